This design comes from an exercise in tuning for small area on the open sky130 flow, not from production work.
RTL that was checked went through simulation tests only; none was proved equivalent to the original.
Runs are listed by start time; runs that overlapped did not see each other's results, and the first one shown may already differ from the original design.
Some runs may be left out. An edit can pass the tests and still lose a function that they never use.
No functional check of the RTL was part of runs 2 and 3.
Power and IR drop assume default switching activity.

$ cat flow/run.sh
#!/bin/bash
# synth_recipe.tcl (not shown) runs the flow's synth.tcl, then flattens the netlist and writes it again
# the make line also repeats each setting of config.mk as NAME=value (left out here)
make -C /OpenROAD-flow-scripts/flow DESIGN_CONFIG=/design/flow/config.mk WORK_HOME=/design/flow/orfs CLKGATE_MAP_FILE= SYNTH_SCRIPT=/design/flow/synth_recipe.tcl finish
$ cat flow/config.mk
export PLATFORM = sky130hd
export DESIGN_NAME = sys_mult
export DESIGN_NICKNAME = sys_mult
export VERILOG_FILES = /design/flow/design.v
export SDC_FILE = /design/flow/constraint.sdc
export NUM_CORES = 4
export LEC_CHECK = 0
export CAP_MARGIN = 20
export CORE_MARGIN = 2
export CORE_UTILIZATION = 40
export SLEW_MARGIN = 20
$ cat flow/constraint.sdc
create_clock -name core_clock -period 6.5 [get_ports {clk}]
set_input_delay 1.3000 -clock core_clock [delete_from_list [all_inputs] [get_ports {clk}]]
set_output_delay 1.3000 -clock core_clock [all_outputs]
set_load 0.01 [all_outputs]
$ cat flow/design.v
module PE (
    input  signed [7:0]  a,
    input  signed [7:0]  b,
    input                clk,
    input                rst,
    output        [15:0] cell_val,
    output reg signed [7:0] a_out,
    output reg signed [7:0] b_out);
reg signed [15:0] accum;
always @(posedge clk or posedge rst) begin
    if (rst) begin
        accum <= 16'sd0;
        a_out <= 8'sd0;
        b_out <= 8'sd0;
    end else begin
        accum <= accum + a * b;
        a_out <= a;
        b_out <= b;
    end
end
assign cell_val = accum;
endmodule
module sys_mult (
    input  [31:0]  a_in,
    input  [31:0]  b_in,
    input          clk,
    input          rst,
    output [255:0] c_out);
wire signed [7:0] C11_a, C11_b, C12_a, C12_b, C13_a, C13_b, C14_a, C14_b;
wire signed [7:0] C21_a, C21_b, C22_a, C22_b, C23_a, C23_b, C24_a, C24_b;
wire signed [7:0] C31_a, C31_b, C32_a, C32_b, C33_a, C33_b, C34_a, C34_b;
wire signed [7:0] C41_a, C42_a, C43_a, C44_a;  
wire [15:0] comp_array [0:15];
reg  [15:0] ans_memory [0:15];
reg [3:0] count;
always @(posedge clk or posedge rst) begin
    if (rst) begin
        count <= 4'd0;
    end else begin
        if (count <= 4'd10) begin
            count <= count + 4'd1;
        end
    end
end
always @(posedge clk) begin
    if (!rst && count <= 4'd10) begin
        if (count == 4'd4) begin
            ans_memory[0] <= comp_array[0];
        end else if (count == 4'd5) begin
            ans_memory[1] <= comp_array[1];
            ans_memory[4] <= comp_array[4];
        end else if (count == 4'd6) begin
            ans_memory[2] <= comp_array[2];
            ans_memory[5] <= comp_array[5];
            ans_memory[8] <= comp_array[8];
        end else if (count == 4'd7) begin
            ans_memory[3] <= comp_array[3];
            ans_memory[6] <= comp_array[6];
            ans_memory[9] <= comp_array[9];
            ans_memory[12] <= comp_array[12];
        end else if (count == 4'd8) begin
            ans_memory[7] <= comp_array[7];
            ans_memory[10] <= comp_array[10];
            ans_memory[13] <= comp_array[13];
        end else if (count == 4'd9) begin
            ans_memory[11] <= comp_array[11];
            ans_memory[14] <= comp_array[14];
        end else if (count == 4'd10) begin
            ans_memory[15] <= comp_array[15];
        end
    end
end
genvar k;
generate
    for (k = 0; k < 16; k = k + 1) begin : g_out
        assign c_out[16*k +: 16] = ans_memory[k];
    end
endgenerate
PE PE_C11 (.a(a_in[7:0]),   .b(b_in[7:0]),   .clk(clk), .rst(rst), .cell_val(comp_array[0]),  .a_out(C11_a), .b_out(C11_b));
PE PE_C12 (.a(C11_a),       .b(b_in[15:8]),  .clk(clk), .rst(rst), .cell_val(comp_array[1]),  .a_out(C12_a), .b_out(C12_b));
PE PE_C13 (.a(C12_a),       .b(b_in[23:16]), .clk(clk), .rst(rst), .cell_val(comp_array[2]),  .a_out(C13_a), .b_out(C13_b));
PE PE_C14 (.a(C13_a),       .b(b_in[31:24]), .clk(clk), .rst(rst), .cell_val(comp_array[3]),  .a_out(C14_a), .b_out(C14_b));
PE PE_C21 (.a(a_in[15:8]),  .b(C11_b),       .clk(clk), .rst(rst), .cell_val(comp_array[4]),  .a_out(C21_a), .b_out(C21_b));
PE PE_C22 (.a(C21_a),       .b(C12_b),       .clk(clk), .rst(rst), .cell_val(comp_array[5]),  .a_out(C22_a), .b_out(C22_b));
PE PE_C23 (.a(C22_a),       .b(C13_b),       .clk(clk), .rst(rst), .cell_val(comp_array[6]),  .a_out(C23_a), .b_out(C23_b));
PE PE_C24 (.a(C23_a),       .b(C14_b),       .clk(clk), .rst(rst), .cell_val(comp_array[7]),  .a_out(C24_a), .b_out(C24_b));
PE PE_C31 (.a(a_in[23:16]), .b(C21_b),       .clk(clk), .rst(rst), .cell_val(comp_array[8]),  .a_out(C31_a), .b_out(C31_b));
PE PE_C32 (.a(C31_a),       .b(C22_b),       .clk(clk), .rst(rst), .cell_val(comp_array[9]),  .a_out(C32_a), .b_out(C32_b));
PE PE_C33 (.a(C32_a),       .b(C23_b),       .clk(clk), .rst(rst), .cell_val(comp_array[10]), .a_out(C33_a), .b_out(C33_b));
PE PE_C34 (.a(C33_a),       .b(C24_b),       .clk(clk), .rst(rst), .cell_val(comp_array[11]), .a_out(C34_a), .b_out(C34_b));
PE PE_C41 (.a(a_in[31:24]), .b(C31_b),       .clk(clk), .rst(rst), .cell_val(comp_array[12]), .a_out(C41_a), .b_out());
PE PE_C42 (.a(C41_a),       .b(C32_b),       .clk(clk), .rst(rst), .cell_val(comp_array[13]), .a_out(C42_a), .b_out());
PE PE_C43 (.a(C42_a),       .b(C33_b),       .clk(clk), .rst(rst), .cell_val(comp_array[14]), .a_out(C43_a), .b_out());
PE PE_C44 (.a(C43_a),       .b(C34_b),       .clk(clk), .rst(rst), .cell_val(comp_array[15]), .a_out(C44_a), .b_out());
endmodule
==> results.json, run 1 <==
{
  "outcome": "complete, no violations",
  "synth-xor-area-share": 0.04306,
  "relSlewSlack": 0.3394,
  "grt_pass1_wl_mm": 241.1,
  "initial_core_util": 0.4036,
  "path_class": "in2reg",
  "grt_pass1_vias": 43920,
  "numCtsBuffers": 88,
  "ant_nets": 0,
  "syn-num-nets": 7283,
  "first_pass_iters": 5,
  "syn_to_final_growth_pct": 14.55,
  "port_buffers": 321,
  "clk_latency_ns": 0.71,
  "ios": 322,
  "final_cells": 8188,
  "avgSynthCellArea_um2": 11.83,
  "period_needed_ns": 5.665,
  "yosysTopAreaCell": "fa_1",
  "die_w_um": 406.8,
  "gp_congestion": 0.8546,
  "crit_arrival_ns": 6.24,
  "netlist_area_mm2": 0.06488,
  "overflow": 0,
  "drt-total-wl_mm": 144.5,
  "synth_top_family_by_area": "adder cells",
  "n_antenna_cell": 0,
  "hold_viol": 0,
  "dp_hpwl_mm": 119.0,
  "drt_iter0_drc": 1452,
  "synth_fa_ha_area_frac": 0.4654,
  "cts.sinks": 708,
  "synth_edf_count": 256,
  "grt_max_degree": 142,
  "hold_buffers": 0,
  "cts_tree": "done",
  "fin_crit_sh": 0.8715,
  "via_per_inst": 4.736,
  "yosysWarnings": 4,
  "wl_per_cell_um": 17.65,
  "cp.required_ns": 7.07,
  "cts.path.max_buffers": 3,
  "clkTransAtPathRegs_ns": 0.06,
  "clock.fmax_mhz": 176.5,
  "ctsHtreeMaxLevel": 3,
  "min_path_type": "reg2reg",
  "drive_gt1_frac": 0.03948,
  "muxShareOfSynthArea": 0.001118,
  "post_cts_resized": 0,
  "cts_setup_buffers": 0,
  "fill_cells": 14710,
  "synth_cell_types": 56,
  "endpoint_kind": "register",
  "root_buffer": "clkbuf_16",
  "tightest_slew_ns": 0.9910,
  "synth_cells": 5485,
  "setup_viol": 0,
  "synth.top_cells.by_area": "fa_1 35%, dfrtp_1 17%, edfxtp_1 12%",
  "final_core_util": 0.4624,
  "tns_ns": 0,
  "slew_violations": 0,
  "startpoint_type": "input pin",
  "fp.dieH_um": 406.8,
  "antenna_found_initial": 10,
  "synth_compound_area_frac": 0.03539,
  "fp.dieArea_mm2": 0.1654,
  "async_reset_ff_frac": 0.6384,
  "yosys.area_share.simple": 0.09509,
  "grt_usage": 0.1863,
  "fin_nets": 7750,
  "synth.top_cell.area_share": 0.3505,
  "ys_ff_latch": 708,
  "dpl.cell_count": 8022,
  "maxCapViolations": 0,
  "rows": 147,
  "drc": 0,
  "vias": 38780,
  "rsz0062_at_grt": "no",
  "cp_max_fo": 9,
  "core_mm2": 0.1608,
  "ys_seq_area_frac": 0.2928,
  "synth_ff_type": "dfrtp_1",
  "finClkSkew_ns": 0.02301
}
[routing by layer]
layer | track usage | vias to the layer above | share of wire
li1 | - | 17820 | -
met1 | 0.2494 | 20190 | 0.43
met2 | 0.3145 | 561 | 0.50
met3 | 0.03294 | 186 | 0.043
met4 | 0.04438 | 12 | 0.023
met5 | 0 | - | 0.00046
[synth_stat cells (7+ instances only)]
| cell type | number |
|---|---|
| fa_1 | 1136 |
| inv_1 | 1136 |
| ha_1 | 596 |
| and2_1 | 512 |
| dfrtp_1 | 452 |
| nand2_1 | 426 |
| xnor2_1 | 269 |
| edfxtp_1 | 256 |
| nor2_1 | 165 |
| a21oi_1 | 80 |
| o21ai_0 | 62 |
| a21o_1 | 53 |
| xor2_1 | 50 |
| nand2b_1 | 29 |
| o21a_1 | 28 |
| o21bai_1 | 26 |
| a211oi_1 | 22 |
| a31oi_1 | 20 |
| nor2b_1 | 19 |
| clkinv_1 | 14 |
| nor3_1 | 12 |
| clkbuf_1 | 10 |
| nand4_1 | 9 |
| o211ai_1 | 8 |
| a211o_1 | 7 |
[worst max-delay path: stages]
cell and delay [ns]:
clkdlybuf4s50_1 0.68, and2_1 0.45, fa_1 0.52, fa_1 0.49, fa_1 0.57, fa_1 0.43
ha_1 0.29, ha_1 0.34, a211o_1 0.31, o21ai_0 0.29, o21ai_0 0.21, a31oi_1 0.26
xnor2_1 0.10
[state kept, by name (all words and copies together), names as in the netlist, 16 cells and up]
| register | count |
|---|---|
| PE_C44.accum | 16 |
| PE_C21.accum | 16 |
| PE_C32.accum | 16 |
| PE_C42.accum | 16 |
| PE_C22.accum | 16 |
| PE_C41.accum | 16 |
| PE_C34.accum | 16 |
| PE_C43.accum | 16 |
| PE_C31.accum | 16 |
| PE_C24.accum | 16 |
| PE_C12.accum | 16 |
| PE_C14.accum | 16 |
| PE_C33.accum | 16 |
| PE_C13.accum | 16 |
| ans_memory | 256 |
| PE_C23.accum | 16 |
| PE_C11.accum | 16 |
[cell families after synthesis]
logic type	Yosys count
flip-flops	708
AND/OR/NAND/NOR	1216
AO/OA/AOI/OAI	343
XOR/XNOR	319
adder cells (fa/ha/maj)	1732
multiplexers	7
buffers and inverters	1160
[path summary, 6_finish.rpt]
path | slack [ns] | end | startpoint | depth (start not counted)
max | 0.84 | PE_C11.accum[15] | b_in[1] | 13
min | 0.45 | ans_memory[2][5] | PE_C13.accum[5] | 0
max reg2reg | 1.15 | PE_C33.accum[15] | PE_C32.a_out[7] | 15
min reg2reg | 0.45 | ans_memory[2][5] | PE_C13.accum[5] | 0
max in group asynchronous | 3.97 | PE_C42.accum[9] | rst | 4
min in group asynchronous | 1.27 | count[0] | rst | 3
[final cells by class]
| class | instances | area (um2) | area share |
|---|---|---|---|
| clock inverter | 51 | 563.0 | 0.007575 |
| timing repair buffer | 387 | 3746 | 0.05040 |
| inverter | 1150 | 4320 | 0.05813 |
| tap | 2160 | 2703 | 0.03636 |
| multi-input combinational | 3617 | 41570 | 0.5593 |
| sequential | 708 | 19000 | 0.2556 |
| clock buffer | 115 | 2426 | 0.03264 |
[cell usage in the layout (no fill, tap or decap), types with 29 or more instances in the layout]
cell type and instances:
dfrtp_1 452, a21oi_1 80, xor2_1 50, ha_1 596
o21ai_0 62, clkdlybuf4s50_1 321, fa_1 1136, buf_4 63
a21o_1 53, clkbuf_16 90, nand2b_1 29, nand2_1 426
xnor2_1 269, nor2_1 164, edfxtp_1 256, and2_1 512
inv_1 1135
[per-stage QoR]
step                      cell area [um2]  hold slack, ns  setup slack [ns]
after floorplan                     64890          0.3519            -3.088
after global placement              71340          0.4308            0.2324
after detailed placement            71340          0.4328            0.1636
after CTS                           74330          0.4476            0.9364
after global routing                74330          0.4567            0.6151
final                               74330          0.4451            0.8352
Power of run 1 is not shown: the default activity estimate is doubtful for this run.
==> run 2, diff against run 1 <==
==> flow/design.v (replaced) <==
module PE (
    input      [7:0]  a,
    input      [7:0]  b,
    input             clk,
    input             rst,
    output reg [15:0] acc);
    wire p1 = a[0] & b[0];
    wire p2 = a[0] & b[1];
    wire p3 = a[0] & b[2];
    wire p4 = a[0] & b[3];
    wire p5 = a[0] & b[4];
    wire p6 = a[0] & b[5];
    wire p7 = a[0] & b[6];
    wire p8 = ~(a[0] & b[7]);
    wire p9 = a[1] & b[0];
    wire p10 = a[1] & b[1];
    wire p11 = a[1] & b[2];
    wire p12 = a[1] & b[3];
    wire p13 = a[1] & b[4];
    wire p14 = a[1] & b[5];
    wire p15 = a[1] & b[6];
    wire p16 = ~(a[1] & b[7]);
    wire p17 = a[2] & b[0];
    wire p18 = a[2] & b[1];
    wire p19 = a[2] & b[2];
    wire p20 = a[2] & b[3];
    wire p21 = a[2] & b[4];
    wire p22 = a[2] & b[5];
    wire p23 = a[2] & b[6];
    wire p24 = ~(a[2] & b[7]);
    wire p25 = a[3] & b[0];
    wire p26 = a[3] & b[1];
    wire p27 = a[3] & b[2];
    wire p28 = a[3] & b[3];
    wire p29 = a[3] & b[4];
    wire p30 = a[3] & b[5];
    wire p31 = a[3] & b[6];
    wire p32 = ~(a[3] & b[7]);
    wire p33 = a[4] & b[0];
    wire p34 = a[4] & b[1];
    wire p35 = a[4] & b[2];
    wire p36 = a[4] & b[3];
    wire p37 = a[4] & b[4];
    wire p38 = a[4] & b[5];
    wire p39 = a[4] & b[6];
    wire p40 = ~(a[4] & b[7]);
    wire p41 = a[5] & b[0];
    wire p42 = a[5] & b[1];
    wire p43 = a[5] & b[2];
    wire p44 = a[5] & b[3];
    wire p45 = a[5] & b[4];
    wire p46 = a[5] & b[5];
    wire p47 = a[5] & b[6];
    wire p48 = ~(a[5] & b[7]);
    wire p49 = a[6] & b[0];
    wire p50 = a[6] & b[1];
    wire p51 = a[6] & b[2];
    wire p52 = a[6] & b[3];
    wire p53 = a[6] & b[4];
    wire p54 = a[6] & b[5];
    wire p55 = a[6] & b[6];
    wire p56 = ~(a[6] & b[7]);
    wire p57 = ~(a[7] & b[0]);
    wire p58 = ~(a[7] & b[1]);
    wire p59 = ~(a[7] & b[2]);
    wire p60 = ~(a[7] & b[3]);
    wire p61 = ~(a[7] & b[4]);
    wire p62 = ~(a[7] & b[5]);
    wire p63 = ~(a[7] & b[6]);
    wire p64 = a[7] & b[7];
    wire s65 = acc[0] ^ p1;
    wire c66 = acc[0] & p1;
    wire s67 = acc[1] ^ p2 ^ p9;
    wire c68 = (acc[1] & p2) | (p9 & (acc[1] ^ p2));
    wire s69 = c66 ^ s67;
    wire c70 = c66 & s67;
    wire s71 = acc[2] ^ p10 ^ p17;
    wire c72 = (acc[2] & p10) | (p17 & (acc[2] ^ p10));
    wire s73 = p3 ^ c68 ^ s71;
    wire c74 = (p3 & c68) | (s71 & (p3 ^ c68));
    wire s75 = c70 ^ s73;
    wire c76 = c70 & s73;
    wire s77 = acc[3] ^ p11 ^ p18;
    wire c78 = (acc[3] & p11) | (p18 & (acc[3] ^ p11));
    wire s79 = p25 ^ p4 ^ c72;
    wire c80 = (p25 & p4) | (c72 & (p25 ^ p4));
    wire s81 = s77 ^ c74 ^ s79;
    wire c82 = (s77 & c74) | (s79 & (s77 ^ c74));
    wire s83 = c76 ^ s81;
    wire c84 = c76 & s81;
    wire s85 = acc[4] ^ p12 ^ p19;
    wire c86 = (acc[4] & p12) | (p19 & (acc[4] ^ p12));
    wire s87 = p26 ^ p33 ^ p5;
    wire c88 = (p26 & p33) | (p5 & (p26 ^ p33));
    wire s89 = c78 ^ s85 ^ s87;
    wire c90 = (c78 & s85) | (s87 & (c78 ^ s85));
    wire s91 = c80 ^ s89 ^ c82;
    wire c92 = (c80 & s89) | (c82 & (c80 ^ s89));
    wire s93 = c84 ^ s91;
    wire c94 = c84 & s91;
    wire s95 = acc[5] ^ p13 ^ p20;
    wire c96 = (acc[5] & p13) | (p20 & (acc[5] ^ p13));
    wire s97 = p27 ^ p34 ^ p41;
    wire c98 = (p27 & p34) | (p41 & (p27 ^ p34));
    wire s99 = p6 ^ c86 ^ c88;
    wire c100 = (p6 & c86) | (c88 & (p6 ^ c86));
    wire s101 = s95 ^ s97 ^ c90;
    wire c102 = (s95 & s97) | (c90 & (s95 ^ s97));
    wire s103 = s99 ^ s101 ^ c92;
    wire c104 = (s99 & s101) | (c92 & (s99 ^ s101));
    wire s105 = c94 ^ s103;
    wire c106 = c94 & s103;
    wire s107 = acc[6] ^ p14 ^ p21;
    wire c108 = (acc[6] & p14) | (p21 & (acc[6] ^ p14));
    wire s109 = p28 ^ p35 ^ p42;
    wire c110 = (p28 & p35) | (p42 & (p28 ^ p35));
    wire s111 = p49 ^ p7 ^ c96;
    wire c112 = (p49 & p7) | (c96 & (p49 ^ p7));
    wire s113 = c98 ^ s107 ^ s109;
    wire c114 = (c98 & s107) | (s109 & (c98 ^ s107));
    wire s115 = c100 ^ s111 ^ s113;
    wire c116 = (c100 & s111) | (s113 & (c100 ^ s111));
    wire s117 = c102 ^ s115 ^ c104;
    wire c118 = (c102 & s115) | (c104 & (c102 ^ s115));
    wire s119 = c106 ^ s117;
    wire c120 = c106 & s117;
    wire s121 = acc[7] ^ p15 ^ p22;
    wire c122 = (acc[7] & p15) | (p22 & (acc[7] ^ p15));
    wire s123 = p29 ^ p36 ^ p43;
    wire c124 = (p29 & p36) | (p43 & (p29 ^ p36));
    wire s125 = p50 ^ p57 ^ p8;
    wire c126 = (p50 & p57) | (p8 & (p50 ^ p57));
    wire s127 = c108 ^ c110 ^ s121;
    wire c128 = (c108 & c110) | (s121 & (c108 ^ c110));
    wire s129 = s123 ^ s125 ^ c112;
    wire c130 = (s123 & s125) | (c112 & (s123 ^ s125));
    wire s131 = c114 ^ s127 ^ s129;
    wire c132 = (c114 & s127) | (s129 & (c114 ^ s127));
    wire s133 = c116 ^ s131 ^ c118;
    wire c134 = (c116 & s131) | (c118 & (c116 ^ s131));
    wire s135 = c120 ^ s133;
    wire c136 = c120 & s133;
    wire s137 = 1'b1 ^ acc[8] ^ p16;
    wire c138 = (1'b1 & acc[8]) | (p16 & (1'b1 ^ acc[8]));
    wire s139 = p23 ^ p30 ^ p37;
    wire c140 = (p23 & p30) | (p37 & (p23 ^ p30));
    wire s141 = p44 ^ p51 ^ p58;
    wire c142 = (p44 & p51) | (p58 & (p44 ^ p51));
    wire s143 = c122 ^ c124 ^ c126;
    wire c144 = (c122 & c124) | (c126 & (c122 ^ c124));
    wire s145 = s137 ^ s139 ^ s141;
    wire c146 = (s137 & s139) | (s141 & (s137 ^ s139));
    wire s147 = c128 ^ s143 ^ s145;
    wire c148 = (c128 & s143) | (s145 & (c128 ^ s143));
    wire s149 = c130 ^ s147 ^ c132;
    wire c150 = (c130 & s147) | (c132 & (c130 ^ s147));
    wire s151 = s149 ^ c134 ^ c136;
    wire c152 = (s149 & c134) | (c136 & (s149 ^ c134));
    wire s153 = acc[9] ^ p24 ^ p31;
    wire c154 = (acc[9] & p24) | (p31 & (acc[9] ^ p24));
    wire s155 = p38 ^ p45 ^ p52;
    wire c156 = (p38 & p45) | (p52 & (p38 ^ p45));
    wire s157 = p59 ^ c138 ^ c140;
    wire c158 = (p59 & c138) | (c140 & (p59 ^ c138));
    wire s159 = c142 ^ s153 ^ s155;
    wire c160 = (c142 & s153) | (s155 & (c142 ^ s153));
    wire s161 = c144 ^ c146 ^ s157;
    wire c162 = (c144 & c146) | (s157 & (c144 ^ c146));
    wire s163 = s159 ^ c148 ^ s161;
    wire c164 = (s159 & c148) | (s161 & (s159 ^ c148));
    wire s165 = s163 ^ c150 ^ c152;
    wire c166 = (s163 & c150) | (c152 & (s163 ^ c150));
    wire s167 = acc[10] ^ p32 ^ p39;
    wire c168 = (acc[10] & p32) | (p39 & (acc[10] ^ p32));
    wire s169 = p46 ^ p53 ^ p60;
    wire c170 = (p46 & p53) | (p60 & (p46 ^ p53));
    wire s171 = c154 ^ c156 ^ s167;
    wire c172 = (c154 & c156) | (s167 & (c154 ^ c156));
    wire s173 = s169 ^ c158 ^ c160;
    wire c174 = (s169 & c158) | (c160 & (s169 ^ c158));
    wire s175 = s171 ^ c162 ^ s173;
    wire c176 = (s171 & c162) | (s173 & (s171 ^ c162));
    wire s177 = c164 ^ s175 ^ c166;
    wire c178 = (c164 & s175) | (c166 & (c164 ^ s175));
    wire s179 = acc[11] ^ p40 ^ p47;
    wire c180 = (acc[11] & p40) | (p47 & (acc[11] ^ p40));
    wire s181 = p54 ^ p61 ^ c168;
    wire c182 = (p54 & p61) | (c168 & (p54 ^ p61));
    wire s183 = c170 ^ s179 ^ c172;
    wire c184 = (c170 & s179) | (c172 & (c170 ^ s179));
    wire s185 = s181 ^ c174 ^ s183;
    wire c186 = (s181 & c174) | (s183 & (s181 ^ c174));
    wire s187 = c176 ^ s185 ^ c178;
    wire c188 = (c176 & s185) | (c178 & (c176 ^ s185));
    wire s189 = acc[12] ^ p48 ^ p55;
    wire c190 = (acc[12] & p48) | (p55 & (acc[12] ^ p48));
    wire s191 = p62 ^ c180 ^ s189;
    wire c192 = (p62 & c180) | (s189 & (p62 ^ c180));
    wire s193 = c182 ^ s191 ^ c184;
    wire c194 = (c182 & s191) | (c184 & (c182 ^ s191));
    wire s195 = c186 ^ s193 ^ c188;
    wire c196 = (c186 & s193) | (c188 & (c186 ^ s193));
    wire s197 = acc[13] ^ p56 ^ p63;
    wire c198 = (acc[13] & p56) | (p63 & (acc[13] ^ p56));
    wire s199 = c190 ^ s197 ^ c192;
    wire c200 = (c190 & s197) | (c192 & (c190 ^ s197));
    wire s201 = s199 ^ c194 ^ c196;
    wire c202 = (s199 & c194) | (c196 & (s199 ^ c194));
    wire s203 = acc[14] ^ p64 ^ c198;
    wire c204 = (acc[14] & p64) | (c198 & (acc[14] ^ p64));
    wire s205 = s203 ^ c200 ^ c202;
    wire c206 = (s203 & c200) | (c202 & (s203 ^ c200));
    wire x207 = 1'b1 ^ acc[15];
    wire x208 = x207 ^ c204;
    wire x209 = x208 ^ c206;
    wire [15:0] nxt = {x209, s205, s201, s195, s187, s177, s165, s151, s135, s119, s105, s93, s83, s75, s69, s65};
always @(posedge clk or posedge rst) begin
    if (rst)
        acc <= 16'd0;
    else
        acc <= nxt;
end
endmodule
module sys_mult (
    input  [31:0]  a_in,
    input  [31:0]  b_in,
    input          clk,
    input          rst,
    output [255:0] c_out);
reg [2:0] cnt;
always @(posedge clk or posedge rst) begin
    if (rst)
        cnt <= 3'd0;
    else if (cnt != 3'd7)
        cnt <= cnt + 3'd1;
end
wire [7:0] ga0 = (cnt < 3'd4) ? a_in[7:0]   : 8'd0;
wire [7:0] ga1 = (cnt < 3'd5) ? a_in[15:8]  : 8'd0;
wire [7:0] ga2 = (cnt < 3'd6) ? a_in[23:16] : 8'd0;
wire [7:0] ga3 = (cnt < 3'd7) ? a_in[31:24] : 8'd0;
reg [7:0] a0_1, a0_2, a0_3, a1_1, a1_2, a2_1;
reg [7:0] b0_1, b0_2, b0_3, b1_1, b1_2, b2_1;
always @(posedge clk) begin
    a0_1 <= ga0; a0_2 <= a0_1; a0_3 <= a0_2;
    a1_1 <= ga1; a1_2 <= a1_1;
    a2_1 <= ga2;
    b0_1 <= b_in[7:0];   b0_2 <= b0_1; b0_3 <= b0_2;
    b1_1 <= b_in[15:8];  b1_2 <= b1_1;
    b2_1 <= b_in[23:16];
end
wire [7:0] b0 = b_in[7:0], b1 = b_in[15:8], b2 = b_in[23:16], b3 = b_in[31:24];
PE PE_C11 (.a(ga0),  .b(b0),   .clk(clk), .rst(rst), .acc(c_out[16*0  +: 16]));
PE PE_C12 (.a(a0_1), .b(b1),   .clk(clk), .rst(rst), .acc(c_out[16*1  +: 16]));
PE PE_C13 (.a(a0_2), .b(b2),   .clk(clk), .rst(rst), .acc(c_out[16*2  +: 16]));
PE PE_C14 (.a(a0_3), .b(b3),   .clk(clk), .rst(rst), .acc(c_out[16*3  +: 16]));
PE PE_C21 (.a(ga1),  .b(b0_1), .clk(clk), .rst(rst), .acc(c_out[16*4  +: 16]));
PE PE_C22 (.a(ga1),  .b(b1),   .clk(clk), .rst(rst), .acc(c_out[16*5  +: 16]));
PE PE_C23 (.a(a1_1), .b(b2),   .clk(clk), .rst(rst), .acc(c_out[16*6  +: 16]));
PE PE_C24 (.a(a1_2), .b(b3),   .clk(clk), .rst(rst), .acc(c_out[16*7  +: 16]));
PE PE_C31 (.a(ga2),  .b(b0_2), .clk(clk), .rst(rst), .acc(c_out[16*8  +: 16]));
PE PE_C32 (.a(ga2),  .b(b1_1), .clk(clk), .rst(rst), .acc(c_out[16*9  +: 16]));
PE PE_C33 (.a(ga2),  .b(b2),   .clk(clk), .rst(rst), .acc(c_out[16*10 +: 16]));
PE PE_C34 (.a(a2_1), .b(b3),   .clk(clk), .rst(rst), .acc(c_out[16*11 +: 16]));
PE PE_C41 (.a(ga3),  .b(b0_3), .clk(clk), .rst(rst), .acc(c_out[16*12 +: 16]));
PE PE_C42 (.a(ga3),  .b(b1_2), .clk(clk), .rst(rst), .acc(c_out[16*13 +: 16]));
PE PE_C43 (.a(ga3),  .b(b2_1), .clk(clk), .rst(rst), .acc(c_out[16*14 +: 16]));
PE PE_C44 (.a(ga3),  .b(b3),   .clk(clk), .rst(rst), .acc(c_out[16*15 +: 16]));
endmodule
==> results.json, run 2 <==
{
  "ctsHtreeMaxLevel": 2,
  "syn-num-nets": 4754,
  "drt_iter0_drc": 1216,
  "root_buffer": "clkbuf_16",
  "worstHoldPathCells": 0,
  "startpoint_type": "input pin",
  "layout_common_cells": "777 x inv_1, 769 x fa_1, 426 x and2_1, 315 x buf_4, 278 x clkdlybuf4s50_1",
  "synth_compound_area_frac": 0.001812,
  "hp-start": "a0_1[0]",
  "clkTransAtPathRegs_ns": 0.06,
  "netlist_area_mm2": 0.04005,
  "async_reset_ff_frac": 0.7296,
  "vdd_drop_max_mv": 0.2730,
  "wl_per_cell_um": 19.81,
  "tightest_slew_ns": 0.9609,
  "grt_usage": 0.2261,
  "synth_ff_type": "dfrtp_1",
  "avgSynthCellArea_um2": 11.28,
  "ios": 322,
  "yosysTopAreaCell": "fa_1",
  "so.violations": "setup timing",
  "synth-xor-area-share": 0.007216,
  "fp.dieArea_mm2": 0.1027,
  "vias": 26510,
  "regArea_mm2": 0.008406,
  "core_mm2": 0.09971,
  "grt_max_degree": 145,
  "drive_gt1_frac": 0.2056,
  "place_ws_ns": -1.849,
  "synth_cell_types": 22,
  "fin_nets": 5379,
  "gp_congestion": 0.8568,
  "initial_core_util": 0.4017,
  "path_class": "in2reg",
  "hold_path_end": "a0_2[0]",
  "antenna_found_initial": 3,
  "rows": 116,
  "final_common_cell": "inv_1",
  "syn_to_final_growth_pct": 27.16,
  "crit_arrival_ns": 7.67,
  "fin_ws_ns": -0.6508,
  "yosys.area_share.simple": 0.1482,
  "final_cells": 5514,
  "setup_viol": 36,
  "cts.path.max_buffers": 3,
  "min_path_type": "reg2reg",
  "power_leakage_nw": 22.70,
  "synth_edf_count": 0,
  "dp_hpwl_mm": 87.16,
  "power_density_mw_per_mm2": 334.4,
  "timing.rr.end": "PE_C31.acc[15]",
  "finClkSkew_ns": 0.01552,
  "grt_pass1_vias": 30730,
  "multi_input_area_mm2": 0.02898,
  "cts_tree": "done",
  "ys_ff_latch": 355,
  "synth_fa_ha_area_frac": 0.5414,
  "rsz0062_at_grt": "yes",
  "relSlewSlack": 0.3594,
  "maxCapViolations": 0,
  "hold_viol": 0,
  "yosysWarnings": 2,
  "rrSetupSlack_ns": -0.48,
  "reg2reg_from": "cnt[2]",
  "via_per_inst": 4.807,
  "synth.top_cell.area_share": 0.4958,
  "clk_latency_ns": 0.64,
  "synth.top_cells.by_area": "fa_1 50%, dfrtp_1 16%, inv_1 7.6%",
  "grt_pass1_wl_mm": 177.1,
  "synthTopCellsByCount": "992 x fa_1, 813 x inv_1, 460 x and2_1, 259 x dfrtp_1, 256 x and3_1",
  "cp.required_ns": 7.02,
  "outcome": "finished with violations",
  "muxShareOfSynthArea": 0.0005623,
  "numCtsBuffers": 49,
  "endpoint_kind": "register",
  "drt-total-wl_mm": 109.3,
  "fill_cells": 8940,
  "n_antenna_cell": 0,
  "fp.dieH_um": 320.4,
  "ys_seq_area_frac": 0.2098,
  "synth_top_family_by_area": "adder cells",
  "yosysMostFrequentCell": "fa_1",
  "port_buffers": 321,
  "reg2reg_depth": 25,
  "clock.fmax_mhz": 139.8,
  "first_pass_iters": 5,
  "synth_cells": 3550,
  "drc": 0,
  "die_w_um": 320.4,
  "cts.sinks": 355,
  "period_needed_ns": 7.151,
  "slew_violations": 0,
  "fin_crit_sh": 1.100,
  "dpl.cell_count": 5338,
  "cp_max_fo": 4,
  "ant_nets": 0,
  "overflow": 0
}
==> run 2: changes by cell type in the layout (fill, tap and decap cells not counted), moves of 119 or more <==
cell / delta
nand3_1: +119
and3_1: +240
nand2_1: -238
dfrtp_1: -195
xnor2_1: -253
edfxtp_1: -256
buf_4: +252
fa_1: -367
fa_2: +223
nor2_1: -164
inv_1: -358
ha_1: -466
==> run 2: report_power, final <==
group          leakage [nW]  internal (mW)  switching [mW]
combinational          18.0           4.85            4.97
clock                 0.904           1.95            1.15
sequential             3.80           3.21           0.906
==> run 2: layout make-up <==
| class | instances | area share |
|---|---|---|
| repair buffers | 725 | 0.1379 |
| clock buffers | 70 | 0.02928 |
| inverters | 813 | 0.05999 |
| flip-flops and latches | 355 | 0.1650 |
| clock inverters | 22 | 0.006903 |
| well taps | 1298 | 0.03189 |
| multi-input cells | 2231 | 0.5690 |
==> run 2: layer usage <==
metal	vias to the layer above	track usage	routed length, um
met1	14110	0.3064	46240
li1	11580	-	-
met4	2	0.06635	3234
met3	148	0.04199	6504
met5	-	0	13
met2	664	0.3720	53260
==> run 2: how the worst max path moves through the flow <==
stage	slack (ns)	from	to	cells after the start
2_1_floorplan	-1.26	a_in[18]	PE_C32.acc[15]	22
3_3_place_gp	-1.80	a_in[18]	PE_C32.acc[15]	22
3_5_place_dp	-1.85	a_in[17]	PE_C31.acc[15]	24
4_1_cts	-0.70	a_in[26]	PE_C41.acc[15]	22
5_1_grt	-0.81	a_in[17]	PE_C31.acc[15]	24
6_report	-0.65	a_in[17]	PE_C31.acc[15]	24
==> run 2: through the flow <==
stage	util	TNS (ns)	hold slack [ns]	power (mW)	instance area (um2)
floorplan	-	-26.07	0.3290	9.957	40890
global placement	0.4802	-73.94	0.4133	13.74	47880
detailed placement	0.4802	-76.39	0.4132	14.04	47880
CTS	0.5090	-14.55	0.4250	17.48	50750
global route	0.5108	-16.87	0.4474	19.01	50930
finish	0.5108	-11.70	0.4280	17.03	50930
==> run 2: cells by family (layout without fill, tap and decap cells) <==
| logic type | count (synthesis) | after routing |
|---|---|---|
| adders and majority gates | 1138 | 1138 |
| and+or+nand+nor | 1049 | 1049 |
| buffers and inverters | 964 | 1630 |
| DFF | 355 | 355 |
| xor gates and xnor gates | 33 | 33 |
| AOI/OAI and AO/OA | 9 | 9 |
| muxes | 2 | 2 |
==> run 2: what timing repair did <==
action / CTS / global route
pin swaps: 98 / 76
endpoints found under the setup margin: 51 / 47
gates resized for setup: 263 / 74
hold buffers: 0 / 0
cloned: 4 / 1
buffers inserted: 72 / 18
==> run 2: critical path, cell delays in order <==
cell and delay, ns:
buf_8 0.10, a21boi_4 0.15, buf_6 0.13, buf_6 0.10, and2_4 0.15, fa_2 0.53
inv_2 0.04, fa_2 0.35, fa_2 0.37, fa_2 0.35, fa_2 0.36, fa_2 0.35
fa_1 0.49, inv_1 0.04, ha_2 0.17, fa_2 0.33, fa_2 0.35, fa_2 0.35
fa_2 0.35, fa_2 0.34, fa_2 0.34, fa_2 0.34, xor2_1 0.15, xnor2_1 0.13
==> run 3, diff against run 2 <==
==> flow/design.v (replaced) <==
module PE (
    input  [7:0]  a,
    input         one0, two0, neg0,
    input         one1, two1, neg1,
    input         sh,
    input         clk,
    input         rst,
    output [15:0] c);
reg [15:0] acc;
reg cr8;
    wire tp1 = acc[0] & ~sh;
    wire tp2 = acc[1] & ~sh;
    wire tp3 = acc[2] & ~sh;
    wire tp4 = acc[3] & ~sh;
    wire tp5 = sh ? acc[0] : acc[4];
    wire tp6 = sh ? acc[1] : acc[5];
    wire tp7 = sh ? acc[2] : acc[6];
    wire tp8 = sh ? acc[3] : acc[7];
    wire tp9 = sh ? acc[4] : acc[8];
    wire tp10 = sh ? acc[5] : acc[9];
    wire tp11 = sh ? acc[6] : acc[10];
    wire tp12 = sh ? acc[7] : acc[11];
    wire tp13 = sh ? acc[8] : acc[12];
    wire tp14 = sh ? acc[9] : acc[13];
    wire tp15 = sh ? acc[10] : acc[14];
    wire tp16 = sh ? acc[11] : acc[15];
    wire tp17 = cr8 & ~sh;
    wire tp18 = cr8 & sh;
    wire tp19 = (one0 & a[0]) ^ neg0;
    wire tp20 = ((one0 & a[1]) | (two0 & a[0])) ^ neg0;
    wire tp21 = ((one0 & a[2]) | (two0 & a[1])) ^ neg0;
    wire tp22 = ((one0 & a[3]) | (two0 & a[2])) ^ neg0;
    wire tp23 = ((one0 & a[4]) | (two0 & a[3])) ^ neg0;
    wire tp24 = ((one0 & a[5]) | (two0 & a[4])) ^ neg0;
    wire tp25 = ((one0 & a[6]) | (two0 & a[5])) ^ neg0;
    wire tp26 = ((one0 & a[7]) | (two0 & a[6])) ^ neg0;
    wire tp27 = ~(((one0 | two0) & a[7]) ^ neg0);
    wire tp28 = (one1 & a[0]) ^ neg1;
    wire tp29 = ((one1 & a[1]) | (two1 & a[0])) ^ neg1;
    wire tp30 = ((one1 & a[2]) | (two1 & a[1])) ^ neg1;
    wire tp31 = ((one1 & a[3]) | (two1 & a[2])) ^ neg1;
    wire tp32 = ((one1 & a[4]) | (two1 & a[3])) ^ neg1;
    wire tp33 = ((one1 & a[5]) | (two1 & a[4])) ^ neg1;
    wire tp34 = ((one1 & a[6]) | (two1 & a[5])) ^ neg1;
    wire tp35 = ((one1 & a[7]) | (two1 & a[6])) ^ neg1;
    wire tp36 = ~(((one1 | two1) & a[7]) ^ neg1);
    wire ts37 = 1'b1 ^ tp17;
    wire tc38 = 1'b1 & tp17;
    wire ts39 = tp3 ^ neg1;
    wire tc40 = tp3 & neg1;
    wire ts41 = tp4 ^ tp22;
    wire tc42 = tp4 & tp22;
    wire ts43 = tp5 ^ tp23;
    wire tc44 = tp5 & tp23;
    wire ts45 = tp6 ^ tp24;
    wire tc46 = tp6 & tp24;
    wire ts47 = tp7 ^ tp25;
    wire tc48 = tp7 & tp25;
    wire ts49 = tp8 ^ tp26;
    wire tc50 = tp8 & tp26;
    wire ts51 = tp9 ^ ts37 ^ tp27;
    wire tc52 = (tp9 & ts37) | (tp27 & (tp9 ^ ts37));
    wire ts53 = 1'b1 ^ tp10 ^ tc38;
    wire tc54 = (1'b1 & tp10) | (tc38 & (1'b1 ^ tp10));
    wire ts55 = tp1 ^ neg0;
    wire tc56 = tp1 & neg0;
    wire ts57 = tp2 ^ tp20;
    wire tc58 = tp2 & tp20;
    wire ts59 = ts39 ^ tp21 ^ tp28;
    wire tc60 = (ts39 & tp21) | (tp28 & (ts39 ^ tp21));
    wire ts61 = tc40 ^ tp29 ^ ts41;
    wire tc62 = (tc40 & tp29) | (ts41 & (tc40 ^ tp29));
    wire ts63 = tp30 ^ tc42 ^ ts43;
    wire tc64 = (tp30 & tc42) | (ts43 & (tp30 ^ tc42));
    wire ts65 = tp31 ^ tc44 ^ ts45;
    wire tc66 = (tp31 & tc44) | (ts45 & (tp31 ^ tc44));
    wire ts67 = tp32 ^ tc46 ^ ts47;
    wire tc68 = (tp32 & tc46) | (ts47 & (tp32 ^ tc46));
    wire ts69 = tp33 ^ tc48 ^ ts49;
    wire tc70 = (tp33 & tc48) | (ts49 & (tp33 ^ tc48));
    wire ts71 = tp34 ^ tc50 ^ ts51;
    wire tc72 = (tp34 & tc50) | (ts51 & (tp34 ^ tc50));
    wire ts73 = ts53 ^ tp35 ^ tc52;
    wire tc74 = (ts53 & tp35) | (tc52 & (ts53 ^ tp35));
    wire ts75 = tp11 ^ tc54 ^ tp36;
    wire tc76 = (tp11 & tc54) | (tp36 & (tp11 ^ tc54));
    wire ts77 = 1'b1 ^ tp12;
    wire tc78 = 1'b1 & tp12;
    wire ts79 = 1'b1 ^ tp13 ^ tp18;
    wire tc80 = (1'b1 & tp13) | (tp18 & (1'b1 ^ tp13));
    wire ts81 = 1'b1 ^ tp14;
    wire tc82 = 1'b1 & tp14;
    wire ts83 = 1'b1 ^ tp15;
    wire tc84 = 1'b1 & tp15;
    wire tx85 = 1'b1 ^ tp16;
    wire ts86 = ts55 ^ tp19;
    wire tc87 = ts55 & tp19;
    wire ts88 = tc56 ^ tc87 ^ ts57;
    wire tc89 = (tc56 & tc87) | (ts57 & (tc56 ^ tc87));
    wire ts90 = tc58 ^ ts59 ^ tc89;
    wire tc91 = (tc58 & ts59) | (tc89 & (tc58 ^ ts59));
    wire ts92 = tc60 ^ ts61 ^ tc91;
    wire tc93 = (tc60 & ts61) | (tc91 & (tc60 ^ ts61));
    wire ts94 = tc62 ^ ts63 ^ tc93;
    wire tc95 = (tc62 & ts63) | (tc93 & (tc62 ^ ts63));
    wire ts96 = tc64 ^ ts65 ^ tc95;
    wire tc97 = (tc64 & ts65) | (tc95 & (tc64 ^ ts65));
    wire ts98 = tc66 ^ ts67 ^ tc97;
    wire tc99 = (tc66 & ts67) | (tc97 & (tc66 ^ ts67));
    wire ts100 = tc68 ^ ts69 ^ tc99;
    wire tc101 = (tc68 & ts69) | (tc99 & (tc68 ^ ts69));
    wire ts102 = tc70 ^ ts71;
    wire tc103 = tc70 & ts71;
    wire ts104 = tc72 ^ ts73 ^ tc103;
    wire tc105 = (tc72 & ts73) | (tc103 & (tc72 ^ ts73));
    wire ts106 = ts75 ^ tc74 ^ tc105;
    wire tc107 = (ts75 & tc74) | (tc105 & (ts75 ^ tc74));
    wire ts108 = ts77 ^ tc76 ^ tc107;
    wire tc109 = (ts77 & tc76) | (tc107 & (ts77 ^ tc76));
    wire ts110 = tc78 ^ ts79 ^ tc109;
    wire tc111 = (tc78 & ts79) | (tc109 & (tc78 ^ ts79));
    wire ts112 = ts81 ^ tc80 ^ tc111;
    wire tc113 = (ts81 & tc80) | (tc111 & (ts81 ^ tc80));
    wire ts114 = tc82 ^ ts83 ^ tc113;
    wire tc115 = (tc82 & ts83) | (tc113 & (tc82 ^ ts83));
    wire tx116 = tc84 ^ tx85;
    wire tx117 = tx116 ^ tc115;
wire [15:0] nxt = {tx117, ts114, ts112, ts110, ts108, ts106, ts104, ts102, ts100, ts98, ts96, ts94, ts92, ts90, ts88, ts86};
always @(posedge clk or posedge rst) begin
    if (rst) begin
        acc <= 16'd0;
        cr8 <= 1'b0;
    end else begin
        acc <= nxt;
        cr8 <= tc101;
    end
end
wire [15:0] k;    
assign c[0] = acc[0];
assign k[0] = 1'b0;
assign c[1] = acc[1];
assign k[1] = 1'b0;
assign c[2] = acc[2];
assign k[2] = 1'b0;
assign c[3] = acc[3];
assign k[3] = 1'b0;
assign c[4] = acc[4];
assign k[4] = 1'b0;
assign c[5] = acc[5];
assign k[5] = 1'b0;
assign c[6] = acc[6];
assign k[6] = 1'b0;
assign c[7] = acc[7];
assign k[7] = 1'b0;
wire ci8 = cr8;
assign c[8] = acc[8] ^ ci8;
assign k[8] = acc[8] & ci8;
wire ci9 = k[8];
assign c[9] = acc[9] ^ ci9;
assign k[9] = acc[9] & ci9;
wire ci10 = k[9];
assign c[10] = acc[10] ^ ci10;
assign k[10] = acc[10] & ci10;
wire ci11 = k[10];
assign c[11] = acc[11] ^ ci11;
assign k[11] = acc[11] & ci11;
wire ci12 = k[11];
assign c[12] = acc[12] ^ ci12;
assign k[12] = acc[12] & ci12;
wire ci13 = k[12];
assign c[13] = acc[13] ^ ci13;
assign k[13] = acc[13] & ci13;
wire ci14 = k[13];
assign c[14] = acc[14] ^ ci14;
assign k[14] = acc[14] & ci14;
wire ci15 = k[14];
assign c[15] = acc[15] ^ ci15;
assign k[15] = acc[15] & ci15;
endmodule
module sys_mult (
    input  [31:0]  a_in,
    input  [31:0]  b_in,
    input          clk,
    input          rst,
    output [255:0] c_out);
reg [3:0] cnt;
always @(posedge clk or posedge rst) begin
    if (rst)
        cnt <= 4'd0;
    else if (cnt != 4'd11)
        cnt <= cnt + 4'd1;
end
wire hi_pass = (cnt >= 4'd3) && (cnt <= 4'd6);
wire lo_pass = (cnt >= 4'd7) && (cnt <= 4'd10);
wire sh      = (cnt == 4'd7);
wire ld0     = (cnt <= 4'd3);
wire ld1     = (cnt <= 4'd4);
wire ld2     = (cnt <= 4'd5);
reg [7:0] ra0_1, ra0_2, ra0_3, ra0_4;
reg [7:0] ra1_1, ra1_2, ra1_3, ra1_4;
reg [7:0] ra2_1, ra2_2, ra2_3, ra2_4;
reg [7:0] ra3_1, ra3_2, ra3_3, ra3_4;
always @(posedge clk) begin
    ra0_1 <= ld0 ? a_in[7:0]   : ra0_4; ra0_2 <= ra0_1; ra0_3 <= ra0_2; ra0_4 <= ra0_3;
    ra1_1 <= ld1 ? a_in[15:8]  : ra1_4; ra1_2 <= ra1_1; ra1_3 <= ra1_2; ra1_4 <= ra1_3;
    ra2_1 <= ld2 ? a_in[23:16] : ra2_4; ra2_2 <= ra2_1; ra2_3 <= ra2_2; ra2_4 <= ra2_3;
    ra3_1 <= a_in[31:24];               ra3_2 <= ra3_1; ra3_3 <= ra3_2; ra3_4 <= ra3_3;
end
wire [7:0] ar0 = ra0_3;
wire [7:0] ar1 = ra1_2;
wire [7:0] ar2 = ra2_1;
wire [7:0] ar3 = lo_pass ? ra3_4 : a_in[31:24];
reg [3:0] rl0_1, rl0_2, rl0_3, rl0_4;
reg [3:0] rl1_1, rl1_2, rl1_3, rl1_4;
reg [3:0] rl2_1, rl2_2, rl2_3, rl2_4;
reg [3:0] rl3_1, rl3_2, rl3_3, rl3_4;
reg [3:0] rh0_1, rh0_2, rh0_3;
reg [3:0] rh1_1, rh1_2;
reg [3:0] rh2_1;
always @(posedge clk) begin
    rl0_1 <= ld0 ? b_in[3:0]   : rl0_4; rl0_2 <= rl0_1; rl0_3 <= rl0_2; rl0_4 <= rl0_3;
    rl1_1 <= ld1 ? b_in[11:8]  : rl1_4; rl1_2 <= rl1_1; rl1_3 <= rl1_2; rl1_4 <= rl1_3;
    rl2_1 <= ld2 ? b_in[19:16] : rl2_4; rl2_2 <= rl2_1; rl2_3 <= rl2_2; rl2_4 <= rl2_3;
    rl3_1 <= b_in[27:24];               rl3_2 <= rl3_1; rl3_3 <= rl3_2; rl3_4 <= rl3_3;
    rh0_1 <= b_in[7:4];   rh0_2 <= rh0_1; rh0_3 <= rh0_2;
    rh1_1 <= b_in[15:12]; rh1_2 <= rh1_1;
    rh2_1 <= b_in[23:20];
end
wire [3:0] lo0 = rl0_3, lo1 = rl1_2, lo2 = rl2_1;
wire [3:0] hi0 = rh0_3, hi1 = rh1_2, hi2 = rh2_1, hi3 = b_in[31:28];
wire [4:0] w0 = ({5{hi_pass}} & {hi0, lo0[3]}) | ({5{lo_pass}} & {lo0, 1'b0});
wire [4:0] w1 = ({5{hi_pass}} & {hi1, lo1[3]}) | ({5{lo_pass}} & {lo1, 1'b0});
wire [4:0] w2 = ({5{hi_pass}} & {hi2, lo2[3]}) | ({5{lo_pass}} & {lo2, 1'b0});
wire [4:0] w3 = ({5{hi_pass}} & {hi3, b_in[27]}) | ({5{lo_pass}} & {rl3_4, 1'b0});
    wire one0_0 = (w0[1]) ^ (w0[0]); 
    wire two0_0 = (w0[2]) ? (~(w0[1]) & ~(w0[0])) : ((w0[1]) & (w0[0])); 
    wire neg0_0 = (w0[2]) & ~((w0[1]) & (w0[0]));
    wire one0_1 = (w0[3]) ^ (w0[2]); 
    wire two0_1 = (w0[4]) ? (~(w0[3]) & ~(w0[2])) : ((w0[3]) & (w0[2])); 
    wire neg0_1 = (w0[4]) & ~((w0[3]) & (w0[2]));
    wire one1_0 = (w1[1]) ^ (w1[0]); 
    wire two1_0 = (w1[2]) ? (~(w1[1]) & ~(w1[0])) : ((w1[1]) & (w1[0])); 
    wire neg1_0 = (w1[2]) & ~((w1[1]) & (w1[0]));
    wire one1_1 = (w1[3]) ^ (w1[2]); 
    wire two1_1 = (w1[4]) ? (~(w1[3]) & ~(w1[2])) : ((w1[3]) & (w1[2])); 
    wire neg1_1 = (w1[4]) & ~((w1[3]) & (w1[2]));
    wire one2_0 = (w2[1]) ^ (w2[0]); 
    wire two2_0 = (w2[2]) ? (~(w2[1]) & ~(w2[0])) : ((w2[1]) & (w2[0])); 
    wire neg2_0 = (w2[2]) & ~((w2[1]) & (w2[0]));
    wire one2_1 = (w2[3]) ^ (w2[2]); 
    wire two2_1 = (w2[4]) ? (~(w2[3]) & ~(w2[2])) : ((w2[3]) & (w2[2])); 
    wire neg2_1 = (w2[4]) & ~((w2[3]) & (w2[2]));
    wire one3_0 = (w3[1]) ^ (w3[0]); 
    wire two3_0 = (w3[2]) ? (~(w3[1]) & ~(w3[0])) : ((w3[1]) & (w3[0])); 
    wire neg3_0 = (w3[2]) & ~((w3[1]) & (w3[0]));
    wire one3_1 = (w3[3]) ^ (w3[2]); 
    wire two3_1 = (w3[4]) ? (~(w3[3]) & ~(w3[2])) : ((w3[3]) & (w3[2])); 
    wire neg3_1 = (w3[4]) & ~((w3[3]) & (w3[2]));
PE PE_C11 (.a(ar0), .one0(one0_0), .two0(two0_0), .neg0(neg0_0), .one1(one0_1), .two1(two0_1), .neg1(neg0_1), .sh(sh), .clk(clk), .rst(rst), .c(c_out[16*0 +: 16]));
PE PE_C12 (.a(ar0), .one0(one1_0), .two0(two1_0), .neg0(neg1_0), .one1(one1_1), .two1(two1_1), .neg1(neg1_1), .sh(sh), .clk(clk), .rst(rst), .c(c_out[16*1 +: 16]));
PE PE_C13 (.a(ar0), .one0(one2_0), .two0(two2_0), .neg0(neg2_0), .one1(one2_1), .two1(two2_1), .neg1(neg2_1), .sh(sh), .clk(clk), .rst(rst), .c(c_out[16*2 +: 16]));
PE PE_C14 (.a(ar0), .one0(one3_0), .two0(two3_0), .neg0(neg3_0), .one1(one3_1), .two1(two3_1), .neg1(neg3_1), .sh(sh), .clk(clk), .rst(rst), .c(c_out[16*3 +: 16]));
PE PE_C21 (.a(ar1), .one0(one0_0), .two0(two0_0), .neg0(neg0_0), .one1(one0_1), .two1(two0_1), .neg1(neg0_1), .sh(sh), .clk(clk), .rst(rst), .c(c_out[16*4 +: 16]));
PE PE_C22 (.a(ar1), .one0(one1_0), .two0(two1_0), .neg0(neg1_0), .one1(one1_1), .two1(two1_1), .neg1(neg1_1), .sh(sh), .clk(clk), .rst(rst), .c(c_out[16*5 +: 16]));
PE PE_C23 (.a(ar1), .one0(one2_0), .two0(two2_0), .neg0(neg2_0), .one1(one2_1), .two1(two2_1), .neg1(neg2_1), .sh(sh), .clk(clk), .rst(rst), .c(c_out[16*6 +: 16]));
PE PE_C24 (.a(ar1), .one0(one3_0), .two0(two3_0), .neg0(neg3_0), .one1(one3_1), .two1(two3_1), .neg1(neg3_1), .sh(sh), .clk(clk), .rst(rst), .c(c_out[16*7 +: 16]));
PE PE_C31 (.a(ar2), .one0(one0_0), .two0(two0_0), .neg0(neg0_0), .one1(one0_1), .two1(two0_1), .neg1(neg0_1), .sh(sh), .clk(clk), .rst(rst), .c(c_out[16*8 +: 16]));
PE PE_C32 (.a(ar2), .one0(one1_0), .two0(two1_0), .neg0(neg1_0), .one1(one1_1), .two1(two1_1), .neg1(neg1_1), .sh(sh), .clk(clk), .rst(rst), .c(c_out[16*9 +: 16]));
PE PE_C33 (.a(ar2), .one0(one2_0), .two0(two2_0), .neg0(neg2_0), .one1(one2_1), .two1(two2_1), .neg1(neg2_1), .sh(sh), .clk(clk), .rst(rst), .c(c_out[16*10 +: 16]));
PE PE_C34 (.a(ar2), .one0(one3_0), .two0(two3_0), .neg0(neg3_0), .one1(one3_1), .two1(two3_1), .neg1(neg3_1), .sh(sh), .clk(clk), .rst(rst), .c(c_out[16*11 +: 16]));
PE PE_C41 (.a(ar3), .one0(one0_0), .two0(two0_0), .neg0(neg0_0), .one1(one0_1), .two1(two0_1), .neg1(neg0_1), .sh(sh), .clk(clk), .rst(rst), .c(c_out[16*12 +: 16]));
PE PE_C42 (.a(ar3), .one0(one1_0), .two0(two1_0), .neg0(neg1_0), .one1(one1_1), .two1(two1_1), .neg1(neg1_1), .sh(sh), .clk(clk), .rst(rst), .c(c_out[16*13 +: 16]));
PE PE_C43 (.a(ar3), .one0(one2_0), .two0(two2_0), .neg0(neg2_0), .one1(one2_1), .two1(two2_1), .neg1(neg2_1), .sh(sh), .clk(clk), .rst(rst), .c(c_out[16*14 +: 16]));
PE PE_C44 (.a(ar3), .one0(one3_0), .two0(two3_0), .neg0(neg3_0), .one1(one3_1), .two1(two3_1), .neg1(neg3_1), .sh(sh), .clk(clk), .rst(rst), .c(c_out[16*15 +: 16]));
endmodule
==> results.json, run 3 <==
{
  "finClkSkew_ns": 0.02088,
  "regArea_mm2": 0.01123,
  "ios": 322,
  "rsz0062_at_grt": "no",
  "synth_cell_types": 64,
  "final_core_util": 0.4669,
  "synthTopCellsByCount": "530 x inv_1, 434 x nand2_1, 352 x fa_1, 340 x ha_1, 276 x dfrtp_1",
  "final_common_cell": "inv_1",
  "maxCapViolations": 0,
  "clock.fmax_mhz": 160.2,
  "yosysMostFrequentCell": "inv_1",
  "syn-num-nets": 4301,
  "hp-start": "rl3_3[2]",
  "min_path_type": "reg2reg",
  "cts.sinks": 492,
  "grt_pass1_vias": 25680,
  "reg2reg_depth": 25,
  "synth_cells": 3543,
  "fp.dieH_um": 307.9,
  "numCtsBuffers": 58,
  "fin_nets": 4436,
  "place_ws_ns": -0.1280,
  "power_density_mw_per_mm2": 352.7,
  "first_pass_iters": 9,
  "dp_hpwl_mm": 79.58,
  "clkTransAtPathRegs_ns": 0.06,
  "netlist_area_mm2": 0.03694,
  "cts_tree": "done",
  "worstHoldPathCells": 0,
  "outcome": "complete, no violations",
  "fin_ws_ns": 0.2564,
  "async_reset_ff_frac": 0.5610,
  "avgSynthCellArea_um2": 10.43,
  "core_mm2": 0.09166,
  "setup_viol": 0,
  "antenna_found_initial": 4,
  "grt_max_degree": 109,
  "hold_buffers": 0,
  "hold_path_end": "rl3_4[2]",
  "yosysTopAreaCell": "fa_1",
  "yosysWarnings": 2,
  "gp_congestion": 0.8869,
  "synth.top_cell.area_share": 0.1907,
  "cp.required_ns": 7.01,
  "fin_crit_sh": 0.9606,
  "endpoint_kind": "register",
  "vdd_drop_max_mv": 0.2021,
  "rrSetupSlack_ns": 0.26,
  "period_needed_ns": 6.244,
  "drt-total-wl_mm": 102.8,
  "wl_per_cell_um": 20.95,
  "die_w_um": 307.9,
  "ys_seq_area_frac": 0.3040,
  "clk_latency_ns": 0.63,
  "tightest_slew_ns": 1.097,
  "syn_to_final_growth_pct": 15.85,
  "slew_violations": 0,
  "drc": 0,
  "synth_ff_type": "dfrtp_1",
  "dpl.cell_count": 4801,
  "cts.path.max_buffers": 3,
  "grt_usage": 0.2175,
  "ys_ff_latch": 492,
  "rows": 111,
  "relSlewSlack": 0.2662,
  "timing.rr.end": "PE_C32.acc[15]",
  "ant_nets": 0,
  "fp.dieArea_mm2": 0.09481,
  "crit_arrival_ns": 6.76,
  "hold_viol": 0,
  "drt_iter0_drc": 2463,
  "final_cells": 4908,
  "synth.top_cells.by_area": "fa_1 19%, dfrtp_1 19%, dfxtp_1 12%",
  "ctsHtreeMaxLevel": 2,
  "overflow": 0,
  "path_class": "reg2reg",
  "root_buffer": "clkbuf_16",
  "via_per_inst": 5.208,
  "port_buffers": 321,
  "drive_gt1_frac": 0.09594,
  "multi_input_area_mm2": 0.02159,
  "tns_ns": 0,
  "initial_core_util": 0.4030,
  "grt_pass1_wl_mm": 157.8,
  "cp_max_fo": 11,
  "layout_common_cells": "528 x inv_1, 434 x nand2_1, 352 x fa_1, 339 x ha_1, 321 x clkdlybuf4s50_1",
  "hold_ws_ns": 0.3194,
  "reg2reg_from": "cnt[0]",
  "synth_edf_count": 0,
  "fill_cells": 8569,
  "vias": 25560,
  "startpoint_type": "register",
  "power_leakage_nw": 20.51
}
-- run 3: cell count changes in the layout (fill, tap and decap cells not counted), moves of 118 or more --
cell and change:
and2_1 -358, xnor2_1 +168, fa_2 -223, fa_1 -417
ha_1 +209, dfxtp_1 +120, buf_4 -190, inv_1 -249
and3_1 -218, nand2_1 +246, nand3_1 -118
-- run 3: final cells by class --
type,instances,area share
repair buffers,462,0.1043
inverters,538,0.04727
clock inverters,22,0.007074
flip-flops and latches,492,0.2624
multi-input cells,2126,0.5045
clock buffers,81,0.03973
diodes,1,0.00005847
well taps,1186,0.03467
-- run 3: what timing repair did --
item	CTS	global route
setup buffers	0	3
endpoints found under the setup margin	0	18
resized for setup	0	6
-- run 3: worst max-delay path, cell delays in order, from the launching register on --
cell and delay, ns:
dfrtp_1 0.41, inv_2 0.08, ha_1 0.20, and3b_2 0.28, nor2_4 0.07, buf_6 0.16
a22o_1 0.26, ha_1 0.37, inv_1 0.06, o2bb2ai_1 0.45, a22o_1 0.38, fa_1 0.49
fa_1 0.51, inv_1 0.05, ha_1 0.19, fa_1 0.38, fa_1 0.39, inv_1 0.08
fa_1 0.15, inv_1 0.04, fa_1 0.35, inv_1 0.07, fa_1 0.15, inv_1 0.05
fa_1 0.37, xnor2_1 0.13
-- run 3: power by group --
part / switching, mW / internal, mW
clock: 1.39 / 2.03
combinational: 3.41 / 3.31
sequential: 0.928 / 4.03
-- run 3: layer usage --
layer  up-vias  share of wire  global-route usage
met3       184          0.069             0.03415
met1     12660           0.45              0.3077
met2       939           0.45              0.3418
met5         -        0.00040                   0
met4         6          0.034             0.06818
li1      11770              -                   -
-- run 3: how the worst max path moves through the flow --
stage / end / cells after the start / startpoint / slack, ns
after global routing: PE_C23.acc[15] / 27 / cnt[0] / 0.02
after floorplan: PE_C11.acc[15] / 28 / cnt[1] / 0.05
after CTS: PE_C32.acc[15] / 25 / cnt[0] / 0.04
final: PE_C32.acc[15] / 25 / cnt[0] / 0.26
after global placement: PE_C34.acc[15] / 24 / b_in[29] / -0.03
after detailed placement: PE_C24.acc[15] / 24 / b_in[29] / -0.13
-- run 3: metrics by stage --
| stage | power (mW) | instance area [um2] |
|---|---|---|
| 2_1_floorplan | 9.270 | 36950 |
| 3_3_place_gp | 11.66 | 40760 |
| 3_5_place_dp | 11.87 | 40760 |
| 4_1_cts | 15.35 | 42760 |
| 5_1_grt | 16.43 | 42800 |
| 6_report | 15.09 | 42800 |
-- run 3: logic make-up (layout without fill, tap and decap cells) --
kind of cell,Yosys count,in the layout,share of synthesized area
buffers and inverters,925,1103,0.1134
adders and majority gates,692,692,0.3059
and+or+nand+nor,583,583,0.06868
DFF,492,492,0.3040
AOI/OAI and AO/OA,480,480,0.1129
xor gates and xnor gates,232,232,0.05500
muxes,139,139,0.04013
other,0,1,0
==> run 4, diff against run 3 <==
--- a/flow/design.v
+++ b/flow/design.v
@@ -7,7 +7,8 @@
     input         rst,
     output [15:0] c);
 reg [15:0] acc;
-reg cr8;
+reg cr5;
+reg cr10;
     wire tp1 = acc[0] & ~sh;
     wire tp2 = acc[1] & ~sh;
     wire tp3 = acc[2] & ~sh;
@@ -24,115 +25,119 @@
     wire tp14 = sh ? acc[9] : acc[13];
     wire tp15 = sh ? acc[10] : acc[14];
     wire tp16 = sh ? acc[11] : acc[15];
-    wire tp17 = cr8 & ~sh;
-    wire tp18 = cr8 & sh;
-    wire tp19 = (one0 & a[0]) ^ neg0;
-    wire tp20 = ((one0 & a[1]) | (two0 & a[0])) ^ neg0;
-    wire tp21 = ((one0 & a[2]) | (two0 & a[1])) ^ neg0;
-    wire tp22 = ((one0 & a[3]) | (two0 & a[2])) ^ neg0;
-    wire tp23 = ((one0 & a[4]) | (two0 & a[3])) ^ neg0;
-    wire tp24 = ((one0 & a[5]) | (two0 & a[4])) ^ neg0;
-    wire tp25 = ((one0 & a[6]) | (two0 & a[5])) ^ neg0;
-    wire tp26 = ((one0 & a[7]) | (two0 & a[6])) ^ neg0;
-    wire tp27 = ~(((one0 | two0) & a[7]) ^ neg0);
-    wire tp28 = (one1 & a[0]) ^ neg1;
-    wire tp29 = ((one1 & a[1]) | (two1 & a[0])) ^ neg1;
-    wire tp30 = ((one1 & a[2]) | (two1 & a[1])) ^ neg1;
-    wire tp31 = ((one1 & a[3]) | (two1 & a[2])) ^ neg1;
-    wire tp32 = ((one1 & a[4]) | (two1 & a[3])) ^ neg1;
-    wire tp33 = ((one1 & a[5]) | (two1 & a[4])) ^ neg1;
-    wire tp34 = ((one1 & a[6]) | (two1 & a[5])) ^ neg1;
-    wire tp35 = ((one1 & a[7]) | (two1 & a[6])) ^ neg1;
-    wire tp36 = ~(((one1 | two1) & a[7]) ^ neg1);
-    wire ts37 = 1'b1 ^ tp17;
-    wire tc38 = 1'b1 & tp17;
+    wire tp17 = cr5 & ~sh;
+    wire tp18 = cr5 & sh;
+    wire tp19 = cr10 & ~sh;
+    wire tp20 = cr10 & sh;
+    wire tp21 = (one0 & a[0]) ^ neg0;
+    wire tp22 = ((one0 & a[1]) | (two0 & a[0])) ^ neg0;
+    wire tp23 = ((one0 & a[2]) | (two0 & a[1])) ^ neg0;
+    wire tp24 = ((one0 & a[3]) | (two0 & a[2])) ^ neg0;
+    wire tp25 = ((one0 & a[4]) | (two0 & a[3])) ^ neg0;
+    wire tp26 = ((one0 & a[5]) | (two0 & a[4])) ^ neg0;
+    wire tp27 = ((one0 & a[6]) | (two0 & a[5])) ^ neg0;
+    wire tp28 = ((one0 & a[7]) | (two0 & a[6])) ^ neg0;
+    wire tp29 = ~(((one0 | two0) & a[7]) ^ neg0);
+    wire tp30 = (one1 & a[0]) ^ neg1;
+    wire tp31 = ((one1 & a[1]) | (two1 & a[0])) ^ neg1;
+    wire tp32 = ((one1 & a[2]) | (two1 & a[1])) ^ neg1;
+    wire tp33 = ((one1 & a[3]) | (two1 & a[2])) ^ neg1;
+    wire tp34 = ((one1 & a[4]) | (two1 & a[3])) ^ neg1;
+    wire tp35 = ((one1 & a[5]) | (two1 & a[4])) ^ neg1;
+    wire tp36 = ((one1 & a[6]) | (two1 & a[5])) ^ neg1;
+    wire tp37 = ((one1 & a[7]) | (two1 & a[6])) ^ neg1;
+    wire tp38 = ~(((one1 | two1) & a[7]) ^ neg1);
     wire ts39 = tp3 ^ neg1;
     wire tc40 = tp3 & neg1;
-    wire ts41 = tp4 ^ tp22;
-    wire tc42 = tp4 & tp22;
-    wire ts43 = tp5 ^ tp23;
-    wire tc44 = tp5 & tp23;
-    wire ts45 = tp6 ^ tp24;
-    wire tc46 = tp6 & tp24;
-    wire ts47 = tp7 ^ tp25;
-    wire tc48 = tp7 & tp25;
-    wire ts49 = tp8 ^ tp26;
-    wire tc50 = tp8 & tp26;
-    wire ts51 = tp9 ^ ts37 ^ tp27;
-    wire tc52 = (tp9 & ts37) | (tp27 & (tp9 ^ ts37));
-    wire ts53 = 1'b1 ^ tp10 ^ tc38;
-    wire tc54 = (1'b1 & tp10) | (tc38 & (1'b1 ^ tp10));
-    wire ts55 = tp1 ^ neg0;
-    wire tc56 = tp1 & neg0;
-    wire ts57 = tp2 ^ tp20;
-    wire tc58 = tp2 & tp20;
-    wire ts59 = ts39 ^ tp21 ^ tp28;
-    wire tc60 = (ts39 & tp21) | (tp28 & (ts39 ^ tp21));
-    wire ts61 = tc40 ^ tp29 ^ ts41;
-    wire tc62 = (tc40 & tp29) | (ts41 & (tc40 ^ tp29));
-    wire ts63 = tp30 ^ tc42 ^ ts43;
-    wire tc64 = (tp30 & tc42) | (ts43 & (tp30 ^ tc42));
-    wire ts65 = tp31 ^ tc44 ^ ts45;
-    wire tc66 = (tp31 & tc44) | (ts45 & (tp31 ^ tc44));
-    wire ts67 = tp32 ^ tc46 ^ ts47;
-    wire tc68 = (tp32 & tc46) | (ts47 & (tp32 ^ tc46));
-    wire ts69 = tp33 ^ tc48 ^ ts49;
-    wire tc70 = (tp33 & tc48) | (ts49 & (tp33 ^ tc48));
-    wire ts71 = tp34 ^ tc50 ^ ts51;
-    wire tc72 = (tp34 & tc50) | (ts51 & (tp34 ^ tc50));
-    wire ts73 = ts53 ^ tp35 ^ tc52;
-    wire tc74 = (ts53 & tp35) | (tc52 & (ts53 ^ tp35));
-    wire ts75 = tp11 ^ tc54 ^ tp36;
-    wire tc76 = (tp11 & tc54) | (tp36 & (tp11 ^ tc54));
-    wire ts77 = 1'b1 ^ tp12;
-    wire tc78 = 1'b1 & tp12;
-    wire ts79 = 1'b1 ^ tp13 ^ tp18;
-    wire tc80 = (1'b1 & tp13) | (tp18 & (1'b1 ^ tp13));
-    wire ts81 = 1'b1 ^ tp14;
-    wire tc82 = 1'b1 & tp14;
-    wire ts83 = 1'b1 ^ tp15;
-    wire tc84 = 1'b1 & tp15;
-    wire tx85 = 1'b1 ^ tp16;
-    wire ts86 = ts55 ^ tp19;
-    wire tc87 = ts55 & tp19;
-    wire ts88 = tc56 ^ tc87 ^ ts57;
-    wire tc89 = (tc56 & tc87) | (ts57 & (tc56 ^ tc87));
-    wire ts90 = tc58 ^ ts59 ^ tc89;
-    wire tc91 = (tc58 & ts59) | (tc89 & (tc58 ^ ts59));
+    wire ts41 = tp4 ^ tp24;
+    wire tc42 = tp4 & tp24;
+    wire ts43 = tp5 ^ tp25;
+    wire tc44 = tp5 & tp25;
+    wire ts45 = tp17 ^ tp6 ^ tp26;
+    wire tc46 = (tp17 & tp6) | (tp26 & (tp17 ^ tp6));
+    wire ts47 = tp7 ^ tp27;
+    wire tc48 = tp7 & tp27;
+    wire ts49 = tp8 ^ tp28;
+    wire tc50 = tp8 & tp28;
+    wire ts51 = 1'b1 ^ tp9 ^ tp29;
+    wire tc52 = (1'b1 & tp9) | (tp29 & (1'b1 ^ tp9));
+    wire ts53 = 1'b1 ^ tp10 ^ tp18;
+    wire tc54 = (1'b1 & tp10) | (tp18 & (1'b1 ^ tp10));
+    wire ts55 = tp11 ^ tp19;
+    wire tc56 = tp11 & tp19;
+    wire ts57 = tp1 ^ neg0;
+    wire tc58 = tp1 & neg0;
+    wire ts59 = tp2 ^ tp22;
+    wire tc60 = tp2 & tp22;
+    wire ts61 = ts39 ^ tp23 ^ tp30;
+    wire tc62 = (ts39 & tp23) | (tp30 & (ts39 ^ tp23));
+    wire ts63 = tc40 ^ tp31 ^ ts41;
+    wire tc64 = (tc40 & tp31) | (ts41 & (tc40 ^ tp31));
+    wire ts65 = tp32 ^ tc42 ^ ts43;
+    wire tc66 = (tp32 & tc42) | (ts43 & (tp32 ^ tc42));
+    wire ts67 = tp33 ^ tc44 ^ ts45;
+    wire tc68 = (tp33 & tc44) | (ts45 & (tp33 ^ tc44));
+    wire ts69 = tp34 ^ ts47 ^ tc46;
+    wire tc70 = (tp34 & ts47) | (tc46 & (tp34 ^ ts47));
+    wire ts71 = tp35 ^ tc48 ^ ts49;
+    wire tc72 = (tp35 & tc48) | (ts49 & (tp35 ^ tc48));
+    wire ts73 = tp36 ^ tc50 ^ ts51;
+    wire tc74 = (tp36 & tc50) | (ts51 & (tp36 ^ tc50));
+    wire ts75 = ts53 ^ tp37 ^ tc52;
+    wire tc76 = (ts53 & tp37) | (tc52 & (ts53 ^ tp37));
+    wire ts77 = ts55 ^ tc54 ^ tp38;
+    wire tc78 = (ts55 & tc54) | (tp38 & (ts55 ^ tc54));
+    wire ts79 = 1'b1 ^ tp12 ^ tc56;
+    wire tc80 = (1'b1 & tp12) | (tc56 & (1'b1 ^ tp12));
+    wire ts81 = 1'b1 ^ tp13;
+    wire tc82 = 1'b1 & tp13;
+    wire ts83 = 1'b1 ^ tp14;
+    wire tc84 = 1'b1 & tp14;
+    wire ts85 = 1'b1 ^ tp15 ^ tp20;
+    wire tc86 = (1'b1 & tp15) | (tp20 & (1'b1 ^ tp15));
+    wire tx87 = 1'b1 ^ tp16;
+    wire ts88 = ts57 ^ tp21;
+    wire tc89 = ts57 & tp21;
+    wire ts90 = tc58 ^ tc89 ^ ts59;
+    wire tc91 = (tc58 & tc89) | (ts59 & (tc58 ^ tc89));
     wire ts92 = tc60 ^ ts61 ^ tc91;
     wire tc93 = (tc60 & ts61) | (tc91 & (tc60 ^ ts61));
     wire ts94 = tc62 ^ ts63 ^ tc93;
     wire tc95 = (tc62 & ts63) | (tc93 & (tc62 ^ ts63));
     wire ts96 = tc64 ^ ts65 ^ tc95;
     wire tc97 = (tc64 & ts65) | (tc95 & (tc64 ^ ts65));
-    wire ts98 = tc66 ^ ts67 ^ tc97;
-    wire tc99 = (tc66 & ts67) | (tc97 & (tc66 ^ ts67));
+    wire ts98 = tc66 ^ ts67;
+    wire tc99 = tc66 & ts67;
     wire ts100 = tc68 ^ ts69 ^ tc99;
     wire tc101 = (tc68 & ts69) | (tc99 & (tc68 ^ ts69));
-    wire ts102 = tc70 ^ ts71;
-    wire tc103 = tc70 & ts71;
+    wire ts102 = ts71 ^ tc70 ^ tc101;
+    wire tc103 = (ts71 & tc70) | (tc101 & (ts71 ^ tc70));
     wire ts104 = tc72 ^ ts73 ^ tc103;
     wire tc105 = (tc72 & ts73) | (tc103 & (tc72 ^ ts73));
-    wire ts106 = ts75 ^ tc74 ^ tc105;
-    wire tc107 = (ts75 & tc74) | (tc105 & (ts75 ^ tc74));
-    wire ts108 = ts77 ^ tc76 ^ tc107;
-    wire tc109 = (ts77 & tc76) | (tc107 & (ts77 ^ tc76));
-    wire ts110 = tc78 ^ ts79 ^ tc109;
-    wire tc111 = (tc78 & ts79) | (tc109 & (tc78 ^ ts79));
+    wire ts106 = tc74 ^ ts75 ^ tc105;
+    wire tc107 = (tc74 & ts75) | (tc105 & (tc74 ^ ts75));
+    wire ts108 = ts77 ^ tc76;
+    wire tc109 = ts77 & tc76;
+    wire ts110 = ts79 ^ tc78 ^ tc109;
+    wire tc111 = (ts79 & tc78) | (tc109 & (ts79 ^ tc78));
     wire ts112 = ts81 ^ tc80 ^ tc111;
     wire tc113 = (ts81 & tc80) | (tc111 & (ts81 ^ tc80));
     wire ts114 = tc82 ^ ts83 ^ tc113;
     wire tc115 = (tc82 & ts83) | (tc113 & (tc82 ^ ts83));
-    wire tx116 = tc84 ^ tx85;
-    wire tx117 = tx116 ^ tc115;
-wire [15:0] nxt = {tx117, ts114, ts112, ts110, ts108, ts106, ts104, ts102, ts100, ts98, ts96, ts94, ts92, ts90, ts88, ts86};
+    wire ts116 = tc84 ^ ts85 ^ tc115;
+    wire tc117 = (tc84 & ts85) | (tc115 & (tc84 ^ ts85));
+    wire tx118 = tx87 ^ tc86;
+    wire tx119 = tx118 ^ tc117;
+wire [15:0] nxt = {tx119, ts116, ts114, ts112, ts110, ts108, ts106, ts104, ts102, ts100, ts98, ts96, ts94, ts92, ts90, ts88};
 always @(posedge clk or posedge rst) begin
     if (rst) begin
         acc <= 16'd0;
-        cr8 <= 1'b0;
+        cr5 <= 1'b0;
+        cr10 <= 1'b0;
     end else begin
         acc <= nxt;
-        cr8 <= tc101;
+        cr5 <= tc97;
+        cr10 <= tc107;
     end
 end
 wire [15:0] k;    
@@ -146,21 +151,23 @@
 assign k[3] = 1'b0;
 assign c[4] = acc[4];
 assign k[4] = 1'b0;
-assign c[5] = acc[5];
-assign k[5] = 1'b0;
-assign c[6] = acc[6];
-assign k[6] = 1'b0;
-assign c[7] = acc[7];
-assign k[7] = 1'b0;
-wire ci8 = cr8;
+wire ci5 = cr5;
+assign c[5] = acc[5] ^ ci5;
+assign k[5] = acc[5] & ci5;
+wire ci6 = k[5];
+assign c[6] = acc[6] ^ ci6;
+assign k[6] = acc[6] & ci6;
+wire ci7 = k[6];
+assign c[7] = acc[7] ^ ci7;
+assign k[7] = acc[7] & ci7;
+wire ci8 = k[7];
 assign c[8] = acc[8] ^ ci8;
 assign k[8] = acc[8] & ci8;
 wire ci9 = k[8];
 assign c[9] = acc[9] ^ ci9;
 assign k[9] = acc[9] & ci9;
-wire ci10 = k[9];
-assign c[10] = acc[10] ^ ci10;
-assign k[10] = acc[10] & ci10;
+assign c[10] = acc[10] ^ cr10 ^ k[9];
+assign k[10] = (acc[10] & cr10) | (acc[10] & k[9]) | (cr10 & k[9]);
 wire ci11 = k[10];
 assign c[11] = acc[11] ^ ci11;
 assign k[11] = acc[11] & ci11;
==> results.json, run 4 <==
{
  "clock.fmax_mhz": 168.2,
  "final_common_cell": "inv_1",
  "gp_congestion": 0.8713,
  "drt_iter0_drc": 2317,
  "drive_gt1_frac": 0.07157,
  "layout_common_cells": "677 x inv_1, 434 x nand2_1, 420 x ha_1, 352 x fa_1, 321 x clkdlybuf4s50_1",
  "cts_setup_buffers": 0,
  "rows": 113,
  "fin_crit_sh": 0.9144,
  "antenna_found_initial": 6,
  "synth_cell_types": 55,
  "synthTopCellsByCount": "678 x inv_1, 434 x nand2_1, 420 x ha_1, 352 x fa_1, 292 x dfrtp_1",
  "slew_violations": 0,
  "cpMaxStageDelayCell": "o21ai_4",
  "grt_max_degree": 148,
  "relSlewSlack": 0.2315,
  "fill_cells": 8933,
  "cpPeakStageDelay_ns": 0.73,
  "die_w_um": 312.8,
  "crit_arrival_ns": 6.45,
  "yosysWarnings": 2,
  "ctsHtreeMaxLevel": 2,
  "clk_latency_ns": 0.64,
  "finClkSkew_ns": 0.01184,
  "timing.rr.end": "PE_C32.acc[9]",
  "port_buffers": 321,
  "core_mm2": 0.09473,
  "maxCapViolations": 0,
  "min_path_type": "reg2reg",
  "path_cells": "nand2b_4, o21ai_4, a22o_1, ha_1, or2_1, o31a_1, a221o_1, fa_1, fa_1, ha_1, inv_1, fa_1, inv_1, fa_1, inv_1, fa_1, inv_1, fa_1",
  "cp.required_ns": 7.01,
  "yosysMostFrequentCell": "inv_1",
  "hold_buffers": 0,
  "post_cts_resized": 0,
  "drc": 0,
  "rrSetupSlack_ns": 0.56,
  "fp.dieH_um": 312.8,
  "final_core_util": 0.4648,
  "numCtsBuffers": 59,
  "async_reset_ff_frac": 0.5748,
  "ys_ff_latch": 508,
  "cp_max_fo": 32,
  "first_pass_iters": 6,
  "crit_top_cell": "fa_1",
  "root_buffer": "clkbuf_16",
  "overflow": 0,
  "endpoint_kind": "register",
  "synth_ff_type": "dfrtp_1",
  "hold_viol": 0,
  "worstHoldPathCells": 0,
  "vdd_drop_max_mv": 0.2056,
  "ant_nets": 0,
  "reg2reg_from": "cnt[2]",
  "fp.dieArea_mm2": 0.09785,
  "cts.path.max_buffers": 3,
  "tightest_slew_ns": 1.153,
  "wl_per_cell_um": 20.59,
  "fin_nets": 4715,
  "cts_tree": "done",
  "synth.top_cell.area_share": 0.1916,
  "rsz0062_at_grt": "no",
  "tns_ns": 0,
  "hp-start": "rl1_3[0]",
  "setup_viol": 0,
  "netlist_area_mm2": 0.03815,
  "power_leakage_nw": 21.27,
  "power_density_mw_per_mm2": 352.3,
  "dp_hpwl_mm": 81.90,
  "syn-num-nets": 4574,
  "clkTransAtPathRegs_ns": 0.07,
  "initial_core_util": 0.4027,
  "crit_buf_inv": 4,
  "yosysTopAreaCell": "dfrtp_1",
  "grt_pass1_wl_mm": 163.3,
  "avgSynthCellArea_um2": 10.21,
  "synth_cells": 3736,
  "grt_usage": 0.2181,
  "synth_edf_count": 0,
  "grt_pass1_vias": 26390,
  "path_class": "reg2reg",
  "startpoint_type": "register",
  "synth.top_cells.by_area": "dfrtp_1 19%, fa_1 18%, ha_1 14%",
  "cts.sinks": 508,
  "syn_to_final_growth_pct": 15.42,
  "ios": 322,
  "hold_path_end": "rl1_4[0]",
  "via_per_inst": 5.123,
  "drt-total-wl_mm": 107.0,
  "outcome": "complete, no violations",
  "path_delay_family": "adder cells",
  "vias": 26620,
  "period_needed_ns": 5.944,
  "ys_seq_area_frac": 0.3049,
  "reg2reg_depth": 18
}
-- run 4: stage by stage --
step	setup WS (ns)	instances	hold slack (ns)	total power, mW	instance area [um2]
after floorplan	1.047	3736	0.3096	9.345	38150
after global placement	0.5415	5081	0.3096	12.09	42020
after detailed placement	0.4675	5081	0.3121	12.29	42020
after CTS	0.6406	5191	0.3226	15.76	44010
after global routing	0.2984	5194	0.3286	16.85	44020
final	0.5561	5196	0.3232	15.51	44030
-- run 4: power breakdown --
group / switching, mW / internal (mW) / leakage (nW)
combinational: 3.57 / 3.46 / 15.0
sequential: 0.933 / 4.13 / 5.29
clock: 1.44 / 1.97 / 0.982
-- run 4: layout make-up --
cell class	instances	area [um2]	share of cell area
Multi-Input combinational cell	2217	22310	0.5068
Antenna cell	5	12.51	0.0002842
Sequential cell	508	11630	0.2642
Timing Repair Buffer	407	3921	0.08906
Inverter	684	2571	0.05840
Tap cell	1265	1583	0.03595
Clock inverter	28	279.0	0.006337
Clock buffer	82	1715	0.03896
-- run 4: worst max path at each step --
stage | from | endpoint | slack, ns | cells past startpoint
final | cnt[2] | PE_C32.acc[9] | 0.56 | 18
after CTS | cnt[2] | PE_C32.acc[9] | 0.64 | 18
after global placement | b_in[28] | PE_C14.acc[9] | 0.54 | 18
after global routing | cnt[2] | PE_C32.acc[9] | 0.30 | 18
after detailed placement | b_in[28] | PE_C44.acc[15] | 0.47 | 19
after floorplan | cnt[0] | PE_C24.acc[9] | 1.05 | 24
-- run 4: logic make-up (layout without fill, tap and decap cells) --
logic type               after synthesis  after routing  synth area share
AO/OA/AOI/OAI                        503            503            0.1066
XOR/XNOR                             190            190           0.04363
adder cells (fa/ha/maj)              772            772            0.3225
buffers and inverters               1011           1201            0.1107
flip-flops                           508            508            0.3049
multiplexers                         158            158           0.04359
other                                  0              5                 0
AND/OR/NAND/NOR                      594            594           0.06806
-- run 4: worst register-to-register path: cells and delay by family, from the launching register on --
family          cells  cell delay (ns)
flops               1             0.48
fa+ha+maj           8             2.57
compound gates      4             1.92
buf+inv             4             0.28
simple gates        2             0.59
-- run 4: layer usage --
layer | up-vias | routed length (um) | GRT usage
li1 | 12390 | - | -
met4 | 2 | 4221 | 0.08362
met1 | 13130 | 48780 | 0.3120
met5 | - | 11 | 0
met2 | 920 | 47410 | 0.3341
met3 | 178 | 6575 | 0.03149
==> run 5, diff against run 4 <==
==> flow/design.v (replaced) <==
module PE (
    input  [7:0]  a,
    input         one0, two0, neg0,
    input         one1, two1, neg1,
    input         sh,
    input         act,
    input         clk,
    input         rst,
    output [15:0] c);
reg [15:0] acc;
reg cr8;
    wire tp1 = acc[0] & ~sh;
    wire tp2 = acc[1] & ~sh;
    wire tp3 = acc[2] & ~sh;
    wire tp4 = acc[3] & ~sh;
    wire tp5 = sh ? acc[0] : acc[4];
    wire tp6 = sh ? acc[1] : acc[5];
    wire tp7 = sh ? acc[2] : acc[6];
    wire tp8 = sh ? acc[3] : acc[7];
    wire tp9 = sh ? acc[4] : acc[8];
    wire tp10 = sh ? acc[5] : acc[9];
    wire tp11 = sh ? acc[6] : acc[10];
    wire tp12 = sh ? acc[7] : acc[11];
    wire tp13 = sh ? acc[8] : acc[12];
    wire tp14 = sh ? acc[9] : acc[13];
    wire tp15 = sh ? acc[10] : acc[14];
    wire tp16 = sh ? acc[11] : acc[15];
    wire tp17 = cr8 & ~sh;
    wire tp18 = cr8 & sh;
    wire tp19 = (one0 & a[0]) ^ neg0;
    wire tp20 = ((one0 & a[1]) | (two0 & a[0])) ^ neg0;
    wire tp21 = ((one0 & a[2]) | (two0 & a[1])) ^ neg0;
    wire tp22 = ((one0 & a[3]) | (two0 & a[2])) ^ neg0;
    wire tp23 = ((one0 & a[4]) | (two0 & a[3])) ^ neg0;
    wire tp24 = ((one0 & a[5]) | (two0 & a[4])) ^ neg0;
    wire tp25 = ((one0 & a[6]) | (two0 & a[5])) ^ neg0;
    wire tp26 = ((one0 & a[7]) | (two0 & a[6])) ^ neg0;
    wire tp27 = act & ~(((one0 | two0) & a[7]) ^ neg0);
    wire tp28 = (one1 & a[0]) ^ neg1;
    wire tp29 = ((one1 & a[1]) | (two1 & a[0])) ^ neg1;
    wire tp30 = ((one1 & a[2]) | (two1 & a[1])) ^ neg1;
    wire tp31 = ((one1 & a[3]) | (two1 & a[2])) ^ neg1;
    wire tp32 = ((one1 & a[4]) | (two1 & a[3])) ^ neg1;
    wire tp33 = ((one1 & a[5]) | (two1 & a[4])) ^ neg1;
    wire tp34 = ((one1 & a[6]) | (two1 & a[5])) ^ neg1;
    wire tp35 = ((one1 & a[7]) | (two1 & a[6])) ^ neg1;
    wire tp36 = act & ~(((one1 | two1) & a[7]) ^ neg1);
    wire ts37 = tp1 ^ neg0 ^ tp19;
    wire tc38 = (tp1 & neg0) | (tp19 & (tp1 ^ neg0));
    wire ts39 = tp2 ^ tp20 ^ tc38;
    wire tc40 = (tp2 & tp20) | (tc38 & (tp2 ^ tp20));
    wire ts41 = tp3 ^ neg1 ^ tp21;
    wire tc42 = (tp3 & neg1) | (tp21 & (tp3 ^ neg1));
    wire ts43 = tp28 ^ ts41 ^ tc40;
    wire tc44 = (tp28 & ts41) | (tc40 & (tp28 ^ ts41));
    wire ts45 = tp4 ^ tp22 ^ tp29;
    wire tc46 = (tp4 & tp22) | (tp29 & (tp4 ^ tp22));
    wire ts47 = tc42 ^ ts45 ^ tc44;
    wire tc48 = (tc42 & ts45) | (tc44 & (tc42 ^ ts45));
    wire ts49 = tp5 ^ tp23 ^ tp30;
    wire tc50 = (tp5 & tp23) | (tp30 & (tp5 ^ tp23));
    wire ts51 = tc46 ^ ts49 ^ tc48;
    wire tc52 = (tc46 & ts49) | (tc48 & (tc46 ^ ts49));
    wire ts53 = tp6 ^ tp24 ^ tp31;
    wire tc54 = (tp6 & tp24) | (tp31 & (tp6 ^ tp24));
    wire ts55 = tc50 ^ ts53 ^ tc52;
    wire tc56 = (tc50 & ts53) | (tc52 & (tc50 ^ ts53));
    wire ts57 = tp7 ^ tp25 ^ tp32;
    wire tc58 = (tp7 & tp25) | (tp32 & (tp7 ^ tp25));
    wire ts59 = tc54 ^ ts57 ^ tc56;
    wire tc60 = (tc54 & ts57) | (tc56 & (tc54 ^ ts57));
    wire ts61 = tp8 ^ tp26 ^ tp33;
    wire tc62 = (tp8 & tp26) | (tp33 & (tp8 ^ tp26));
    wire ts63 = tc58 ^ ts61 ^ tc60;
    wire tc64 = (tc58 & ts61) | (tc60 & (tc58 ^ ts61));
    wire ts65 = tp17 ^ tp9 ^ tp27;
    wire tc66 = (tp17 & tp9) | (tp27 & (tp17 ^ tp9));
    wire ts67 = tp34 ^ tc62 ^ ts65;
    wire tc68 = (tp34 & tc62) | (ts65 & (tp34 ^ tc62));
    wire ts69 = tp10 ^ tp35 ^ tc66;
    wire tc70 = (tp10 & tp35) | (tc66 & (tp10 ^ tp35));
    wire ts71 = tc68 ^ ts69;
    wire tc72 = tc68 & ts69;
    wire ts73 = tp11 ^ tp36 ^ tc70;
    wire tc74 = (tp11 & tp36) | (tc70 & (tp11 ^ tp36));
    wire ts75 = tc72 ^ ts73;
    wire tc76 = tc72 & ts73;
    wire ts77 = tp12 ^ tc74 ^ tc76;
    wire tc78 = (tp12 & tc74) | (tc76 & (tp12 ^ tc74));
    wire ts79 = tp13 ^ tp18 ^ tc78;
    wire tc80 = (tp13 & tp18) | (tc78 & (tp13 ^ tp18));
    wire ts81 = tp14 ^ tc80;
    wire tc82 = tp14 & tc80;
    wire ts83 = tp15 ^ tc82;
    wire tc84 = tp15 & tc82;
    wire tx85 = tp16 ^ tc84;
wire [15:0] nxt = {tx85, ts83, ts81, ts79, ts77, ts75, ts71, ts67, ts63, ts59, ts55, ts51, ts47, ts43, ts39, ts37};
always @(posedge clk or posedge rst) begin
    if (rst) begin
        acc <= 16'h0AC0;
        cr8 <= 1'b0;
    end else begin
        acc <= nxt;
        cr8 <= tc64;
    end
end
wire [15:0] k;    
assign c[0] = acc[0];
assign k[0] = 1'b0;
assign c[1] = acc[1];
assign k[1] = 1'b0;
assign c[2] = acc[2];
assign k[2] = 1'b0;
assign c[3] = acc[3];
assign k[3] = 1'b0;
assign c[4] = acc[4];
assign k[4] = 1'b0;
assign c[5] = acc[5];
assign k[5] = 1'b0;
assign c[6] = acc[6];
assign k[6] = 1'b0;
assign c[7] = acc[7];
assign k[7] = 1'b0;
wire ci8 = cr8;
assign c[8] = acc[8] ^ ci8;
assign k[8] = acc[8] & ci8;
wire ci9 = k[8];
assign c[9] = acc[9] ^ ci9;
assign k[9] = acc[9] & ci9;
wire ci10 = k[9];
assign c[10] = acc[10] ^ ci10;
assign k[10] = acc[10] & ci10;
wire ci11 = k[10];
assign c[11] = acc[11] ^ ci11;
assign k[11] = acc[11] & ci11;
wire ci12 = k[11];
assign c[12] = acc[12] ^ ci12;
assign k[12] = acc[12] & ci12;
wire ci13 = k[12];
assign c[13] = acc[13] ^ ci13;
assign k[13] = acc[13] & ci13;
wire ci14 = k[13];
assign c[14] = acc[14] ^ ci14;
assign k[14] = acc[14] & ci14;
wire ci15 = k[14];
assign c[15] = acc[15] ^ ci15;
assign k[15] = acc[15] & ci15;
endmodule
module sys_mult (
    input  [31:0]  a_in,
    input  [31:0]  b_in,
    input          clk,
    input          rst,
    output [255:0] c_out);
reg [3:0] cnt;
always @(posedge clk or posedge rst) begin
    if (rst)
        cnt <= 4'd0;
    else if (cnt != 4'd11)
        cnt <= cnt + 4'd1;
end
reg hi_pass, lo_pass, sh, act;
always @(posedge clk or posedge rst) begin
    if (rst) begin
        hi_pass <= 1'b0;
        lo_pass <= 1'b0;
        sh      <= 1'b0;
        act     <= 1'b0;
    end else begin
        hi_pass <= (cnt >= 4'd2) && (cnt <= 4'd5);
        lo_pass <= (cnt >= 4'd6) && (cnt <= 4'd9);
        sh      <= (cnt == 4'd6);
        act     <= (cnt >= 4'd2) && (cnt <= 4'd9);
    end
end
wire ld0     = (cnt <= 4'd3);
wire ld1     = (cnt <= 4'd4);
wire ld2     = (cnt <= 4'd5);
reg [7:0] ra0_1, ra0_2, ra0_3, ra0_4;
reg [7:0] ra1_1, ra1_2, ra1_3, ra1_4;
reg [7:0] ra2_1, ra2_2, ra2_3, ra2_4;
reg [7:0] ra3_1, ra3_2, ra3_3, ra3_4;
always @(posedge clk) begin
    ra0_1 <= ld0 ? a_in[7:0]   : ra0_4; ra0_2 <= ra0_1; ra0_3 <= ra0_2; ra0_4 <= ra0_3;
    ra1_1 <= ld1 ? a_in[15:8]  : ra1_4; ra1_2 <= ra1_1; ra1_3 <= ra1_2; ra1_4 <= ra1_3;
    ra2_1 <= ld2 ? a_in[23:16] : ra2_4; ra2_2 <= ra2_1; ra2_3 <= ra2_2; ra2_4 <= ra2_3;
    ra3_1 <= a_in[31:24];               ra3_2 <= ra3_1; ra3_3 <= ra3_2; ra3_4 <= ra3_3;
end
wire [7:0] ar0 = ra0_3;
wire [7:0] ar1 = ra1_2;
wire [7:0] ar2 = ra2_1;
wire [7:0] ar3 = lo_pass ? ra3_4 : a_in[31:24];
reg [3:0] rl0_1, rl0_2, rl0_3, rl0_4;
reg [3:0] rl1_1, rl1_2, rl1_3, rl1_4;
reg [3:0] rl2_1, rl2_2, rl2_3, rl2_4;
reg [3:0] rl3_1, rl3_2, rl3_3, rl3_4;
reg [3:0] rh0_1, rh0_2, rh0_3;
reg [3:0] rh1_1, rh1_2;
reg [3:0] rh2_1;
always @(posedge clk) begin
    rl0_1 <= ld0 ? b_in[3:0]   : rl0_4; rl0_2 <= rl0_1; rl0_3 <= rl0_2; rl0_4 <= rl0_3;
    rl1_1 <= ld1 ? b_in[11:8]  : rl1_4; rl1_2 <= rl1_1; rl1_3 <= rl1_2; rl1_4 <= rl1_3;
    rl2_1 <= ld2 ? b_in[19:16] : rl2_4; rl2_2 <= rl2_1; rl2_3 <= rl2_2; rl2_4 <= rl2_3;
    rl3_1 <= b_in[27:24];               rl3_2 <= rl3_1; rl3_3 <= rl3_2; rl3_4 <= rl3_3;
    rh0_1 <= b_in[7:4];   rh0_2 <= rh0_1; rh0_3 <= rh0_2;
    rh1_1 <= b_in[15:12]; rh1_2 <= rh1_1;
    rh2_1 <= b_in[23:20];
end
wire [3:0] lo0 = rl0_3, lo1 = rl1_2, lo2 = rl2_1;
wire [3:0] hi0 = rh0_3, hi1 = rh1_2, hi2 = rh2_1, hi3 = b_in[31:28];
wire [4:0] w0 = ({5{hi_pass}} & {hi0, lo0[3]}) | ({5{lo_pass}} & {lo0, 1'b0});
wire [4:0] w1 = ({5{hi_pass}} & {hi1, lo1[3]}) | ({5{lo_pass}} & {lo1, 1'b0});
wire [4:0] w2 = ({5{hi_pass}} & {hi2, lo2[3]}) | ({5{lo_pass}} & {lo2, 1'b0});
wire [4:0] w3 = ({5{hi_pass}} & {hi3, b_in[27]}) | ({5{lo_pass}} & {rl3_4, 1'b0});
    wire one0_0 = (w0[1]) ^ (w0[0]); 
    wire two0_0 = (w0[2]) ? (~(w0[1]) & ~(w0[0])) : ((w0[1]) & (w0[0])); 
    wire neg0_0 = (w0[2]) & ~((w0[1]) & (w0[0]));
    wire one0_1 = (w0[3]) ^ (w0[2]); 
    wire two0_1 = (w0[4]) ? (~(w0[3]) & ~(w0[2])) : ((w0[3]) & (w0[2])); 
    wire neg0_1 = (w0[4]) & ~((w0[3]) & (w0[2]));
    wire one1_0 = (w1[1]) ^ (w1[0]); 
    wire two1_0 = (w1[2]) ? (~(w1[1]) & ~(w1[0])) : ((w1[1]) & (w1[0])); 
    wire neg1_0 = (w1[2]) & ~((w1[1]) & (w1[0]));
    wire one1_1 = (w1[3]) ^ (w1[2]); 
    wire two1_1 = (w1[4]) ? (~(w1[3]) & ~(w1[2])) : ((w1[3]) & (w1[2])); 
    wire neg1_1 = (w1[4]) & ~((w1[3]) & (w1[2]));
    wire one2_0 = (w2[1]) ^ (w2[0]); 
    wire two2_0 = (w2[2]) ? (~(w2[1]) & ~(w2[0])) : ((w2[1]) & (w2[0])); 
    wire neg2_0 = (w2[2]) & ~((w2[1]) & (w2[0]));
    wire one2_1 = (w2[3]) ^ (w2[2]); 
    wire two2_1 = (w2[4]) ? (~(w2[3]) & ~(w2[2])) : ((w2[3]) & (w2[2])); 
    wire neg2_1 = (w2[4]) & ~((w2[3]) & (w2[2]));
    wire one3_0 = (w3[1]) ^ (w3[0]); 
    wire two3_0 = (w3[2]) ? (~(w3[1]) & ~(w3[0])) : ((w3[1]) & (w3[0])); 
    wire neg3_0 = (w3[2]) & ~((w3[1]) & (w3[0]));
    wire one3_1 = (w3[3]) ^ (w3[2]); 
    wire two3_1 = (w3[4]) ? (~(w3[3]) & ~(w3[2])) : ((w3[3]) & (w3[2])); 
    wire neg3_1 = (w3[4]) & ~((w3[3]) & (w3[2]));
PE PE_C11 (.a(ar0), .one0(one0_0), .two0(two0_0), .neg0(neg0_0), .one1(one0_1), .two1(two0_1), .neg1(neg0_1), .sh(sh), .act(act), .clk(clk), .rst(rst), .c(c_out[16*0 +: 16]));
PE PE_C12 (.a(ar0), .one0(one1_0), .two0(two1_0), .neg0(neg1_0), .one1(one1_1), .two1(two1_1), .neg1(neg1_1), .sh(sh), .act(act), .clk(clk), .rst(rst), .c(c_out[16*1 +: 16]));
PE PE_C13 (.a(ar0), .one0(one2_0), .two0(two2_0), .neg0(neg2_0), .one1(one2_1), .two1(two2_1), .neg1(neg2_1), .sh(sh), .act(act), .clk(clk), .rst(rst), .c(c_out[16*2 +: 16]));
PE PE_C14 (.a(ar0), .one0(one3_0), .two0(two3_0), .neg0(neg3_0), .one1(one3_1), .two1(two3_1), .neg1(neg3_1), .sh(sh), .act(act), .clk(clk), .rst(rst), .c(c_out[16*3 +: 16]));
PE PE_C21 (.a(ar1), .one0(one0_0), .two0(two0_0), .neg0(neg0_0), .one1(one0_1), .two1(two0_1), .neg1(neg0_1), .sh(sh), .act(act), .clk(clk), .rst(rst), .c(c_out[16*4 +: 16]));
PE PE_C22 (.a(ar1), .one0(one1_0), .two0(two1_0), .neg0(neg1_0), .one1(one1_1), .two1(two1_1), .neg1(neg1_1), .sh(sh), .act(act), .clk(clk), .rst(rst), .c(c_out[16*5 +: 16]));
PE PE_C23 (.a(ar1), .one0(one2_0), .two0(two2_0), .neg0(neg2_0), .one1(one2_1), .two1(two2_1), .neg1(neg2_1), .sh(sh), .act(act), .clk(clk), .rst(rst), .c(c_out[16*6 +: 16]));
PE PE_C24 (.a(ar1), .one0(one3_0), .two0(two3_0), .neg0(neg3_0), .one1(one3_1), .two1(two3_1), .neg1(neg3_1), .sh(sh), .act(act), .clk(clk), .rst(rst), .c(c_out[16*7 +: 16]));
PE PE_C31 (.a(ar2), .one0(one0_0), .two0(two0_0), .neg0(neg0_0), .one1(one0_1), .two1(two0_1), .neg1(neg0_1), .sh(sh), .act(act), .clk(clk), .rst(rst), .c(c_out[16*8 +: 16]));
PE PE_C32 (.a(ar2), .one0(one1_0), .two0(two1_0), .neg0(neg1_0), .one1(one1_1), .two1(two1_1), .neg1(neg1_1), .sh(sh), .act(act), .clk(clk), .rst(rst), .c(c_out[16*9 +: 16]));
PE PE_C33 (.a(ar2), .one0(one2_0), .two0(two2_0), .neg0(neg2_0), .one1(one2_1), .two1(two2_1), .neg1(neg2_1), .sh(sh), .act(act), .clk(clk), .rst(rst), .c(c_out[16*10 +: 16]));
PE PE_C34 (.a(ar2), .one0(one3_0), .two0(two3_0), .neg0(neg3_0), .one1(one3_1), .two1(two3_1), .neg1(neg3_1), .sh(sh), .act(act), .clk(clk), .rst(rst), .c(c_out[16*11 +: 16]));
PE PE_C41 (.a(ar3), .one0(one0_0), .two0(two0_0), .neg0(neg0_0), .one1(one0_1), .two1(two0_1), .neg1(neg0_1), .sh(sh), .act(act), .clk(clk), .rst(rst), .c(c_out[16*12 +: 16]));
PE PE_C42 (.a(ar3), .one0(one1_0), .two0(two1_0), .neg0(neg1_0), .one1(one1_1), .two1(two1_1), .neg1(neg1_1), .sh(sh), .act(act), .clk(clk), .rst(rst), .c(c_out[16*13 +: 16]));
PE PE_C43 (.a(ar3), .one0(one2_0), .two0(two2_0), .neg0(neg2_0), .one1(one2_1), .two1(two2_1), .neg1(neg2_1), .sh(sh), .act(act), .clk(clk), .rst(rst), .c(c_out[16*14 +: 16]));
PE PE_C44 (.a(ar3), .one0(one3_0), .two0(two3_0), .neg0(neg3_0), .one1(one3_1), .two1(two3_1), .neg1(neg3_1), .sh(sh), .act(act), .clk(clk), .rst(rst), .c(c_out[16*15 +: 16]));
endmodule
==> results.json, run 5 <==
{
  "place_ws_ns": 0.2695,
  "fin_crit_sh": 0.8936,
  "clkTransAtPathRegs_ns": 0.07,
  "power_density_mw_per_mm2": 332.0,
  "cpMaxStageDelayCell": "dfrtp_1",
  "ant_nets": 0,
  "die_w_um": 291.2,
  "combPwrFrac": 0.349,
  "grt_usage": 0.2218,
  "cts.path.max_buffers": 3,
  "initial_core_util": 0.4031,
  "drive_gt1_frac": 0.1526,
  "rows": 105,
  "crit_buf_inv": 6,
  "hold_buffers": 0,
  "synthTopCellsByCount": "304 x fa_1, 304 x inv_1, 216 x dfrtp_1, 216 x dfxtp_1, 204 x ha_1",
  "grt_pass1_wl_mm": 144.1,
  "relSlewSlack": 0.2913,
  "path_cells": "buf_4, a22o_1, inv_1, ha_1, buf_4, and2_1, a221oi_1, fa_1, fa_1, fa_1, fa_1, inv_1, fa_1, inv_1, fa_1, inv_1, fa_1",
  "layout_common_cells": "321 x clkdlybuf4s50_1, 304 x fa_1, 303 x inv_1, 216 x dfxtp_1, 215 x dfrtp_1",
  "fp.dieArea_mm2": 0.08481,
  "core_mm2": 0.08185,
  "drc": 0,
  "vias": 22290,
  "syn-num-nets": 3463,
  "fp.dieH_um": 291.2,
  "finClkSkew_ns": 0.03244,
  "setup_viol": 0,
  "numCtsBuffers": 56,
  "overflow": 0,
  "via_per_inst": 5.370,
  "synth_cell_types": 52,
  "rsz0062_at_grt": "no",
  "ios": 322,
  "post_cts_resized": 0,
  "cts_setup_buffers": 0,
  "synth_ff_type": "dfxtp_1",
  "gp_congestion": 0.9086,
  "final_common_cell": "clkdlybuf4s50_1",
  "async_reset_ff_frac": 0.5645,
  "final_cells": 4150,
  "cpPeakStageDelay_ns": 0.80,
  "hp-start": "ra0_2[0]",
  "root_buffer": "clkbuf_16",
  "place_area_mm2": 0.03651,
  "synth_cells": 2889,
  "cp_max_fo": 18,
  "synth.top_cell.area_share": 0.1844,
  "tightest_slew_ns": 1.062,
  "reg2reg_from": "hi_pass",
  "fin_nets": 3605,
  "grt_max_degree": 143,
  "cts_tree": "done",
  "drt-total-wl_mm": 93.91,
  "slew_violations": 0,
  "dpl.cell_count": 4043,
  "hold_viol": 0,
  "avgSynthCellArea_um2": 11.42,
  "tns_ns": 0,
  "port_buffers": 321,
  "path_delay_family": "adder cells",
  "synth_edf_count": 0,
  "clk_latency_ns": 0.63,
  "period_needed_ns": 5.809,
  "cp.required_ns": 7.02,
  "drt_iter0_drc": 1600,
  "intPower_mw": 8.437,
  "outcome": "complete, no violations",
  "first_pass_iters": 6,
  "path_class": "reg2reg",
  "rrSetupSlack_ns": 0.69,
  "p_clk_frac": 0.259,
  "syn_to_final_growth_pct": 16.51,
  "vdd_drop_max_mv": 0.2093,
  "crit_arrival_ns": 6.33,
  "power_leakage_nw": 16.72,
  "grt_pass1_vias": 23230,
  "synth.top_cells.by_area": "fa_1 18%, dfrtp_1 16%, dfxtp_1 13%",
  "wl_per_cell_um": 22.63,
  "fin_ws_ns": 0.6914,
  "ys_ff_latch": 496,
  "min_path_type": "reg2reg",
  "clock.fmax_mhz": 172.2,
  "crit_top_cell": "fa_1",
  "antenna_found_initial": 0,
  "crit_start": "hi_pass",
  "ctsHtreeMaxLevel": 2,
  "yosysWarnings": 2,
  "dp_hpwl_mm": 70.79,
  "final_area_mm2": 0.03844,
  "cts.sinks": 496,
  "maxCapViolations": 0,
  "p_switching_mw": 4.326,
  "p_seq_frac": 0.391,
  "endpoint_kind": "register",
  "netlist_area_mm2": 0.03300,
  "yosysTopAreaCell": "fa_1",
  "hold_ws_ns": 0.3016,
  "fin_total_pwr_mw": 12.76,
  "startpoint_type": "register",
  "ys_seq_area_frac": 0.3458,
  "p_sw_frac": 0.3390,
  "final_core_util": 0.4697
}
-- run 5: cell count changes after synthesis, sizes merged, moves of 63 or more --
| cell | previous run | this run |
|---|---|---|
| a21o | 0 | 84 |
| a221o | 111 | 48 |
| and2 | 88 | 23 |
| dfrtp | 292 | 216 |
| dfstp | 0 | 64 |
| ha | 420 | 204 |
| inv | 684 | 312 |
| mux2 | 65 | 182 |
| nand2 | 435 | 99 |
-- run 5: worst paths after layout --
| kind | end | cells after the start |
|---|---|---|
| hold reg to reg | ra0_3[0] | 0 |
| min in group asynchronous | PE_C41.acc[2] | 2 |
| setup / recovery | PE_C13.acc[7] | 17 |
| setup reg to reg | PE_C13.acc[7] | 17 |
| max in group asynchronous | PE_C13.acc[12] | 3 |
| hold / removal | ra0_3[0] | 0 |
-- run 5: cell families after synthesis --
| group | share of synthesized area |
|---|---|
| XOR/XNOR | 0.05388 |
| multiplexers | 0.09116 |
| flip-flops | 0.3458 |
| buffers and inverters | 0.09176 |
| adder cells (fa/ha/maj) | 0.2618 |
| AO/OA/AOI/OAI | 0.1181 |
| AND/OR/NAND/NOR | 0.03746 |
-- run 5: power by group through the flow --
stage          Combinational (mW)  Clock, mW  Sequential [mW]
3_5_place_dp                 4.55          0             5.07
2_1_floorplan                3.01          0             4.54
6_report                     4.46       3.31             4.99
3_3_place_gp                 4.41          0             5.05
5_1_grt                      5.00       3.51             5.11
4_1_cts                      4.57       3.39             5.02
-- run 5: layout make-up --
cell class,count,area (um2)
clock buffers,77,1634
clock inverters,29,296.5
well taps,1070,1339
multi-input cells,1747,18600
diodes,1,2.502
inverters,313,1179
flip-flops and latches,496,11410
repair buffers,417,3984
fillers,7380,43400
-- run 5: routing by layer --
| metal | up-vias | GRT usage | wire length (um) |
|---|---|---|---|
| li1 | 9922 | - | - |
| met1 | 11400 | 0.3000 | 40770 |
| met2 | 815 | 0.3657 | 44760 |
| met3 | 151 | 0.03436 | 5532 |
| met4 | 0 | 0.06925 | 2845 |
| met5 | - | 0 | 0 |
==> run 6, diff against run 5 <==
==> flow/flow/run.sh (new file) <==
#!/bin/bash
# Layout flow: the standard flow (standard.sh) with these changes:
#  - after the standard synthesis, flow/fapol.py re-chooses the polarity of
#    the full-adder cells to remove inverters (same logic, registers
#    untouched), and the flow goes on from that netlist;
#  - ports are buffered with buf_1 instead of the default buffer cell;
#  - CTS builds the tree from clkbuf_4/clkbuf_8 and adds no dummy loads.
# Each tool's output goes to a log file of its own here.
set -euo pipefail
R=orfs/results/sky130hd/sys_mult/base
bash standard.sh synth > synth.log 2>&1
cp $R/1_2_yosys.v $R/1_2_yosys_std.v
python3 flow/fapol.py $R/1_2_yosys_std.v $R/1_2_yosys.v > fapol.log 2>&1
rm -f $R/1_synth.odb $R/1_synth.sdc
bash standard.sh finish \
  BUFFER_PORTS_ARGS="-buffer_cell sky130_fd_sc_hd__buf_1" \
  CTS_ARGS="-sink_clustering_enable -repair_clock_nets -dont_use_dummy_load -buf_list {sky130_fd_sc_hd__clkbuf_4 sky130_fd_sc_hd__clkbuf_8}" \
  > finish.log 2>&1
==> flow/flow/fapol.py (new file) <==
#!/usr/bin/env python3
"""Re-choose the polarity of full-adder cells in a mapped netlist to remove
inverters.

A full adder is self-dual: FA(~a, ~b, ~c) = (~sum, ~cout). So a full adder
may be replaced by one that reads the complements of its inputs and drives
the complements of its outputs. Yosys' extract_fa leaves many inverters
between full adders; this pass picks, for every full adder, the polarity
that needs the fewest inverters, and rebuilds the inverters.

usage: fapol.py IN.v OUT.v
"""
import re, sys, random

OUTPINS = {"X", "Y", "Q", "Q_N", "SUM", "COUT", "HI", "LO", "GCLK"}
INV = re.compile(r"sky130_fd_sc_hd__(inv|clkinv)_\d+$")
FA = re.compile(r"sky130_fd_sc_hd__fa_\d+$")

src = open(sys.argv[1]).read()
m = re.search(r"^module\s+(\w+)\s*\((.*?)\);", src, re.S | re.M)
body_start = m.end()
endm = src.rindex("endmodule")
body = src[body_start:endm]

decl_re = re.compile(r"^\s*(input|output|inout|wire)\s+(\[\d+:\d+\]\s+)?([^;]+);", re.M)
cell_re = re.compile(r"^\s*(sky130_fd_sc_hd__\w+)\s+(\\\S+\s|\S+)\s*\((.*?)\);", re.S | re.M)
pin_re = re.compile(r"\.(\w+)\(\s*(\\\S+\s|[^()\s]+)\s*\)")

ports_in, ports_out = set(), set()
decls = []
for d in decl_re.finditer(body):
    kind, rng, names = d.group(1), d.group(2), d.group(3)
    decls.append(d.group(0))
    for nm in [x.strip() for x in names.split(",")]:
        if rng:
            hi, lo = map(int, re.findall(r"\d+", rng))
            bits = [f"{nm}[{i}]" for i in range(min(hi, lo), max(hi, lo) + 1)]
        else:
            bits = [nm]
        if kind == "input":
            ports_in.update(bits)
        elif kind == "output":
            ports_out.update(bits)

if re.search(r"^\s*assign\b", body, re.M):
    sys.exit("fapol: netlist has assign statements; not handled")

def norm(n):
    return n.strip()

cells = []
for c in cell_re.finditer(body):
    typ, name, pins = c.group(1), c.group(2).strip(), c.group(3)
    pd = {}
    for p, n in pin_re.findall(pins):
        pd[p] = norm(n)
    cells.append([typ, name, pd])

driver = {}
loads = {}
for idx, (typ, name, pd) in enumerate(cells):
    for p, n in pd.items():
        if p in OUTPINS:
            driver[n] = (idx, p)
        else:
            loads.setdefault(n, []).append((idx, p))
for n in ports_in:
    driver[n] = ("PORT", None)

is_inv = [bool(INV.match(t)) for t, _, _ in cells]
is_fa = [bool(FA.match(t)) for t, _, _ in cells]

# collapse inverter chains into classes: root net and parity
root = {}
def find(n):
    if n in root:
        return root[n]
    d = driver.get(n)
    if d and d[0] != "PORT" and is_inv[d[0]]:
        r, par = find(cells[d[0]][2]["A"])
        res = (r, par ^ 1)
    else:
        res = (n, 0)
    root[n] = res
    return res

nets = set(driver) | set(loads)
members = {}
for n in nets:
    r, par = find(n)
    members.setdefault(r, []).append((n, par))

# sinks of each class: non-inverter loads with parity; frozen if it holds a port
cls_sinks = {}
frozen = set()
for r, mem in members.items():
    s = []
    for n, par in mem:
        if n in ports_out or n in ports_in:
            frozen.add(r)
        for (ci, p) in loads.get(n, []):
            if not is_inv[ci]:
                s.append((ci, p, par))
    cls_sinks[r] = s
    d = driver.get(r)
    if d is None:
        frozen.add(r)

fa_ids = [i for i in range(len(cells)) if is_fa[i]]
fa_in = {i: [find(cells[i][2][p])[0] for p in ("A", "B", "CIN")] for i in fa_ids}
fa_out = {i: [find(cells[i][2][p])[0] for p in ("SUM", "COUT") if p in cells[i][2]] for i in fa_ids}
flippable = set(i for i in fa_ids
                if not any(r in frozen for r in fa_in[i] + fa_out[i]))

x = {}  # flip state of full adders
def cost(r):
    d = driver.get(r)
    P = x.get(d[0], 0) if d and d[0] != "PORT" else 0
    for ci, p, par in cls_sinks[r]:
        if (par ^ x.get(ci, 0)) != P:
            return 1
    return 0

def local(i):
    return sum(cost(r) for r in set(fa_in[i] + fa_out[i]))

classes = [r for r in members if r not in frozen]
before = sum(cost(r) for r in classes)
order = sorted(flippable)
random.seed(1)
improved = True
passes = 0
while improved and passes < 50:
    improved = False
    passes += 1
    random.shuffle(order)
    for i in order:
        c0 = local(i)
        x[i] = x.get(i, 0) ^ 1
        c1 = local(i)
        if c1 < c0:
            improved = True
        elif c1 == c0 and random.random() < 0.3:
            pass
        else:
            x[i] ^= 1
after = sum(cost(r) for r in classes)
n_inv_before = sum(1 for i in range(len(cells)) if is_inv[i])

# rebuild: drop inverters inside non-frozen classes, re-add one per class
drop = set()
for r in classes:
    for n, par in members[r]:
        d = driver.get(n)
        if d and d[0] != "PORT" and is_inv[d[0]]:
            drop.add(d[0])
new_cells = []
new_wires = []
k = 0
for r in classes:
    d = driver.get(r)
    P = x.get(d[0], 0) if d[0] != "PORT" else 0
    need_inv = [(ci, p) for ci, p, par in cls_sinks[r] if (par ^ x.get(ci, 0)) != P]
    keep = [(ci, p) for ci, p, par in cls_sinks[r] if (par ^ x.get(ci, 0)) == P]
    for ci, p in keep:
        cells[ci][2][p] = r
    if need_inv:
        k += 1
        nn = f"_fapol{k}_"
        new_wires.append(nn)
        new_cells.append(["sky130_fd_sc_hd__inv_1", f"_fapolinv{k}_", {"A": r, "Y": nn}])
        for ci, p in need_inv:
            cells[ci][2][p] = nn

out = [src[:body_start]]
out.append("\n".join("  " + d.strip() for d in decls))
for w in new_wires:
    out.append(f"  wire {w};")
def fmt(n):
    return n + " " if n.startswith("\\") else n
for i, (typ, name, pd) in enumerate(cells + new_cells):
    if i < len(cells) and i in drop:
        continue
    nm = name + " " if name.startswith("\\") else name
    pins = ",\n".join(f"    .{p}({fmt(n)})" for p, n in pd.items())
    out.append(f"  {typ} {nm}(\n{pins}\n  );")
out.append("endmodule\n")
open(sys.argv[2], "w").write("\n".join(out))
n_inv_after = n_inv_before - len(drop) + k
print(f"fapol: {len(fa_ids)} full adders, {len(flippable)} flippable, "
      f"{sum(x.values())} flipped; inverters {n_inv_before} -> {n_inv_after}")
==> flow/standard.sh (new file) <==
#!/bin/bash
# synth_recipe.tcl (not shown) runs the flow's synth.tcl, then flattens the netlist and writes it again
# the make line also repeats each setting of config.mk as NAME=value (left out here)
make -C /OpenROAD-flow-scripts/flow DESIGN_CONFIG=/design/flow/config.mk WORK_HOME=/design/flow/orfs CLKGATE_MAP_FILE= SYNTH_SCRIPT=/design/flow/synth_recipe.tcl "${@:-finish}"
removed: flow/run.sh
==> results.json, run 6 <==
{
  "rrSetupSlack_ns": 0.83,
  "drt-total-wl_mm": 91.62,
  "vias": 21620,
  "avgSynthCellArea_um2": 11.82,
  "numCtsBuffers": 88,
  "ios": 322,
  "clk_latency_ns": 0.71,
  "cp_max_fo": 22,
  "ant_nets": 0,
  "path_class": "reg2reg",
  "netlist_area_mm2": 0.03246,
  "slew_violations": 0,
  "maxCapViolations": 0,
  "reg2reg_from": "hi_pass",
  "final_area_mm2": 0.03519,
  "relSlewSlack": 0.2802,
  "tns_ns": 0,
  "final_common_cell": "buf_1",
  "hold_ws_ns": 0.2926,
  "endpoint_kind": "register",
  "fill_cells": 7549,
  "via_per_inst": 5.431,
  "grt_pass1_vias": 22970,
  "finClkSkew_ns": 0.09497,
  "post_cts_resized": 0,
  "root_buffer": "clkbuf_8",
  "hold_buffers": 0,
  "tightest_slew_ns": 1.078,
  "rsz0062_at_grt": "no",
  "port_buffers": 321,
  "cts.path.max_buffers": 3,
  "period_needed_ns": 5.666,
  "hp-start": "ra2_3[4]",
  "top_layer_used": "met4",
  "clkTransAtPathRegs_ns": 0.06,
  "first_pass_iters": 5,
  "drive_gt1_frac": 0.1559,
  "vdd_drop_max_mv": 0.1954,
  "core_mm2": 0.08042,
  "antenna_found_initial": 2,
  "setup_viol": 0,
  "worstHoldPathCells": 0,
  "crit_start": "hi_pass",
  "cp.required_ns": 7.06,
  "grt_usage": 0.2214,
  "clock.fmax_mhz": 176.5,
  "grt_pass1_wl_mm": 140.1,
  "fin_nets": 3495,
  "drc": 0,
  "crit_arrival_ns": 6.23,
  "dp_hpwl_mm": 70.11,
  "synth_cells": 2745,
  "grt_max_degree": 133,
  "syn_to_final_growth_pct": 8.431,
  "power_density_mw_per_mm2": 303.6,
  "wl_met1_mm": 39.61,
  "wl_per_cell_um": 23.01,
  "startpoint_type": "register",
  "cts.sinks": 496,
  "rows": 104,
  "yosysWarnings": 2,
  "cts_setup_buffers": 0,
  "fp.dieH_um": 288.9,
  "final_core_util": 0.4376,
  "hold_viol": 0,
  "overflow": 0,
  "reg2reg_depth": 13,
  "met2WireLength_mm": 43.55,
  "drt_iter0_drc": 1531,
  "die_w_um": 288.9,
  "fin_total_pwr_mw": 10.68,
  "ctsHtreeMaxLevel": 3,
  "outcome": "complete, no violations",
  "fin_crit_sh": 0.8717,
  "cts_tree": "done",
  "gp_congestion": 0.8977,
  "layout_common_cells": "321 x buf_1, 304 x fa_1, 216 x dfxtp_1, 215 x dfrtp_1, 204 x ha_1",
  "power_leakage_nw": 15.28,
  "wl_met3_mm": 5.152,
  "fp.dieArea_mm2": 0.08343,
  "place_area_mm2": 0.03398,
  "initial_core_util": 0.4036,
  "min_path_type": "reg2reg",
  "syn-num-nets": 3319
}
-- run 6: area by class of cell --
cell class	instances	area [um2]	area share
clock buffer	88	1211	0.03442
timing repair buffer	419	2003	0.05692
inverter	169	638.1	0.01813
tap	1060	1326	0.03769
multi-input combinational	1747	18590	0.5284
antenna	2	5.005	0.0001422
sequential	496	11410	0.3244
-- run 6: worst paths after layout --
path / to
min in group asynchronous: PE_C44.acc[2]
worst max-delay path: PE_C14.acc[7]
max in group asynchronous: sh
worst min register to register: ra2_4[4]
worst max register to register: PE_C14.acc[7]
worst min-delay path: ra2_4[4]
-- run 6: worst max-delay path, cell delays in order (launching register included) --
cell and delay, ns:
dfrtp_1 0.82, a22o_1 0.51, buf_4 0.33, nand2_1 0.45
a221oi_1 0.41, a221oi_1 0.12, fa_1 0.58, fa_1 0.18
inv_1 0.05, fa_1 0.38, fa_1 0.40, fa_1 0.41
fa_1 0.40, fa_1 0.50
-- run 6: metal layers --
| metal | track usage | vias to the layer above |
|---|---|---|
| li1 | - | 9627 |
| met1 | 0.2952 | 11050 |
| met2 | 0.3605 | 767 |
| met3 | 0.03677 | 181 |
| met4 | 0.08750 | 0 |
| met5 | 0 | - |
-- run 6: report_power, final --
group          leakage, nW  internal [mW]  switching, mW  total, mW
Sequential            5.05           4.09          0.864       4.95
Combinational         9.59           1.40           1.97       3.38
Clock                0.633           1.18           1.17       2.36
-- run 6: metrics by stage --
step | setup WS, ns | cells
after detailed placement | 0.4955 | 3891
after global placement | 0.5966 | 3891
after floorplan | 0.7591 | 2745
after global routing | 0.5587 | 3981
final | 0.8342 | 3981
after CTS | 0.8731 | 3979
==> run 7, diff against run 6 <==
--- a/flow/design.v
+++ b/flow/design.v
@@ -4,15 +4,15 @@
     input         one1, two1, neg1,
     input         sh,
     input         act,
+    input  [3:1]  kin,
     input         clk,
-    input         rst,
     output [15:0] c);
 reg [15:0] acc;
 reg cr8;
     wire tp1 = acc[0] & ~sh;
-    wire tp2 = acc[1] & ~sh;
-    wire tp3 = acc[2] & ~sh;
-    wire tp4 = acc[3] & ~sh;
+    wire tp2 = (acc[1] & ~sh) | kin[1];
+    wire tp3 = (acc[2] & ~sh) | kin[2];
+    wire tp4 = (acc[3] & ~sh) | kin[3];
     wire tp5 = sh ? acc[0] : acc[4];
     wire tp6 = sh ? acc[1] : acc[5];
     wire tp7 = sh ? acc[2] : acc[6];
@@ -95,14 +95,9 @@
     wire tc84 = tp15 & tc82;
     wire tx85 = tp16 ^ tc84;
 wire [15:0] nxt = {tx85, ts83, ts81, ts79, ts77, ts75, ts71, ts67, ts63, ts59, ts55, ts51, ts47, ts43, ts39, ts37};
-always @(posedge clk or posedge rst) begin
-    if (rst) begin
-        acc <= 16'h0AC0;
-        cr8 <= 1'b0;
-    end else begin
-        acc <= nxt;
-        cr8 <= tc64;
-    end
+always @(posedge clk) begin
+    acc <= nxt;
+    cr8 <= tc64;
 end
 wire [15:0] k;    
 assign c[0] = acc[0];
@@ -159,20 +154,25 @@
     else if (cnt != 4'd11)
         cnt <= cnt + 4'd1;
 end
-reg hi_pass, lo_pass, sh, act;
+reg hi_pass, lo_pass, sh, act, e1, e2;
 always @(posedge clk or posedge rst) begin
     if (rst) begin
         hi_pass <= 1'b0;
         lo_pass <= 1'b0;
-        sh      <= 1'b0;
+        sh      <= 1'b1;
         act     <= 1'b0;
+        e1      <= 1'b0;
+        e2      <= 1'b0;
     end else begin
         hi_pass <= (cnt >= 4'd2) && (cnt <= 4'd5);
         lo_pass <= (cnt >= 4'd6) && (cnt <= 4'd9);
-        sh      <= (cnt == 4'd6);
+        sh      <= (cnt <= 4'd2) || (cnt == 4'd6);
         act     <= (cnt >= 4'd2) && (cnt <= 4'd9);
+        e1      <= (cnt == 4'd0);
+        e2      <= (cnt == 4'd1);
     end
 end
+wire [3:1] kn = {e1 | e2, e2, e1};
 wire ld0     = (cnt <= 4'd3);
 wire ld1     = (cnt <= 4'd4);
 wire ld2     = (cnt <= 4'd5);
@@ -236,20 +236,20 @@
     wire one3_1 = (w3[3]) ^ (w3[2]); 
     wire two3_1 = (w3[4]) ? (~(w3[3]) & ~(w3[2])) : ((w3[3]) & (w3[2])); 
     wire neg3_1 = (w3[4]) & ~((w3[3]) & (w3[2]));
-PE PE_C11 (.a(ar0), .one0(one0_0), .two0(two0_0), .neg0(neg0_0), .one1(one0_1), .two1(two0_1), .neg1(neg0_1), .sh(sh), .act(act), .clk(clk), .rst(rst), .c(c_out[16*0 +: 16]));
-PE PE_C12 (.a(ar0), .one0(one1_0), .two0(two1_0), .neg0(neg1_0), .one1(one1_1), .two1(two1_1), .neg1(neg1_1), .sh(sh), .act(act), .clk(clk), .rst(rst), .c(c_out[16*1 +: 16]));
-PE PE_C13 (.a(ar0), .one0(one2_0), .two0(two2_0), .neg0(neg2_0), .one1(one2_1), .two1(two2_1), .neg1(neg2_1), .sh(sh), .act(act), .clk(clk), .rst(rst), .c(c_out[16*2 +: 16]));
-PE PE_C14 (.a(ar0), .one0(one3_0), .two0(two3_0), .neg0(neg3_0), .one1(one3_1), .two1(two3_1), .neg1(neg3_1), .sh(sh), .act(act), .clk(clk), .rst(rst), .c(c_out[16*3 +: 16]));
-PE PE_C21 (.a(ar1), .one0(one0_0), .two0(two0_0), .neg0(neg0_0), .one1(one0_1), .two1(two0_1), .neg1(neg0_1), .sh(sh), .act(act), .clk(clk), .rst(rst), .c(c_out[16*4 +: 16]));
-PE PE_C22 (.a(ar1), .one0(one1_0), .two0(two1_0), .neg0(neg1_0), .one1(one1_1), .two1(two1_1), .neg1(neg1_1), .sh(sh), .act(act), .clk(clk), .rst(rst), .c(c_out[16*5 +: 16]));
-PE PE_C23 (.a(ar1), .one0(one2_0), .two0(two2_0), .neg0(neg2_0), .one1(one2_1), .two1(two2_1), .neg1(neg2_1), .sh(sh), .act(act), .clk(clk), .rst(rst), .c(c_out[16*6 +: 16]));
-PE PE_C24 (.a(ar1), .one0(one3_0), .two0(two3_0), .neg0(neg3_0), .one1(one3_1), .two1(two3_1), .neg1(neg3_1), .sh(sh), .act(act), .clk(clk), .rst(rst), .c(c_out[16*7 +: 16]));
-PE PE_C31 (.a(ar2), .one0(one0_0), .two0(two0_0), .neg0(neg0_0), .one1(one0_1), .two1(two0_1), .neg1(neg0_1), .sh(sh), .act(act), .clk(clk), .rst(rst), .c(c_out[16*8 +: 16]));
-PE PE_C32 (.a(ar2), .one0(one1_0), .two0(two1_0), .neg0(neg1_0), .one1(one1_1), .two1(two1_1), .neg1(neg1_1), .sh(sh), .act(act), .clk(clk), .rst(rst), .c(c_out[16*9 +: 16]));
-PE PE_C33 (.a(ar2), .one0(one2_0), .two0(two2_0), .neg0(neg2_0), .one1(one2_1), .two1(two2_1), .neg1(neg2_1), .sh(sh), .act(act), .clk(clk), .rst(rst), .c(c_out[16*10 +: 16]));
-PE PE_C34 (.a(ar2), .one0(one3_0), .two0(two3_0), .neg0(neg3_0), .one1(one3_1), .two1(two3_1), .neg1(neg3_1), .sh(sh), .act(act), .clk(clk), .rst(rst), .c(c_out[16*11 +: 16]));
-PE PE_C41 (.a(ar3), .one0(one0_0), .two0(two0_0), .neg0(neg0_0), .one1(one0_1), .two1(two0_1), .neg1(neg0_1), .sh(sh), .act(act), .clk(clk), .rst(rst), .c(c_out[16*12 +: 16]));
-PE PE_C42 (.a(ar3), .one0(one1_0), .two0(two1_0), .neg0(neg1_0), .one1(one1_1), .two1(two1_1), .neg1(neg1_1), .sh(sh), .act(act), .clk(clk), .rst(rst), .c(c_out[16*13 +: 16]));
-PE PE_C43 (.a(ar3), .one0(one2_0), .two0(two2_0), .neg0(neg2_0), .one1(one2_1), .two1(two2_1), .neg1(neg2_1), .sh(sh), .act(act), .clk(clk), .rst(rst), .c(c_out[16*14 +: 16]));
-PE PE_C44 (.a(ar3), .one0(one3_0), .two0(two3_0), .neg0(neg3_0), .one1(one3_1), .two1(two3_1), .neg1(neg3_1), .sh(sh), .act(act), .clk(clk), .rst(rst), .c(c_out[16*15 +: 16]));
+PE PE_C11 (.a(ar0), .one0(one0_0), .two0(two0_0), .neg0(neg0_0), .one1(one0_1), .two1(two0_1), .neg1(neg0_1), .sh(sh), .act(act), .kin(kn), .clk(clk), .c(c_out[16*0 +: 16]));
+PE PE_C12 (.a(ar0), .one0(one1_0), .two0(two1_0), .neg0(neg1_0), .one1(one1_1), .two1(two1_1), .neg1(neg1_1), .sh(sh), .act(act), .kin(kn), .clk(clk), .c(c_out[16*1 +: 16]));
+PE PE_C13 (.a(ar0), .one0(one2_0), .two0(two2_0), .neg0(neg2_0), .one1(one2_1), .two1(two2_1), .neg1(neg2_1), .sh(sh), .act(act), .kin(kn), .clk(clk), .c(c_out[16*2 +: 16]));
+PE PE_C14 (.a(ar0), .one0(one3_0), .two0(two3_0), .neg0(neg3_0), .one1(one3_1), .two1(two3_1), .neg1(neg3_1), .sh(sh), .act(act), .kin(kn), .clk(clk), .c(c_out[16*3 +: 16]));
+PE PE_C21 (.a(ar1), .one0(one0_0), .two0(two0_0), .neg0(neg0_0), .one1(one0_1), .two1(two0_1), .neg1(neg0_1), .sh(sh), .act(act), .kin(kn), .clk(clk), .c(c_out[16*4 +: 16]));
+PE PE_C22 (.a(ar1), .one0(one1_0), .two0(two1_0), .neg0(neg1_0), .one1(one1_1), .two1(two1_1), .neg1(neg1_1), .sh(sh), .act(act), .kin(kn), .clk(clk), .c(c_out[16*5 +: 16]));
+PE PE_C23 (.a(ar1), .one0(one2_0), .two0(two2_0), .neg0(neg2_0), .one1(one2_1), .two1(two2_1), .neg1(neg2_1), .sh(sh), .act(act), .kin(kn), .clk(clk), .c(c_out[16*6 +: 16]));
+PE PE_C24 (.a(ar1), .one0(one3_0), .two0(two3_0), .neg0(neg3_0), .one1(one3_1), .two1(two3_1), .neg1(neg3_1), .sh(sh), .act(act), .kin(kn), .clk(clk), .c(c_out[16*7 +: 16]));
+PE PE_C31 (.a(ar2), .one0(one0_0), .two0(two0_0), .neg0(neg0_0), .one1(one0_1), .two1(two0_1), .neg1(neg0_1), .sh(sh), .act(act), .kin(kn), .clk(clk), .c(c_out[16*8 +: 16]));
+PE PE_C32 (.a(ar2), .one0(one1_0), .two0(two1_0), .neg0(neg1_0), .one1(one1_1), .two1(two1_1), .neg1(neg1_1), .sh(sh), .act(act), .kin(kn), .clk(clk), .c(c_out[16*9 +: 16]));
+PE PE_C33 (.a(ar2), .one0(one2_0), .two0(two2_0), .neg0(neg2_0), .one1(one2_1), .two1(two2_1), .neg1(neg2_1), .sh(sh), .act(act), .kin(kn), .clk(clk), .c(c_out[16*10 +: 16]));
+PE PE_C34 (.a(ar2), .one0(one3_0), .two0(two3_0), .neg0(neg3_0), .one1(one3_1), .two1(two3_1), .neg1(neg3_1), .sh(sh), .act(act), .kin(kn), .clk(clk), .c(c_out[16*11 +: 16]));
+PE PE_C41 (.a(ar3), .one0(one0_0), .two0(two0_0), .neg0(neg0_0), .one1(one0_1), .two1(two0_1), .neg1(neg0_1), .sh(sh), .act(act), .kin(kn), .clk(clk), .c(c_out[16*12 +: 16]));
+PE PE_C42 (.a(ar3), .one0(one1_0), .two0(two1_0), .neg0(neg1_0), .one1(one1_1), .two1(two1_1), .neg1(neg1_1), .sh(sh), .act(act), .kin(kn), .clk(clk), .c(c_out[16*13 +: 16]));
+PE PE_C43 (.a(ar3), .one0(one2_0), .two0(two2_0), .neg0(neg2_0), .one1(one2_1), .two1(two2_1), .neg1(neg2_1), .sh(sh), .act(act), .kin(kn), .clk(clk), .c(c_out[16*14 +: 16]));
+PE PE_C44 (.a(ar3), .one0(one3_0), .two0(two3_0), .neg0(neg3_0), .one1(one3_1), .two1(two3_1), .neg1(neg3_1), .sh(sh), .act(act), .kin(kn), .clk(clk), .c(c_out[16*15 +: 16]));
 endmodule
==> results.json, run 7 <==
{
  "cp_max_fo": 25,
  "synth_cells": 2858,
  "cpMaxStageDelayCell": "dfrtp_1",
  "syn_to_final_growth_pct": 8.601,
  "rows": 102,
  "rsz0062_at_grt": "no",
  "clock.fmax_mhz": 173.7,
  "syn-num-nets": 3433,
  "setup_viol": 0,
  "final_common_cell": "dfxtp_1",
  "antenna_found_initial": 2,
  "power_leakage_nw": 14.75,
  "port_buffers": 321,
  "tightest_slew_ns": 1.147,
  "outcome": "complete, no violations",
  "drc": 0,
  "hold_viol": 0,
  "fin_nets": 3597,
  "ctsHtreeMaxLevel": 3,
  "min_path_type": "reg2reg",
  "vdd_drop_max_mv": 0.2420,
  "place_ws_ns": 0.4593,
  "path_cells": "buf_4, nand2_1, buf_4, inv_1, ha_1, mux2_4, o21a_1, a221o_1, fa_1, fa_1, inv_1, fa_1, ha_1, fa_1, fa_1, ha_1, ha_1, xnor2_1",
  "cts_setup_buffers": 0,
  "p_clk_frac": 0.231,
  "combPwrFrac": 0.309,
  "layout_common_cells": "488 x dfxtp_1, 321 x buf_1, 304 x fa_1, 216 x nand2_1, 205 x ha_1",
  "core_mm2": 0.07734,
  "drt-total-wl_mm": 90.28,
  "fp.dieArea_mm2": 0.08037,
  "tns_ns": 0,
  "clkTransAtPathRegs_ns": 0.06,
  "grt_usage": 0.2231,
  "path_delay_family": "adder cells",
  "cpPeakStageDelay_ns": 0.49,
  "finClkSkew_ns": 0.07058,
  "gp_congestion": 0.9011,
  "crit_buf_inv": 4,
  "overflow": 0,
  "post_cts_resized": 0,
  "endpoint_kind": "register",
  "dp_hpwl_mm": 67.07,
  "yosysWarnings": 2,
  "grt_pass1_wl_mm": 137.2,
  "slew_violations": 0,
  "path_class": "reg2reg",
  "dpl.cell_count": 3969,
  "relSlewSlack": 0.2341,
  "clk_latency_ns": 0.70,
  "numCtsBuffers": 91,
  "p_sw_frac": 0.3775,
  "grt_max_degree": 115,
  "fill_cells": 7410,
  "cts.path.max_buffers": 3,
  "via_per_inst": 5.393,
  "startpoint_type": "register",
  "drt_iter0_drc": 1836,
  "ios": 322,
  "grt_pass1_vias": 22030,
  "crit_top_cell": "fa_1",
  "intPower_mw": 6.558,
  "fp.dieH_um": 283.5,
  "cts.sinks": 498,
  "final_core_util": 0.4388,
  "hold_buffers": 0,
  "vias": 21900,
  "wl_per_cell_um": 22.23,
  "p_switching_mw": 3.977,
  "fin_crit_sh": 0.8859,
  "cts_tree": "done",
  "power_density_mw_per_mm2": 310.5,
  "fin_total_pwr_mw": 10.54,
  "period_needed_ns": 5.758,
  "final_cells": 4061,
  "die_w_um": 283.5,
  "initial_core_util": 0.4040,
  "first_pass_iters": 6,
  "root_buffer": "clkbuf_8",
  "maxCapViolations": 0,
  "crit_arrival_ns": 6.27,
  "p_seq_frac": 0.460,
  "drive_gt1_frac": 0.1348,
  "fin_ws_ns": 0.7416,
  "avgSynthCellArea_um2": 10.93,
  "cp.required_ns": 7.01,
  "netlist_area_mm2": 0.03125,
  "ant_nets": 0
}
-- run 7: power by group through the flow --
stage	Combinational [mW]	Clock (mW)	Sequential, mW
global route	3.76	2.63	4.96
detailed placement	3.32	0	4.93
CTS	3.34	2.52	4.88
floorplan	2.88	0	4.44
finish	3.26	2.43	4.85
global placement	3.24	0	4.93
-- run 7: worst reg2reg max path, stage by stage, from the launching register on --
cell and delay (ns):
dfrtp_1 0.49, buf_4 0.26, nand2_1 0.23, buf_4 0.34, inv_1 0.15, ha_1 0.26, mux2_4 0.31, o21a_1 0.32
a221o_1 0.46, fa_1 0.41, fa_1 0.37, inv_1 0.07, fa_1 0.41, ha_1 0.21, fa_1 0.39, fa_1 0.38
ha_1 0.20, ha_1 0.20, xnor2_1 0.12
-- run 7: through the flow --
| step | area (um2) | hold WS (ns) |
|---|---|---|
| floorplan | 31250 | 0.3096 |
| global placement | 32680 | 0.3098 |
| detailed placement | 32680 | 0.3121 |
| CTS | 33930 | 0.3013 |
| global route | 33940 | 0.3024 |
| finish | 33940 | 0.2963 |
-- run 7: worst paths after layout --
check | start | end | slack [ns] | cells after the start
hold reg to reg | rh0_2[0] | rh0_3[0] | 0.30 | 0
min in group asynchronous | rst | cnt[1] | 0.57 | 2
setup / recovery | hi_pass | PE_C23.acc[15] | 0.74 | 18
hold / removal | rh0_2[0] | rh0_3[0] | 0.30 | 0
max in group asynchronous | rst | sh | 5.59 | 2
setup reg to reg | hi_pass | PE_C23.acc[15] | 0.74 | 18
-- run 7: per-layer routing --
metal	wire length, um	global-route usage
met5	13	0
met1	38250	0.2950
met2	41900	0.3575
met3	7118	0.05121
met4	3008	0.08056
-- run 7: final cells by class --
cell class	instances	area (um2)	area share
Inverter	168	630.6	0.01858
Timing Repair Buffer	424	2028	0.05977
Multi-Input combinational cell	1839	18700	0.5509
Sequential cell	498	10020	0.2954
Tap cell	1040	1301	0.03835
Antenna cell	1	2.502	0.00007374
Clock buffer	91	1252	0.03691
==> run 8, diff against run 7 <==
--- a/flow/design.v
+++ b/flow/design.v
@@ -9,95 +9,93 @@
     output [15:0] c);
 reg [15:0] acc;
 reg cr8;
-    wire tp1 = acc[0] & ~sh;
-    wire tp2 = (acc[1] & ~sh) | kin[1];
-    wire tp3 = (acc[2] & ~sh) | kin[2];
-    wire tp4 = (acc[3] & ~sh) | kin[3];
-    wire tp5 = sh ? acc[0] : acc[4];
-    wire tp6 = sh ? acc[1] : acc[5];
-    wire tp7 = sh ? acc[2] : acc[6];
-    wire tp8 = sh ? acc[3] : acc[7];
-    wire tp9 = sh ? acc[4] : acc[8];
-    wire tp10 = sh ? acc[5] : acc[9];
-    wire tp11 = sh ? acc[6] : acc[10];
-    wire tp12 = sh ? acc[7] : acc[11];
-    wire tp13 = sh ? acc[8] : acc[12];
-    wire tp14 = sh ? acc[9] : acc[13];
-    wire tp15 = sh ? acc[10] : acc[14];
-    wire tp16 = sh ? acc[11] : acc[15];
-    wire tp17 = cr8 & ~sh;
-    wire tp18 = cr8 & sh;
-    wire tp19 = (one0 & a[0]) ^ neg0;
-    wire tp20 = ((one0 & a[1]) | (two0 & a[0])) ^ neg0;
-    wire tp21 = ((one0 & a[2]) | (two0 & a[1])) ^ neg0;
-    wire tp22 = ((one0 & a[3]) | (two0 & a[2])) ^ neg0;
-    wire tp23 = ((one0 & a[4]) | (two0 & a[3])) ^ neg0;
-    wire tp24 = ((one0 & a[5]) | (two0 & a[4])) ^ neg0;
-    wire tp25 = ((one0 & a[6]) | (two0 & a[5])) ^ neg0;
-    wire tp26 = ((one0 & a[7]) | (two0 & a[6])) ^ neg0;
-    wire tp27 = act & ~(((one0 | two0) & a[7]) ^ neg0);
-    wire tp28 = (one1 & a[0]) ^ neg1;
-    wire tp29 = ((one1 & a[1]) | (two1 & a[0])) ^ neg1;
-    wire tp30 = ((one1 & a[2]) | (two1 & a[1])) ^ neg1;
-    wire tp31 = ((one1 & a[3]) | (two1 & a[2])) ^ neg1;
-    wire tp32 = ((one1 & a[4]) | (two1 & a[3])) ^ neg1;
-    wire tp33 = ((one1 & a[5]) | (two1 & a[4])) ^ neg1;
-    wire tp34 = ((one1 & a[6]) | (two1 & a[5])) ^ neg1;
-    wire tp35 = ((one1 & a[7]) | (two1 & a[6])) ^ neg1;
-    wire tp36 = act & ~(((one1 | two1) & a[7]) ^ neg1);
-    wire ts37 = tp1 ^ neg0 ^ tp19;
-    wire tc38 = (tp1 & neg0) | (tp19 & (tp1 ^ neg0));
-    wire ts39 = tp2 ^ tp20 ^ tc38;
-    wire tc40 = (tp2 & tp20) | (tc38 & (tp2 ^ tp20));
-    wire ts41 = tp3 ^ neg1 ^ tp21;
-    wire tc42 = (tp3 & neg1) | (tp21 & (tp3 ^ neg1));
-    wire ts43 = tp28 ^ ts41 ^ tc40;
-    wire tc44 = (tp28 & ts41) | (tc40 & (tp28 ^ ts41));
-    wire ts45 = tp4 ^ tp22 ^ tp29;
-    wire tc46 = (tp4 & tp22) | (tp29 & (tp4 ^ tp22));
-    wire ts47 = tc42 ^ ts45 ^ tc44;
-    wire tc48 = (tc42 & ts45) | (tc44 & (tc42 ^ ts45));
-    wire ts49 = tp5 ^ tp23 ^ tp30;
-    wire tc50 = (tp5 & tp23) | (tp30 & (tp5 ^ tp23));
-    wire ts51 = tc46 ^ ts49 ^ tc48;
-    wire tc52 = (tc46 & ts49) | (tc48 & (tc46 ^ ts49));
-    wire ts53 = tp6 ^ tp24 ^ tp31;
-    wire tc54 = (tp6 & tp24) | (tp31 & (tp6 ^ tp24));
-    wire ts55 = tc50 ^ ts53 ^ tc52;
-    wire tc56 = (tc50 & ts53) | (tc52 & (tc50 ^ ts53));
-    wire ts57 = tp7 ^ tp25 ^ tp32;
-    wire tc58 = (tp7 & tp25) | (tp32 & (tp7 ^ tp25));
-    wire ts59 = tc54 ^ ts57 ^ tc56;
-    wire tc60 = (tc54 & ts57) | (tc56 & (tc54 ^ ts57));
-    wire ts61 = tp8 ^ tp26 ^ tp33;
-    wire tc62 = (tp8 & tp26) | (tp33 & (tp8 ^ tp26));
-    wire ts63 = tc58 ^ ts61 ^ tc60;
-    wire tc64 = (tc58 & ts61) | (tc60 & (tc58 ^ ts61));
-    wire ts65 = tp17 ^ tp9 ^ tp27;
-    wire tc66 = (tp17 & tp9) | (tp27 & (tp17 ^ tp9));
-    wire ts67 = tp34 ^ tc62 ^ ts65;
-    wire tc68 = (tp34 & tc62) | (ts65 & (tp34 ^ tc62));
-    wire ts69 = tp10 ^ tp35 ^ tc66;
-    wire tc70 = (tp10 & tp35) | (tc66 & (tp10 ^ tp35));
-    wire ts71 = tc68 ^ ts69;
-    wire tc72 = tc68 & ts69;
-    wire ts73 = tp11 ^ tp36 ^ tc70;
-    wire tc74 = (tp11 & tp36) | (tc70 & (tp11 ^ tp36));
-    wire ts75 = tc72 ^ ts73;
-    wire tc76 = tc72 & ts73;
-    wire ts77 = tp12 ^ tc74 ^ tc76;
-    wire tc78 = (tp12 & tc74) | (tc76 & (tp12 ^ tc74));
-    wire ts79 = tp13 ^ tp18 ^ tc78;
-    wire tc80 = (tp13 & tp18) | (tc78 & (tp13 ^ tp18));
-    wire ts81 = tp14 ^ tc80;
-    wire tc82 = tp14 & tc80;
-    wire ts83 = tp15 ^ tc82;
-    wire tc84 = tp15 & tc82;
-    wire tx85 = tp16 ^ tc84;
-wire [15:0] nxt = {tx85, ts83, ts81, ts79, ts77, ts75, ts71, ts67, ts63, ts59, ts55, ts51, ts47, ts43, ts39, ts37};
+    wire tp1 = c[0] & ~sh;
+    wire tp2 = (c[1] & ~sh) | kin[1];
+    wire tp3 = (c[2] & ~sh) | kin[2];
+    wire tp4 = (c[3] & ~sh) | kin[3];
+    wire tp5 = sh ? c[0] : c[4];
+    wire tp6 = sh ? c[1] : c[5];
+    wire tp7 = sh ? c[2] : c[6];
+    wire tp8 = sh ? c[3] : c[7];
+    wire tp9 = sh ? c[4] : c[8];
+    wire tp10 = sh ? c[5] : c[9];
+    wire tp11 = sh ? c[6] : c[10];
+    wire tp12 = sh ? c[7] : c[11];
+    wire tp13 = sh ? c[8] : c[12];
+    wire tp14 = sh ? c[9] : c[13];
+    wire tp15 = sh ? c[10] : c[14];
+    wire tp16 = sh ? c[11] : c[15];
+    wire tp17 = (one0 & a[0]) ^ neg0;
+    wire tp18 = ((one0 & a[1]) | (two0 & a[0])) ^ neg0;
+    wire tp19 = ((one0 & a[2]) | (two0 & a[1])) ^ neg0;
+    wire tp20 = ((one0 & a[3]) | (two0 & a[2])) ^ neg0;
+    wire tp21 = ((one0 & a[4]) | (two0 & a[3])) ^ neg0;
+    wire tp22 = ((one0 & a[5]) | (two0 & a[4])) ^ neg0;
+    wire tp23 = ((one0 & a[6]) | (two0 & a[5])) ^ neg0;
+    wire tp24 = ((one0 & a[7]) | (two0 & a[6])) ^ neg0;
+    wire tp25 = act & ~(((one0 | two0) & a[7]) ^ neg0);
+    wire tp26 = (one1 & a[0]) ^ neg1;
+    wire tp27 = ((one1 & a[1]) | (two1 & a[0])) ^ neg1;
+    wire tp28 = ((one1 & a[2]) | (two1 & a[1])) ^ neg1;
+    wire tp29 = ((one1 & a[3]) | (two1 & a[2])) ^ neg1;
+    wire tp30 = ((one1 & a[4]) | (two1 & a[3])) ^ neg1;
+    wire tp31 = ((one1 & a[5]) | (two1 & a[4])) ^ neg1;
+    wire tp32 = ((one1 & a[6]) | (two1 & a[5])) ^ neg1;
+    wire tp33 = ((one1 & a[7]) | (two1 & a[6])) ^ neg1;
+    wire tp34 = act & ~(((one1 | two1) & a[7]) ^ neg1);
+    wire ts35 = tp1 ^ neg0 ^ tp17;
+    wire tc36 = (tp1 & neg0) | (tp17 & (tp1 ^ neg0));
+    wire ts37 = tp2 ^ tp18 ^ tc36;
+    wire tc38 = (tp2 & tp18) | (tc36 & (tp2 ^ tp18));
+    wire ts39 = tp3 ^ neg1 ^ tp19;
+    wire tc40 = (tp3 & neg1) | (tp19 & (tp3 ^ neg1));
+    wire ts41 = tp26 ^ ts39 ^ tc38;
+    wire tc42 = (tp26 & ts39) | (tc38 & (tp26 ^ ts39));
+    wire ts43 = tp4 ^ tp20 ^ tp27;
+    wire tc44 = (tp4 & tp20) | (tp27 & (tp4 ^ tp20));
+    wire ts45 = tc40 ^ ts43 ^ tc42;
+    wire tc46 = (tc40 & ts43) | (tc42 & (tc40 ^ ts43));
+    wire ts47 = tp5 ^ tp21 ^ tp28;
+    wire tc48 = (tp5 & tp21) | (tp28 & (tp5 ^ tp21));
+    wire ts49 = tc44 ^ ts47 ^ tc46;
+    wire tc50 = (tc44 & ts47) | (tc46 & (tc44 ^ ts47));
+    wire ts51 = tp6 ^ tp22 ^ tp29;
+    wire tc52 = (tp6 & tp22) | (tp29 & (tp6 ^ tp22));
+    wire ts53 = tc48 ^ ts51 ^ tc50;
+    wire tc54 = (tc48 & ts51) | (tc50 & (tc48 ^ ts51));
+    wire ts55 = tp7 ^ tp23 ^ tp30;
+    wire tc56 = (tp7 & tp23) | (tp30 & (tp7 ^ tp23));
+    wire ts57 = tc52 ^ ts55 ^ tc54;
+    wire tc58 = (tc52 & ts55) | (tc54 & (tc52 ^ ts55));
+    wire ts59 = tp8 ^ tp24 ^ tp31;
+    wire tc60 = (tp8 & tp24) | (tp31 & (tp8 ^ tp24));
+    wire ts61 = tc56 ^ ts59 ^ tc58;
+    wire tc62 = (tc56 & ts59) | (tc58 & (tc56 ^ ts59));
+    wire ts63 = tp9 ^ tp25 ^ tp32;
+    wire tc64 = (tp9 & tp25) | (tp32 & (tp9 ^ tp25));
+    wire ts65 = tc60 ^ ts63;
+    wire tc66 = tc60 & ts63;
+    wire ts67 = tp10 ^ tp33 ^ tc64;
+    wire tc68 = (tp10 & tp33) | (tc64 & (tp10 ^ tp33));
+    wire ts69 = tc66 ^ ts67;
+    wire tc70 = tc66 & ts67;
+    wire ts71 = tp11 ^ tp34 ^ tc68;
+    wire tc72 = (tp11 & tp34) | (tc68 & (tp11 ^ tp34));
+    wire ts73 = tc70 ^ ts71;
+    wire tc74 = tc70 & ts71;
+    wire ts75 = tp12 ^ tc72 ^ tc74;
+    wire tc76 = (tp12 & tc72) | (tc74 & (tp12 ^ tc72));
+    wire ts77 = tp13 ^ tc76;
+    wire tc78 = tp13 & tc76;
+    wire ts79 = tp14 ^ tc78;
+    wire tc80 = tp14 & tc78;
+    wire ts81 = tp15 ^ tc80;
+    wire tc82 = tp15 & tc80;
+    wire tx83 = tp16 ^ tc82;
+wire [15:0] nxt = {tx83, ts81, ts79, ts77, ts75, ts73, ts69, ts65, ts61, ts57, ts53, ts49, ts45, ts41, ts37, ts35};
 always @(posedge clk) begin
     acc <= nxt;
-    cr8 <= tc64;
+    cr8 <= tc62;
 end
 wire [15:0] k;    
 assign c[0] = acc[0];
==> flow/flow/run.sh (replaced) <==
#!/bin/bash
# Layout flow: the standard flow (standard.sh) with these changes:
#  - after the standard synthesis, flow/fapol.py re-chooses the polarity of
#    full adders and of gates that have a complementary library cell, to
#    remove inverters (same logic, registers untouched), and the flow goes
#    on from that netlist;
#  - ports are buffered with buf_1 instead of the default buffer cell;
#  - CTS builds the tree from clkbuf_4/clkbuf_8 with larger sink clusters
#    and adds no dummy loads.
# Each tool's output goes to a log file of its own here.
set -euo pipefail
R=orfs/results/sky130hd/sys_mult/base
LIB=$FLOW_HOME/platforms/sky130hd/lib/sky130_fd_sc_hd__tt_025C_1v80.lib
bash standard.sh synth > synth.log 2>&1
cp $R/1_2_yosys.v $R/1_2_yosys_std.v
python3 flow/fapol.py $LIB $R/1_2_yosys_std.v $R/1_2_yosys.v > fapol.log 2>&1
rm -f $R/1_synth.odb $R/1_synth.sdc
bash standard.sh finish \
  BUFFER_PORTS_ARGS="-buffer_cell sky130_fd_sc_hd__buf_1" \
  CTS_ARGS="-sink_clustering_enable -sink_clustering_size 16 -sink_clustering_max_diameter 50 -repair_clock_nets -dont_use_dummy_load -buf_list {sky130_fd_sc_hd__clkbuf_4 sky130_fd_sc_hd__clkbuf_8}" \
  > finish.log 2>&1
==> flow/flow/fapol.py (replaced) <==
#!/usr/bin/env python3
"""Re-choose signal polarities in a mapped netlist to remove inverters.

A full adder is self-dual: FA(~a, ~b, ~c) = (~sum, ~cout), so a full adder
may read the complements of its inputs and then drives the complements of
its outputs. A gate with a complementary cell in the library (xor2/xnor2,
a22o/a22oi, nand2/and2, mux2/mux2i, ...) may be swapped for it and then
drives the complement of its output. Yosys' extract_fa leaves many inverters
between full adders; this pass picks, for every full adder and swappable
gate, the polarity that needs the least area (inverters plus the area change
of swapped gates), and rebuilds the inverters. Registers, ports and the
logic function are unchanged.

usage: fapol.py LIBERTY IN.v OUT.v
"""
import re, sys, random, itertools

lib_text = open(sys.argv[1]).read()
src = open(sys.argv[2]).read()
PFX = "sky130_fd_sc_hd__"

# ---- library: areas, pins, output functions -------------------------------
cells_lib = {}
for m in re.finditer(r'\n\s*cell\s*\(\s*"?(\w+)"?\s*\)\s*\{', lib_text):
    name = m.group(1)
    start = m.end()
    depth, i = 1, start
    while depth:
        ch = lib_text[i]
        depth += ch == "{"
        depth -= ch == "}"
        i += 1
    body = lib_text[start:i]
    a = re.search(r"\barea\s*:\s*([\d.]+)", body)
    pins = {}
    for pm in re.finditer(r'\n\s*pin\s*\(\s*"?(\w+)"?\s*\)\s*\{', body):
        pname = pm.group(1)
        j, d = pm.end(), 1
        while d:
            d += body[j] == "{"
            d -= body[j] == "}"
            j += 1
        pb = body[pm.end():j]
        dirm = re.search(r"direction\s*:\s*\"?(\w+)", pb)
        fm = re.search(r'function\s*:\s*"([^"]*)"', pb)
        pins[pname] = (dirm.group(1) if dirm else None, fm.group(1) if fm else None)
    cells_lib[name] = (float(a.group(1)) if a else 0.0, pins)

def truth(func, ins):
    f = func.replace("!", " not ").replace("&", " and ").replace("|", " or ").replace("^", " != ")
    f = re.sub(r"\)\s*\(", ") and (", f)
    res = []
    for vals in itertools.product([False, True], repeat=len(ins)):
        env = dict(zip(ins, vals))
        res.append(bool(eval(f, {}, env)))
    return res

def sig(name):
    area, pins = cells_lib[name]
    ins = sorted(p for p, (d, f) in pins.items() if d == "input")
    outs = [(p, f) for p, (d, f) in pins.items() if d == "output" and f]
    if len(outs) != 1 or any(p.startswith(("VPWR", "VGND", "VPB", "VNB")) for p in ins):
        return None
    try:
        return ins, outs[0][0], truth(outs[0][1], ins)
    except Exception:
        return None

COMP = {}   # cell -> (complement cell, its output pin)
for name in cells_lib:
    if not name.startswith(PFX) or "fa_" in name or "ha_" in name:
        continue
    base = name[len(PFX):]
    m = re.match(r"(\w+?)_(\d+)$", base)
    if not m:
        continue
    f, s = m.groups()
    if f.startswith(("buf", "inv", "clk", "dly", "lpflow", "probe")):
        continue
    cands = [f[:-1]] if f.endswith("i") else [f + "i"]
    for x, y in (("and", "nand"), ("or", "nor"), ("xor", "xnor")):
        if f.startswith(x):
            cands.append(y + f[len(x):])
        if f.startswith(y):
            cands.append(x + f[len(y):])
    sa = sig(name)
    if not sa:
        continue
    for c in cands:
        other = f"{PFX}{c}_{s}"
        if other in cells_lib:
            sb = sig(other)
            if sb and sb[0] == sa[0] and all(x != y for x, y in zip(sa[2], sb[2])):
                COMP[name] = (other, sb[1], sa[1])
AREA = {n: v[0] for n, v in cells_lib.items()}
INV_AREA = AREA[PFX + "inv_1"]

# ---- netlist ----------------------------------------------------------------
OUTPINS = {"X", "Y", "Q", "Q_N", "SUM", "COUT", "HI", "LO", "GCLK"}
INV = re.compile(PFX + r"(inv|clkinv)_\d+$")
FA = re.compile(PFX + r"fa_\d+$")

m = re.search(r"^module\s+(\w+)\s*\((.*?)\);", src, re.S | re.M)
body_start = m.end()
body = src[body_start:src.rindex("endmodule")]
decl_re = re.compile(r"^\s*(input|output|inout|wire)\s+(\[\d+:\d+\]\s+)?([^;]+);", re.M)
cell_re = re.compile(r"^\s*(" + PFX + r"\w+)\s+(\\\S+\s|\S+)\s*\((.*?)\);", re.S | re.M)
pin_re = re.compile(r"\.(\w+)\(\s*(\\\S+\s|[^()\s]+)\s*\)")
if re.search(r"^\s*assign\b", body, re.M):
    sys.exit("fapol: netlist has assign statements; not handled")

ports = set()
decls = []
for d in decl_re.finditer(body):
    kind, rng, names = d.group(1), d.group(2), d.group(3)
    decls.append(d.group(0).strip())
    if kind in ("input", "output", "inout"):
        for nm in [x.strip() for x in names.split(",")]:
            if rng:
                hi, lo = map(int, re.findall(r"\d+", rng))
                ports.update(f"{nm}[{i}]" for i in range(min(hi, lo), max(hi, lo) + 1))
            ports.add(nm)

cells = []
for c in cell_re.finditer(body):
    pd = {p: n.strip() for p, n in pin_re.findall(c.group(3))}
    cells.append([c.group(1), c.group(2).strip(), pd])

driver, loads = {}, {}
for idx, (typ, name, pd) in enumerate(cells):
    for p, n in pd.items():
        if p in OUTPINS:
            driver[n] = (idx, p)
        else:
            loads.setdefault(n, []).append((idx, p))
is_inv = [bool(INV.match(t)) for t, _, _ in cells]
is_fa = [bool(FA.match(t)) for t, _, _ in cells]
is_gate = [t in COMP and len([p for p in pd if p in OUTPINS]) == 1 for t, _, pd in cells]

root = {}
def find(n):
    if n in root:
        return root[n]
    d = driver.get(n)
    if d and is_inv[d[0]]:
        r, par = find(cells[d[0]][2]["A"])
        res = (r, par ^ 1)
    else:
        res = (n, 0)
    root[n] = res
    return res

members = {}
for n in set(driver) | set(loads):
    r, par = find(n)
    members.setdefault(r, []).append((n, par))

frozen = set()
cls_sinks = {}
for r, mem in members.items():
    s = []
    for n, par in mem:
        if n in ports:
            frozen.add(r)
        for (ci, p) in loads.get(n, []):
            if not is_inv[ci]:
                s.append((ci, p, par))
    cls_sinks[r] = s
    if r not in driver:
        frozen.add(r)

# flippable drivers: full adders (inputs flip too) and swappable gates
var_in, var_out, var_cost = {}, {}, {}
for i, (typ, name, pd) in enumerate(cells):
    if is_fa[i]:
        ins = [find(pd[p])[0] for p in ("A", "B", "CIN")]
        outs = [find(pd[p])[0] for p in ("SUM", "COUT") if p in pd]
        if not any(r in frozen for r in ins + outs):
            var_in[i], var_out[i], var_cost[i] = ins, outs, 0.0
    elif is_gate[i]:
        outs = [find(n)[0] for p, n in pd.items() if p in OUTPINS]
        if not any(r in frozen for r in outs):
            var_in[i], var_out[i] = [], outs
            var_cost[i] = AREA[COMP[typ][0]] - AREA[typ]

x = {}
def cost(r):
    if r in frozen:
        return 0.0
    d = driver[r][0]
    P = x.get(d, 0)
    for ci, p, par in cls_sinks[r]:
        if (par ^ (x.get(ci, 0) if is_fa[ci] else 0)) != P:
            return INV_AREA
    return 0.0

def local(i):
    return sum(cost(r) for r in set(var_in[i] + var_out[i])) + (var_cost[i] if x.get(i, 0) else 0.0)

def total():
    return sum(cost(r) for r in members) + sum(var_cost[i] for i in x if x[i])

before = total()
order = list(var_in)
best, best_x = before, dict(x)
random.seed(1)
for rnd in range(8):
    T = 2.0 if rnd else 0.0
    for sweep in range(60):
        changed = False
        random.shuffle(order)
        for i in order:
            c0 = local(i)
            x[i] = x.get(i, 0) ^ 1
            c1 = local(i)
            if c1 < c0 - 1e-9 or (T > 0 and random.random() < 2.718 ** (-(c1 - c0) / T) and c1 != c0):
                changed = changed or c1 < c0
            else:
                x[i] ^= 1
        T *= 0.8
        if T < 0.05:
            T = 0.0
        if not changed and T == 0.0:
            break
    t = total()
    if t < best - 1e-9:
        best, best_x = t, dict(x)
    x = dict(best_x)
x = best_x

# ---- rebuild ----------------------------------------------------------------
drop = set()
for r in members:
    if r in frozen:
        continue
    for n, par in members[r]:
        d = driver.get(n)
        if d and is_inv[d[0]]:
            drop.add(d[0])
new_cells, new_wires = [], []
k = 0
for r in members:
    if r in frozen:
        continue
    P = x.get(driver[r][0], 0)
    need, keep = [], []
    for ci, p, par in cls_sinks[r]:
        (need if (par ^ (x.get(ci, 0) if is_fa[ci] else 0)) != P else keep).append((ci, p))
    for ci, p in keep:
        cells[ci][2][p] = r
    if need:
        k += 1
        nn = f"_fapol{k}_"
        new_wires.append(nn)
        new_cells.append([PFX + "inv_1", f"_fapolinv{k}_", {"A": r, "Y": nn}])
        for ci, p in need:
            cells[ci][2][p] = nn
nswap = 0
for i in x:
    if x[i] and is_gate[i]:
        typ = cells[i][0]
        other, opin, ipin = COMP[typ]
        pd = cells[i][2]
        net = pd.pop(ipin)
        pd[opin] = net
        cells[i][0] = other
        nswap += 1

def fmt(n):
    return n + " " if n.startswith("\\") else n
out = [src[:body_start]]
out += ["  " + d for d in decls]
out += [f"  wire {w};" for w in new_wires]
for i, (typ, name, pd) in enumerate(cells + new_cells):
    if i < len(cells) and i in drop:
        continue
    pins = ",\n".join(f"    .{p}({fmt(n)})" for p, n in pd.items())
    out.append(f"  {typ} {fmt(name)}(\n{pins}\n  );")
out.append("endmodule\n")
open(sys.argv[3], "w").write("\n".join(out))
n_inv = sum(is_inv)
print(f"fapol: {sum(is_fa)} full adders, {len(var_in)} flippable drivers, "
      f"{sum(1 for i in x if x[i] and is_fa[i])} adders flipped, {nswap} gates swapped; "
      f"inverters {n_inv} -> {n_inv - len(drop) + k}; area change {best - before - len(drop) * INV_AREA + sum(cost(r) for r in members if r not in frozen) * 0:.1f}")
==> flow/config.mk (replaced) <==
export PLATFORM = sky130hd
export DESIGN_NAME = sys_mult
export DESIGN_NICKNAME = sys_mult
export VERILOG_FILES = /design/flow/design.v
export SDC_FILE = /design/flow/constraint.sdc
export NUM_CORES = 4
export LEC_CHECK = 0
export CAP_MARGIN = 0
export CORE_MARGIN = 2
export CORE_UTILIZATION = 65
export SLEW_MARGIN = 0
==> results.json, run 8 <==
{
  "outcome": "complete, no violations",
  "grt_usage": 0.3308,
  "dp_hpwl_mm": 60.00,
  "netlist_area_mm2": 0.03065,
  "grt_most_used_layer": "met2",
  "setup_viol": 0,
  "drive_gt1_frac": 0.1271,
  "clk_latency_ns": 0.70,
  "antenna_found_initial": 2,
  "fp.dieH_um": 221.2,
  "timing.rr.end": "PE_C11.acc[7]",
  "gp_congestion": 0.9158,
  "clkTransAtPathRegs_ns": 0.09,
  "cts.path.max_buffers": 3,
  "avgSynthCellArea_um2": 11.29,
  "fin_crit_sh": 0.8992,
  "port_buffers": 321,
  "grt_pass1_vias": 21510,
  "fin_nets": 3394,
  "overflow": 0,
  "numCtsBuffers": 51,
  "cts_setup_buffers": 0,
  "cpPeakStageDelay_ns": 0.81,
  "min_path_type": "reg2reg",
  "startpoint_type": "register",
  "period_needed_ns": 5.845,
  "fp.dieArea_mm2": 0.04891,
  "grt_max_degree": 99,
  "tightest_slew_ns": 1.051,
  "vdd_drop_max_mv": 0.3075,
  "use_met3": 0.07051,
  "reg2reg_depth": 14,
  "layout_common_cells": "488 x dfxtp_1, 321 x buf_1, 272 x fa_1, 229 x ha_1, 205 x nand2_1",
  "synth_cells": 2716,
  "die_w_um": 221.2,
  "wl_per_cell_um": 23.70,
  "yosysWarnings": 2,
  "syn-num-nets": 3283,
  "hold_viol": 0,
  "ctsHtreeMaxLevel": 2,
  "rrSetupSlack_ns": 0.66,
  "crit_arrival_ns": 6.48,
  "cts_tree": "done",
  "root_buffer": "clkbuf_8",
  "use_met2": 0.5223,
  "first_pass_iters": 9,
  "crit_buf_inv": 3,
  "final_area_mm2": 0.03204,
  "grtUsageMet1": 0.4518,
  "relSlewSlack": 0.2986,
  "path_class": "reg2reg",
  "syn_to_final_growth_pct": 4.531,
  "maxCapViolations": 0,
  "drt_iter0_drc": 1641,
  "grt_pass1_wl_mm": 125.6,
  "crit_top_cell": "fa_1",
  "core_mm2": 0.04656,
  "cp_max_fo": 26,
  "crit_end": "PE_C11.acc[7]",
  "vias": 21340,
  "fin_total_pwr_mw": 9.691,
  "cts.sinks": 498,
  "initial_core_util": 0.6584,
  "drt-total-wl_mm": 81.33,
  "rows": 79,
  "slew_violations": 0,
  "ios": 322,
  "hp-start": "rl1_1[2]",
  "crit_start": "hi_pass",
  "ant_nets": 0,
  "cp.required_ns": 7.14,
  "finClkSkew_ns": 0.1144,
  "drc": 0,
  "endpoint_kind": "register",
  "reg2reg_from": "hi_pass",
  "n_antenna_cell": 0,
  "worst-path-stages": 14,
  "power_density_mw_per_mm2": 302.4,
  "place_area_mm2": 0.03134,
  "rsz0062_at_grt": "no",
  "final_core_util": 0.6883,
  "power_leakage_nw": 13.65,
  "path_delay_family": "adder cells",
  "post_cts_resized": 0,
  "clock.fmax_mhz": 171.1,
  "tns_ns": 0,
  "hold_buffers": 0,
  "final_common_cell": "dfxtp_1",
  "path_cells": "buf_4, nand2_1, buf_4, inv_1, nor2_1, o211ai_1, o211ai_1, fa_1, fa_1, fa_1, fa_1, fa_1, fa_1, fa_1",
  "via_per_inst": 6.218,
  "cpMaxStageDelayCell": "nor2_1"
}
run 8: worst min-delay path by stage:
| stage | endpoint | slack [ns] | depth (start not counted) |
|---|---|---|---|
| floorplan | ra0_2[0] | 0.31 | 0 |
| global route | rl1_2[2] | 0.27 | 0 |
| finish | rl1_2[2] | 0.28 | 0 |
| detailed placement | ra0_2[0] | 0.31 | 0 |
| global placement | ra0_2[0] | 0.31 | 0 |
| CTS | rl1_2[2] | 0.27 | 0 |
run 8: metal layers:
metal  vias up  share of wire
met5         -        0.00014
met4         2          0.035
li1       9564              -
met3       172          0.083
met2       921           0.46
met1     10680           0.42
run 8: power by group:
part	internal [mW]	switching, mW
combinational	1.48	1.94
sequential	3.95	0.618
clock	0.694	1.01
run 8: area by class of cell:
| type | instances | area [um2] |
|---|---|---|
| Inverter | 52 | 195.2 |
| Sequential cell | 498 | 10020 |
| Fill cell | 3583 | 14510 |
| Multi-Input combinational cell | 1814 | 18450 |
| Clock buffer | 51 | 701.9 |
| Tap cell | 607 | 759.5 |
| Timing Repair Buffer | 410 | 1911 |
run 8: metrics by stage:
| step | std cells | hold slack (ns) | setup WS (ns) |
|---|---|---|---|
| after global placement | 3381 | 0.3098 | 0.1909 |
| final | 3432 | 0.2774 | 0.6555 |
| after CTS | 3432 | 0.2678 | 0.6797 |
| after global routing | 3432 | 0.2715 | 0.3297 |
| after detailed placement | 3381 | 0.3121 | 0.1560 |
| after floorplan | 2716 | 0.3096 | 0.03574 |
==> run 9, diff against run 8 <==
--- a/flow/flow/run.sh
+++ b/flow/flow/run.sh
@@ -17,5 +17,5 @@
 rm -f $R/1_synth.odb $R/1_synth.sdc
 bash standard.sh finish \
   BUFFER_PORTS_ARGS="-buffer_cell sky130_fd_sc_hd__buf_1" \
-  CTS_ARGS="-sink_clustering_enable -sink_clustering_size 16 -sink_clustering_max_diameter 50 -repair_clock_nets -dont_use_dummy_load -buf_list {sky130_fd_sc_hd__clkbuf_4 sky130_fd_sc_hd__clkbuf_8}" \
+  CTS_ARGS="-sink_clustering_enable -sink_clustering_size 20 -sink_clustering_max_diameter 60 -repair_clock_nets -dont_use_dummy_load -buf_list {sky130_fd_sc_hd__clkbuf_4 sky130_fd_sc_hd__clkbuf_8}" \
   > finish.log 2>&1
==> flow/config.mk (replaced) <==
export PLATFORM = sky130hd
export DESIGN_NAME = sys_mult
export DESIGN_NICKNAME = sys_mult
export VERILOG_FILES = /design/flow/design.v
export SDC_FILE = /design/flow/constraint.sdc
export NUM_CORES = 4
export LEC_CHECK = 0
export CAP_MARGIN = 20
export CORE_MARGIN = 2
export CORE_UTILIZATION = 55
export SLEW_MARGIN = 20
==> results.json, run 9 <==
{
  "relSlewSlack": 0.2312,
  "grt_pass1_vias": 21500,
  "initial_core_util": 0.5564,
  "rrSetupSlack_ns": 0.48,
  "power_density_mw_per_mm2": 298.4,
  "min_path_type": "reg2reg",
  "netlist_area_mm2": 0.03065,
  "drc": 0,
  "first_pass_iters": 6,
  "rsz0062_at_grt": "no",
  "p_clk_frac": 0.167,
  "vdd_drop_max_mv": 0.2562,
  "grt_max_degree": 97,
  "via_per_inst": 5.899,
  "dp_hpwl_mm": 62.48,
  "synth_cells": 2716,
  "hold_viol": 0,
  "fin_nets": 3394,
  "intPower_mw": 6.047,
  "clk_latency_ns": 0.67,
  "clock.fmax_mhz": 166.0,
  "p_sw_frac": 0.3703,
  "vias": 21090,
  "drt_iter0_drc": 1413,
  "syn-num-nets": 3283,
  "finClkSkew_ns": 0.08227,
  "root_buffer": "clkbuf_8",
  "dpl.cell_count": 3528,
  "grt_pass1_wl_mm": 127.3,
  "p_seq_frac": 0.478,
  "setup_viol": 0,
  "period_needed_ns": 6.024,
  "tns_ns": 0,
  "cp_max_fo": 25,
  "combPwrFrac": 0.355,
  "grt_usage": 0.2920,
  "port_buffers": 321,
  "cts_setup_buffers": 0,
  "outcome": "complete, no violations",
  "slew_violations": 0,
  "final_cells": 3575,
  "fp.dieH_um": 240.1,
  "die_w_um": 240.1,
  "core_mm2": 0.05509,
  "power_leakage_nw": 13.64,
  "overflow": 0,
  "yosysWarnings": 2,
  "layout_common_cells": "486 x dfxtp_1, 321 x buf_1, 272 x fa_1, 229 x ha_1, 205 x nand2_1",
  "drt-total-wl_mm": 83.82,
  "syn_to_final_growth_pct": 4.980,
  "ctsHtreeMaxLevel": 2,
  "maxCapViolations": 0,
  "ant_nets": 0,
  "fin_crit_sh": 0.9268,
  "cts.sinks": 498,
  "antenna_found_initial": 2,
  "ios": 322,
  "tightest_slew_ns": 1.149,
  "post_cts_resized": 0,
  "path_class": "reg2reg",
  "hold_path_end": "ra0_2[4]",
  "hp-start": "ra0_1[4]",
  "endpoint_kind": "register",
  "cts_tree": "done",
  "wl_per_cell_um": 23.45,
  "fp.dieArea_mm2": 0.05764,
  "gp_congestion": 0.9200,
  "hold_buffers": 0,
  "clkTransAtPathRegs_ns": 0.11,
  "final_common_cell": "dfxtp_1",
  "cp.required_ns": 6.98,
  "timing.rr.end": "PE_C13.acc[7]",
  "worstHoldPathCells": 0,
  "p_switching_mw": 3.556,
  "reg2reg_from": "hi_pass",
  "avgSynthCellArea_um2": 11.29,
  "rows": 86,
  "startpoint_type": "register",
  "numCtsBuffers": 45,
  "drive_gt1_frac": 0.1281,
  "cts.path.max_buffers": 3,
  "crit_arrival_ns": 6.50,
  "reg2reg_depth": 13
}
run 9: cell count changes in the layout (fill, tap and decap cells not counted):
cell / delta
buf_12: -1
a21oi_1: -1
dfxtp_1: -2
dfxtp_2: +2
buf_4: +7
diode_2: +2
a21oi_2: +1
clkbuf_8: -6
run 9: metrics by stage:
| step | hold slack (ns) | power (mW) | util | cell area [um2] | worst slack, ns |
|---|---|---|---|---|---|
| global route | 0.2617 | 10.34 | 0.5841 | 32180 | 0.2675 |
| floorplan | 0.3096 | 7.263 | - | 30650 | 0.03574 |
| finish | 0.2634 | 9.603 | 0.5841 | 32180 | 0.4757 |
| CTS | 0.2620 | 9.764 | 0.5840 | 32180 | 0.5109 |
| detailed placement | 0.3120 | 8.147 | 0.5728 | 31560 | 0.1282 |
| global placement | 0.3095 | 7.966 | 0.5728 | 31560 | 0.1918 |
run 9: power groups by stage:
| stage | clock network [mW] | registers, mW | logic [mW] |
|---|---|---|---|
| floorplan | 0 | 4.32 | 2.94 |
| global placement | 0 | 4.64 | 3.33 |
| detailed placement | 0 | 4.67 | 3.48 |
| CTS | 1.67 | 4.60 | 3.49 |
| global route | 1.76 | 4.68 | 3.90 |
| finish | 1.60 | 4.59 | 3.41 |
run 9: cell type report:
cell class | instances | area, um2
antenna | 2 | 5.005
clock buffer | 45 | 619.3
fill | 4790 | 22910
inverter | 52 | 195.2
multi-input combinational | 1814 | 18460
sequential | 498 | 10030
tap | 748 | 935.9
timing repair buffer | 416 | 1943
run 9: how the worst max path moves through the flow:
stage,from,end,slack [ns]
final,hi_pass,PE_C13.acc[7],0.48
after global routing,hi_pass,PE_C13.acc[7],0.27
after CTS,hi_pass,PE_C13.acc[7],0.51
after detailed placement,b_in[28],PE_C14.acc[7],0.13
after global placement,b_in[28],PE_C14.acc[7],0.19
after floorplan,b_in[29],PE_C14.acc[7],0.04
run 9: critical path, cell delays in order (launching register included):
cell and delay [ns]:
dfrtp_1 0.61, nand2_1 0.32, buf_4 0.34, inv_1 0.13, nor2_1 0.82, o211ai_1 0.20, o211ai_1 0.17, fa_1 0.45
fa_1 0.44, fa_1 0.47, fa_1 0.46, fa_1 0.46, fa_1 0.46, fa_1 0.48
run 9: per-layer routing:
layer | vias to the layer above | track usage | part of all wire
met5 | - | 0 | 0.00013
met4 | 2 | 0.1003 | 0.035
met3 | 162 | 0.05488 | 0.071
met2 | 785 | 0.4711 | 0.46
met1 | 10580 | 0.3949 | 0.43
li1 | 9564 | - | -
==> run 10, diff against run 9 <==
--- a/flow/design.v
+++ b/flow/design.v
@@ -8,7 +8,7 @@
     input         clk,
     output [15:0] c);
 reg [15:0] acc;
-reg cr8;
+reg cr9;
     wire tp1 = c[0] & ~sh;
     wire tp2 = (c[1] & ~sh) | kin[1];
     wire tp3 = (c[2] & ~sh) | kin[2];
@@ -73,29 +73,25 @@
     wire tc62 = (tc56 & ts59) | (tc58 & (tc56 ^ ts59));
     wire ts63 = tp9 ^ tp25 ^ tp32;
     wire tc64 = (tp9 & tp25) | (tp32 & (tp9 ^ tp25));
-    wire ts65 = tc60 ^ ts63;
-    wire tc66 = tc60 & ts63;
+    wire ts65 = tc60 ^ ts63 ^ tc62;
+    wire tc66 = (tc60 & ts63) | (tc62 & (tc60 ^ ts63));
     wire ts67 = tp10 ^ tp33 ^ tc64;
     wire tc68 = (tp10 & tp33) | (tc64 & (tp10 ^ tp33));
-    wire ts69 = tc66 ^ ts67;
-    wire tc70 = tc66 & ts67;
-    wire ts71 = tp11 ^ tp34 ^ tc68;
-    wire tc72 = (tp11 & tp34) | (tc68 & (tp11 ^ tp34));
-    wire ts73 = tc70 ^ ts71;
-    wire tc74 = tc70 & ts71;
-    wire ts75 = tp12 ^ tc72 ^ tc74;
-    wire tc76 = (tp12 & tc72) | (tc74 & (tp12 ^ tc72));
-    wire ts77 = tp13 ^ tc76;
-    wire tc78 = tp13 & tc76;
-    wire ts79 = tp14 ^ tc78;
-    wire tc80 = tp14 & tc78;
-    wire ts81 = tp15 ^ tc80;
-    wire tc82 = tp15 & tc80;
-    wire tx83 = tp16 ^ tc82;
-wire [15:0] nxt = {tx83, ts81, ts79, ts77, ts75, ts73, ts69, ts65, ts61, ts57, ts53, ts49, ts45, ts41, ts37, ts35};
+    wire ts69 = tp11 ^ tp34 ^ tc68;
+    wire tc70 = (tp11 & tp34) | (tc68 & (tp11 ^ tp34));
+    wire ts71 = tp12 ^ tc70;
+    wire tc72 = tp12 & tc70;
+    wire ts73 = tp13 ^ tc72;
+    wire tc74 = tp13 & tc72;
+    wire ts75 = tp14 ^ tc74;
+    wire tc76 = tp14 & tc74;
+    wire ts77 = tp15 ^ tc76;
+    wire tc78 = tp15 & tc76;
+    wire tx79 = tp16 ^ tc78;
+wire [15:0] nxt = {tx79, ts77, ts75, ts73, ts71, ts69, ts67, ts65, ts61, ts57, ts53, ts49, ts45, ts41, ts37, ts35};
 always @(posedge clk) begin
     acc <= nxt;
-    cr8 <= tc62;
+    cr9 <= tc66;
 end
 wire [15:0] k;    
 assign c[0] = acc[0];
@@ -114,10 +110,9 @@
 assign k[6] = 1'b0;
 assign c[7] = acc[7];
 assign k[7] = 1'b0;
-wire ci8 = cr8;
-assign c[8] = acc[8] ^ ci8;
-assign k[8] = acc[8] & ci8;
-wire ci9 = k[8];
+assign c[8] = acc[8];
+assign k[8] = 1'b0;
+wire ci9 = cr9;
 assign c[9] = acc[9] ^ ci9;
 assign k[9] = acc[9] & ci9;
 wire ci10 = k[9];
--- a/flow/flow/run.sh
+++ b/flow/flow/run.sh
@@ -17,5 +17,5 @@
 rm -f $R/1_synth.odb $R/1_synth.sdc
 bash standard.sh finish \
   BUFFER_PORTS_ARGS="-buffer_cell sky130_fd_sc_hd__buf_1" \
-  CTS_ARGS="-sink_clustering_enable -sink_clustering_size 20 -sink_clustering_max_diameter 60 -repair_clock_nets -dont_use_dummy_load -buf_list {sky130_fd_sc_hd__clkbuf_4 sky130_fd_sc_hd__clkbuf_8}" \
+  CTS_ARGS="-sink_clustering_enable -sink_clustering_size 16 -sink_clustering_max_diameter 50 -repair_clock_nets -dont_use_dummy_load -buf_list {sky130_fd_sc_hd__clkbuf_4 sky130_fd_sc_hd__clkbuf_8}" \
   > finish.log 2>&1
==> flow/config.mk (replaced) <==
export PLATFORM = sky130hd
export DESIGN_NAME = sys_mult
export DESIGN_NICKNAME = sys_mult
export VERILOG_FILES = /design/flow/design.v
export SDC_FILE = /design/flow/constraint.sdc
export NUM_CORES = 4
export LEC_CHECK = 0
export CAP_MARGIN = 0
export CORE_MARGIN = 2
export CORE_UTILIZATION = 65
export SLEW_MARGIN = 0
==> results.json, run 10 <==
{
  "outcome": "complete, no violations",
  "rows": 78,
  "final_common_cell": "dfxtp_1",
  "cpMaxStageDelayCell": "dfrtp_1",
  "fin_nets": 3291,
  "hold_viol": 0,
  "netlist_area_mm2": 0.03021,
  "tns_ns": 0,
  "initial_core_util": 0.6627,
  "power_density_mw_per_mm2": 305.9,
  "min_path_type": "reg2reg",
  "cp_max_fo": 24,
  "p_clk_frac": 0.182,
  "place_ws_ns": 0.1286,
  "cts_tree": "done",
  "grt_pass1_vias": 21070,
  "root_buffer": "clkbuf_8",
  "p_seq_frac": 0.474,
  "first_pass_iters": 8,
  "intPower_mw": 6.112,
  "via_per_inst": 6.223,
  "rsz0062_at_grt": "no",
  "syn-num-nets": 3171,
  "grt_max_degree": 67,
  "drc": 0,
  "core_mm2": 0.04558,
  "gp_congestion": 0.9403,
  "clock.fmax_mhz": 163.4,
  "layout_common_cells": "488 x dfxtp_1, 321 x buf_1, 272 x fa_1, 186 x mux2_2, 181 x ha_1",
  "dpl.cell_count": 3317,
  "hp-start": "ra3_3[4]",
  "vdd_drop_max_mv": 0.2874,
  "clk_latency_ns": 0.70,
  "maxCapViolations": 0,
  "synth_cells": 2652,
  "port_buffers": 321,
  "avgSynthCellArea_um2": 11.39,
  "ios": 322,
  "p_sw_frac": 0.3698,
  "post_cts_resized": 0,
  "relSlewSlack": 0.1808,
  "grt_usage": 0.3375,
  "final_cells": 3370,
  "fin_crit_sh": 0.9417,
  "antenna_found_initial": 1,
  "ant_nets": 0,
  "tightest_slew_ns": 1.227,
  "vias": 20970,
  "fill_cells": 3461,
  "rrSetupSlack_ns": 0.38,
  "crit_arrival_ns": 6.67,
  "path_cells": "a22o_4, inv_1, ha_1, buf_4, nand2_1, mux2_1, fa_1, fa_1, fa_1, fa_1, fa_1, fa_1, fa_1, fa_1",
  "hold_buffers": 0,
  "ctsHtreeMaxLevel": 2,
  "final_core_util": 0.6958,
  "syn_to_final_growth_pct": 4.987,
  "cts.path.max_buffers": 3,
  "fin_ws_ns": 0.3789,
  "combPwrFrac": 0.344,
  "numCtsBuffers": 53,
  "cpPeakStageDelay_ns": 0.68,
  "cts_setup_buffers": 0,
  "dp_hpwl_mm": 59.83,
  "overflow": 0,
  "crit_start": "hi_pass",
  "cts.sinks": 498,
  "fp.dieH_um": 219.6,
  "path_class": "reg2reg",
  "finClkSkew_ns": 0.06820,
  "period_needed_ns": 6.121,
  "cp.required_ns": 7.05,
  "setup_viol": 0,
  "fin_total_pwr_mw": 9.699,
  "die_w_um": 219.6,
  "slew_violations": 0,
  "drt_iter0_drc": 2052,
  "n_antenna_cell": 0,
  "reg2reg_from": "hi_pass",
  "power_leakage_nw": 13.54,
  "drive_gt1_frac": 0.1477,
  "endpoint_kind": "register",
  "p_switching_mw": 3.587,
  "crit_top_cell": "fa_1",
  "fp.dieArea_mm2": 0.04821,
  "yosysWarnings": 2,
  "clkTransAtPathRegs_ns": 0.09,
  "grt_pass1_wl_mm": 123.0,
  "drt-total-wl_mm": 80.55,
  "wl_per_cell_um": 23.90,
  "startpoint_type": "register"
}
-- run 10: layout make-up --
| type | count | area, um2 | share of cell area |
|---|---|---|---|
| multi-input combinational | 1737 | 17920 | 0.5650 |
| sequential | 498 | 10020 | 0.3161 |
| timing repair buffer | 439 | 2128 | 0.06711 |
| tap | 600 | 750.7 | 0.02367 |
| clock buffer | 53 | 729.5 | 0.02300 |
| inverter | 43 | 161.4 | 0.005090 |
-- run 10: layer usage --
metal,part of all wire,global-route usage,vias to the layer above
met4,0.041,0.1356,2
li1,-,-,9364
met5,0.00016,0,-
met2,0.44,0.5172,1042
met1,0.43,0.4756,10350
met3,0.090,0.06170,217
-- run 10: power by group through the flow --
| stage | Combinational, mW | Sequential, mW | Clock [mW] |
|---|---|---|---|
| floorplan | 2.93 | 4.34 | 0 |
| global placement | 3.22 | 4.63 | 0 |
| detailed placement | 3.40 | 4.67 | 0 |
| CTS | 3.40 | 4.60 | 1.80 |
| global route | 3.79 | 4.69 | 1.91 |
| finish | 3.34 | 4.60 | 1.76 |
-- run 10: final timing paths --
check                                 to  depth (start not counted)
hold reg to reg                 ra3_4[4]                          0
max in group asynchronous             sh                          2
min in group asynchronous         cnt[1]                          2
setup / recovery           PE_C13.acc[8]                         14
setup reg to reg           PE_C13.acc[8]                         14
hold / removal                  ra3_4[4]                          0
-- run 10: metrics by stage --
step | hold slack, ns | area [um2]
finish | 0.2713 | 31710
floorplan | 0.3096 | 30210
global route | 0.2679 | 31710
detailed placement | 0.3121 | 30980
global placement | 0.3095 | 30980
CTS | 0.2710 | 31710
-- run 10: worst max-delay path: cells and delay by family, from the launching register on --
| family | cells | cell delay, ns |
|---|---|---|
| adder cells (fa/ha/maj) | 9 | 4.09 |
| AO/OA/AOI/OAI | 1 | 0.35 |
| buffers and inverters | 2 | 0.33 |
| flip-flops | 1 | 0.68 |
| multiplexers | 1 | 0.39 |
| AND/OR/NAND/NOR | 1 | 0.12 |
==> run 11, diff against run 10 <==
--- a/flow/flow/run.sh
+++ b/flow/flow/run.sh
@@ -17,5 +17,5 @@
 rm -f $R/1_synth.odb $R/1_synth.sdc
 bash standard.sh finish \
   BUFFER_PORTS_ARGS="-buffer_cell sky130_fd_sc_hd__buf_1" \
-  CTS_ARGS="-sink_clustering_enable -sink_clustering_size 16 -sink_clustering_max_diameter 50 -repair_clock_nets -dont_use_dummy_load -buf_list {sky130_fd_sc_hd__clkbuf_4 sky130_fd_sc_hd__clkbuf_8}" \
+  CTS_ARGS="-sink_clustering_enable -sink_clustering_size 12 -sink_clustering_max_diameter 40 -sink_clustering_buffer sky130_fd_sc_hd__clkbuf_4 -repair_clock_nets -dont_use_dummy_load -buf_list {sky130_fd_sc_hd__clkbuf_4 sky130_fd_sc_hd__clkbuf_8}" \
   > finish.log 2>&1
==> results.json, run 11 <==
{
  "outcome": "complete, no violations",
  "cts.path.max_buffers": 3,
  "antenna_found_initial": 0,
  "cts_setup_buffers": 0,
  "multi_input_area_mm2": 0.01792,
  "fin_crit_sh": 0.9505,
  "grt_pass1_vias": 21600,
  "drive_gt1_frac": 0.1527,
  "power_density_mw_per_mm2": 301.6,
  "die_w_um": 219.6,
  "fill_cells": 3477,
  "tns_ns": 0,
  "power_leakage_nw": 13.49,
  "regArea_mm2": 0.01002,
  "fin_ws_ns": 0.3218,
  "fin_nets": 3304,
  "wl_per_cell_um": 23.95,
  "via_per_inst": 6.206,
  "fp.dieArea_mm2": 0.04821,
  "maxCapViolations": 0,
  "place_ws_ns": -0.02734,
  "dp_hpwl_mm": 60.58,
  "slew_violations": 0,
  "crit_arrival_ns": 6.70,
  "final_common_cell": "dfxtp_1",
  "numCtsBuffers": 71,
  "ant_nets": 0,
  "rrSetupSlack_ns": 0.32,
  "clkTransAtPathRegs_ns": 0.12,
  "drc": 0,
  "drt_iter0_drc": 1915,
  "tightest_slew_ns": 1.113,
  "vias": 21020,
  "ctsHtreeMaxLevel": 3,
  "min_path_type": "reg2reg",
  "path_delay_family": "adder cells",
  "drt-total-wl_mm": 81.13,
  "fp.dieH_um": 219.6,
  "cpPeakStageDelay_ns": 0.65,
  "relSlewSlack": 0.2567,
  "layout_common_cells": "488 x dfxtp_1, 321 x buf_1, 272 x fa_1, 186 x mux2_2, 181 x ha_1",
  "rsz0062_at_grt": "no",
  "startpoint_type": "register",
  "grt_usage": 0.3416,
  "cts_tree": "done",
  "intPower_mw": 5.952,
  "syn_to_final_growth_pct": 4.416,
  "reg2reg_from": "lo_pass",
  "period_needed_ns": 6.178,
  "hp-start": "rl3_3[0]",
  "port_buffers": 321,
  "first_pass_iters": 6,
  "grt_max_degree": 65,
  "p_clk_frac": 0.165,
  "worstHoldPathCells": 0,
  "path_cells": "buf_4, a21oi_2, o21ai_2, and2_2, a221o_1, fa_1, fa_1, fa_1, fa_1, fa_1, fa_1, fa_1, fa_1",
  "hold_path_end": "rl3_4[0]",
  "syn-num-nets": 3171,
  "path_class": "reg2reg",
  "rows": 78,
  "vdd_drop_max_mv": 0.2919,
  "setup_viol": 0,
  "cts.sinks": 498,
  "clock.fmax_mhz": 161.9,
  "reg2reg_depth": 13,
  "p_switching_mw": 3.560,
  "core_mm2": 0.04558,
  "p_sw_frac": 0.3743,
  "synth_cells": 2652,
  "timing.rr.end": "PE_C13.acc[8]",
  "clk_latency_ns": 0.66,
  "cp.required_ns": 7.02,
  "finClkSkew_ns": 0.07616,
  "crit_top_cell": "fa_1",
  "netlist_area_mm2": 0.03021,
  "p_seq_frac": 0.484,
  "crit_buf_inv": 1,
  "initial_core_util": 0.6627,
  "cp_max_fo": 21,
  "root_buffer": "clkbuf_8",
  "avgSynthCellArea_um2": 11.39,
  "ios": 322,
  "endpoint_kind": "register",
  "grt_pass1_wl_mm": 124.8,
  "cpMaxStageDelayCell": "dfrtp_1",
  "overflow": 0,
  "combPwrFrac": 0.351,
  "yosysWarnings": 2,
  "gp_congestion": 0.9120,
  "hold_viol": 0
}
[run 11: per-stage QoR]
step	hold WS, ns	power [mW]	util	area [um2]	instances
after floorplan	0.3096	7.265	-	30210	2652
after global placement	0.3098	7.855	0.6788	30940	3312
after detailed placement	0.3121	8.065	0.6788	30940	3312
after CTS	0.3091	9.619	0.6918	31530	3383
after global routing	0.3079	10.23	0.6918	31530	3383
final	0.2999	9.512	0.6920	31540	3387
[run 11: worst reg2reg max path, delay by kind of cell, from the launching register on]
kind,cells,cell delay [ns]
adder cells (fa/ha/maj),8,3.73
AO/OA/AOI/OAI,3,0.86
flip-flops,1,0.65
AND/OR/NAND/NOR,1,0.52
buffers and inverters,1,0.28
[run 11: cell type report]
cell class,count,share of cell area
multi-input combinational,1737,0.5683
sequential,498,0.3178
antenna,4,0.0003174
timing repair buffer,434,0.06589
clock buffer,71,0.01869
tap,600,0.02380
inverter,43,0.005118
[run 11: worst max-delay path by stage]
stage	from	endpoint	slack (ns)	cells after the start
floorplan	b_in[29]	PE_C14.acc[8]	0.08	15
global placement	b_in[28]	PE_C14.acc[8]	0.003	13
detailed placement	b_in[28]	PE_C14.acc[8]	-0.03	13
CTS	lo_pass	PE_C13.acc[8]	0.13	13
global route	lo_pass	PE_C13.acc[8]	0.09	14
finish	lo_pass	PE_C13.acc[8]	0.32	13
[run 11: what timing repair did]
| item | 4_1_cts | 5_1_grt |
|---|---|---|
| setup endpoints to repair | 0 | 2 |
| gates resized for setup | 0 | 1 |
| hold buffers | 0 | 0 |
[run 11: power groups by stage]
stage / clock network [mW] / registers [mW] / logic (mW)
detailed placement: 0 / 4.67 / 3.39
CTS: 1.62 / 4.60 / 3.39
floorplan: 0 / 4.34 / 2.93
global route: 1.75 / 4.69 / 3.79
finish: 1.57 / 4.60 / 3.34
global placement: 0 / 4.63 / 3.23
[run 11: layer usage]
layer,up-vias,track usage,wire [um]
met5,-,0,0
met4,0,0.1418,3162
met3,210,0.06404,7061
met2,1034,0.5292,36620
met1,10350,0.4731,34280
li1,9426,-,-
==> run 12, diff against run 11 <==
--- a/flow/flow/run.sh
+++ b/flow/flow/run.sh
@@ -5,7 +5,7 @@
 #    remove inverters (same logic, registers untouched), and the flow goes
 #    on from that netlist;
 #  - ports are buffered with buf_1 instead of the default buffer cell;
-#  - CTS builds the tree from clkbuf_4/clkbuf_8 with larger sink clusters
+#  - CTS builds the tree from clkbuf_4/clkbuf_8 with sink clusters of up to 16
 #    and adds no dummy loads.
 # Each tool's output goes to a log file of its own here.
 set -euo pipefail
@@ -17,5 +17,5 @@
 rm -f $R/1_synth.odb $R/1_synth.sdc
 bash standard.sh finish \
   BUFFER_PORTS_ARGS="-buffer_cell sky130_fd_sc_hd__buf_1" \
-  CTS_ARGS="-sink_clustering_enable -sink_clustering_size 12 -sink_clustering_max_diameter 40 -sink_clustering_buffer sky130_fd_sc_hd__clkbuf_4 -repair_clock_nets -dont_use_dummy_load -buf_list {sky130_fd_sc_hd__clkbuf_4 sky130_fd_sc_hd__clkbuf_8}" \
+  CTS_ARGS="-sink_clustering_enable -sink_clustering_size 16 -sink_clustering_max_diameter 50 -repair_clock_nets -dont_use_dummy_load -buf_list {sky130_fd_sc_hd__clkbuf_4 sky130_fd_sc_hd__clkbuf_8}" \
   > finish.log 2>&1
==> results.json, run 12 <==
{
  "ios": 322,
  "die_w_um": 219.6,
  "regArea_mm2": 0.01002,
  "p_clk_frac": 0.182,
  "fin_nets": 3282,
  "fin_total_pwr_mw": 9.738,
  "cp.required_ns": 7.04,
  "syn-num-nets": 3171,
  "cts.sinks": 498,
  "startpoint_type": "register",
  "grt_most_used_layer": "met2",
  "yosysWarnings": 2,
  "rsz0062_at_grt": "no",
  "ctsHtreeMaxLevel": 2,
  "vdd_drop_max_mv": 0.2986,
  "ant_nets": 0,
  "grt_usage": 0.3405,
  "core_mm2": 0.04558,
  "overflow": 0,
  "intPower_mw": 6.125,
  "root_buffer": "clkbuf_8",
  "clkTransAtPathRegs_ns": 0.10,
  "numCtsBuffers": 54,
  "endpoint_kind": "register",
  "drt_iter0_drc": 2213,
  "clk_latency_ns": 0.69,
  "cpMaxStageDelayCell": "dfrtp_1",
  "synth_cells": 2652,
  "power_leakage_nw": 13.50,
  "slew_violations": 0,
  "syn_to_final_growth_pct": 4.793,
  "dp_hpwl_mm": 60.07,
  "cts_setup_buffers": 0,
  "dpl.cell_count": 3307,
  "drive_gt1_frac": 0.1449,
  "fp.dieArea_mm2": 0.04821,
  "place_area_mm2": 0.03091,
  "initial_core_util": 0.6627,
  "relSlewSlack": 0.1996,
  "hold_buffers": 0,
  "wl_per_cell_um": 24.17,
  "finClkSkew_ns": 0.06574,
  "combPwrFrac": 0.342,
  "netlist_area_mm2": 0.03021,
  "fill_cells": 3506,
  "final_common_cell": "dfxtp_1",
  "use_met2": 0.5238,
  "use_met3": 0.07026,
  "tightest_slew_ns": 1.199,
  "fin_crit_sh": 0.9472,
  "rows": 78,
  "p_sw_frac": 0.3710,
  "tns_ns": 0,
  "post_cts_resized": 0,
  "crit_arrival_ns": 6.70,
  "hold_ws_ns": 0.3260,
  "maxCapViolations": 0,
  "outcome": "complete, no violations",
  "cts.path.max_buffers": 3,
  "antenna_found_initial": 0,
  "layout_common_cells": "488 x dfxtp_1, 321 x buf_1, 272 x fa_1, 186 x mux2_2, 181 x ha_1",
  "gp_congestion": 0.9207,
  "hold_viol": 0,
  "cts_tree": "done",
  "first_pass_iters": 6,
  "grtUsageMet1": 0.4815,
  "via_per_inst": 6.203,
  "drc": 0,
  "avgSynthCellArea_um2": 11.39,
  "path_class": "reg2reg",
  "cp_max_fo": 16,
  "crit_top_cell": "fa_1",
  "path_cells": "nand2_2, buf_4, nor3_2, buf_4, a221o_1, fa_1, fa_1, fa_1, fa_1, fa_1, fa_1, fa_1, fa_1",
  "drt-total-wl_mm": 81.26,
  "period_needed_ns": 6.157,
  "p_seq_frac": 0.476,
  "cpPeakStageDelay_ns": 0.73,
  "port_buffers": 321,
  "grt_pass1_vias": 20890,
  "p_switching_mw": 3.613,
  "min_path_type": "reg2reg",
  "final_area_mm2": 0.03165,
  "setup_viol": 0,
  "vias": 20850,
  "grt_pass1_wl_mm": 123.8,
  "final_cells": 3362,
  "fp.dieH_um": 219.6,
  "multi_input_area_mm2": 0.01792,
  "power_density_mw_per_mm2": 307.7,
  "clock.fmax_mhz": 162.4,
  "grt_max_degree": 100
}
-- run 12: power groups by stage --
stage | logic, mW | registers, mW | clock network (mW)
6_report | 3.33 | 4.64 | 1.78
5_1_grt | 3.78 | 4.71 | 1.92
4_1_cts | 3.39 | 4.63 | 1.82
3_5_place_dp | 3.39 | 4.69 | 0
3_3_place_gp | 3.21 | 4.65 | 0
2_1_floorplan | 2.93 | 4.34 | 0
-- run 12: final timing paths --
kind                               start             to  slack (ns)  cells after the start
worst max register to register   hi_pass  PE_C13.acc[8]        0.34                     13
worst max-delay path             hi_pass  PE_C13.acc[8]        0.34                     13
min in group asynchronous            rst            act        0.58                      2
worst min-delay path            ra0_1[3]       ra0_2[3]        0.33                      0
worst min register to register  ra0_1[3]       ra0_2[3]        0.33                      0
max in group asynchronous            rst             sh        5.60                      2
-- run 12: per-layer routing --
metal,share of wire,up-vias
met4,0.033,0
li1,-,9359
met5,0,-
met2,0.45,1018
met3,0.092,161
met1,0.43,10320
-- run 12: layout make-up --
type | instances | area share
diodes | 1 | 0.00007906
clock buffers | 54 | 0.02348
inverters | 43 | 0.005099
multi-input cells | 1737 | 0.5661
flip-flops and latches | 498 | 0.3167
well taps | 600 | 0.02372
repair buffers | 429 | 0.06487
-- run 12: stage by stage --
step / setup WS [ns] / utilization
finish: 0.3432 / 0.6945
global route: 0.07413 / 0.6944
CTS: 0.3536 / 0.6944
detailed placement: -0.04543 / 0.6781
global placement: 0.005856 / 0.6781
floorplan: 0.08235 / -
-- run 12: critical path: cells and delay by family (launching register included) --
| kind | cells | cell delay [ns] |
|---|---|---|
| DFF | 1 | 0.73 |
| AOI/OAI and AO/OA | 1 | 0.20 |
| buffers and inverters | 2 | 0.59 |
| adders and majority gates | 8 | 3.70 |
| and+or+nand+nor | 2 | 0.79 |
==> run 13, diff against run 12 <==
--- a/flow/flow/run.sh
+++ b/flow/flow/run.sh
@@ -5,6 +5,9 @@
 #    remove inverters (same logic, registers untouched), and the flow goes
 #    on from that netlist;
 #  - ports are buffered with buf_1 instead of the default buffer cell;
+#  - the resizer may not use buffers larger than buf_2 (added to the
+#    platform's don't-use list through the environment, which the platform
+#    config appends to);
 #  - CTS builds the tree from clkbuf_4/clkbuf_8 with sink clusters of up to 16
 #    and adds no dummy loads.
 # Each tool's output goes to a log file of its own here.
@@ -15,6 +18,7 @@
 cp $R/1_2_yosys.v $R/1_2_yosys_std.v
 python3 flow/fapol.py $LIB $R/1_2_yosys_std.v $R/1_2_yosys.v > fapol.log 2>&1
 rm -f $R/1_synth.odb $R/1_synth.sdc
+DONT_USE_CELLS="sky130_fd_sc_hd__buf_4 sky130_fd_sc_hd__buf_6 sky130_fd_sc_hd__buf_8 sky130_fd_sc_hd__buf_12 sky130_fd_sc_hd__buf_16" \
 bash standard.sh finish \
   BUFFER_PORTS_ARGS="-buffer_cell sky130_fd_sc_hd__buf_1" \
   CTS_ARGS="-sink_clustering_enable -sink_clustering_size 16 -sink_clustering_max_diameter 50 -repair_clock_nets -dont_use_dummy_load -buf_list {sky130_fd_sc_hd__clkbuf_4 sky130_fd_sc_hd__clkbuf_8}" \
==> results.json, run 13 <==
{
  "outcome": "complete, no violations",
  "tightest_slew_ns": 0.9584,
  "cts_tree": "done",
  "cp_max_fo": 15,
  "cts.path.max_buffers": 3,
  "post_cts_resized": 0,
  "rsz0062_at_grt": "no",
  "wl_per_cell_um": 23.97,
  "hold_ws_ns": 0.2911,
  "synth_cells": 2652,
  "hold_viol": 0,
  "antenna_found_initial": 3,
  "layout_common_cells": "488 x dfxtp_1, 321 x buf_1, 272 x fa_1, 186 x mux2_2, 181 x ha_1",
  "syn-num-nets": 3171,
  "grt_pass1_vias": 21050,
  "cts.sinks": 498,
  "initial_core_util": 0.6627,
  "yosysWarnings": 2,
  "fin_nets": 3291,
  "fin_crit_sh": 0.9130,
  "cp.required_ns": 7.11,
  "numCtsBuffers": 51,
  "port_buffers": 321,
  "slew_violations": 0,
  "startpoint_type": "register",
  "maxCapViolations": 0,
  "path_class": "reg2reg",
  "die_w_um": 219.6,
  "syn_to_final_growth_pct": 4.967,
  "dpl.cell_count": 3319,
  "drt-total-wl_mm": 80.81,
  "drc": 0,
  "grt_usage": 0.3381,
  "clkTransAtPathRegs_ns": 0.09,
  "cts_setup_buffers": 0,
  "relSlewSlack": 0.3602,
  "crit_arrival_ns": 6.55,
  "grt_max_degree": 92,
  "fp.dieH_um": 219.6,
  "tns_ns": 0,
  "power_density_mw_per_mm2": 304.5,
  "period_needed_ns": 5.935,
  "drive_gt1_frac": 0.1480,
  "ios": 322,
  "min_path_type": "reg2reg",
  "drt_iter0_drc": 2038,
  "dp_hpwl_mm": 60.36,
  "endpoint_kind": "register",
  "clk_latency_ns": 0.68,
  "setup_viol": 0,
  "vias": 20940,
  "grt_pass1_wl_mm": 123.2,
  "core_mm2": 0.04558,
  "rows": 78,
  "fp.dieArea_mm2": 0.04821,
  "final_cells": 3371,
  "finClkSkew_ns": 0.08751,
  "avgSynthCellArea_um2": 11.39,
  "gp_congestion": 0.9336,
  "final_common_cell": "dfxtp_1",
  "overflow": 0,
  "fin_total_pwr_mw": 9.655,
  "power_leakage_nw": 13.54,
  "ctsHtreeMaxLevel": 2,
  "clock.fmax_mhz": 168.5,
  "ant_nets": 0,
  "vdd_drop_max_mv": 0.3091,
  "netlist_area_mm2": 0.03021,
  "first_pass_iters": 6,
  "root_buffer": "clkbuf_8",
  "hold_buffers": 0,
  "via_per_inst": 6.211
}
==> run 13: critical path: stages (launching register included) <==
cell and delay (ns):
dfrtp_1 0.52, a22o_2 0.31, inv_1 0.13, ha_1 0.61
nand2_1 0.17, mux2_1 0.39, fa_1 0.45, fa_1 0.46
fa_1 0.47, fa_1 0.46, fa_1 0.46, fa_1 0.46
fa_1 0.46, fa_1 0.53
==> run 13: layout make-up <==
class                   count  area, um2
repair buffers            441       2143
multi-input cells        1737      17920
well taps                 600      750.7
flip-flops and latches    498      10020
fillers                  3473      13870
inverters                  43      161.4
clock buffers              51      701.9
diodes                      1      2.502
==> run 13: routing by layer <==
metal | up-vias | wire length, um | GRT usage
li1 | 9371 | - | -
met2 | 952 | 37000 | 0.5339
met4 | 2 | 2831 | 0.1277
met1 | 10440 | 34500 | 0.4761
met5 | - | 11 | 0
met3 | 174 | 6475 | 0.04693
==> run 13: worst paths after layout <==
kind                            cells past startpoint       endpoint     start  slack (ns)
min in group asynchronous                           2         cnt[2]       rst        0.58
max in group asynchronous                           2             sh       rst        5.57
worst min-delay path                                0       ra3_3[6]  ra3_2[6]        0.29
worst max-delay path                               13  PE_C11.acc[8]   hi_pass        0.57
worst max register to register                     13  PE_C11.acc[8]   hi_pass        0.57
worst min register to register                      0       ra3_3[6]  ra3_2[6]        0.29
==> run 13: through the flow <==
step / worst slack (ns) / utilization / area (um2)
floorplan: 0.08235 / - / 30210
global placement: 0.2360 / 0.6802 / 31000
detailed placement: 0.1788 / 0.6802 / 31000
CTS: 0.5862 / 0.6956 / 31700
global route: 0.2636 / 0.6957 / 31710
finish: 0.5653 / 0.6957 / 31710
==> run 13: report_power, final <==
| group | internal [mW] | leakage (nW) | switching [mW] | total (mW) |
|---|---|---|---|---|
| Sequential | 3.95 | 4.23 | 0.643 | 4.60 |
| Combinational | 1.44 | 8.94 | 1.90 | 3.34 |
| Clock | 0.694 | 0.367 | 1.02 | 1.72 |
==> run 14, diff against run 13 <==
--- a/flow/flow/run.sh
+++ b/flow/flow/run.sh
@@ -5,9 +5,6 @@
 #    remove inverters (same logic, registers untouched), and the flow goes
 #    on from that netlist;
 #  - ports are buffered with buf_1 instead of the default buffer cell;
-#  - the resizer may not use buffers larger than buf_2 (added to the
-#    platform's don't-use list through the environment, which the platform
-#    config appends to);
 #  - CTS builds the tree from clkbuf_4/clkbuf_8 with sink clusters of up to 16
 #    and adds no dummy loads.
 # Each tool's output goes to a log file of its own here.
@@ -18,7 +15,6 @@
 cp $R/1_2_yosys.v $R/1_2_yosys_std.v
 python3 flow/fapol.py $LIB $R/1_2_yosys_std.v $R/1_2_yosys.v > fapol.log 2>&1
 rm -f $R/1_synth.odb $R/1_synth.sdc
-DONT_USE_CELLS="sky130_fd_sc_hd__buf_4 sky130_fd_sc_hd__buf_6 sky130_fd_sc_hd__buf_8 sky130_fd_sc_hd__buf_12 sky130_fd_sc_hd__buf_16" \
 bash standard.sh finish \
   BUFFER_PORTS_ARGS="-buffer_cell sky130_fd_sc_hd__buf_1" \
   CTS_ARGS="-sink_clustering_enable -sink_clustering_size 16 -sink_clustering_max_diameter 50 -repair_clock_nets -dont_use_dummy_load -buf_list {sky130_fd_sc_hd__clkbuf_4 sky130_fd_sc_hd__clkbuf_8}" \
--- a/flow/config.mk
+++ b/flow/config.mk
@@ -7,5 +7,5 @@
 export LEC_CHECK = 0
 export CAP_MARGIN = 0
 export CORE_MARGIN = 2
-export CORE_UTILIZATION = 65
+export CORE_UTILIZATION = 75
 export SLEW_MARGIN = 0
==> results.json, run 14 <==
{
  "clk_latency_ns": 0.66,
  "synth_cells": 2652,
  "gp_congestion": 0.9215,
  "vias": 21370,
  "setup_viol": 0,
  "final_cells": 3278,
  "layout_common_cells": "488 x dfxtp_1, 321 x buf_1, 272 x fa_1, 186 x mux2_2, 181 x ha_1",
  "wl_per_cell_um": 24.54,
  "maxCapViolations": 0,
  "crit_arrival_ns": 6.74,
  "n_antenna_cell": 0,
  "clock.fmax_mhz": 160.9,
  "hold_buffers": 0,
  "overflow": 0,
  "cts_setup_buffers": 0,
  "min_path_type": "reg2reg",
  "cp_max_fo": 24,
  "ctsHtreeMaxLevel": 2,
  "cts_tree": "done",
  "core_mm2": 0.03973,
  "clkTransAtPathRegs_ns": 0.10,
  "fin_crit_sh": 0.9560,
  "drive_gt1_frac": 0.1431,
  "final_common_cell": "dfxtp_1",
  "antenna_found_initial": 2,
  "first_pass_iters": 7,
  "path_delay_family": "adder cells",
  "dpl.cell_count": 3231,
  "port_buffers": 321,
  "cpPeakStageDelay_ns": 0.73,
  "slew_violations": 0,
  "crit_top_cell": "fa_1",
  "met2WireLength_mm": 36.69,
  "cp.required_ns": 7.02,
  "power_leakage_nw": 13.44,
  "cts.path.max_buffers": 3,
  "tightest_slew_ns": 1.221,
  "syn_to_final_growth_pct": 4.134,
  "drt-total-wl_mm": 80.44,
  "fin_total_pwr_mw": 9.649,
  "vdd_drop_max_mv": 0.3259,
  "cpMaxStageDelayCell": "dfrtp_1",
  "cts.sinks": 498,
  "wl_met3_mm": 8.824,
  "top_layer_used": "met5",
  "final_core_util": 0.7917,
  "avgSynthCellArea_um2": 11.39,
  "ios": 322,
  "final_area_mm2": 0.03145,
  "place_ws_ns": -0.3190,
  "ant_nets": 0,
  "dp_hpwl_mm": 59.87,
  "tns_ns": 0,
  "grt_usage": 0.3853,
  "numCtsBuffers": 47,
  "grt_max_degree": 48,
  "fp.dieH_um": 204.7,
  "startpoint_type": "register",
  "syn-num-nets": 3171,
  "hold_ws_ns": 0.2973,
  "root_buffer": "clkbuf_8",
  "drc": 0,
  "finClkSkew_ns": 0.05764,
  "grt_pass1_vias": 21510,
  "rsz0062_at_grt": "no",
  "initial_core_util": 0.7602,
  "drt_iter0_drc": 2494,
  "hold_viol": 0,
  "power_density_mw_per_mm2": 306.8,
  "outcome": "complete, no violations",
  "path_class": "reg2reg",
  "period_needed_ns": 6.214,
  "grt_pass1_wl_mm": 123.4,
  "post_cts_resized": 0,
  "endpoint_kind": "register",
  "fin_ws_ns": 0.2859,
  "path_cells": "a22o_4, inv_1, ha_1, buf_4, buf_4, nand2_1, mux2_1, fa_1, fa_1, fa_1, fa_1, fa_1, fa_1, fa_1, fa_1",
  "wl_met1_mm": 31.33,
  "rows": 73,
  "die_w_um": 204.7,
  "fill_cells": 2560,
  "fin_nets": 3274,
  "fp.dieArea_mm2": 0.04189,
  "crit_buf_inv": 3,
  "yosysWarnings": 2,
  "via_per_inst": 6.520,
  "place_area_mm2": 0.03080,
  "netlist_area_mm2": 0.03021,
  "relSlewSlack": 0.1851
}
## run 14: layout make-up
cell class,instances,area (um2),share of cell area
inverters,43,161.4,0.005131
multi-input cells,1737,17930,0.5701
clock buffers,47,646.9,0.02057
flip-flops and latches,498,10020,0.3187
well taps,525,656.9,0.02088
repair buffers,428,2033,0.06464
## run 14: power breakdown
part / internal, mW / total (mW) / switching [mW]
Sequential: 3.95 / 4.64 / 0.690
Clock: 0.643 / 1.65 / 1.01
Combinational: 1.45 / 3.36 / 1.91
Total: 6.04 / 9.65 / 3.61
## run 14: layer usage
layer,vias up,track usage
met2,1214,0.5988
met1,10560,0.5170
met3,250,0.09831
met5,-,0
li1,9344,-
met4,4,0.1573
## run 14: worst paths after layout
path	from	slack, ns	cells after the start	to
min in group asynchronous	rst	0.62	2	cnt[1]
max	hi_pass	0.29	15	PE_C43.acc[8]
min	ra2_2[4]	0.30	0	ra2_3[4]
min reg2reg	ra2_2[4]	0.30	0	ra2_3[4]
max reg2reg	hi_pass	0.29	15	PE_C43.acc[8]
max in group asynchronous	rst	5.54	2	sh
==> run 15, diff against run 14 <==
--- a/flow/flow/run.sh
+++ b/flow/flow/run.sh
@@ -1,6 +1,8 @@
 #!/bin/bash
 # Layout flow: the standard flow (standard.sh) with these changes:
-#  - after the standard synthesis, flow/fapol.py re-chooses the polarity of
+#  - after the standard synthesis, flow/reabc.tcl re-maps the logic between
+#    the adders, flip-flops and tie cells for area with ABC, then
+#    flow/fapol.py re-chooses the polarity of
 #    full adders and of gates that have a complementary library cell, to
 #    remove inverters (same logic, registers untouched), and the flow goes
 #    on from that netlist;
@@ -13,7 +15,9 @@
 LIB=$FLOW_HOME/platforms/sky130hd/lib/sky130_fd_sc_hd__tt_025C_1v80.lib
 bash standard.sh synth > synth.log 2>&1
 cp $R/1_2_yosys.v $R/1_2_yosys_std.v
-python3 flow/fapol.py $LIB $R/1_2_yosys_std.v $R/1_2_yosys.v > fapol.log 2>&1
+LIB=$LIB IN_V=$R/1_2_yosys_std.v OUT_V=$R/1_2_yosys_reabc.v TOP=$FLOW_TOP \
+  yosys -c flow/reabc.tcl > reabc.log 2>&1
+python3 flow/fapol.py $LIB $R/1_2_yosys_reabc.v $R/1_2_yosys.v > fapol.log 2>&1
 rm -f $R/1_synth.odb $R/1_synth.sdc
 bash standard.sh finish \
   BUFFER_PORTS_ARGS="-buffer_cell sky130_fd_sc_hd__buf_1" \
==> flow/flow/reabc.tcl (new file) <==
# Re-map the logic between the full/half adders, flip-flops and tie cells
# for area with ABC (those cells are kept as they are). Run: yosys -c reabc.tcl
# with LIB, IN_V, OUT_V and TOP in the environment.
yosys read_liberty -ignore_miss_func $::env(LIB)
yosys read_verilog $::env(IN_V)
yosys hierarchy -top $::env(TOP)
yosys setattr -mod -set keep_hierarchy 1 sky130_fd_sc_hd__fa_* sky130_fd_sc_hd__ha_* sky130_fd_sc_hd__df* sky130_fd_sc_hd__conb_*
yosys flatten
yosys rename -hide w:*.*
yosys opt_clean -purge
yosys abc -liberty $::env(LIB) -dont_use sky130_fd_sc_hd__lpflow_* -dont_use sky130_fd_sc_hd__probe* -dont_use sky130_fd_sc_hd__clkdly* -dont_use sky130_fd_sc_hd__dlygate* -dont_use sky130_fd_sc_hd__dlymetal*
yosys opt_clean -purge
yosys splitnets
yosys opt_clean -purge
yosys select $::env(TOP)
yosys write_verilog -noattr -noexpr -selected $::env(OUT_V)
==> results.json, run 15 <==
{
  "path_class": "reg2reg",
  "wl_per_cell_um": 24.41,
  "power_density_mw_per_mm2": 308.6,
  "hold_viol": 0,
  "period_needed_ns": 6.153,
  "cts.sinks": 498,
  "drive_gt1_frac": 0.08613,
  "drt-total-wl_mm": 79.18,
  "multi_input_area_mm2": 0.01774,
  "dp_hpwl_mm": 56.90,
  "netlist_area_mm2": 0.02775,
  "hold_buffers": 0,
  "overflow": 0,
  "tightest_slew_ns": 1.293,
  "first_pass_iters": 7,
  "clock.fmax_mhz": 162.5,
  "fp.dieH_um": 196.3,
  "die_w_um": 196.3,
  "ant_nets": 0,
  "power_leakage_nw": 13.54,
  "grt_pass1_wl_mm": 123.1,
  "grt_max_degree": 135,
  "core_mm2": 0.03652,
  "initial_core_util": 0.7597,
  "crit_arrival_ns": 6.65,
  "final_common_cell": "dfxtp_1",
  "relSlewSlack": 0.1346,
  "maxCapViolations": 0,
  "layout_common_cells": "488 x dfxtp_1, 321 x buf_1, 210 x mux2_1, 194 x fa_1, 182 x nand2_1",
  "clk_latency_ns": 0.66,
  "vias": 21630,
  "final_cells": 3244,
  "ios": 322,
  "fp.dieArea_mm2": 0.03855,
  "finClkSkew_ns": 0.05300,
  "drt_iter0_drc": 2491,
  "port_buffers": 321,
  "syn_to_final_growth_pct": 12.55,
  "yosysWarnings": 2,
  "fin_total_pwr_mw": 9.637,
  "endpoint_kind": "register",
  "fin_crit_sh": 0.9467,
  "grt_pass1_vias": 22660,
  "antenna_found_initial": 1,
  "cp_max_fo": 17,
  "vdd_drop_max_mv": 0.2915,
  "cp.required_ns": 6.99,
  "rows": 70,
  "avgSynthCellArea_um2": 12.03,
  "slew_violations": 0,
  "clkTransAtPathRegs_ns": 0.10,
  "numCtsBuffers": 45,
  "dpl.cell_count": 3198,
  "root_buffer": "clkbuf_8",
  "cts_tree": "done",
  "ctsHtreeMaxLevel": 2,
  "fill_cells": 1910,
  "startpoint_type": "register",
  "grt_usage": 0.4140,
  "outcome": "complete, no violations",
  "gp_congestion": 0.9120,
  "rsz0062_at_grt": "no",
  "regArea_mm2": 0.01002,
  "setup_viol": 0,
  "cts.path.max_buffers": 3,
  "via_per_inst": 6.668,
  "final_core_util": 0.8550,
  "synth_cells": 2307,
  "cts_setup_buffers": 0,
  "post_cts_resized": 0,
  "fin_nets": 3296,
  "syn-num-nets": 2826,
  "min_path_type": "reg2reg",
  "drc": 0
}
==> run 15: cell type report <==
| class | instances | area share |
|---|---|---|
| flip-flops and latches | 498 | 0.3210 |
| clock buffers | 45 | 0.01983 |
| multi-input cells | 1740 | 0.5681 |
| well taps | 468 | 0.01875 |
| inverters | 69 | 0.008294 |
| diodes | 1 | 0.00008014 |
| repair buffers | 423 | 0.06391 |
==> run 15: path summary, 6_finish.rpt <==
check	from	to	slack [ns]	depth (start not counted)
worst max-delay path	lo_pass	PE_C33.acc[8]	0.35	13
worst max register to register	lo_pass	PE_C33.acc[8]	0.35	13
worst min-delay path	ra3_1[4]	ra3_2[4]	0.29	0
max in group asynchronous	rst	sh	5.70	2
min in group asynchronous	rst	cnt[2]	0.54	2
worst min register to register	ra3_1[4]	ra3_2[4]	0.29	0
==> run 15: per-layer routing <==
metal	up-vias	track usage	routed length, um
li1	9370	-	-
met2	1335	0.6799	38110
met3	364	0.07615	7451
met5	-	0	14
met4	2	0.2629	5097
met1	10560	0.5087	28500
==> run 15: critical path, stage by stage (launching register included) <==
cell and delay [ns]:
dfrtp_1 0.64, a22oi_1 0.64, inv_1 0.40, ha_1 0.40
mux2_1 0.61, a22oi_1 0.33, xnor2_1 0.19, fa_1 0.48
fa_1 0.42, fa_1 0.39, fa_2 0.35, fa_2 0.35
fa_2 0.36, fa_1 0.43
==> run 15: power breakdown <==
group | total, mW | internal, mW | switching, mW
registers | 4.61 | 3.95 | 0.661
clock network | 1.62 | 0.618 | 1.01
logic | 3.40 | 1.36 | 2.04
total | 9.64 | 5.93 | 3.71
==> run 15: through the flow <==
stage	hold WS [ns]	TNS, ns	cell area [um2]	setup WS, ns
floorplan	0.3096	-0.02843	27980	-0.02195
global placement	0.3100	0	30600	0.4139
detailed placement	0.3121	0	30600	0.2999
CTS	0.2907	0	31220	0.4626
global route	0.2953	0	31220	0.2503
finish	0.2925	0	31230	0.3468

[what the ideal ports hide]
The results above use ideal ports. As a check the final layouts listed here were re-extracted and re-timed, cells and wires unchanged.
Step 1, drivers: a clkbuf_16 drives clk and a buf_2 each remaining input, both assumed.
Step 2 also shifts input and output timing later by t, the mid clock arrival at the registers, as if the neighbouring blocks saw the same clock.
Three values: no drivers, after step 1, after step 2; two values: the first two.
| run | shift t [ns] | setup slack, ns | slew at the worst register clock pin (ns) | pins driven straight from the clock port |
|---|---|---|---|---|
| run 1 | 0.776 | 0.835 / 0.878 / 0.103 | 0.07 / 0.07 | 1 |
| run 2 | 0.698 | -0.651 / -0.625 / -1.323 | 0.06 / 0.06 | 1 |
| run 3 | 0.684 | 0.256 / 0.256 / -0.224 | 0.07 / 0.07 | 1 |
| run 4 | 0.704 | 0.556 / 0.556 / 0.377 | 0.07 / 0.07 | 1 |
| run 5 | 0.679 | 0.691 / 0.691 / 0.152 | 0.07 / 0.07 | 1 |
| run 6 | 0.728 | 0.834 / 0.834 / 0.343 | 0.07 / 0.07 | 1 |
| run 7 | 0.720 | 0.742 / 0.742 / 0.344 | 0.06 / 0.06 | 1 |
| run 8 | 0.694 | 0.655 / 0.655 / 0.111 | 0.10 / 0.10 | 1 |
| run 9 | 0.684 | 0.476 / 0.476 / 0.115 | 0.12 / 0.12 | 1 |
| run 10 | 0.728 | 0.379 / 0.379 / 0.008 | 0.10 / 0.10 | 1 |
| run 11 | 0.678 | 0.322 / 0.322 / -0.098 | 0.12 / 0.12 | 1 |
| run 12 | 0.715 | 0.343 / 0.343 / -0.120 | 0.10 / 0.10 | 1 |
| run 13 | 0.696 | 0.565 / 0.565 / 0.091 | 0.10 / 0.10 | 1 |
| run 14 | 0.688 | 0.286 / 0.286 / -0.007 | 0.10 / 0.10 | 1 |
| run 15 | 0.693 | 0.347 / 0.347 / 0.236 | 0.11 / 0.11 | 1 |
Met with ideal ports but missed after step 2: setup timing in run 3, run 11, run 12 and run 14. The setup slack of run 1, which loses most, moves by +0.043 ns with the drivers and by -0.732 ns with both steps.
